What follows belongs to an exercise in optimizing a design on an open flow for small area; a production flow would make more cautious choices.
Where RTL was checked, it was by simulation tests only, not by an equivalence proof against the original.
The runs stand in the order in which they began. Some may have run side by side, so a run need not build on the results above it, and the first need not be the original design.
Not every run is shown, and edits may drop behaviour that the tests do not exercise.
Function not checked in runs 2 to 8 and 11 to 13: the RTL went through the layout flow alone.
Power and IR drop assume default switching activity.

$ cat config.mk
export PLATFORM = sky130hd
export DESIGN_NAME = osd_core
export DESIGN_NICKNAME = osd_core
export VERILOG_FILES = /design/flow/design.v
export SDC_FILE = /design/flow/constraint.sdc
export NUM_CORES = 4
export LEC_CHECK = 0
export CAP_MARGIN = 20
export CORE_MARGIN = 2
export CORE_UTILIZATION = 40
export SLEW_MARGIN = 20
$ cat constraint.sdc
create_clock -name core_clock -period 25.0 [get_ports {pix_clk}]
set_input_delay 5.0000 -clock core_clock [delete_from_list [all_inputs] [get_ports {pix_clk}]]
set_output_delay 5.0000 -clock core_clock [all_outputs]
set_load 0.01 [all_outputs]
$ cat design.v
`timescale 1ns / 1ps
module string_decoder #(
    parameter STRING_LENGTH = 60,
    parameter CHAR_ENCODING = 12,
    parameter DATA_WIDTH = 24,
    parameter PAGES = 2, 
    parameter PNG_W = 64,
    parameter PNG_H = 64,
    parameter LAST_CHAR = 383
    ) (
    input [CHAR_ENCODING*STRING_LENGTH-1 : 0] str, 
    input [STRING_LENGTH*DATA_WIDTH-1 : 0] str_color,
    input [5*CHAR_ENCODING-1:0] data_in,
    input enable_start,
    input [$clog2(STRING_LENGTH)-1:0] char_count,
    output reg [$clog2((LAST_CHAR-31)*6)-1:0] data_addr, 
    output reg [$clog2(PAGES*PNG_W*PNG_H)-1:0] pattern_addr,
    output reg [CHAR_ENCODING-1:0] char_width,
    output reg [CHAR_ENCODING-1:0] char_length,
    output reg [DATA_WIDTH-1:0] char_color 
);
always @(*) begin 
char_width = data_in[3*CHAR_ENCODING-1:2*CHAR_ENCODING];
char_length = data_in[2*CHAR_ENCODING-1:CHAR_ENCODING];
pattern_addr = PNG_W*data_in[4*CHAR_ENCODING-1:3*CHAR_ENCODING] + data_in[5*CHAR_ENCODING-1:4*CHAR_ENCODING] + data_in[CHAR_ENCODING-1:0]*PNG_W*PNG_H;
char_color = str_color[STRING_LENGTH*DATA_WIDTH - DATA_WIDTH*char_count - 1 -: DATA_WIDTH];
case (enable_start) 
1'b0: begin data_addr = 'd0; 
             end
1'b1: begin data_addr = (str[CHAR_ENCODING*STRING_LENGTH - CHAR_ENCODING*char_count - 1 -: CHAR_ENCODING] - 32)*6;
             end
endcase
end
endmodule
`timescale 1ns / 1ps
module modify_pixel #(
    parameter PAGES = 2,
    parameter PNG_W = 64,
    parameter PNG_H = 64,
    parameter FRAME_W = 640,
    parameter FRAME_H = 480,
    parameter STRING_LENGTH = 60,
    parameter DATA_WIDTH = 24,
    parameter MSB_BPP = 8,
    parameter CHAR_ENCODING = 12
    ) (
    input [$clog2(PAGES*PNG_W*PNG_H)-1:0] pattern_addr,
    input [MSB_BPP-1:0] pix_font,
    input [DATA_WIDTH-1:0] char_color,
    input [CHAR_ENCODING-1:0] char_width, 
    input [CHAR_ENCODING-1:0] char_length, 
    input [MSB_BPP-1:0] pix_data,
    input pix_clk, rstb, fval, lval, dval,
    input [$clog2(FRAME_W-2):0] start_x,
    input [$clog2(FRAME_H-2):0] start_y,
    output reg [$clog2(PAGES*PNG_W*PNG_H)-1:0] scan_addr,
    output reg [DATA_WIDTH-1:0] pix_modified, 
    output enable_start,
    output reg [$clog2(STRING_LENGTH)-1:0] char_count,
    output reg fval_out, dval_out, lval_out
);
reg start;
integer line, column, pixel_count;
parameter TOP_VALUE = 2**MSB_BPP - 1;
assign enable_start = start;
always @(posedge pix_clk) begin
    scan_addr <= pattern_addr;
    if (dval == 1) begin
        pixel_count <= pixel_count + 1;
        if ((start_y*FRAME_W + start_x-1 + line*FRAME_W == pixel_count) || start == 1'b1) begin
            start <= 1'b1; 
            if (start == 1'b1) begin
                if (column < char_width ) begin  
                    scan_addr <= pattern_addr + PNG_W*line + column;
                    pix_modified[DATA_WIDTH-1:DATA_WIDTH-MSB_BPP] <= (TOP_VALUE - pix_font)*pix_data/TOP_VALUE + char_color[DATA_WIDTH-1:DATA_WIDTH-MSB_BPP]*pix_font/TOP_VALUE;  
                    pix_modified[DATA_WIDTH-MSB_BPP-1:DATA_WIDTH-MSB_BPP*2] <= (TOP_VALUE - pix_font)*pix_data/TOP_VALUE + char_color[DATA_WIDTH-MSB_BPP-1:DATA_WIDTH-MSB_BPP*2]*pix_font/TOP_VALUE;  
                    pix_modified[DATA_WIDTH-2*MSB_BPP-1:DATA_WIDTH-MSB_BPP*3] <= (TOP_VALUE - pix_font)*pix_data/TOP_VALUE + char_color[DATA_WIDTH-2*MSB_BPP-1:DATA_WIDTH-MSB_BPP*3]*pix_font/TOP_VALUE;  
                    column <= column + 1; 
                end
                else if (column == char_width && line + 1 == char_length) begin  
                    start <= 1'b0;
                    line <= 0;
                    column <= 0;
                end
                else if (char_count + 1 == STRING_LENGTH) begin  
                    start <= 1'b0;
                    char_count <= 0;
                    column <= 0;
                    line <= line + 1;
                    scan_addr <= pattern_addr + PNG_W*line + column;
                    pix_modified[DATA_WIDTH-1:DATA_WIDTH-MSB_BPP] <= (TOP_VALUE - pix_font)*pix_data/TOP_VALUE + char_color[DATA_WIDTH-1:DATA_WIDTH-MSB_BPP]*pix_font/TOP_VALUE;  
                    pix_modified[DATA_WIDTH-MSB_BPP-1:DATA_WIDTH-MSB_BPP*2] <= (TOP_VALUE - pix_font)*pix_data/TOP_VALUE + char_color[DATA_WIDTH-MSB_BPP-1:DATA_WIDTH-MSB_BPP*2]*pix_font/TOP_VALUE;  
                    pix_modified[DATA_WIDTH-2*MSB_BPP-1:DATA_WIDTH-MSB_BPP*3] <= (TOP_VALUE - pix_font)*pix_data/TOP_VALUE + char_color[DATA_WIDTH-2*MSB_BPP-1:DATA_WIDTH-MSB_BPP*3]*pix_font/TOP_VALUE;  
                end
                else begin  
                    char_count <= char_count + 1;
                    column <= 0;
                    scan_addr <= pattern_addr + PNG_W*line + column;
                    pix_modified[DATA_WIDTH-1:DATA_WIDTH-MSB_BPP] <= (TOP_VALUE - pix_font)*pix_data/TOP_VALUE + char_color[DATA_WIDTH-1:DATA_WIDTH-MSB_BPP]*pix_font/TOP_VALUE;  
                    pix_modified[DATA_WIDTH-MSB_BPP-1:DATA_WIDTH-MSB_BPP*2] <= (TOP_VALUE - pix_font)*pix_data/TOP_VALUE + char_color[DATA_WIDTH-MSB_BPP-1:DATA_WIDTH-MSB_BPP*2]*pix_font/TOP_VALUE;  
                    pix_modified[DATA_WIDTH-2*MSB_BPP-1:DATA_WIDTH-MSB_BPP*3] <= (TOP_VALUE - pix_font)*pix_data/TOP_VALUE + char_color[DATA_WIDTH-2*MSB_BPP-1:DATA_WIDTH-MSB_BPP*3]*pix_font/TOP_VALUE;  
                end
            end
            else begin
                pix_modified <= {DATA_WIDTH/MSB_BPP{pix_data}};
            end  
        end
        else begin
            pix_modified <= {DATA_WIDTH/MSB_BPP{pix_data}};
        end
    end
    else begin
        pix_modified <= {DATA_WIDTH/MSB_BPP{pix_data}};
    end
    fval_out <= fval; dval_out <= dval; lval_out <= lval;
    if (fval == 0) begin 
        pixel_count <= 0;
        char_count <= 0;
        column <= 0;
        line <= 0;
    end
    if (rstb == 0) begin
        start <= 1'b0;
        pixel_count <= 0;
        char_count <= 0;
        column <= 0;
        line <= 0;
        scan_addr <= 0;
        pix_modified <= 0;
        fval_out <= 0; dval_out <= 0; lval_out <= 0;
    end
end
endmodule
`timescale 1ns / 1ps
module osd_core #(
    parameter STRING_LENGTH=4,
    parameter CHAR_ENCODING=8,
    parameter LAST_CHAR = 255,
    parameter DATA_WIDTH=24,
    parameter MSB_BPP=8,
    parameter PAGES=1,
    parameter PNG_W=256,
    parameter PNG_H=256,
    parameter FRAME_W=640,
    parameter FRAME_H=480
    ) (
    input pix_clk, rstb,
    input fval, dval, lval,
    input [CHAR_ENCODING*STRING_LENGTH-1:0] str,
    input [STRING_LENGTH*DATA_WIDTH-1:0] str_color,
    input [$clog2(FRAME_W-2):0] start_x,
    input [$clog2(FRAME_H-2):0] start_y,
    input [MSB_BPP-1:0] pix_data,
    output [$clog2((LAST_CHAR-31)*6)-1:0] data_addr,
    input [5*CHAR_ENCODING-1:0] data_in,
    output [$clog2(PAGES*PNG_W*PNG_H)-1:0] scan_addr,
    input [MSB_BPP-1:0] pix_font,
    output [DATA_WIDTH-1:0] pix_modified,
    output fval_out, dval_out, lval_out
);
wire [$clog2(PAGES*PNG_W*PNG_H)-1:0] pattern_add;
wire [DATA_WIDTH-1:0] char_color;
wire [CHAR_ENCODING-1:0] char_lengthh;
wire [CHAR_ENCODING-1:0] char_widthh;
wire [$clog2(STRING_LENGTH)-1:0] char_count;
wire start;
string_decoder #(.STRING_LENGTH(STRING_LENGTH), .CHAR_ENCODING(CHAR_ENCODING), .DATA_WIDTH(DATA_WIDTH), .PAGES(PAGES), .PNG_W(PNG_W), .PNG_H(PNG_H), .LAST_CHAR(LAST_CHAR))
d1 (
    .str(str),
    .str_color(str_color),
    .data_in(data_in),
    .enable_start(start),
    .data_addr(data_addr),
    .pattern_addr(pattern_add),
    .char_length(char_lengthh),
    .char_width(char_widthh),
    .char_count(char_count),
    .char_color(char_color)
);
modify_pixel #(.PAGES(PAGES), .PNG_W(PNG_W), .PNG_H(PNG_H), .FRAME_W(FRAME_W), .FRAME_H(FRAME_H), .STRING_LENGTH(STRING_LENGTH), .DATA_WIDTH(DATA_WIDTH), .MSB_BPP(MSB_BPP), .CHAR_ENCODING(CHAR_ENCODING))
d2 (
    .pattern_addr(pattern_add),
    .pix_font(pix_font),
    .scan_addr(scan_addr),
    .start_x(start_x),
    .start_y(start_y),
    .char_color(char_color),
    .char_length(char_lengthh),
    .char_width(char_widthh),
    .pix_clk(pix_clk),
    .rstb(rstb),
    .fval(fval),
    .lval(lval),
    .dval(dval),
    .pix_data(pix_data),
    .pix_modified(pix_modified),
    .enable_start(start),
    .char_count(char_count),
    .fval_out(fval_out),
    .lval_out(lval_out),
    .dval_out(dval_out)
);
endmodule
$ cat run.sh
#!/bin/bash
# synth_recipe.tcl (not shown) runs the flow's synth.tcl, then flattens the netlist and writes it again
# the make line also repeats each setting of config.mk as NAME=value (left out here)
make -C /OpenROAD-flow-scripts/flow DESIGN_CONFIG=/design/flow/config.mk WORK_HOME=/design/flow/orfs CLKGATE_MAP_FILE= SYNTH_SCRIPT=/design/flow/synth_recipe.tcl finish
==> out/results.tsv, run 1 <==
metric	value	unit
slew at the pin closest to its max-slew limit	1015	ps
ys flop type	dfxtp_1	
Antenna Nets Post-Route	0	
multiplexer area fraction after synthesis	6.180	%
#FFs+latches synth	142	
Max Cap Viol	0	
Synth top area share	13.76	%
clk root buf	clkbuf_16	
Final period util	81.70	%
I/O pin cnt	264	
initial core utilization	40.15	%
status	complete, no violations	
gpl congestion	0.8983	
vias post-DR	29840	
Area Overhead vs Synth	12.91	%
worst reg-to-reg path cell count	56	
CTS sink count	142	
Worst-path clk slew	70	ps
Yosys cell types	132	
CP Launch Type	primary input	
Total Wirelength	88840	um
buffers from clock root to sink, at most	2	
CTS Hold Buffers Added	0	
vias in the first global route	27980	
CTS Buf Count	17	
pre-CTS setup slack	4244	ps
Worst Hold Path Cells	2	
Final nets	4895	
Remaining DRCs	0	
Ys Warns	2	
Worst slew margin	31.68	%
Post-DP Area	35080	um2
Synth area leaders	ha_1 14%, fa_1 10%, dfxtp_1 9.0%	
Final Instance Count excl. Fillers	5238	
Placed Cells	5206	
Final Hold Fails	0	
top cells by count, synth	349 x inv_1, 347 x ha_1, 343 x nand2_1	
number of flops mapped to enable cells by yosys	0	
die area	81170	um2
pin count of the biggest net entering global routing	69	
CTS tree	yes	
DR pass1 iterations	6	
critical-path cell with the highest stage delay	mux2i_1	
kind of critical path	in2reg	
Crit Path Max Fanout	13	
# diodes	0	
Slew Viols, Final	0	
Reg2Reg Setup Slack	7490	ps
Synth Area in Simple Gates	22.82	%
final setup TNS	0	ps
max incr delay on CP	810	ps
final worst slack	4574	ps
Wirelength per Cell	16.96	um
area leader, netlist	ha_1	
grt ovf	0	
XOR/XNOR share of the synthesized area	8.011	%
Setup crit end kind	register	
Worst Hold End	d2.column[31]	
CTS H-tree lvls	4	
core footprint	78610	um2
Mapped Cells	4019	
die height	284.9	um
unrepaired setup endpoints after global routing	false	
Compound-Gate Fraction of Synth Area	23.49	%
Rows	103	
hold path start	d2.column[31]	
main combinational cell family by area after synthesis	adder cells	
Req. time, crit path	25310	ps
clock latency on the worst-skew pair	440	ps
Worst Path Arrival	20740	ps
most frequent cell after synthesis	inv_1	
Setup-failing EPs final	0	
Synth Area in Adders	24.32	%
DRT iter0 DRCs	1883	
fin area	35640	um2
Mapped Area	31560	um2
antenna violations before repair	1	
clock skew	15.28	ps
layout cells sized above 1	6.208	%
Max Clock Freq	0.04896	GHz
GRT Util Overall	21.27	%
worst reg2reg startpoint	d2.char_count[0]	
final worst path period need	20430	ps
vias per cell	5.696	
die width	284.9	um
post-CTS setup repair buffer count	0	
IO Port Bufs	254	
worst r2r dst	d2.pix_modified[7]	
syn_area_per_cell	7.854	um2
number of gates resized after cts	0	
Hold WC Path Type	reg2reg	
post-detail-place hpwl	71200	um
Post-synth ARST share	0	%
register area share after synthesis	9.006	%
first-pass GRT wire length	145600	um
[registers in the layout, indices dropped and copies added, names as in the netlist]
register and cells:
d2.column 32, d2.line 32, d2.pixel_count 32, d2.pix_modified 24
d2.scan_addr 16, d2.char_count 2, d2.dval_out 1, d2.fval_out 1
d2.lval_out 1, d2.start 1
[through the flow]
step / hold WS (ps) / util [%]
2_1_floorplan: 441.7 / -
3_3_place_gp: 461.5 / 44.62
3_5_place_dp: 471.1 / 44.63
4_1_cts: 486.6 / 45.34
5_1_grt: 518.1 / 45.34
6_report: 488.2 / 45.34
[worst max-delay path: cells and delay by family]
kind,cells,cell delay [ps]
adders and majority gates,8,3260
buffers and inverters,4,840
muxes,3,1420
xor gates and xnor gates,5,1000
and+or+nand+nor,14,3030
AOI/OAI and AO/OA,21,6150
[cell usage in the layout, fill, tap and decap left out, drive strengths merged, types with 159 or more instances in the layout]
cell / n
inv: 356
nand2: 343
nor2: 261
and2: 159
a21oi: 240
o21ai: 180
clkdlybuf4s50: 254
ha: 347
xnor2: 187
fa: 163
[layer usage]
metal	wire (um)	vias up	GRT usage, %
met5	0	-	0
met4	1348	0	3.914
met3	3741	72	1.736
met2	39210	676	34.09
met1	44530	14260	31.29
li1	-	14830	-
[final cells by class]
cell class,instances,area [um2]
multi-input cells,3374,26800
clock buffers,20,456.7
repair buffers,288,2798
well taps,1050,1314
flip-flops and latches,142,2846
clock inverters,12,101.3
fillers,7959,42970
inverters,352,1321
[logic make-up after synthesis]
logic type                 after synthesis
other                                    1
DFF                                    142
and+or+nand+nor                       1386
muxes                                  143
xor gates and xnor gates               284
adders and majority gates              517
buffers and inverters                  503
AOI/OAI and AO/OA                     1043
[worst max-delay path by stage]
stage	startpoint	endpoint	slack, ps	cells past startpoint
2_1_floorplan	str_color[49]	d2.pix_modified[7]	7760	54
3_3_place_gp	str_color[33]	d2.pix_modified[7]	4360	54
3_5_place_dp	str_color[51]	d2.pix_modified[7]	4240	55
4_1_cts	str_color[51]	d2.pix_modified[7]	4680	55
5_1_grt	str_color[33]	d2.pix_modified[7]	3470	55
6_report	str_color[33]	d2.pix_modified[7]	4570	55
Power of run 1 is not shown: the default activity estimate is doubtful for this run.
==> inputs of run 2 (changes only) <==
==> design.v (replaced) <==
`timescale 1ns / 1ps
module osd_core (
    input pix_clk, rstb,
    input fval, dval, lval,
    input [31:0] str,
    input [95:0] str_color,
    input [10:0] start_x,
    input [9:0] start_y,
    input [7:0] pix_data,
    output [10:0] data_addr,
    input [39:0] data_in,
    output [15:0] scan_addr,
    input [7:0] pix_font,
    output [23:0] pix_modified,
    output fval_out, dval_out, lval_out
);
reg        start;
reg  [1:0] char_count;
reg  [7:0] column;
reg  [8:0] line;
reg  [8:0] prow;
reg  [9:0] pcol;
reg [15:0] scan_r;
reg [23:0] pix_r;
reg        fval_r, dval_r, lval_r;
assign scan_addr = scan_r;
assign pix_modified = pix_r;
assign fval_out = fval_r;
assign dval_out = dval_r;
assign lval_out = lval_r;
reg  [7:0] ch;
reg [23:0] color;
always @(*) begin
    case (char_count)
    2'd0: begin ch = str[31:24]; color = str_color[95:72]; end
    2'd1: begin ch = str[23:16]; color = str_color[71:48]; end
    2'd2: begin ch = str[15:8];  color = str_color[47:24]; end
    default: begin ch = str[7:0]; color = str_color[23:0]; end
    endcase
end
wire [9:0] rec = {2'b00, ch} + {1'b0, ch, 1'b0} + 10'd928;
assign data_addr = start ? {rec, 1'b0} : 11'd0;
wire [7:0] gx = data_in[39:32];
wire [7:0] gy = data_in[31:24];
wire [7:0] gw = data_in[23:16];
wire [7:0] gh = data_in[15:8];
wire col_end   = (column == gw);
wire last_line = ({1'b0, line} + 10'd1 == {2'b00, gh});
wire act       = dval & start & rstb;
wire hold      = act & col_end & last_line;    
wire blend     = act & ~(col_end & last_line);
wire last_char = (char_count == 2'd3);
wire [9:0] trow  = {1'b0, start_y[8:0]} + {1'b0, line};
wire match = (pcol == start_x[9:0]) && ({1'b0, prow} == trow);
wire pwrap = pcol[9] & (&pcol[6:0]);           
wire [7:0] a = pix_font & {8{blend}};
wire [7:0] p = pix_data & {8{rstb}};
wire [7:0] na = ~a;
wire [15:0] x1 = na * p;
wire [8:0]  s1 = {1'b0, x1[15:8]} + {1'b0, x1[7:0]} + 9'd1;
wire [7:0]  q1 = x1[15:8] + {7'd0, s1[8]};
function [7:0] chan;
    input [7:0] c;
    input [7:0] aa;
    input [7:0] qq;
    reg [15:0] x2;
    reg [8:0] s2;
    begin
        x2 = c * aa;
        s2 = {1'b0, x2[15:8]} + {1'b0, x2[7:0]} + 9'd1;
        chan = qq + x2[15:8] + {7'd0, s2[8]};
    end
endfunction
wire [23:0] pix_next = {chan(color[23:16], a, q1), chan(color[15:8], a, q1), chan(color[7:0], a, q1)};
always @(posedge pix_clk) begin
    fval_r <= fval & rstb;
    dval_r <= dval & rstb;
    lval_r <= lval & rstb;
    if (!hold) pix_r <= pix_next;
    scan_r <= ({gy, gx} + (blend ? {line[7:0], column} : 16'd0)) & {16{rstb}};
    if (!rstb)
        start <= 1'b0;
    else if (dval & (match | start))
        start <= ~(start & col_end & (last_line | last_char));
    if (!fval || !rstb) begin
        prow <= 9'd0;
        pcol <= 10'd1;
        char_count <= 2'd0;
        column <= 8'd0;
        line <= 9'd0;
    end else begin
        if (dval) begin
            pcol <= pwrap ? 10'd0 : pcol + 10'd1;
            prow <= prow + {8'd0, pwrap};
        end
        if (act) column <= col_end ? 8'd0 : column + 8'd1;
        if (act & col_end & ~last_line) char_count <= char_count + 2'd1;
        if (hold) line <= 9'd0;
        else if (act & col_end & last_char) line <= line + 9'd1;
    end
end
endmodule
--- a/config.mk
+++ b/config.mk
@@ -6,4 +6,5 @@
 export NUM_CORES = 4
 export LEC_CHECK = 0
+export ABC_AREA = 1
 export CAP_MARGIN = 20
 export CORE_MARGIN = 2
==> out/results.tsv, run 2 <==
metric	value	unit	change
#FFs+latches synth	82		-42%
Total Wirelength	49460	um	-44%
IO Port Bufs	252		-0.79%
final setup TNS	0	ps	unchanged
CTS Buf Count	9		-8
register area share after synthesis	11.45	%	+2.4 points
Worst-path clk slew	70	ps	about the same
syn_area_per_cell	7.049	um2	-10%
most frequent cell after synthesis	nand2_1		
Crit Path Max Fanout	4		-9
Core Util, Final	48.32	%	+3.0 points
max reg flops	24		
clock latency on the worst-skew pair	380	ps	-60 ps
Final Hold Fails	0		unchanged
Post-synth ARST share	0	%	unchanged
Rows	74		-28%
CP Launch Type	primary input		
antenna violations before repair	3		+2
die height	206.7	um	-27%
post-CTS setup repair buffer count	0		unchanged
grt ovf	0		unchanged
Wirelength per Cell	15.96	um	-5.9%
Final period util	53.65	%	-28 points
Req. time, crit path	20000	ps	-5310 ps
Synth area leaders	fa_1 19%, ha_1 18%, nand2_1 13%		
top cells by count, synth	578 x nand2_1, 509 x inv_1, 232 x ha_1		
GRT Util Overall	23.66	%	+2.4 points
Final nets	3155		-36%
most frequent CP cell	nor2_1		
Largest regs	pix_r: 24 flops, scan_r: 16 flops, pcol: 10 flops		
gpl congestion	0.9135		+1.7%
Antenna Nets Post-Route	0		unchanged
Remaining DRCs	0		unchanged
most frequent cells in the layout	578 x nand2_1, 508 x inv_1, 252 x clkdlybuf4s50_1		
clk root buf	clkbuf_16		
status	complete, no violations		
unrepaired setup endpoints after global routing	false		
Setup-failing EPs final	0		unchanged
ys flop type	dfxtp_1		
Worst slew margin	30.28	%	-1.4 points
Yosys cell types	54		-59%
area leader, netlist	fa_1		
Hold WC Path Type	reg2reg		
die area	42730	um2	-47%
Final Instance Count excl. Fillers	3099		-41%
VDD IR max	49.71	uV	
kind of critical path	in2out		
I/O pin cnt	264		unchanged
Placed Cells	3080		-41%
CTS tree	yes		
number of gates resized after cts	0		unchanged
clock skew	11.11	ps	-4.168 ps
Slew Viols, Final	0		unchanged
max incr delay on CP	620	ps	-190 ps
number of flops mapped to enable cells by yosys	24		+24
slew at the pin closest to its max-slew limit	1046	ps	+30.31 ps
vias post-DR	15470		-48%
first-pass GRT wire length	79170	um	-46%
post-detail-place hpwl	40820	um	-43%
CTS Hold Buffers Added	0		unchanged
pin count of the biggest net entering global routing	62		-10%
core footprint	40740	um2	-48%
vias in the first global route	15520		-45%
critical-path cell with the highest stage delay	clkdlybuf4s50_1		
most common cell after layout, fill and taps aside	nand2_1		
final worst path period need	13410	ps	-7014 ps
Biggest register	pix_r		
Mapped Area	16440	um2	-48%
DR pass1 iterations	5		-1
Ys Warns	1		-1
filler cell count in the final layout	4027		-49%
die width	206.7	um	-27%
layout cells sized above 1	2.769	%	-3.4 points
Max Cap Viol	0		unchanged
cell family with most CP delay	buffers and inverters		
Worst Path Arrival	8410	ps	-12,330 ps
Mapped Cells	2332		-42%
DRT iter0 DRCs	856		-55%
CTS H-tree lvls	3		-1
Pleak	10.78	nW	
vias per cell	4.991		-12%
pwr/cell area	44.34	nW/um2	
CTS sink count	82		-42%
Setup crit end kind	output port		
Max Clock Freq	0.07456	GHz	+52%
CP Cell Sequence	clkdlybuf4s50_1 > a22o_1 > o22ai_1 > inv_1 > ha_1 > ha_1 > inv_1 > nor2_1 > nor2_1 > nor2_1 > nor2_1 > inv_1 > a21oi_1 > nor2_1 > inv_1 > o21ai_0 > o21ai_0 > a21oi_1 > clkdlybuf4s50_1		
buffers from clock root to sink, at most	2		unchanged
Synth top area share	18.75	%	+5.0 points
Area Overhead vs Synth	19.76	%	
crit path buf inv count	6		+2
initial core utilization	40.35	%	+0.20 points
run 2: per-stage QoR:
step	setup slack, ps	cell area [um2]	hold WS, ps	power, mW
after floorplan	12970	16440	443.4	0.5233
after global placement	11460	19400	458.9	0.7311
after detailed placement	11390	19400	476.0	0.7324
after CTS	11560	19680	488.4	0.8790
after global routing	11170	19690	505.9	0.9522
final	11590	19690	489.1	0.8730
run 2: layout make-up:
type | count | area [um2] | share of cell area (%)
Multi-Input combinational cell | 1684 | 12300 | 62.48
Timing Repair Buffer | 261 | 2590 | 13.16
Inverter | 521 | 1966 | 9.985
Sequential cell | 82 | 1882 | 9.559
Tap cell | 532 | 665.6 | 3.381
Clock buffer | 10 | 229.0 | 1.163
Clock inverter | 6 | 46.29 | 0.2352
Antenna cell | 3 | 7.507 | 0.03813
run 2: worst paths after layout:
kind,cells after the start,endpoint,slack (ps),from
worst max-delay path,19,data_addr[10],11590,str[20]
worst min-delay path,1,prow[3],490,prow[3]
worst max register to register,47,pix_r[14],15870,line[0]
worst min register to register,1,prow[3],490,prow[3]
run 2: kinds of logic after synthesis:
group,synth area share [%]
xor+xnor,4.369
fa+ha+maj,36.41
compound gates,9.560
simple gates,24.46
flops,11.45
buf+inv,13.72
other cells,0.02281
run 2: power breakdown:
part / switching, mW / internal (mW) / total (mW)
registers: 0.00797 / 0.179 / 0.187
clock network: 0.0672 / 0.0688 / 0.136
logic: 0.335 / 0.215 / 0.550
total: 0.410 / 0.463 / 0.873
run 2: layer usage:
| layer | up-vias | part of all wire [%] | global-route usage, % |
|---|---|---|---|
| met5 | - | 0 | 0 |
| met4 | 0 | 3.1 | 8.916 |
| met3 | 79 | 6.2 | 3.642 |
| met2 | 423 | 45 | 39.61 |
| met1 | 7260 | 45 | 30.79 |
| li1 | 7706 | - | - |
==> inputs of run 3 (changes only) <==
--- a/config.mk
+++ b/config.mk
@@ -6,5 +6,4 @@
 export NUM_CORES = 4
 export LEC_CHECK = 0
-export ABC_AREA = 1
 export CAP_MARGIN = 20
 export CORE_MARGIN = 2
==> out/results.tsv, run 3 <==
metric	value	unit	change
most common cell after layout, fill and taps aside	inv_1		
ys flop type	dfxtp_1		
number of gates resized after cts	0		unchanged
Highest Signal Layer	met5		
unrepaired setup endpoints after global routing	false		
initial core utilization	40.74	%	+0.39 points
fin area	18740	um2	-4.8%
Max Clock Freq	0.06584	GHz	-12%
Synth area leaders	fa_1 20%, ha_1 19%, dfxtp_1 7.5%		
Post-DP Area	18450	um2	-4.9%
Mapped Cells	1830		-22%
Synth top area share	20.00	%	+1.2 points
die width	200.3	um	-3.1%
met3 routed WL	2597	um	-15%
pin count of the biggest net entering global routing	62		unchanged
Worst-path clk slew	70	ps	about the same
Crit Path Max Fanout	28		+24
syn_area_per_cell	8.425	um2	+20%
clock latency on the worst-skew pair	380	ps	about the same
number of flops mapped to enable cells by yosys	24		unchanged
CTS tree	yes		
clk root buf	clkbuf_16		
most frequent cells in the layout	253 x inv_1, 252 x clkdlybuf4s50_1, 232 x ha_1		
DR pass1 iterations	6		+1
Hold WC Path Type	reg2reg		
buffers from clock root to sink, at most	2		unchanged
Yosys cell types	75		+39%
top cells by count, synth	253 x inv_1, 232 x ha_1, 204 x nor2_1		
Setup crit end kind	register		
Ys Warns	1		unchanged
area leader, netlist	fa_1		
max reg flops	24		unchanged
Rows	71		-4.1%
register area share after synthesis	12.20	%	+0.76 points
gpl congestion	0.8835		-3.3%
Hold WS	503.7	ps	+14.60 ps
post-CTS setup repair buffer count	0		unchanged
post-detail-place hpwl	38080	um	-6.7%
CP Launch Type	primary input		
first-pass GRT wire length	75430	um	-4.7%
Core Util, Final	49.52	%	+1.2 points
Placed Cells	2552		-17%
Worst slew margin	30.80	%	+0.52 points
Mapped Area	15420	um2	-6.2%
DRT iter0 DRCs	643		-25%
VDD IR max	78.37	uV	+58%
core footprint	37840	um2	-7.1%
vias in the first global route	13800		-11%
Final period util	60.75	%	+7.1 points
Worst Path Arrival	15310	ps	+6900 ps
critical-path cell with the highest stage delay	fa_1		
CTS sink count	82		unchanged
Final Instance Count excl. Fillers	2571		-17%
layout cells sized above 1	3.014	%	+0.24 points
filler cell count in the final layout	3692		-8.3%
CTS Buf Count	9		unchanged
Antenna Nets Post-Route	0		unchanged
#FFs+latches synth	82		unchanged
Final Hold Fails	0		unchanged
Total Wirelength	47010	um	-5.0%
GRT Util Overall	23.80	%	+0.14 points
CTS Hold Buffers Added	0		unchanged
pwr/cell area	46.21	nW/um2	+4.2%
status	complete, no violations		
Biggest register	pix_r		
metal2 WL	21590	um	-3.9%
Post-synth ARST share	0	%	unchanged
CTS H-tree lvls	3		unchanged
die height	200.3	um	-3.1%
antenna violations before repair	4		+1
kind of critical path	in2reg		
Slew Viols, Final	0		unchanged
pre-CTS setup slack	9494	ps	-1900 ps
Max Cap Viol	0		unchanged
Req. time, crit path	25130	ps	+5130 ps
vias post-DR	13470		-13%
Final nets	2648		-16%
clock skew	13.79	ps	+2.677 ps
final setup TNS	0	ps	unchanged
vias per cell	5.240		+5.0%
total power	0.8659	mW	-0.81%
Pleak	9.226	nW	-14%
most frequent CP cell	fa_1		
final worst slack	9812	ps	-1776 ps
most frequent cell after synthesis	inv_1		
max incr delay on CP	550	ps	-70 ps
IO Port Bufs	252		unchanged
length of routed wiring on met1	21620	um	-3.5%
Wirelength per Cell	18.28	um	+15%
Largest regs	pix_r: 24 flops, scan_r: 16 flops, pcol: 10 flops		
I/O pin cnt	264		unchanged
slew at the pin closest to its max-slew limit	1038	ps	-7.865 ps
final worst path period need	15190	ps	+1776 ps
Setup-failing EPs final	0		unchanged
Remaining DRCs	0		unchanged
die area	40130	um2	-6.1%
Area Overhead vs Synth	21.54	%	
grt ovf	0		unchanged
## run 3: changes by cell type after synthesis, moves of 29 or more
| cell | before | now |
|---|---|---|
| and2_1 | 0 | 48 |
| inv_1 | 509 | 253 |
| o22ai_1 | 30 | 1 |
| xnor2_1 | 28 | 112 |
| a21oi_1 | 110 | 70 |
| a21o_1 | 6 | 41 |
| nand3_1 | 82 | 27 |
| nand2_1 | 578 | 194 |
## run 3: layer usage
metal  vias up  track usage [%]
met4         2            6.905
met5         -                0
met2       397            39.24
li1       6486                -
met3        59            3.824
met1      6529            32.20
## run 3: area by class of cell
class / count / area, um2 / area share (%)
Multi-Input combinational cell: 1438 / 12340 / 65.85
Timing Repair Buffer: 267 / 2635 / 14.06
Sequential cell: 82 / 1882 / 10.04
Inverter: 254 / 953.4 / 5.088
Tap cell: 511 / 639.4 / 3.412
Clock buffer: 12 / 246.5 / 1.315
Clock inverter: 4 / 36.28 / 0.1936
Antenna cell: 3 / 7.507 / 0.04006
## run 3: cell families after synthesis
| kind of cell | after synthesis | share of synthesized area, % |
|---|---|---|
| muxes | 34 | 2.329 |
| and+or+nand+nor | 583 | 17.14 |
| buffers and inverters | 310 | 7.766 |
| other | 1 | 0.02432 |
| DFF | 82 | 12.20 |
| xor gates and xnor gates | 162 | 9.340 |
| adders and majority gates | 398 | 39.62 |
| AOI/OAI and AO/OA | 260 | 11.58 |
## run 3: path summary, 6_finish.rpt
path               startpoint        end  slack, ps  depth (start not counted)
hold / removal        prow[8]    prow[8]        500                          2
hold reg to reg       prow[8]    prow[8]        500                          2
setup reg to reg      line[2]  pix_r[22]      14110                         34
setup / recovery  data_in[15]  pix_r[22]       9810                         35
## run 3: power breakdown
| part | internal, mW | switching, mW | total (mW) |
|---|---|---|---|
| clock | 0.0713 | 0.0650 | 0.136 |
| sequential | 0.181 | 0.00678 | 0.188 |
| combinational | 0.243 | 0.298 | 0.541 |
| total | 0.496 | 0.370 | 0.866 |
## run 3: critical path, delay by kind of cell
family                     cells  cell delay [ps]
adders and majority gates     11             4840
xor gates and xnor gates       1               80
AOI/OAI and AO/OA             11             2360
and+or+nand+nor                6             1840
buffers and inverters          6             1140
==> inputs of run 4 (changes only) <==
==> design.v (replaced) <==
`timescale 1ns / 1ps
module rca #(parameter N = 8) (
    input  [N-1:0] a,
    input  [N-1:0] b,
    input          ci,
    output [N-1:0] s,
    output         co
);
wire [N:0] c;
assign c[0] = ci;
genvar i;
generate for (i = 0; i < N; i = i + 1) begin : g
    assign s[i] = a[i] ^ b[i] ^ c[i];
    assign c[i+1] = (a[i] & b[i]) | (a[i] & c[i]) | (b[i] & c[i]);
end endgenerate
assign co = c[N];
endmodule
module inc #(parameter N = 8) (
    input  [N-1:0] a,
    input          ci,
    output [N-1:0] s
);
wire [N:0] c;
assign c[0] = ci;
genvar i;
generate for (i = 0; i < N; i = i + 1) begin : g
    assign s[i] = a[i] ^ c[i];
    assign c[i+1] = a[i] & c[i];
end endgenerate
endmodule
module cge #(parameter N = 8) (
    input  [N-1:0] a,
    input  [N-1:0] b,
    output         co
);
wire [N:0] c;
assign c[0] = 1'b1;
genvar i;
generate for (i = 0; i < N; i = i + 1) begin : g
    assign c[i+1] = (a[i] & b[i]) | (a[i] & c[i]) | (b[i] & c[i]);
end endgenerate
assign co = c[N];
endmodule
module mul8 (
    input  [7:0] a,
    input  [7:0] b,
    output [15:0] p
);
    wire pp0_0 = a[0] & b[0];
    wire pp0_1 = a[0] & b[1];
    wire pp0_2 = a[0] & b[2];
    wire pp0_3 = a[0] & b[3];
    wire pp0_4 = a[0] & b[4];
    wire pp0_5 = a[0] & b[5];
    wire pp0_6 = a[0] & b[6];
    wire pp0_7 = a[0] & b[7];
    wire pp1_0 = a[1] & b[0];
    wire pp1_1 = a[1] & b[1];
    wire pp1_2 = a[1] & b[2];
    wire pp1_3 = a[1] & b[3];
    wire pp1_4 = a[1] & b[4];
    wire pp1_5 = a[1] & b[5];
    wire pp1_6 = a[1] & b[6];
    wire pp1_7 = a[1] & b[7];
    wire pp2_0 = a[2] & b[0];
    wire pp2_1 = a[2] & b[1];
    wire pp2_2 = a[2] & b[2];
    wire pp2_3 = a[2] & b[3];
    wire pp2_4 = a[2] & b[4];
    wire pp2_5 = a[2] & b[5];
    wire pp2_6 = a[2] & b[6];
    wire pp2_7 = a[2] & b[7];
    wire pp3_0 = a[3] & b[0];
    wire pp3_1 = a[3] & b[1];
    wire pp3_2 = a[3] & b[2];
    wire pp3_3 = a[3] & b[3];
    wire pp3_4 = a[3] & b[4];
    wire pp3_5 = a[3] & b[5];
    wire pp3_6 = a[3] & b[6];
    wire pp3_7 = a[3] & b[7];
    wire pp4_0 = a[4] & b[0];
    wire pp4_1 = a[4] & b[1];
    wire pp4_2 = a[4] & b[2];
    wire pp4_3 = a[4] & b[3];
    wire pp4_4 = a[4] & b[4];
    wire pp4_5 = a[4] & b[5];
    wire pp4_6 = a[4] & b[6];
    wire pp4_7 = a[4] & b[7];
    wire pp5_0 = a[5] & b[0];
    wire pp5_1 = a[5] & b[1];
    wire pp5_2 = a[5] & b[2];
    wire pp5_3 = a[5] & b[3];
    wire pp5_4 = a[5] & b[4];
    wire pp5_5 = a[5] & b[5];
    wire pp5_6 = a[5] & b[6];
    wire pp5_7 = a[5] & b[7];
    wire pp6_0 = a[6] & b[0];
    wire pp6_1 = a[6] & b[1];
    wire pp6_2 = a[6] & b[2];
    wire pp6_3 = a[6] & b[3];
    wire pp6_4 = a[6] & b[4];
    wire pp6_5 = a[6] & b[5];
    wire pp6_6 = a[6] & b[6];
    wire pp6_7 = a[6] & b[7];
    wire pp7_0 = a[7] & b[0];
    wire pp7_1 = a[7] & b[1];
    wire pp7_2 = a[7] & b[2];
    wire pp7_3 = a[7] & b[3];
    wire pp7_4 = a[7] & b[4];
    wire pp7_5 = a[7] & b[5];
    wire pp7_6 = a[7] & b[6];
    wire pp7_7 = a[7] & b[7];
    wire h0_s = pp0_6 ^ pp1_5;
    wire h0_c = pp0_6 & pp1_5;
    wire f1_s = pp0_7 ^ pp1_6 ^ pp2_5;
    wire f1_c = (pp0_7 & pp1_6) | (pp0_7 & pp2_5) | (pp1_6 & pp2_5);
    wire h2_s = pp3_4 ^ pp4_3;
    wire h2_c = pp3_4 & pp4_3;
    wire f3_s = pp1_7 ^ pp2_6 ^ pp3_5;
    wire f3_c = (pp1_7 & pp2_6) | (pp1_7 & pp3_5) | (pp2_6 & pp3_5);
    wire h4_s = pp4_4 ^ pp5_3;
    wire h4_c = pp4_4 & pp5_3;
    wire f5_s = pp2_7 ^ pp3_6 ^ pp4_5;
    wire f5_c = (pp2_7 & pp3_6) | (pp2_7 & pp4_5) | (pp3_6 & pp4_5);
    wire h6_s = pp0_4 ^ pp1_3;
    wire h6_c = pp0_4 & pp1_3;
    wire f7_s = pp0_5 ^ pp1_4 ^ pp2_3;
    wire f7_c = (pp0_5 & pp1_4) | (pp0_5 & pp2_3) | (pp1_4 & pp2_3);
    wire h8_s = pp3_2 ^ pp4_1;
    wire h8_c = pp3_2 & pp4_1;
    wire f9_s = h0_s ^ pp2_4 ^ pp3_3;
    wire f9_c = (h0_s & pp2_4) | (h0_s & pp3_3) | (pp2_4 & pp3_3);
    wire f10_s = pp4_2 ^ pp5_1 ^ pp6_0;
    wire f10_c = (pp4_2 & pp5_1) | (pp4_2 & pp6_0) | (pp5_1 & pp6_0);
    wire f11_s = f1_s ^ h2_s ^ pp5_2;
    wire f11_c = (f1_s & h2_s) | (f1_s & pp5_2) | (h2_s & pp5_2);
    wire f12_s = pp6_1 ^ pp7_0 ^ h0_c;
    wire f12_c = (pp6_1 & pp7_0) | (pp6_1 & h0_c) | (pp7_0 & h0_c);
    wire f13_s = f3_s ^ h4_s ^ pp6_2;
    wire f13_c = (f3_s & h4_s) | (f3_s & pp6_2) | (h4_s & pp6_2);
    wire f14_s = pp7_1 ^ f1_c ^ h2_c;
    wire f14_c = (pp7_1 & f1_c) | (pp7_1 & h2_c) | (f1_c & h2_c);
    wire f15_s = f5_s ^ pp5_4 ^ pp6_3;
    wire f15_c = (f5_s & pp5_4) | (f5_s & pp6_3) | (pp5_4 & pp6_3);
    wire f16_s = pp7_2 ^ f3_c ^ h4_c;
    wire f16_c = (pp7_2 & f3_c) | (pp7_2 & h4_c) | (f3_c & h4_c);
    wire f17_s = pp3_7 ^ pp4_6 ^ pp5_5;
    wire f17_c = (pp3_7 & pp4_6) | (pp3_7 & pp5_5) | (pp4_6 & pp5_5);
    wire f18_s = pp6_4 ^ pp7_3 ^ f5_c;
    wire f18_c = (pp6_4 & pp7_3) | (pp6_4 & f5_c) | (pp7_3 & f5_c);
    wire f19_s = pp4_7 ^ pp5_6 ^ pp6_5;
    wire f19_c = (pp4_7 & pp5_6) | (pp4_7 & pp6_5) | (pp5_6 & pp6_5);
    wire h20_s = pp0_3 ^ pp1_2;
    wire h20_c = pp0_3 & pp1_2;
    wire f21_s = h6_s ^ pp2_2 ^ pp3_1;
    wire f21_c = (h6_s & pp2_2) | (h6_s & pp3_1) | (pp2_2 & pp3_1);
    wire f22_s = f7_s ^ h8_s ^ pp5_0;
    wire f22_c = (f7_s & h8_s) | (f7_s & pp5_0) | (h8_s & pp5_0);
    wire f23_s = f9_s ^ f10_s ^ f7_c;
    wire f23_c = (f9_s & f10_s) | (f9_s & f7_c) | (f10_s & f7_c);
    wire f24_s = f11_s ^ f12_s ^ f9_c;
    wire f24_c = (f11_s & f12_s) | (f11_s & f9_c) | (f12_s & f9_c);
    wire f25_s = f13_s ^ f14_s ^ f11_c;
    wire f25_c = (f13_s & f14_s) | (f13_s & f11_c) | (f14_s & f11_c);
    wire f26_s = f15_s ^ f16_s ^ f13_c;
    wire f26_c = (f15_s & f16_s) | (f15_s & f13_c) | (f16_s & f13_c);
    wire f27_s = f17_s ^ f18_s ^ f15_c;
    wire f27_c = (f17_s & f18_s) | (f17_s & f15_c) | (f18_s & f15_c);
    wire f28_s = f19_s ^ pp7_4 ^ f17_c;
    wire f28_c = (f19_s & pp7_4) | (f19_s & f17_c) | (pp7_4 & f17_c);
    wire f29_s = pp5_7 ^ pp6_6 ^ pp7_5;
    wire f29_c = (pp5_7 & pp6_6) | (pp5_7 & pp7_5) | (pp6_6 & pp7_5);
    wire h30_s = pp0_2 ^ pp1_1;
    wire h30_c = pp0_2 & pp1_1;
    wire f31_s = h20_s ^ pp2_1 ^ pp3_0;
    wire f31_c = (h20_s & pp2_1) | (h20_s & pp3_0) | (pp2_1 & pp3_0);
    wire f32_s = f21_s ^ pp4_0 ^ h20_c;
    wire f32_c = (f21_s & pp4_0) | (f21_s & h20_c) | (pp4_0 & h20_c);
    wire f33_s = f22_s ^ h6_c ^ f21_c;
    wire f33_c = (f22_s & h6_c) | (f22_s & f21_c) | (h6_c & f21_c);
    wire f34_s = f23_s ^ h8_c ^ f22_c;
    wire f34_c = (f23_s & h8_c) | (f23_s & f22_c) | (h8_c & f22_c);
    wire f35_s = f24_s ^ f10_c ^ f23_c;
    wire f35_c = (f24_s & f10_c) | (f24_s & f23_c) | (f10_c & f23_c);
    wire f36_s = f25_s ^ f12_c ^ f24_c;
    wire f36_c = (f25_s & f12_c) | (f25_s & f24_c) | (f12_c & f24_c);
    wire f37_s = f26_s ^ f14_c ^ f25_c;
    wire f37_c = (f26_s & f14_c) | (f26_s & f25_c) | (f14_c & f25_c);
    wire f38_s = f27_s ^ f16_c ^ f26_c;
    wire f38_c = (f27_s & f16_c) | (f27_s & f26_c) | (f16_c & f26_c);
    wire f39_s = f28_s ^ f18_c ^ f27_c;
    wire f39_c = (f28_s & f18_c) | (f28_s & f27_c) | (f18_c & f27_c);
    wire f40_s = f29_s ^ f19_c ^ f28_c;
    wire f40_c = (f29_s & f19_c) | (f29_s & f28_c) | (f19_c & f28_c);
    wire f41_s = pp6_7 ^ pp7_6 ^ f29_c;
    wire f41_c = (pp6_7 & pp7_6) | (pp6_7 & f29_c) | (pp7_6 & f29_c);
    wire r1_s = pp0_1 ^ pp1_0;
    wire r1_c = pp0_1 & pp1_0;
    wire r2_s = h30_s ^ pp2_0 ^ r1_c;
    wire r2_c = (h30_s & pp2_0) | (h30_s & r1_c) | (pp2_0 & r1_c);
    wire r3_s = f31_s ^ h30_c ^ r2_c;
    wire r3_c = (f31_s & h30_c) | (f31_s & r2_c) | (h30_c & r2_c);
    wire r4_s = f32_s ^ f31_c ^ r3_c;
    wire r4_c = (f32_s & f31_c) | (f32_s & r3_c) | (f31_c & r3_c);
    wire r5_s = f33_s ^ f32_c ^ r4_c;
    wire r5_c = (f33_s & f32_c) | (f33_s & r4_c) | (f32_c & r4_c);
    wire r6_s = f34_s ^ f33_c ^ r5_c;
    wire r6_c = (f34_s & f33_c) | (f34_s & r5_c) | (f33_c & r5_c);
    wire r7_s = f35_s ^ f34_c ^ r6_c;
    wire r7_c = (f35_s & f34_c) | (f35_s & r6_c) | (f34_c & r6_c);
    wire r8_s = f36_s ^ f35_c ^ r7_c;
    wire r8_c = (f36_s & f35_c) | (f36_s & r7_c) | (f35_c & r7_c);
    wire r9_s = f37_s ^ f36_c ^ r8_c;
    wire r9_c = (f37_s & f36_c) | (f37_s & r8_c) | (f36_c & r8_c);
    wire r10_s = f38_s ^ f37_c ^ r9_c;
    wire r10_c = (f38_s & f37_c) | (f38_s & r9_c) | (f37_c & r9_c);
    wire r11_s = f39_s ^ f38_c ^ r10_c;
    wire r11_c = (f39_s & f38_c) | (f39_s & r10_c) | (f38_c & r10_c);
    wire r12_s = f40_s ^ f39_c ^ r11_c;
    wire r12_c = (f40_s & f39_c) | (f40_s & r11_c) | (f39_c & r11_c);
    wire r13_s = f41_s ^ f40_c ^ r12_c;
    wire r13_c = (f41_s & f40_c) | (f41_s & r12_c) | (f40_c & r12_c);
    wire r14_s = pp7_7 ^ f41_c ^ r13_c;
    wire r14_c = (pp7_7 & f41_c) | (pp7_7 & r13_c) | (f41_c & r13_c);
    assign p = {r14_c, r14_s, r13_s, r12_s, r11_s, r10_s, r9_s, r8_s, r7_s, r6_s, r5_s, r4_s, r3_s, r2_s, r1_s, pp0_0};
endmodule
`timescale 1ns / 1ps
module osd_core (
    input pix_clk, rstb,
    input fval, dval, lval,
    input [31:0] str,
    input [95:0] str_color,
    input [10:0] start_x,
    input [9:0] start_y,
    input [7:0] pix_data,
    output [10:0] data_addr,
    input [39:0] data_in,
    output [15:0] scan_addr,
    input [7:0] pix_font,
    output [23:0] pix_modified,
    output fval_out, dval_out, lval_out
);
reg        start;         
reg  [1:0] char_count;
reg  [7:0] column;
reg  [8:0] line;
reg  [8:0] prow;          
reg  [9:0] pcol;
reg [15:0] scan_r;
reg [23:0] pix_r;
reg        fval_r, dval_r, lval_r;
assign scan_addr = scan_r;
assign pix_modified = pix_r;
assign fval_out = fval_r;
assign dval_out = dval_r;
assign lval_out = lval_r;
reg  [7:0] ch;
reg [23:0] color;
always @(*) begin
    case (char_count)
    2'd0: begin ch = str[31:24]; color = str_color[95:72]; end
    2'd1: begin ch = str[23:16]; color = str_color[71:48]; end
    2'd2: begin ch = str[15:8];  color = str_color[47:24]; end
    default: begin ch = str[7:0]; color = str_color[23:0]; end
    endcase
end
wire [9:0] ch3;
wire [9:0] rec;
wire       ch3_co, rec_co;
rca #(9) u_ch3 (.a({1'b0, ch}), .b({ch, 1'b0}), .ci(1'b0), .s(ch3[8:0]), .co(ch3_co));
assign ch3[9] = ch3_co;
rca #(10) u_rec (.a(ch3), .b(10'd928), .ci(1'b0), .s(rec), .co(rec_co));
assign data_addr = {rec & {10{start}}, 1'b0};
wire [7:0] gx = data_in[39:32];
wire [7:0] gy = data_in[31:24];
wire [7:0] gw = data_in[23:16];
wire [7:0] gh = data_in[15:8];
wire [8:0] line_inc;
inc #(9) u_line_inc (.a(line), .ci(1'b1), .s(line_inc));
wire col_end   = (column == gw);
wire last_line = (line_inc == {1'b0, gh});
wire act       = dval & start & rstb;
wire hold      = act & col_end & last_line;    
wire blend     = act & ~(col_end & last_line);
wire last_char = char_count[1] & char_count[0];
wire [8:0] trow;
wire       trow_co;
rca #(9) u_trow (.a(start_y[8:0]), .b(line), .ci(1'b0), .s(trow), .co(trow_co));
wire match = (pcol == start_x[9:0]) && (prow == trow) && !trow_co;
wire pwrap = pcol[9] & (&pcol[6:0]);           
wire [7:0] a = pix_font & {8{blend}};
wire [7:0] p = pix_data & {8{rstb}};
wire [15:0] x1;
mul8 u_m1 (.a(~a), .b(p), .p(x1));
wire c1;
cge #(8) u_c1 (.a(x1[15:8]), .b(x1[7:0]), .co(c1));
wire [7:0] q1;                                  
inc #(8) u_q1 (.a(x1[15:8]), .ci(c1), .s(q1));
wire [23:0] pix_next;
genvar k;
generate for (k = 0; k < 3; k = k + 1) begin : ch_g
    wire [15:0] x2;
    wire c2, co;
    mul8 u_m2 (.a(color[8*k +: 8]), .b(a), .p(x2));
    cge #(8) u_c2 (.a(x2[15:8]), .b(x2[7:0]), .co(c2));
    rca #(8) u_out (.a(q1), .b(x2[15:8]), .ci(c2), .s(pix_next[8*k +: 8]), .co(co));
end endgenerate
wire [7:0] column_inc;
inc #(8) u_col (.a(column), .ci(1'b1), .s(column_inc));
wire [9:0] pcol_inc;
inc #(10) u_pcol (.a(pcol), .ci(1'b1), .s(pcol_inc));
wire [8:0] prow_inc;
inc #(9) u_prow (.a(prow), .ci(pwrap), .s(prow_inc));
wire [15:0] scan_next;
wire scan_co;
rca #(16) u_scan (.a({gy, gx}), .b({line[7:0], column} & {16{blend}}), .ci(1'b0), .s(scan_next), .co(scan_co));
always @(posedge pix_clk) begin
    fval_r <= fval & rstb;
    dval_r <= dval & rstb;
    lval_r <= lval & rstb;
    if (!hold) pix_r <= pix_next;
    scan_r <= scan_next & {16{rstb}};
    if (!rstb)
        start <= 1'b0;
    else if (dval & (match | start))
        start <= ~(start & col_end & (last_line | last_char));
    if (!fval || !rstb) begin
        prow <= 9'd0;
        pcol <= 10'd1;
        char_count <= 2'd0;
        column <= 8'd0;
        line <= 9'd0;
    end else begin
        if (dval) begin
            pcol <= pwrap ? 10'd0 : pcol_inc;
            prow <= prow_inc;
        end
        if (act) column <= col_end ? 8'd0 : column_inc;
        if (act & col_end & ~last_line) char_count <= char_count + 2'd1;
        if (act & col_end & last_char & ~last_line) line <= line_inc;
    end
end
endmodule
==> flow/run.sh (new file) <==
#!/bin/bash
set -e
cp standard.sh standard.sh.log
echo 'export BUFFER_PORTS_ARGS = -buffer_cell sky130_fd_sc_hd__buf_1' >> config.mk
bash standard.sh > standard_run.log 2>&1
==> standard.sh (new file) <==
#!/bin/bash
# synth_recipe.tcl (not shown) runs the flow's synth.tcl, then flattens the netlist and writes it again
# the make line also repeats each setting of config.mk as NAME=value (left out here)
make -C /OpenROAD-flow-scripts/flow DESIGN_CONFIG=/design/flow/config.mk WORK_HOME=/design/flow/orfs CLKGATE_MAP_FILE= SYNTH_SCRIPT=/design/flow/synth_recipe.tcl "${@:-finish}"
--- a/config.mk
+++ b/config.mk
@@ -10,2 +10,3 @@
 export CORE_UTILIZATION = 40
 export SLEW_MARGIN = 20
+export BUFFER_PORTS_ARGS = -buffer_cell sky130_fd_sc_hd__buf_1
removed: run.sh
==> out/results.tsv, run 4 <==
metric	value	unit	change
Post-DP Area	14230	um2	-23%
Area Overhead vs Synth	12.62	%	
most frequent CP cell	fa_1		
CTS Buf Count	9		unchanged
Mapped Cells	1448		-21%
CTS tree	yes		
Rows	65		-8.5%
CTS sink count	82		unchanged
combinational share of power	56.5	%	-6.0 points
most common cell after layout, fill and taps aside	buf_1		
Clk network pwr share	18.2	%	+2.5 points
ys flop type	dfxtp_1		
number of gates resized after cts	0		unchanged
fin area	14520	um2	-23%
first-pass GRT wire length	57080	um	-24%
Max Clock Freq	0.05795	GHz	-12%
initial core utilization	40.75	%	about the same
Post-synth ARST share	0	%	unchanged
#FFs+latches synth	82		unchanged
top cells by count, synth	245 x inv_1, 226 x fa_1, 214 x nor2_1		
max reg flops	24		unchanged
Ys Warns	1		unchanged
kind of critical path	in2reg		
vias post-DR	10420		-23%
Synth area leaders	fa_1 35%, dfxtp_1 9.0%, ha_1 8.0%		
syn_area_per_cell	8.904	um2	+5.7%
register area share after synthesis	14.60	%	+2.4 points
GRT Util Overall	21.92	%	-1.9 points
clock latency on the worst-skew pair	350	ps	-30 ps
most frequent cells in the layout	251 x buf_1, 245 x inv_1, 226 x fa_1		
Hold WC Path Type	reg2reg		
Antenna Nets Post-Route	0		unchanged
Final Hold Fails	0		unchanged
Req. time, crit path	25090	ps	-40 ps
DR pass1 iterations	5		-1
vias per cell	5.031		-4.0%
Final nets	2182		-18%
Wirelength per Cell	17.22	um	-5.8%
buffers from clock root to sink, at most	2		unchanged
gpl congestion	0.8543		-3.3%
final setup TNS	0	ps	unchanged
Max Cap Viol	0		unchanged
layout cells sized above 1	6.055	%	+3.0 points
# diodes	0		-3
vias in the first global route	10840		-21%
Worst-path clk slew	60	ps	about the same
number of flops mapped to enable cells by yosys	24		unchanged
status	complete, no violations		
CP Launch Type	primary input		
final worst path period need	17260	ps	+2068 ps
post-detail-place hpwl	29030	um	-24%
clock skew	12.91	ps	-0.8792 ps
IO Port Bufs	252		unchanged
Worst Path Arrival	17350	ps	+2040 ps
clk root buf	clkbuf_16		
Final period util	69.02	%	+8.3 points
pwr/cell area	50.26	nW/um2	+8.8%
Sw Share	42.46	%	-0.29 points
pin count of the biggest net entering global routing	60		-3.2%
antenna violations before repair	0		-4
die area	33680	um2	-16%
Net Sw Power	0.3098	mW	-16%
P_int	0.4198	mW	-15%
CTS Hold Buffers Added	0		unchanged
Synth top area share	35.09	%	+15 points
Mapped Area	12890	um2	-16%
Total Wirelength	35660	um	-24%
Worst slew margin	31.43	%	+0.63 points
grt ovf	0		unchanged
Setup crit end kind	register		
VDD IR max	80.63	uV	+2.9%
DRT iter0 DRCs	623		-3.1%
share of total power in sequential cells	25.3	%	+3.6 points
Biggest register	pix_r		
post-CTS setup repair buffer count	0		unchanged
Pleak	6.416	nW	-30%
die width	183.5	um	-8.4%
Yosys cell types	64		-15%
Remaining DRCs	0		unchanged
Slew Viols, Final	0		unchanged
I/O pin cnt	264		unchanged
die height	183.5	um	-8.4%
unrepaired setup endpoints after global routing	false		
total power	0.7297	mW	-16%
CTS H-tree lvls	3		unchanged
core footprint	31640	um2	-16%
area leader, netlist	fa_1		
most frequent cell after synthesis	inv_1		
Largest regs	pix_r: 24 flops, scan_r: 16 flops, pcol: 10 flops		
Setup-failing EPs final	0		unchanged
Crit Path Max Fanout	44		+57%
critical-path cell with the highest stage delay	nor2_2		
slew at the pin closest to its max-slew limit	1029	ps	-9.414 ps
max incr delay on CP	590	ps	+40 ps
[run 4: area by class of cell]
type / count / area, um2
clock inverter: 6 / 66.31
fill: 3147 / 17120
multi-input combinational: 1053 / 9833
tap: 402 / 503.0
sequential: 82 / 1882
inverter: 249 / 934.6
timing repair buffer: 269 / 1075
clock buffer: 9 / 225.2
[run 4: worst paths after layout]
| path | from | endpoint | slack [ps] | cells past startpoint |
|---|---|---|---|---|
| worst min register to register | pcol[7] | pcol[7] | 490 | 2 |
| worst min-delay path | pcol[7] | pcol[7] | 490 | 2 |
| worst max register to register | line[0] | pix_r[15] | 11190 | 50 |
| worst max-delay path | rstb | pix_r[15] | 7740 | 42 |
[run 4: worst max-delay path, delay by kind of cell]
| family | cells | cell delay [ps] |
|---|---|---|
| xor gates and xnor gates | 2 | 280 |
| AOI/OAI and AO/OA | 3 | 480 |
| buffers and inverters | 9 | 1230 |
| adders and majority gates | 21 | 8170 |
| and+or+nand+nor | 7 | 2130 |
[run 4: cells by family (layout without fill, tap and decap cells)]
family / count (synthesis) / after routing / synth area share [%]
flops: 82 / 82 / 14.60
xor+xnor: 74 / 74 / 5.027
fa+ha+maj: 320 / 320 / 44.02
other cells: 1 / 1 / 0.02909
mux: 33 / 33 / 2.649
simple gates: 496 / 496 / 17.05
compound gates: 129 / 129 / 7.473
buf+inv: 313 / 533 / 9.152
[run 4: power groups by stage]
stage                     registers [mW]  logic [mW]  clock network, mW
after floorplan                    0.198       0.271                  0
after global placement             0.188       0.412                  0
after detailed placement           0.188       0.417                  0
after CTS                          0.185       0.418              0.136
after global routing               0.187       0.462              0.141
final                              0.185       0.413              0.132
[run 4: stage by stage]
stage	hold WS [ps]	util (%)	std cells	worst slack [ps]
floorplan	464.8	-	1448	9092
global placement	480.6	44.97	2055	7452
detailed placement	490.0	44.97	2055	7316
CTS	499.6	45.89	2070	7680
global route	522.6	45.89	2070	7037
finish	494.0	45.89	2070	7744
[run 4: layer usage]
metal,track usage (%),vias up,share of wire [%]
met4,7.392,0,2.6
met1,29.05,5045,44
li1,-,4955,-
met5,0,-,0
met3,3.110,39,6.6
met2,36.86,376,47
==> inputs of run 5 (changes only) <==
--- a/config.mk
+++ b/config.mk
@@ -9,4 +9,5 @@
 export CORE_MARGIN = 2
 export CORE_UTILIZATION = 40
+export CTS_BUF_LIST = sky130_fd_sc_hd__clkbuf_8
 export SLEW_MARGIN = 20
 export BUFFER_PORTS_ARGS = -buffer_cell sky130_fd_sc_hd__buf_1
==> out/results.tsv, run 5 <==
metric	value	unit	change
top cells by count, synth	245 x inv_1, 226 x fa_1, 214 x nor2_1		
die width	183.5	um	unchanged
CTS Buf Count	9		unchanged
Max Clock Freq	0.05799	GHz	about the same
Total Wirelength	35510	um	-0.41%
final setup TNS	0	ps	unchanged
Worst Path Arrival	17360	ps	about the same
VDD IR max	78.70	uV	-2.4%
Synth top area share	35.09	%	unchanged
Area Overhead vs Synth	11.83	%	
Biggest register	pix_r		
CTS Hold Buffers Added	0		unchanged
# diodes	0		unchanged
Req. time, crit path	25120	ps	+30 ps
critical-path cell with the highest stage delay	nor2_2		
final worst path period need	17240	ps	-12.28 ps
Pleak	6.370	nW	-0.72%
Antenna Nets Post-Route	0		unchanged
I/O pin cnt	264		unchanged
Synth area leaders	fa_1 35%, dfxtp_1 9.0%, ha_1 8.0%		
most frequent CP cell	fa_1		
slew at the pin closest to its max-slew limit	1008	ps	-20.13 ps
pre-CTS setup slack	7316	ps	unchanged
clock skew	20.69	ps	+7.784 ps
Ys Warns	1		unchanged
most common cell after layout, fill and taps aside	buf_1		
layout cells sized above 1	6.055	%	unchanged
max incr delay on CP	590	ps	about the same
syn_area_per_cell	8.904	um2	unchanged
number of gates resized after cts	0		unchanged
IO Port Bufs	252		unchanged
Core Util, Final	45.57	%	-0.32 points
worst r2r dst	pix_r[15]		
post-detail-place hpwl	29030	um	unchanged
vias in the first global route	10800		-0.34%
Remaining DRCs	0		unchanged
#FFs+latches synth	82		unchanged
fin area	14420	um2	-0.70%
vias per cell	5.053		+0.43%
Largest regs	pix_r: 24 flops, scan_r: 16 flops, pcol: 10 flops		
final worst slack	7756	ps	+12.28 ps
first-pass GRT wire length	56890	um	-0.34%
pin count of the biggest net entering global routing	60		unchanged
Crit Path Max Fanout	44		unchanged
antenna violations before repair	0		unchanged
register area share after synthesis	14.60	%	unchanged
Post-DP Area	14230	um2	unchanged
ys flop type	dfxtp_1		
Hold WS	500.4	ps	+6.413 ps
clock latency on the worst-skew pair	380	ps	+30 ps
Reg2Reg Setup Slack	11180	ps	about the same
Mapped Cells	1448		unchanged
gpl congestion	0.8543		unchanged
Yosys cell types	64		unchanged
CTS H-tree lvls	3		unchanged
CP Launch Type	primary input		
most frequent cell after synthesis	inv_1		
CTS sink count	82		unchanged
worst reg-to-reg path cell count	50		unchanged
GRT Util Overall	21.79	%	-0.13 points
Rows	65		unchanged
pwr/cell area	48.10	nW/um2	-4.3%
vias post-DR	10460		+0.43%
worst reg2reg startpoint	line[0]		
area leader, netlist	fa_1		
Worst Hold Path Cells	2		unchanged
die area	33680	um2	unchanged
CTS tree	yes		
most frequent cells in the layout	251 x buf_1, 245 x inv_1, 226 x fa_1		
number of flops mapped to enable cells by yosys	24		unchanged
Slew Viols, Final	0		unchanged
DR pass1 iterations	5		unchanged
initial core utilization	40.75	%	unchanged
Final period util	68.97	%	about the same
Wirelength per Cell	17.15	um	-0.41%
post-CTS setup repair buffer count	0		unchanged
Max Cap Viol	0		unchanged
Mapped Area	12890	um2	unchanged
Worst slew margin	32.77	%	+1.3 points
DRT iter0 DRCs	581		-6.7%
clk root buf	clkbuf_8		
status	complete, no violations		
max reg flops	24		unchanged
Worst Hold End	pcol[7]		
Final Hold Fails	0		unchanged
die height	183.5	um	unchanged
hold path start	pcol[7]		
Worst-path clk slew	80	ps	+20 ps
grt ovf	0		unchanged
buffers from clock root to sink, at most	2		unchanged
unrepaired setup endpoints after global routing	false		
Setup crit end kind	register		
Hold WC Path Type	reg2reg		
core footprint	31640	um2	unchanged
Final nets	2182		unchanged
Setup-failing EPs final	0		unchanged
kind of critical path	in2reg		
Post-synth ARST share	0	%	unchanged
==> run 5: cell types whose count changed in the layout (fill, tap and decap cells not counted) <==
cell / delta
clkbuf_8: +9
clkbuf_16: -9
==> run 5: worst max-delay path by stage <==
| stage | cells after the start | start | end | slack (ps) |
|---|---|---|---|---|
| detailed placement | 42 | rstb | pix_r[15] | 7320 |
| floorplan | 44 | data_in[16] | pix_r[15] | 9090 |
| global placement | 41 | rstb | pix_r[15] | 7450 |
| CTS | 42 | rstb | pix_r[15] | 7710 |
| global route | 42 | rstb | pix_r[15] | 7070 |
| finish | 42 | rstb | pix_r[15] | 7760 |
==> run 5: through the flow <==
| step | std cells | power, mW |
|---|---|---|
| CTS | 2070 | 0.7038 |
| floorplan | 1448 | 0.4686 |
| detailed placement | 2055 | 0.6055 |
| global route | 2070 | 0.7536 |
| finish | 2070 | 0.6935 |
| global placement | 2055 | 0.5996 |
==> run 5: logic make-up (layout without fill, tap and decap cells) <==
kind of cell | count (synthesis) | count (layout) | synth area share [%]
AO/OA/AOI/OAI | 129 | 129 | 7.473
flip-flops | 82 | 82 | 14.60
buffers and inverters | 313 | 533 | 9.152
adder cells (fa/ha/maj) | 320 | 320 | 44.02
AND/OR/NAND/NOR | 496 | 496 | 17.05
multiplexers | 33 | 33 | 2.649
other | 1 | 1 | 0.02909
XOR/XNOR | 74 | 74 | 5.027
==> run 5: cell type report <==
class                           count  area, um2
Timing Repair Buffer              269       1075
Sequential cell                    82       1882
Tap cell                          402      503.0
Fill cell                        3156      17220
Multi-Input combinational cell   1053       9833
Clock inverter                      6      66.31
Clock buffer                        9      123.9
Inverter                          249      934.6
==> run 5: per-layer routing <==
metal	part of all wire, %	vias to the layer above	track usage, %
met1	43	5080	29.06
met5	0	-	0
met4	2.7	0	7.040
met3	7.1	41	2.971
li1	-	4953	-
met2	47	386	36.68
==> run 5: critical path: cells and delay by family <==
kind / cells / cell delay [ps]
xor+xnor: 2 / 280
simple gates: 7 / 2140
fa+ha+maj: 21 / 8170
buf+inv: 9 / 1230
compound gates: 3 / 480
==> run 5: power breakdown <==
group / internal [mW] / switching, mW
Sequential: 0.178 / 0.00625
Combinational: 0.164 / 0.248
Clock: 0.0460 / 0.0510
==> inputs of run 6 (changes only) <==
==> design.v (replaced) <==
`timescale 1ns / 1ps
module fa (input a, input b, input c, output s, output co);
assign s = a ^ b ^ c;
assign co = (a & b) | (a & c) | (b & c);
endmodule
module ha (input a, input b, output s, output co);
assign s = a ^ b;
assign co = a & b;
endmodule
module rca #(parameter N = 8) (
    input  [N-1:0] a,
    input  [N-1:0] b,
    output [N-1:0] s,
    output         co
);
wire [N:0] c;
ha u0 (.a(a[0]), .b(b[0]), .s(s[0]), .co(c[1]));
genvar i;
generate for (i = 1; i < N; i = i + 1) begin : g
    fa u (.a(a[i]), .b(b[i]), .c(c[i]), .s(s[i]), .co(c[i+1]));
end endgenerate
assign co = c[N];
endmodule
module rcac #(parameter N = 8) (
    input  [N-1:0] a,
    input  [N-1:0] b,
    input          ci,
    output [N-1:0] s
);
wire [N:0] c;
assign c[0] = ci;
genvar i;
generate for (i = 0; i < N - 1; i = i + 1) begin : g
    fa u (.a(a[i]), .b(b[i]), .c(c[i]), .s(s[i]), .co(c[i+1]));
end endgenerate
assign s[N-1] = a[N-1] ^ b[N-1] ^ c[N-1];
endmodule
module inc #(parameter N = 8) (
    input  [N-1:0] a,
    input          ci,
    output [N-1:0] s
);
wire [N:0] c;
assign c[0] = ci;
genvar i;
generate for (i = 0; i < N - 1; i = i + 1) begin : g
    ha u (.a(a[i]), .b(c[i]), .s(s[i]), .co(c[i+1]));
end endgenerate
assign s[N-1] = a[N-1] ^ c[N-1];
endmodule
module inc1 #(parameter N = 8) (
    input  [N-1:0] a,
    output [N-1:0] s
);
wire [N:0] c;
assign s[0] = ~a[0];
assign c[1] = a[0];
genvar i;
generate for (i = 1; i < N - 1; i = i + 1) begin : g
    ha u (.a(a[i]), .b(c[i]), .s(s[i]), .co(c[i+1]));
end endgenerate
assign s[N-1] = a[N-1] ^ c[N-1];
endmodule
module cge #(parameter N = 8) (
    input  [N-1:0] a,
    input  [N-1:0] b,
    output         co
);
wire [N:0] c;
assign c[0] = 1'b1;
genvar i;
generate for (i = 0; i < N; i = i + 1) begin : g
    assign c[i+1] = (a[i] & b[i]) | (a[i] & c[i]) | (b[i] & c[i]);
end endgenerate
assign co = c[N];
endmodule
module rec_addr (
    input  [7:0] ch,
    output [9:0] rec
);
wire [2:0] u = ch[7:5] - 3'd1;
wire sg = ~(ch[7] | ch[6] | ch[5]);
wire [9:0] d = {sg, sg, u, ch[4:0]};
wire [9:0] c;
assign rec[0] = d[0];
ha u1 (.a(d[1]), .b(d[0]), .s(rec[1]), .co(c[2]));
genvar i;
generate for (i = 2; i < 9; i = i + 1) begin : g
    fa u (.a(d[i]), .b(d[i-1]), .c(c[i]), .s(rec[i]), .co(c[i+1]));
end endgenerate
assign rec[9] = c[9];
endmodule
module mul8 (
    input  [7:0] a,
    input  [7:0] b,
    output [15:0] p
);
    wire pp0_0 = a[0] & b[0];
    wire pp0_1 = a[0] & b[1];
    wire pp0_2 = a[0] & b[2];
    wire pp0_3 = a[0] & b[3];
    wire pp0_4 = a[0] & b[4];
    wire pp0_5 = a[0] & b[5];
    wire pp0_6 = a[0] & b[6];
    wire pp0_7 = a[0] & b[7];
    wire pp1_0 = a[1] & b[0];
    wire pp1_1 = a[1] & b[1];
    wire pp1_2 = a[1] & b[2];
    wire pp1_3 = a[1] & b[3];
    wire pp1_4 = a[1] & b[4];
    wire pp1_5 = a[1] & b[5];
    wire pp1_6 = a[1] & b[6];
    wire pp1_7 = a[1] & b[7];
    wire pp2_0 = a[2] & b[0];
    wire pp2_1 = a[2] & b[1];
    wire pp2_2 = a[2] & b[2];
    wire pp2_3 = a[2] & b[3];
    wire pp2_4 = a[2] & b[4];
    wire pp2_5 = a[2] & b[5];
    wire pp2_6 = a[2] & b[6];
    wire pp2_7 = a[2] & b[7];
    wire pp3_0 = a[3] & b[0];
    wire pp3_1 = a[3] & b[1];
    wire pp3_2 = a[3] & b[2];
    wire pp3_3 = a[3] & b[3];
    wire pp3_4 = a[3] & b[4];
    wire pp3_5 = a[3] & b[5];
    wire pp3_6 = a[3] & b[6];
    wire pp3_7 = a[3] & b[7];
    wire pp4_0 = a[4] & b[0];
    wire pp4_1 = a[4] & b[1];
    wire pp4_2 = a[4] & b[2];
    wire pp4_3 = a[4] & b[3];
    wire pp4_4 = a[4] & b[4];
    wire pp4_5 = a[4] & b[5];
    wire pp4_6 = a[4] & b[6];
    wire pp4_7 = a[4] & b[7];
    wire pp5_0 = a[5] & b[0];
    wire pp5_1 = a[5] & b[1];
    wire pp5_2 = a[5] & b[2];
    wire pp5_3 = a[5] & b[3];
    wire pp5_4 = a[5] & b[4];
    wire pp5_5 = a[5] & b[5];
    wire pp5_6 = a[5] & b[6];
    wire pp5_7 = a[5] & b[7];
    wire pp6_0 = a[6] & b[0];
    wire pp6_1 = a[6] & b[1];
    wire pp6_2 = a[6] & b[2];
    wire pp6_3 = a[6] & b[3];
    wire pp6_4 = a[6] & b[4];
    wire pp6_5 = a[6] & b[5];
    wire pp6_6 = a[6] & b[6];
    wire pp6_7 = a[6] & b[7];
    wire pp7_0 = a[7] & b[0];
    wire pp7_1 = a[7] & b[1];
    wire pp7_2 = a[7] & b[2];
    wire pp7_3 = a[7] & b[3];
    wire pp7_4 = a[7] & b[4];
    wire pp7_5 = a[7] & b[5];
    wire pp7_6 = a[7] & b[6];
    wire pp7_7 = a[7] & b[7];
    wire h0_s, h0_c;
    ha u_h0 (.a(pp0_6), .b(pp1_5), .s(h0_s), .co(h0_c));
    wire f1_s, f1_c;
    fa u_f1 (.a(pp0_7), .b(pp1_6), .c(pp2_5), .s(f1_s), .co(f1_c));
    wire h2_s, h2_c;
    ha u_h2 (.a(pp3_4), .b(pp4_3), .s(h2_s), .co(h2_c));
    wire f3_s, f3_c;
    fa u_f3 (.a(pp1_7), .b(pp2_6), .c(pp3_5), .s(f3_s), .co(f3_c));
    wire h4_s, h4_c;
    ha u_h4 (.a(pp4_4), .b(pp5_3), .s(h4_s), .co(h4_c));
    wire f5_s, f5_c;
    fa u_f5 (.a(pp2_7), .b(pp3_6), .c(pp4_5), .s(f5_s), .co(f5_c));
    wire h6_s, h6_c;
    ha u_h6 (.a(pp0_4), .b(pp1_3), .s(h6_s), .co(h6_c));
    wire f7_s, f7_c;
    fa u_f7 (.a(pp0_5), .b(pp1_4), .c(pp2_3), .s(f7_s), .co(f7_c));
    wire h8_s, h8_c;
    ha u_h8 (.a(pp3_2), .b(pp4_1), .s(h8_s), .co(h8_c));
    wire f9_s, f9_c;
    fa u_f9 (.a(h0_s), .b(pp2_4), .c(pp3_3), .s(f9_s), .co(f9_c));
    wire f10_s, f10_c;
    fa u_f10 (.a(pp4_2), .b(pp5_1), .c(pp6_0), .s(f10_s), .co(f10_c));
    wire f11_s, f11_c;
    fa u_f11 (.a(f1_s), .b(h2_s), .c(pp5_2), .s(f11_s), .co(f11_c));
    wire f12_s, f12_c;
    fa u_f12 (.a(pp6_1), .b(pp7_0), .c(h0_c), .s(f12_s), .co(f12_c));
    wire f13_s, f13_c;
    fa u_f13 (.a(f3_s), .b(h4_s), .c(pp6_2), .s(f13_s), .co(f13_c));
    wire f14_s, f14_c;
    fa u_f14 (.a(pp7_1), .b(f1_c), .c(h2_c), .s(f14_s), .co(f14_c));
    wire f15_s, f15_c;
    fa u_f15 (.a(f5_s), .b(pp5_4), .c(pp6_3), .s(f15_s), .co(f15_c));
    wire f16_s, f16_c;
    fa u_f16 (.a(pp7_2), .b(f3_c), .c(h4_c), .s(f16_s), .co(f16_c));
    wire f17_s, f17_c;
    fa u_f17 (.a(pp3_7), .b(pp4_6), .c(pp5_5), .s(f17_s), .co(f17_c));
    wire f18_s, f18_c;
    fa u_f18 (.a(pp6_4), .b(pp7_3), .c(f5_c), .s(f18_s), .co(f18_c));
    wire f19_s, f19_c;
    fa u_f19 (.a(pp4_7), .b(pp5_6), .c(pp6_5), .s(f19_s), .co(f19_c));
    wire h20_s, h20_c;
    ha u_h20 (.a(pp0_3), .b(pp1_2), .s(h20_s), .co(h20_c));
    wire f21_s, f21_c;
    fa u_f21 (.a(h6_s), .b(pp2_2), .c(pp3_1), .s(f21_s), .co(f21_c));
    wire f22_s, f22_c;
    fa u_f22 (.a(f7_s), .b(h8_s), .c(pp5_0), .s(f22_s), .co(f22_c));
    wire f23_s, f23_c;
    fa u_f23 (.a(f9_s), .b(f10_s), .c(f7_c), .s(f23_s), .co(f23_c));
    wire f24_s, f24_c;
    fa u_f24 (.a(f11_s), .b(f12_s), .c(f9_c), .s(f24_s), .co(f24_c));
    wire f25_s, f25_c;
    fa u_f25 (.a(f13_s), .b(f14_s), .c(f11_c), .s(f25_s), .co(f25_c));
    wire f26_s, f26_c;
    fa u_f26 (.a(f15_s), .b(f16_s), .c(f13_c), .s(f26_s), .co(f26_c));
    wire f27_s, f27_c;
    fa u_f27 (.a(f17_s), .b(f18_s), .c(f15_c), .s(f27_s), .co(f27_c));
    wire f28_s, f28_c;
    fa u_f28 (.a(f19_s), .b(pp7_4), .c(f17_c), .s(f28_s), .co(f28_c));
    wire f29_s, f29_c;
    fa u_f29 (.a(pp5_7), .b(pp6_6), .c(pp7_5), .s(f29_s), .co(f29_c));
    wire h30_s, h30_c;
    ha u_h30 (.a(pp0_2), .b(pp1_1), .s(h30_s), .co(h30_c));
    wire f31_s, f31_c;
    fa u_f31 (.a(h20_s), .b(pp2_1), .c(pp3_0), .s(f31_s), .co(f31_c));
    wire f32_s, f32_c;
    fa u_f32 (.a(f21_s), .b(pp4_0), .c(h20_c), .s(f32_s), .co(f32_c));
    wire f33_s, f33_c;
    fa u_f33 (.a(f22_s), .b(h6_c), .c(f21_c), .s(f33_s), .co(f33_c));
    wire f34_s, f34_c;
    fa u_f34 (.a(f23_s), .b(h8_c), .c(f22_c), .s(f34_s), .co(f34_c));
    wire f35_s, f35_c;
    fa u_f35 (.a(f24_s), .b(f10_c), .c(f23_c), .s(f35_s), .co(f35_c));
    wire f36_s, f36_c;
    fa u_f36 (.a(f25_s), .b(f12_c), .c(f24_c), .s(f36_s), .co(f36_c));
    wire f37_s, f37_c;
    fa u_f37 (.a(f26_s), .b(f14_c), .c(f25_c), .s(f37_s), .co(f37_c));
    wire f38_s, f38_c;
    fa u_f38 (.a(f27_s), .b(f16_c), .c(f26_c), .s(f38_s), .co(f38_c));
    wire f39_s, f39_c;
    fa u_f39 (.a(f28_s), .b(f18_c), .c(f27_c), .s(f39_s), .co(f39_c));
    wire f40_s, f40_c;
    fa u_f40 (.a(f29_s), .b(f19_c), .c(f28_c), .s(f40_s), .co(f40_c));
    wire f41_s, f41_c;
    fa u_f41 (.a(pp6_7), .b(pp7_6), .c(f29_c), .s(f41_s), .co(f41_c));
    wire r1_s, r1_c;
    ha u_r1 (.a(pp0_1), .b(pp1_0), .s(r1_s), .co(r1_c));
    wire r2_s, r2_c;
    fa u_r2 (.a(h30_s), .b(pp2_0), .c(r1_c), .s(r2_s), .co(r2_c));
    wire r3_s, r3_c;
    fa u_r3 (.a(f31_s), .b(h30_c), .c(r2_c), .s(r3_s), .co(r3_c));
    wire r4_s, r4_c;
    fa u_r4 (.a(f32_s), .b(f31_c), .c(r3_c), .s(r4_s), .co(r4_c));
    wire r5_s, r5_c;
    fa u_r5 (.a(f33_s), .b(f32_c), .c(r4_c), .s(r5_s), .co(r5_c));
    wire r6_s, r6_c;
    fa u_r6 (.a(f34_s), .b(f33_c), .c(r5_c), .s(r6_s), .co(r6_c));
    wire r7_s, r7_c;
    fa u_r7 (.a(f35_s), .b(f34_c), .c(r6_c), .s(r7_s), .co(r7_c));
    wire r8_s, r8_c;
    fa u_r8 (.a(f36_s), .b(f35_c), .c(r7_c), .s(r8_s), .co(r8_c));
    wire r9_s, r9_c;
    fa u_r9 (.a(f37_s), .b(f36_c), .c(r8_c), .s(r9_s), .co(r9_c));
    wire r10_s, r10_c;
    fa u_r10 (.a(f38_s), .b(f37_c), .c(r9_c), .s(r10_s), .co(r10_c));
    wire r11_s, r11_c;
    fa u_r11 (.a(f39_s), .b(f38_c), .c(r10_c), .s(r11_s), .co(r11_c));
    wire r12_s, r12_c;
    fa u_r12 (.a(f40_s), .b(f39_c), .c(r11_c), .s(r12_s), .co(r12_c));
    wire r13_s, r13_c;
    fa u_r13 (.a(f41_s), .b(f40_c), .c(r12_c), .s(r13_s), .co(r13_c));
    wire r14_s, r14_c;
    fa u_r14 (.a(pp7_7), .b(f41_c), .c(r13_c), .s(r14_s), .co(r14_c));
    assign p = {r14_c, r14_s, r13_s, r12_s, r11_s, r10_s, r9_s, r8_s, r7_s, r6_s, r5_s, r4_s, r3_s, r2_s, r1_s, pp0_0};
endmodule
`timescale 1ns / 1ps
module osd_core (
    input pix_clk, rstb,
    input fval, dval, lval,
    input [31:0] str,
    input [95:0] str_color,
    input [10:0] start_x,
    input [9:0] start_y,
    input [7:0] pix_data,
    output [10:0] data_addr,
    input [39:0] data_in,
    output [15:0] scan_addr,
    input [7:0] pix_font,
    output [23:0] pix_modified,
    output fval_out, dval_out, lval_out
);
reg        start;         
reg  [1:0] char_count;
reg  [7:0] column;
reg  [8:0] line;
reg  [8:0] prow;          
reg  [9:0] pcol;
reg [15:0] scan_r;
reg [23:0] pix_r;
reg        fval_r, dval_r, lval_r;
assign scan_addr = scan_r;
assign pix_modified = pix_r;
assign fval_out = fval_r;
assign dval_out = dval_r;
assign lval_out = lval_r;
reg  [7:0] ch;
reg [23:0] color;
always @(*) begin
    case (char_count)
    2'd0: begin ch = str[31:24]; color = str_color[95:72]; end
    2'd1: begin ch = str[23:16]; color = str_color[71:48]; end
    2'd2: begin ch = str[15:8];  color = str_color[47:24]; end
    default: begin ch = str[7:0]; color = str_color[23:0]; end
    endcase
end
wire [9:0] rec;
rec_addr u_rec (.ch(ch), .rec(rec));
assign data_addr = {rec & {10{start}}, 1'b0};
wire [7:0] gx = data_in[39:32];
wire [7:0] gy = data_in[31:24];
wire [7:0] gw = data_in[23:16];
wire [7:0] gh = data_in[15:8];
wire [8:0] line_inc;
inc1 #(9) u_line_inc (.a(line), .s(line_inc));
wire col_end   = (column == gw);
wire last_line = (line_inc == {1'b0, gh});
wire act       = dval & start & rstb;
wire hold      = act & col_end & last_line;    
wire blend     = act & ~(col_end & last_line);
wire last_char = char_count[1] & char_count[0];
wire [8:0] trow;
wire       trow_co;
rca #(9) u_trow (.a(start_y[8:0]), .b(line), .s(trow), .co(trow_co));
wire match = (pcol == start_x[9:0]) && (prow == trow) && !trow_co;
wire pwrap = pcol[9] & (&pcol[6:0]);           
wire [7:0] a = pix_font & {8{blend}};
wire [7:0] p = pix_data & {8{rstb}};
wire [15:0] x1;
mul8 u_m1 (.a(~a), .b(p), .p(x1));
wire c1;
cge #(8) u_c1 (.a(x1[15:8]), .b(x1[7:0]), .co(c1));
wire [7:0] q1;                                  
inc #(8) u_q1 (.a(x1[15:8]), .ci(c1), .s(q1));
wire [23:0] pix_next;
genvar k;
generate for (k = 0; k < 3; k = k + 1) begin : ch_g
    wire [15:0] x2;
    wire c2;
    mul8 u_m2 (.a(color[8*k +: 8]), .b(a), .p(x2));
    cge #(8) u_c2 (.a(x2[15:8]), .b(x2[7:0]), .co(c2));
    rcac #(8) u_out (.a(q1), .b(x2[15:8]), .ci(c2), .s(pix_next[8*k +: 8]));
end endgenerate
wire [7:0] column_inc;
inc1 #(8) u_col (.a(column), .s(column_inc));
wire [9:0] pcol_inc;
inc1 #(10) u_pcol (.a(pcol), .s(pcol_inc));
wire [8:0] prow_inc;
inc #(9) u_prow (.a(prow), .ci(pwrap), .s(prow_inc));
wire [15:0] scan_next;
wire scan_co;
rca #(16) u_scan (.a({gy, gx}), .b({line[7:0], column} & {16{blend}}), .s(scan_next), .co(scan_co));
always @(posedge pix_clk) begin
    fval_r <= fval & rstb;
    dval_r <= dval & rstb;
    lval_r <= lval & rstb;
    if (!hold) pix_r <= pix_next;
    scan_r <= scan_next & {16{rstb}};
    if (!rstb)
        start <= 1'b0;
    else if (dval & (match | start))
        start <= ~(start & col_end & (last_line | last_char));
    if (!fval || !rstb) begin
        prow <= 9'd0;
        pcol <= 10'd1;
        char_count <= 2'd0;
        column <= 8'd0;
        line <= 9'd0;
    end else begin
        if (dval) begin
            pcol <= pwrap ? 10'd0 : pcol_inc;
            prow <= prow_inc;
        end
        if (act) column <= col_end ? 8'd0 : column_inc;
        if (act & col_end & ~last_line) char_count <= char_count + 2'd1;
        if (act & col_end & last_char & ~last_line) line <= line_inc;
    end
end
endmodule
--- a/config.mk
+++ b/config.mk
@@ -9,5 +9,5 @@
 export CORE_MARGIN = 2
 export CORE_UTILIZATION = 40
-export CTS_BUF_LIST = sky130_fd_sc_hd__clkbuf_8
 export SLEW_MARGIN = 20
+export SYNTH_HIERARCHICAL = 1
 export BUFFER_PORTS_ARGS = -buffer_cell sky130_fd_sc_hd__buf_1
==> out/results.tsv, run 6 <==
metric	value	unit	change
vias post-DR	9170		-12%
first-pass GRT wire length	52230	um	-8.2%
Pleak	6.411	nW	+0.63%
most frequent CP cell	fa_1		
Mapped Cells	1182		-18%
worst reg-to-reg path cell count	39		-22%
DRT iter0 DRCs	629		+8.3%
pin count of the biggest net entering global routing	75		+25%
I/O pin cnt	264		unchanged
Setup crit end kind	register		
die width	181.2	um	-1.3%
clock latency on the worst-skew pair	360	ps	-20 ps
Synth area leaders	fa_1 39%, and2_1 16%, dfxtp_1 9.2%		
clk root buf	clkbuf_16		
Largest regs	pix_r: 24 flops, scan_r: 16 flops, pcol: 10 flops		
Synth top area share	38.74	%	+3.6 points
most frequent cell after synthesis	and2_1		
Worst-path clk slew	70	ps	about the same
max incr delay on CP	880	ps	+290 ps
Remaining DRCs	0		unchanged
Worst Path Arrival	16780	ps	-580 ps
area leader, netlist	fa_1		
Slew Viols, Final	0		unchanged
max reg flops	24		unchanged
pwr/cell area	46.93	nW/um2	-2.4%
Mapped Area	12560	um2	-2.6%
Hold WC Path Type	reg2reg		
Biggest register	pix_r		
number of flops mapped to enable cells by yosys	24		unchanged
Yosys cell types	36		-44%
Area Overhead vs Synth	9.495	%	
die area	32830	um2	-2.5%
Final Hold Fails	0		unchanged
post-CTS setup repair buffer count	0		unchanged
Worst Hold Path Cells	2		unchanged
Max Clock Freq	0.05987	GHz	+3.2%
DR pass1 iterations	9		+4
final worst path period need	16700	ps	-541.3 ps
ys flop type	dfxtp_1		
most common cell after layout, fill and taps aside	and2_1		
IO Port Bufs	252		unchanged
unrepaired setup endpoints after global routing	false		
Total Wirelength	32030	um	-9.8%
number of gates resized after cts	0		unchanged
kind of critical path	in2reg		
grt ovf	0		unchanged
buffers from clock root to sink, at most	2		unchanged
Max Cap Viol	0		unchanged
antenna violations before repair	2		+2
Setup-failing EPs final	0		unchanged
Post-synth ARST share	0	%	unchanged
clock skew	14.80	ps	-5.889 ps
Reg2Reg Setup Slack	11410	ps	+230 ps
register area share after synthesis	14.98	%	+0.39 points
core footprint	30750	um2	-2.8%
Antenna Nets Post-Route	0		unchanged
CTS tree	yes		
gpl congestion	0.8222		-3.8%
CTS H-tree lvls	3		unchanged
status	complete, no violations		
vias per cell	5.225		+3.4%
die height	181.2	um	-1.3%
Ys Warns	7		+6
#FFs+latches synth	82		unchanged
vias in the first global route	9791		-9.4%
initial core utilization	40.84	%	+0.089 points
GRT Util Overall	20.21	%	-1.6 points
Core Util, Final	44.72	%	-0.85 points
post-detail-place hpwl	24870	um	-14%
Rows	64		-1.5%
CTS Buf Count	9		unchanged
CTS sink count	82		unchanged
Final nets	1881		-14%
layout cells sized above 1	2.727	%	-3.3 points
most frequent cells in the layout	316 x and2_1, 252 x buf_1, 243 x fa_1		
final setup TNS	0	ps	unchanged
Worst slew margin	25.70	%	-7.1 points
CTS Hold Buffers Added	0		unchanged
slew at the pin closest to its max-slew limit	1114	ps	+106.1 ps
Final period util	66.81	%	-2.2 points
critical-path cell with the highest stage delay	and2_1		
VDD IR max	47.74	uV	-39%
Crit Path Max Fanout	24		-45%
Req. time, crit path	25080	ps	-40 ps
CP Launch Type	primary input		
Wirelength per Cell	18.25	um	+6.4%
top cells by count, synth	316 x and2_1, 243 x fa_1, 76 x ha_1		
syn_area_per_cell	10.62	um2	+19%
-- run 6: cell count changes in the layout (fill, tap and decap cells not counted), moves of 15 or more --
cell | previous run | this run
and2_1 | 23 | 316
o21ai_1 | 18 | 0
mux2i_1 | 24 | 9
nand2_1 | 137 | 38
xnor2_1 | 35 | 5
a21oi_1 | 29 | 61
or2_2 | 37 | 1
fa_1 | 226 | 243
inv_1 | 245 | 11
nor2_1 | 213 | 59
nor2b_1 | 20 | 0
-- run 6: cells by family (layout without fill, tap and decap cells) --
| logic type | after synthesis | count (layout) | share of synthesized area, % |
|---|---|---|---|
| AO/OA/AOI/OAI | 139 | 139 | 7.702 |
| XOR/XNOR | 44 | 44 | 3.427 |
| adder cells (fa/ha/maj) | 319 | 319 | 46.31 |
| buffers and inverters | 117 | 292 | 5.559 |
| flip-flops | 82 | 82 | 14.98 |
| multiplexers | 9 | 9 | 0.7174 |
| other | 1 | 3 | 0.02986 |
| AND/OR/NAND/NOR | 471 | 471 | 21.27 |
-- run 6: report_power, final --
group          internal (mW)  switching [mW]
Sequential             0.180         0.00642
Clock                 0.0808          0.0589
Combinational          0.122           0.198
Total                  0.382           0.263
-- run 6: final cells by class --
| class | instances | area (um2) |
|---|---|---|
| repair buffers | 264 | 1036 |
| clock inverters | 5 | 57.56 |
| clock buffers | 11 | 242.7 |
| diodes | 2 | 5.005 |
| fillers | 3019 | 17000 |
| multi-input cells | 983 | 9987 |
| inverters | 12 | 45.04 |
| well taps | 396 | 495.5 |
| flip-flops and latches | 82 | 1882 |
-- run 6: path summary, 6_finish.rpt --
path | from | to
max | dval | pix_r[23]
min | column[5] | column[5]
max reg2reg | line[0] | pix_r[23]
min reg2reg | column[5] | column[5]
-- run 6: worst max-delay path: cells and delay by family --
kind | cells | cell delay [ps]
AO/OA/AOI/OAI | 2 | 590
XOR/XNOR | 1 | 230
adder cells (fa/ha/maj) | 20 | 8240
buffers and inverters | 3 | 650
AND/OR/NAND/NOR | 7 | 2030
-- run 6: stage by stage --
stage / total power [mW] / hold WS [ps] / setup slack [ps] / area, um2 / cells
6_report: 0.6453 / 499.0 / 8298 / 13750 / 1755
5_1_grt: 0.6938 / 522.0 / 7637 / 13750 / 1755
4_1_cts: 0.6572 / 501.8 / 8331 / 13740 / 1753
3_5_place_dp: 0.5146 / 490.8 / 7955 / 13440 / 1737
3_3_place_gp: 0.5102 / 482.1 / 8058 / 13440 / 1737
2_1_floorplan: 0.4015 / 468.5 / 9207 / 12560 / 1182
-- run 6: per-layer routing --
layer  global-route usage [%]  vias to the layer above  wire length [um]
li1                         -                     4257                 -
met1                    27.76                     4644             14470
met2                    33.87                      244             15660
met3                    2.661                       25              1452
met4                    5.106                        0               446
met5                        0                        -                 0
-- run 6: per-module statistics from Yosys, one instance, submodules excluded, a selection --
module / times used / flops+latches
osd_core: 1 / 82
mul8: 4 / 0
fa: 243 / 0
ha: 71 / 0
rec_addr: 1 / 0
==> inputs of run 7 (changes only) <==
--- a/design.v
+++ b/design.v
@@ -91,73 +91,73 @@
 assign rec[9] = c[9];
 endmodule
-module mul8 (
-    input  [7:0] a,
-    input  [7:0] b,
+module mul8n (
+    input  [7:0] an,
+    input  [7:0] bn,
     output [15:0] p
 );
-    wire pp0_0 = a[0] & b[0];
-    wire pp0_1 = a[0] & b[1];
-    wire pp0_2 = a[0] & b[2];
-    wire pp0_3 = a[0] & b[3];
-    wire pp0_4 = a[0] & b[4];
-    wire pp0_5 = a[0] & b[5];
-    wire pp0_6 = a[0] & b[6];
-    wire pp0_7 = a[0] & b[7];
-    wire pp1_0 = a[1] & b[0];
-    wire pp1_1 = a[1] & b[1];
-    wire pp1_2 = a[1] & b[2];
-    wire pp1_3 = a[1] & b[3];
-    wire pp1_4 = a[1] & b[4];
-    wire pp1_5 = a[1] & b[5];
-    wire pp1_6 = a[1] & b[6];
-    wire pp1_7 = a[1] & b[7];
-    wire pp2_0 = a[2] & b[0];
-    wire pp2_1 = a[2] & b[1];
-    wire pp2_2 = a[2] & b[2];
-    wire pp2_3 = a[2] & b[3];
-    wire pp2_4 = a[2] & b[4];
-    wire pp2_5 = a[2] & b[5];
-    wire pp2_6 = a[2] & b[6];
-    wire pp2_7 = a[2] & b[7];
-    wire pp3_0 = a[3] & b[0];
-    wire pp3_1 = a[3] & b[1];
-    wire pp3_2 = a[3] & b[2];
-    wire pp3_3 = a[3] & b[3];
-    wire pp3_4 = a[3] & b[4];
-    wire pp3_5 = a[3] & b[5];
-    wire pp3_6 = a[3] & b[6];
-    wire pp3_7 = a[3] & b[7];
-    wire pp4_0 = a[4] & b[0];
-    wire pp4_1 = a[4] & b[1];
-    wire pp4_2 = a[4] & b[2];
-    wire pp4_3 = a[4] & b[3];
-    wire pp4_4 = a[4] & b[4];
-    wire pp4_5 = a[4] & b[5];
-    wire pp4_6 = a[4] & b[6];
-    wire pp4_7 = a[4] & b[7];
-    wire pp5_0 = a[5] & b[0];
-    wire pp5_1 = a[5] & b[1];
-    wire pp5_2 = a[5] & b[2];
-    wire pp5_3 = a[5] & b[3];
-    wire pp5_4 = a[5] & b[4];
-    wire pp5_5 = a[5] & b[5];
-    wire pp5_6 = a[5] & b[6];
-    wire pp5_7 = a[5] & b[7];
-    wire pp6_0 = a[6] & b[0];
-    wire pp6_1 = a[6] & b[1];
-    wire pp6_2 = a[6] & b[2];
-    wire pp6_3 = a[6] & b[3];
-    wire pp6_4 = a[6] & b[4];
-    wire pp6_5 = a[6] & b[5];
-    wire pp6_6 = a[6] & b[6];
-    wire pp6_7 = a[6] & b[7];
-    wire pp7_0 = a[7] & b[0];
-    wire pp7_1 = a[7] & b[1];
-    wire pp7_2 = a[7] & b[2];
-    wire pp7_3 = a[7] & b[3];
-    wire pp7_4 = a[7] & b[4];
-    wire pp7_5 = a[7] & b[5];
-    wire pp7_6 = a[7] & b[6];
-    wire pp7_7 = a[7] & b[7];
+    wire pp0_0 = ~(an[0] | bn[0]);
+    wire pp0_1 = ~(an[0] | bn[1]);
+    wire pp0_2 = ~(an[0] | bn[2]);
+    wire pp0_3 = ~(an[0] | bn[3]);
+    wire pp0_4 = ~(an[0] | bn[4]);
+    wire pp0_5 = ~(an[0] | bn[5]);
+    wire pp0_6 = ~(an[0] | bn[6]);
+    wire pp0_7 = ~(an[0] | bn[7]);
+    wire pp1_0 = ~(an[1] | bn[0]);
+    wire pp1_1 = ~(an[1] | bn[1]);
+    wire pp1_2 = ~(an[1] | bn[2]);
+    wire pp1_3 = ~(an[1] | bn[3]);
+    wire pp1_4 = ~(an[1] | bn[4]);
+    wire pp1_5 = ~(an[1] | bn[5]);
+    wire pp1_6 = ~(an[1] | bn[6]);
+    wire pp1_7 = ~(an[1] | bn[7]);
+    wire pp2_0 = ~(an[2] | bn[0]);
+    wire pp2_1 = ~(an[2] | bn[1]);
+    wire pp2_2 = ~(an[2] | bn[2]);
+    wire pp2_3 = ~(an[2] | bn[3]);
+    wire pp2_4 = ~(an[2] | bn[4]);
+    wire pp2_5 = ~(an[2] | bn[5]);
+    wire pp2_6 = ~(an[2] | bn[6]);
+    wire pp2_7 = ~(an[2] | bn[7]);
+    wire pp3_0 = ~(an[3] | bn[0]);
+    wire pp3_1 = ~(an[3] | bn[1]);
+    wire pp3_2 = ~(an[3] | bn[2]);
+    wire pp3_3 = ~(an[3] | bn[3]);
+    wire pp3_4 = ~(an[3] | bn[4]);
+    wire pp3_5 = ~(an[3] | bn[5]);
+    wire pp3_6 = ~(an[3] | bn[6]);
+    wire pp3_7 = ~(an[3] | bn[7]);
+    wire pp4_0 = ~(an[4] | bn[0]);
+    wire pp4_1 = ~(an[4] | bn[1]);
+    wire pp4_2 = ~(an[4] | bn[2]);
+    wire pp4_3 = ~(an[4] | bn[3]);
+    wire pp4_4 = ~(an[4] | bn[4]);
+    wire pp4_5 = ~(an[4] | bn[5]);
+    wire pp4_6 = ~(an[4] | bn[6]);
+    wire pp4_7 = ~(an[4] | bn[7]);
+    wire pp5_0 = ~(an[5] | bn[0]);
+    wire pp5_1 = ~(an[5] | bn[1]);
+    wire pp5_2 = ~(an[5] | bn[2]);
+    wire pp5_3 = ~(an[5] | bn[3]);
+    wire pp5_4 = ~(an[5] | bn[4]);
+    wire pp5_5 = ~(an[5] | bn[5]);
+    wire pp5_6 = ~(an[5] | bn[6]);
+    wire pp5_7 = ~(an[5] | bn[7]);
+    wire pp6_0 = ~(an[6] | bn[0]);
+    wire pp6_1 = ~(an[6] | bn[1]);
+    wire pp6_2 = ~(an[6] | bn[2]);
+    wire pp6_3 = ~(an[6] | bn[3]);
+    wire pp6_4 = ~(an[6] | bn[4]);
+    wire pp6_5 = ~(an[6] | bn[5]);
+    wire pp6_6 = ~(an[6] | bn[6]);
+    wire pp6_7 = ~(an[6] | bn[7]);
+    wire pp7_0 = ~(an[7] | bn[0]);
+    wire pp7_1 = ~(an[7] | bn[1]);
+    wire pp7_2 = ~(an[7] | bn[2]);
+    wire pp7_3 = ~(an[7] | bn[3]);
+    wire pp7_4 = ~(an[7] | bn[4]);
+    wire pp7_5 = ~(an[7] | bn[5]);
+    wire pp7_6 = ~(an[7] | bn[6]);
+    wire pp7_7 = ~(an[7] | bn[7]);
     wire h0_s, h0_c;
     ha u_h0 (.a(pp0_6), .b(pp1_5), .s(h0_s), .co(h0_c));
@@ -337,5 +337,5 @@
 wire [7:0] p = pix_data & {8{rstb}};
 wire [15:0] x1;
-mul8 u_m1 (.a(~a), .b(p), .p(x1));
+mul8n u_m1 (.an(a), .bn(~p), .p(x1));
 wire c1;
 cge #(8) u_c1 (.a(x1[15:8]), .b(x1[7:0]), .co(c1));
@@ -347,5 +347,5 @@
     wire [15:0] x2;
     wire c2;
-    mul8 u_m2 (.a(color[8*k +: 8]), .b(a), .p(x2));
+    mul8n u_m2 (.an(~color[8*k +: 8]), .bn(~a), .p(x2));
     cge #(8) u_c2 (.a(x2[15:8]), .b(x2[7:0]), .co(c2));
     rcac #(8) u_out (.a(q1), .b(x2[15:8]), .ci(c2), .s(pix_next[8*k +: 8]));
--- a/config.mk
+++ b/config.mk
@@ -9,4 +9,5 @@
 export CORE_MARGIN = 2
 export CORE_UTILIZATION = 40
+export CTS_BUF_LIST = sky130_fd_sc_hd__clkbuf_8
 export SLEW_MARGIN = 20
 export SYNTH_HIERARCHICAL = 1
==> out/results.tsv, run 7 <==
metric	value	unit	change
max reg flops	24		unchanged
worst reg-to-reg path cell count	40		+2.6%
I/O pin cnt	264		unchanged
Post-synth ARST share	0	%	unchanged
Max Clock Freq	0.06034	GHz	+0.79%
vias in the first global route	9975		+1.9%
layout cells sized above 1	4.348	%	+1.6 points
pin count of the biggest net entering global routing	51		-32%
Area Overhead vs Synth	5.055	%	
most frequent cells in the layout	291 x nor2_1, 252 x buf_1, 243 x fa_1		
unrepaired setup endpoints after global routing	false		
number of gates resized after cts	0		unchanged
Max Cap Viol	0		unchanged
Final Hold Fails	0		unchanged
die height	181.0	um	-0.13%
vias post-DR	9430		+2.8%
#FFs+latches synth	82		unchanged
Hold WC Path Type	reg2reg		
Reg2Reg Setup Slack	11450	ps	+40 ps
buffers from clock root to sink, at most	2		unchanged
CP Launch Type	primary input		
final worst path period need	16570	ps	-130.4 ps
Req. time, crit path	25120	ps	+40 ps
Setup-failing EPs final	0		unchanged
die area	32750	um2	-0.25%
register area share after synthesis	15.02	%	+0.039 points
Final period util	66.29	%	-0.52 points
IO Port Bufs	252		unchanged
kind of critical path	in2reg		
gpl congestion	0.8346		+1.5%
DRT iter0 DRCs	644		+2.4%
clock skew	11.09	ps	-3.710 ps
Worst slew margin	26.77	%	+1.1 points
number of flops mapped to enable cells by yosys	24		unchanged
post-detail-place hpwl	25880	um	+4.1%
CP Capture Point	pix_r[23]		
Core Util, Final	42.79	%	-1.9 points
Worst Path Arrival	16700	ps	-80 ps
Worst-path clk slew	100	ps	+30 ps
CTS tree	yes		
Wirelength per Cell	18.32	um	+0.37%
CTS sink count	82		unchanged
vias per cell	5.310		+1.6%
Largest regs	pix_r: 24 flops, scan_r: 16 flops, pcol: 10 flops		
Antenna Nets Post-Route	0		unchanged
grt ovf	0		unchanged
top cells by count, synth	291 x nor2_1, 243 x fa_1, 91 x buf_4		
post-CTS setup repair buffer count	0		unchanged
pwr/cell area	45.92	nW/um2	-2.1%
Slew Viols, Final	0		unchanged
Synth area leaders	fa_1 39%, dfxtp_1 9.3%, nor2_1 8.7%		
Placed Cells	1759		+1.3%
filler cell count in the final layout	3054		+1.2%
max incr delay on CP	810	ps	-70 ps
Biggest register	pix_r		
clock latency on the worst-skew pair	400	ps	+40 ps
clk root buf	clkbuf_8		
most frequent cell after synthesis	nor2_1		
area leader, netlist	fa_1		
die width	181.0	um	-0.13%
most frequent CP cell	fa_1		
area of the multi-input gates	9326	um2	-6.6%
Yosys cell types	36		unchanged
Final Instance Count excl. Fillers	1776		+1.2%
Total Wirelength	32530	um	+1.6%
Synth top area share	38.84	%	+0.10 points
status	complete, no violations		
Pleak	6.231	nW	-2.8%
# diodes	0		-2
GRT Util Overall	20.58	%	+0.36 points
slew at the pin closest to its max-slew limit	1096	ps	-18.63 ps
final setup TNS	0	ps	unchanged
crit path launch	data_in[13]		
CTS Buf Count	9		unchanged
syn_area_per_cell	10.05	um2	-5.4%
Mapped Area	12530	um2	-0.26%
initial core utilization	40.73	%	-0.11 points
worst reg2reg startpoint	line[1]		
worst r2r dst	pix_r[23]		
VDD IR max	76.25	uV	+60%
CTS H-tree lvls	3		unchanged
Ys Warns	7		unchanged
Final nets	1904		+1.2%
Mapped Cells	1246		+5.4%
core footprint	30750	um2	unchanged
antenna violations before repair	1		-1
Remaining DRCs	0		unchanged
ys flop type	dfxtp_1		
DR pass1 iterations	8		-1
first-pass GRT wire length	52650	um	+0.79%
most common cell after layout, fill and taps aside	nor2_1		
register area	1882	um2	unchanged
Setup crit end kind	register		
CTS Hold Buffers Added	0		unchanged
critical-path cell with the highest stage delay	nand2_1		
Rows	64		unchanged
Crit Path Max Fanout	32		+33%
run 7: cell types whose count changed after synthesis, sizes merged:
| cell | change |
|---|---|
| a21oi | -24 |
| and2 | -264 |
| buf | +61 |
| clkbuf | +3 |
| nand2 | +32 |
| nor2 | +232 |
| o21ai | +24 |
run 7: worst max-delay path: cells and delay by family:
| family | cells | cell delay (ps) |
|---|---|---|
| compound gates | 2 | 220 |
| xor+xnor | 2 | 380 |
| buf+inv | 2 | 350 |
| fa+ha+maj | 21 | 8510 |
| simple gates | 7 | 2220 |
run 7: final cells by class:
| type | instances | area share [%] |
|---|---|---|
| clock buffer | 9 | 0.9413 |
| clock inverter | 7 | 0.6085 |
| inverter | 12 | 0.3423 |
| multi-input combinational | 983 | 70.88 |
| sequential | 82 | 14.30 |
| tap | 396 | 3.765 |
| timing repair buffer | 287 | 9.166 |
run 7: power breakdown:
group | internal, mW | switching, mW
registers | 0.180 | 0.00602
logic | 0.117 | 0.198
clock network | 0.0472 | 0.0569
run 7: worst min path at each step:
stage / startpoint / endpoint / slack [ps] / depth (start not counted)
detailed placement: pcol[7] / pcol[7] / 480 / 2
floorplan: pcol[7] / pcol[7] / 460 / 2
global placement: pcol[7] / pcol[7] / 470 / 2
CTS: pcol[7] / pcol[7] / 490 / 2
global route: pcol[7] / pcol[7] / 520 / 2
finish: pcol[7] / pcol[7] / 490 / 2
run 7: per-module statistics from Yosys (local to each module, per instance), a selection:
module	flip-flops and latches	cell area (um2)	cells	copies in the design
fa	0	20.02	1	243
ha	0	12.51	1	71
osd_core	82	4146	465	1
mul8n	0	518.0	96	4
rec_addr	0	52.55	8	1
run 7: metal layers:
metal	vias up	GRT usage, %	share of wire [%]
li1	4298	-	-
met3	46	2.681	5.2
met5	-	0	0.040
met2	316	35.40	50
met4	2	6.732	2.7
met1	4768	26.97	42
run 7: through the flow:
stage | setup WS, ps | area, um2 | hold slack [ps] | power [mW]
6_report | 8428 | 13160 | 494.6 | 0.6043
2_1_floorplan | 9095 | 12530 | 460.8 | 0.4070
5_1_grt | 7850 | 13160 | 522.8 | 0.6492
4_1_cts | 8471 | 13150 | 492.8 | 0.6132
3_5_place_dp | 8021 | 12950 | 478.4 | 0.5064
3_3_place_gp | 8178 | 12950 | 467.4 | 0.5020
run 7: cell families after synthesis:
family                   count (synthesis)  share of synthesized area [%]
AND/OR/NAND/NOR                        471                          16.05
adder cells (fa/ha/maj)                319                          46.43
buffers and inverters                  181                          10.59
AO/OA/AOI/OAI                          139                          7.722
flip-flops                              82                          15.02
XOR/XNOR                                44                          3.436
multiplexers                             9                         0.7192
other                                    1                        0.02994
==> inputs of run 8 (changes only) <==
==> design.v (replaced) <==
`timescale 1ns / 1ps
module fa (input a, input b, input c, output s, output co);
assign s = a ^ b ^ c;
assign co = (a & b) | (a & c) | (b & c);
endmodule
module ha (input a, input b, output s, output co);
assign s = a ^ b;
assign co = a & b;
endmodule
module rca #(parameter N = 8) (
    input  [N-1:0] a,
    input  [N-1:0] b,
    output [N-1:0] s,
    output         co
);
wire [N:0] c;
ha u0 (.a(a[0]), .b(b[0]), .s(s[0]), .co(c[1]));
genvar i;
generate for (i = 1; i < N; i = i + 1) begin : g
    fa u (.a(a[i]), .b(b[i]), .c(c[i]), .s(s[i]), .co(c[i+1]));
end endgenerate
assign co = c[N];
endmodule
module rcac #(parameter N = 8) (
    input  [N-1:0] a,
    input  [N-1:0] b,
    input          ci,
    output [N-1:0] s
);
wire [N:0] c;
assign c[0] = ci;
genvar i;
generate for (i = 0; i < N - 1; i = i + 1) begin : g
    fa u (.a(a[i]), .b(b[i]), .c(c[i]), .s(s[i]), .co(c[i+1]));
end endgenerate
assign s[N-1] = a[N-1] ^ b[N-1] ^ c[N-1];
endmodule
module inc #(parameter N = 8) (
    input  [N-1:0] a,
    input          ci,
    output [N-1:0] s
);
wire [N:0] c;
assign c[0] = ci;
genvar i;
generate for (i = 0; i < N - 1; i = i + 1) begin : g
    ha u (.a(a[i]), .b(c[i]), .s(s[i]), .co(c[i+1]));
end endgenerate
assign s[N-1] = a[N-1] ^ c[N-1];
endmodule
module inc1 #(parameter N = 8) (
    input  [N-1:0] a,
    output [N-1:0] s
);
wire [N:0] c;
assign s[0] = ~a[0];
assign c[1] = a[0];
genvar i;
generate for (i = 1; i < N - 1; i = i + 1) begin : g
    ha u (.a(a[i]), .b(c[i]), .s(s[i]), .co(c[i+1]));
end endgenerate
assign s[N-1] = a[N-1] ^ c[N-1];
endmodule
module cge #(parameter N = 8) (
    input  [N-1:0] a,
    input  [N-1:0] b,
    output         co
);
wire [N:0] c;
assign c[0] = 1'b1;
genvar i;
generate for (i = 0; i < N; i = i + 1) begin : g
    assign c[i+1] = (a[i] & b[i]) | (a[i] & c[i]) | (b[i] & c[i]);
end endgenerate
assign co = c[N];
endmodule
module rec_addr (
    input  [7:0] ch,
    output [9:0] rec
);
wire [2:0] u = ch[7:5] - 3'd1;
wire sg = ~(ch[7] | ch[6] | ch[5]);
wire [9:0] d = {sg, sg, u, ch[4:0]};
wire [9:0] c;
assign rec[0] = d[0];
ha u1 (.a(d[1]), .b(d[0]), .s(rec[1]), .co(c[2]));
genvar i;
generate for (i = 2; i < 9; i = i + 1) begin : g
    fa u (.a(d[i]), .b(d[i-1]), .c(c[i]), .s(rec[i]), .co(c[i+1]));
end endgenerate
assign rec[9] = c[9];
endmodule
module cgen #(parameter N = 8) (
    input  [N-1:0] an,
    input  [N-1:0] bn,
    output         cn
);
wire [N:0] c;
assign c[0] = 1'b0;
genvar i;
generate for (i = 0; i < N; i = i + 1) begin : g
    assign c[i+1] = (an[i] & bn[i]) | (an[i] & c[i]) | (bn[i] & c[i]);
end endgenerate
assign cn = c[N];
endmodule
module dec #(parameter N = 8) (
    input  [N-1:0] a,
    input          bi,
    output [N-1:0] s
);
wire [N:0] b;
assign b[0] = bi;
genvar i;
generate for (i = 0; i < N; i = i + 1) begin : g
    xor2m u_x (.a(a[i]), .b(b[i]), .y(s[i]));
    assign b[i+1] = ~a[i] & b[i];
end endgenerate
endmodule
module xor2m (input a, input b, output y);
assign y = a ^ b;
endmodule
module han (input an, input bn, output sn, output cn);
xnor2m u_x (.a(an), .b(bn), .y(sn));
or2m u_o (.a(an), .b(bn), .y(cn));
endmodule
module xnor2m (input a, input b, output y);
assign y = ~(a ^ b);
endmodule
module or2m (input a, input b, output y);
assign y = a | b;
endmodule
module triple (
    input  [7:0] x,
    output [9:0] x3
);
wire [9:0] c;
assign x3[0] = x[0];
ha u1 (.a(x[1]), .b(x[0]), .s(x3[1]), .co(c[2]));
genvar i;
generate for (i = 2; i < 8; i = i + 1) begin : g
    fa u (.a(x[i]), .b(x[i-1]), .c(c[i]), .s(x3[i]), .co(c[i+1]));
end endgenerate
ha u8 (.a(x[7]), .b(c[8]), .s(x3[8]), .co(x3[9]));
endmodule
module mul8r4 (
    input  [7:0] x,
    input  [9:0] x3,
    input  [3:0] s1,
    input  [3:0] s2,
    input  [3:0] s3,
    output [15:0] pn
);
    wire ppn0_0 = ~((s1[0] & x[0]) | (s3[0] & x3[0]));
    wire ppn0_1 = ~((s1[0] & x[1]) | (s2[0] & x[0]) | (s3[0] & x3[1]));
    wire ppn0_2 = ~((s1[0] & x[2]) | (s2[0] & x[1]) | (s3[0] & x3[2]));
    wire ppn0_3 = ~((s1[0] & x[3]) | (s2[0] & x[2]) | (s3[0] & x3[3]));
    wire ppn0_4 = ~((s1[0] & x[4]) | (s2[0] & x[3]) | (s3[0] & x3[4]));
    wire ppn0_5 = ~((s1[0] & x[5]) | (s2[0] & x[4]) | (s3[0] & x3[5]));
    wire ppn0_6 = ~((s1[0] & x[6]) | (s2[0] & x[5]) | (s3[0] & x3[6]));
    wire ppn0_7 = ~((s1[0] & x[7]) | (s2[0] & x[6]) | (s3[0] & x3[7]));
    wire ppn0_8 = ~((s2[0] & x[7]) | (s3[0] & x3[8]));
    wire ppn0_9 = ~((s3[0] & x3[9]));
    wire ppn1_0 = ~((s1[1] & x[0]) | (s3[1] & x3[0]));
    wire ppn1_1 = ~((s1[1] & x[1]) | (s2[1] & x[0]) | (s3[1] & x3[1]));
    wire ppn1_2 = ~((s1[1] & x[2]) | (s2[1] & x[1]) | (s3[1] & x3[2]));
    wire ppn1_3 = ~((s1[1] & x[3]) | (s2[1] & x[2]) | (s3[1] & x3[3]));
    wire ppn1_4 = ~((s1[1] & x[4]) | (s2[1] & x[3]) | (s3[1] & x3[4]));
    wire ppn1_5 = ~((s1[1] & x[5]) | (s2[1] & x[4]) | (s3[1] & x3[5]));
    wire ppn1_6 = ~((s1[1] & x[6]) | (s2[1] & x[5]) | (s3[1] & x3[6]));
    wire ppn1_7 = ~((s1[1] & x[7]) | (s2[1] & x[6]) | (s3[1] & x3[7]));
    wire ppn1_8 = ~((s2[1] & x[7]) | (s3[1] & x3[8]));
    wire ppn1_9 = ~((s3[1] & x3[9]));
    wire ppn2_0 = ~((s1[2] & x[0]) | (s3[2] & x3[0]));
    wire ppn2_1 = ~((s1[2] & x[1]) | (s2[2] & x[0]) | (s3[2] & x3[1]));
    wire ppn2_2 = ~((s1[2] & x[2]) | (s2[2] & x[1]) | (s3[2] & x3[2]));
    wire ppn2_3 = ~((s1[2] & x[3]) | (s2[2] & x[2]) | (s3[2] & x3[3]));
    wire ppn2_4 = ~((s1[2] & x[4]) | (s2[2] & x[3]) | (s3[2] & x3[4]));
    wire ppn2_5 = ~((s1[2] & x[5]) | (s2[2] & x[4]) | (s3[2] & x3[5]));
    wire ppn2_6 = ~((s1[2] & x[6]) | (s2[2] & x[5]) | (s3[2] & x3[6]));
    wire ppn2_7 = ~((s1[2] & x[7]) | (s2[2] & x[6]) | (s3[2] & x3[7]));
    wire ppn2_8 = ~((s2[2] & x[7]) | (s3[2] & x3[8]));
    wire ppn2_9 = ~((s3[2] & x3[9]));
    wire ppn3_0 = ~((s1[3] & x[0]) | (s3[3] & x3[0]));
    wire ppn3_1 = ~((s1[3] & x[1]) | (s2[3] & x[0]) | (s3[3] & x3[1]));
    wire ppn3_2 = ~((s1[3] & x[2]) | (s2[3] & x[1]) | (s3[3] & x3[2]));
    wire ppn3_3 = ~((s1[3] & x[3]) | (s2[3] & x[2]) | (s3[3] & x3[3]));
    wire ppn3_4 = ~((s1[3] & x[4]) | (s2[3] & x[3]) | (s3[3] & x3[4]));
    wire ppn3_5 = ~((s1[3] & x[5]) | (s2[3] & x[4]) | (s3[3] & x3[5]));
    wire ppn3_6 = ~((s1[3] & x[6]) | (s2[3] & x[5]) | (s3[3] & x3[6]));
    wire ppn3_7 = ~((s1[3] & x[7]) | (s2[3] & x[6]) | (s3[3] & x3[7]));
    wire ppn3_8 = ~((s2[3] & x[7]) | (s3[3] & x3[8]));
    wire ppn3_9 = ~((s3[3] & x3[9]));
    wire h0_s, h0_c;
    han u_h0 (.an(ppn0_6), .bn(ppn1_4), .sn(h0_s), .cn(h0_c));
    wire f1_s, f1_c;
    fa u_f1 (.a(ppn0_7), .b(ppn1_5), .c(ppn2_3), .s(f1_s), .co(f1_c));
    wire f2_s, f2_c;
    fa u_f2 (.a(ppn0_8), .b(ppn1_6), .c(ppn2_4), .s(f2_s), .co(f2_c));
    wire f3_s, f3_c;
    fa u_f3 (.a(ppn0_9), .b(ppn1_7), .c(ppn2_5), .s(f3_s), .co(f3_c));
    wire h4_s, h4_c;
    han u_h4 (.an(ppn1_8), .bn(ppn2_6), .sn(h4_s), .cn(h4_c));
    wire h5_s, h5_c;
    han u_h5 (.an(ppn1_9), .bn(ppn2_7), .sn(h5_s), .cn(h5_c));
    wire h6_s, h6_c;
    han u_h6 (.an(ppn0_4), .bn(ppn1_2), .sn(h6_s), .cn(h6_c));
    wire f7_s, f7_c;
    fa u_f7 (.a(ppn0_5), .b(ppn1_3), .c(ppn2_1), .s(f7_s), .co(f7_c));
    wire f8_s, f8_c;
    fa u_f8 (.a(h0_s), .b(ppn2_2), .c(ppn3_0), .s(f8_s), .co(f8_c));
    wire f9_s, f9_c;
    fa u_f9 (.a(f1_s), .b(ppn3_1), .c(h0_c), .s(f9_s), .co(f9_c));
    wire f10_s, f10_c;
    fa u_f10 (.a(f2_s), .b(ppn3_2), .c(f1_c), .s(f10_s), .co(f10_c));
    wire f11_s, f11_c;
    fa u_f11 (.a(f3_s), .b(ppn3_3), .c(f2_c), .s(f11_s), .co(f11_c));
    wire f12_s, f12_c;
    fa u_f12 (.a(h4_s), .b(ppn3_4), .c(f3_c), .s(f12_s), .co(f12_c));
    wire f13_s, f13_c;
    fa u_f13 (.a(h5_s), .b(ppn3_5), .c(h4_c), .s(f13_s), .co(f13_c));
    wire f14_s, f14_c;
    fa u_f14 (.a(ppn2_8), .b(ppn3_6), .c(h5_c), .s(f14_s), .co(f14_c));
    wire h15_s, h15_c;
    han u_h15 (.an(ppn2_9), .bn(ppn3_7), .sn(h15_s), .cn(h15_c));
    wire h16_s, h16_c;
    han u_h16 (.an(ppn0_2), .bn(ppn1_0), .sn(h16_s), .cn(h16_c));
    wire f17_s, f17_c;
    fa u_f17 (.a(ppn0_3), .b(ppn1_1), .c(h16_c), .s(f17_s), .co(f17_c));
    wire f18_s, f18_c;
    fa u_f18 (.a(h6_s), .b(ppn2_0), .c(f17_c), .s(f18_s), .co(f18_c));
    wire f19_s, f19_c;
    fa u_f19 (.a(f7_s), .b(h6_c), .c(f18_c), .s(f19_s), .co(f19_c));
    wire f20_s, f20_c;
    fa u_f20 (.a(f8_s), .b(f7_c), .c(f19_c), .s(f20_s), .co(f20_c));
    wire f21_s, f21_c;
    fa u_f21 (.a(f9_s), .b(f8_c), .c(f20_c), .s(f21_s), .co(f21_c));
    wire f22_s, f22_c;
    fa u_f22 (.a(f10_s), .b(f9_c), .c(f21_c), .s(f22_s), .co(f22_c));
    wire f23_s, f23_c;
    fa u_f23 (.a(f11_s), .b(f10_c), .c(f22_c), .s(f23_s), .co(f23_c));
    wire f24_s, f24_c;
    fa u_f24 (.a(f12_s), .b(f11_c), .c(f23_c), .s(f24_s), .co(f24_c));
    wire f25_s, f25_c;
    fa u_f25 (.a(f13_s), .b(f12_c), .c(f24_c), .s(f25_s), .co(f25_c));
    wire f26_s, f26_c;
    fa u_f26 (.a(f14_s), .b(f13_c), .c(f25_c), .s(f26_s), .co(f26_c));
    wire f27_s, f27_c;
    fa u_f27 (.a(h15_s), .b(f14_c), .c(f26_c), .s(f27_s), .co(f27_c));
    wire f28_s, f28_c;
    fa u_f28 (.a(ppn3_8), .b(h15_c), .c(f27_c), .s(f28_s), .co(f28_c));
    wire o15 = ~(ppn3_9 ^ f28_c);
    assign pn = {o15, f28_s, f27_s, f26_s, f25_s, f24_s, f23_s, f22_s, f21_s, f20_s, f19_s, f18_s, f17_s, h16_s, ppn0_1, ppn0_0};
endmodule
`timescale 1ns / 1ps
module osd_core (
    input pix_clk, rstb,
    input fval, dval, lval,
    input [31:0] str,
    input [95:0] str_color,
    input [10:0] start_x,
    input [9:0] start_y,
    input [7:0] pix_data,
    output [10:0] data_addr,
    input [39:0] data_in,
    output [15:0] scan_addr,
    input [7:0] pix_font,
    output [23:0] pix_modified,
    output fval_out, dval_out, lval_out
);
reg        start;         
reg  [1:0] char_count;
reg  [7:0] column;
reg  [8:0] line;
reg  [8:0] prow;          
reg  [9:0] pcol;
reg [15:0] scan_r;
reg [23:0] pix_r;
reg        fval_r, dval_r, lval_r;
assign scan_addr = scan_r;
assign pix_modified = pix_r;
assign fval_out = fval_r;
assign dval_out = dval_r;
assign lval_out = lval_r;
reg  [7:0] ch;
reg [23:0] color;
always @(*) begin
    case (char_count)
    2'd0: begin ch = str[31:24]; color = str_color[95:72]; end
    2'd1: begin ch = str[23:16]; color = str_color[71:48]; end
    2'd2: begin ch = str[15:8];  color = str_color[47:24]; end
    default: begin ch = str[7:0]; color = str_color[23:0]; end
    endcase
end
wire [9:0] rec;
rec_addr u_rec (.ch(ch), .rec(rec));
assign data_addr = {rec & {10{start}}, 1'b0};
wire [7:0] gx = data_in[39:32];
wire [7:0] gy = data_in[31:24];
wire [7:0] gw = data_in[23:16];
wire [7:0] gh = data_in[15:8];
wire [8:0] line_inc;
inc1 #(9) u_line_inc (.a(line), .s(line_inc));
wire col_end   = (column == gw);
wire last_line = (line_inc == {1'b0, gh});
wire act       = dval & start & rstb;
wire hold      = act & col_end & last_line;    
wire blend     = act & ~(col_end & last_line);
wire last_char = char_count[1] & char_count[0];
wire [8:0] trow;
wire       trow_co;
rca #(9) u_trow (.a(start_y[8:0]), .b(line), .s(trow), .co(trow_co));
wire match = (pcol == start_x[9:0]) && (prow == trow) && !trow_co;
wire pwrap = pcol[9] & (&pcol[6:0]);           
wire [7:0] a = pix_font & {8{blend}};
wire [7:0] p = pix_data & {8{rstb}};
wire [3:0] s0, s1, s2, s3;                      
genvar k;
generate for (k = 0; k < 4; k = k + 1) begin : dig_g
    assign s0[k] = ~a[2*k] & ~a[2*k+1];
    assign s1[k] =  a[2*k] & ~a[2*k+1];
    assign s2[k] = ~a[2*k] &  a[2*k+1];
    assign s3[k] =  a[2*k] &  a[2*k+1];
end endgenerate
wire [9:0] p3;
triple u_p3 (.x(p), .x3(p3));
wire [15:0] x1n;
mul8r4 u_m1 (.x(p), .x3(p3), .s1(s2), .s2(s1), .s3(s0), .pn(x1n));
wire c1n;
cgen #(8) u_c1 (.an(x1n[15:8]), .bn(x1n[7:0]), .cn(c1n));
wire [7:0] q1n;
dec #(8) u_q1 (.a(x1n[15:8]), .bi(~c1n), .s(q1n));
wire [23:0] pix_next;
generate for (k = 0; k < 3; k = k + 1) begin : ch_g
    wire [7:0] c = color[8*k +: 8];
    wire [9:0] c3;
    triple u_c3 (.x(c), .x3(c3));
    wire [15:0] x2n;
    mul8r4 u_m2 (.x(c), .x3(c3), .s1(s1), .s2(s2), .s3(s3), .pn(x2n));
    wire c2n;
    cgen #(8) u_c2 (.an(x2n[15:8]), .bn(x2n[7:0]), .cn(c2n));
    wire [7:0] outn;
    rcac #(8) u_out (.a(q1n), .b(x2n[15:8]), .ci(c2n), .s(outn));
    assign pix_next[8*k +: 8] = ~outn;
end endgenerate
wire [7:0] column_inc;
inc1 #(8) u_col (.a(column), .s(column_inc));
wire [9:0] pcol_inc;
inc1 #(10) u_pcol (.a(pcol), .s(pcol_inc));
wire [8:0] prow_inc;
inc #(9) u_prow (.a(prow), .ci(pwrap), .s(prow_inc));
wire [15:0] scan_next;
wire scan_co;
rca #(16) u_scan (.a({gy, gx}), .b({line[7:0], column} & {16{blend}}), .s(scan_next), .co(scan_co));
always @(posedge pix_clk) begin
    fval_r <= fval & rstb;
    dval_r <= dval & rstb;
    lval_r <= lval & rstb;
    if (!hold) pix_r <= pix_next;
    scan_r <= scan_next & {16{rstb}};
    if (!rstb)
        start <= 1'b0;
    else if (dval & (match | start))
        start <= ~(start & col_end & (last_line | last_char));
    if (!fval || !rstb) begin
        prow <= 9'd0;
        pcol <= 10'd1;
        char_count <= 2'd0;
        column <= 8'd0;
        line <= 9'd0;
    end else begin
        if (dval) begin
            pcol <= pwrap ? 10'd0 : pcol_inc;
            prow <= prow_inc;
        end
        if (act) column <= col_end ? 8'd0 : column_inc;
        if (act & col_end & ~last_line) char_count <= char_count + 2'd1;
        if (act & col_end & last_char & ~last_line) line <= line_inc;
    end
end
endmodule
==> out/results.tsv, run 8 <==
metric	value	unit	change
Final period util	68.41	%	+2.1 points
Largest regs	pix_r: 24 flops, scan_r: 16 flops, pcol: 10 flops		
number of gates resized after cts	0		unchanged
Final Hold Fails	0		unchanged
number of flops mapped to enable cells by yosys	24		unchanged
Max Clock Freq	0.05847	GHz	-3.1%
GRT Util Overall	21.59	%	+1.0 points
share of total power in sequential cells	29.3	%	-1.4 points
ys flop type	dfxtp_1		
CP Launch Type	primary input		
critical-path cell with the highest stage delay	fa_1		
final setup TNS	0	ps	unchanged
Yosys cell types	51		+42%
Clk network pwr share	18.6	%	+1.4 points
area leader, netlist	fa_1		
most frequent cell after synthesis	fa_1		
Mapped Cells	1144		-8.2%
Pleak	3.977	nW	-36%
pwr/cell area	50.70	nW/um2	+10%
Net Sw Power	0.2679	mW	+2.7%
top cells by count, synth	167 x fa_1, 152 x a222oi_1, 76 x buf_4		
vias in the first global route	9772		-2.0%
Total Wirelength	33380	um	+2.6%
Mapped Area	11830	um2	-5.6%
CTS Buf Count	9		unchanged
unrepaired setup endpoints after global routing	false		
IO Port Bufs	252		unchanged
Synth area leaders	fa_1 28%, a222oi_1 13%, dfxtp_1 9.8%		
filler cell count in the final layout	2816		-7.8%
pre-CTS setup slack	7583	ps	-437.7 ps
register area share after synthesis	15.91	%	+0.89 points
Hold WC Path Type	reg2reg		
CTS tree	yes		
Area Overhead vs Synth	5.364	%	
clock skew	20.57	ps	+9.483 ps
final worst path period need	17100	ps	+530.2 ps
layout cells sized above 1	6.041	%	+1.7 points
Core Util, Final	43.06	%	+0.27 points
VDD IR max	39.65	uV	-48%
slew at the pin closest to its max-slew limit	1085	ps	-11.15 ps
final worst slack	7898	ps	-530.2 ps
Ys Warns	7		unchanged
core footprint	28940	um2	-5.9%
Post-synth ARST share	0	%	unchanged
Setup-failing EPs final	0		unchanged
Sw Share	42.41	%	-0.75 points
Worst Hold Path Cells	2		unchanged
most frequent CP cell	fa_1		
Worst slew margin	27.69	%	+0.92 points
Max Cap Viol	0		unchanged
Final nets	1675		-12%
vias per cell	5.979		+13%
post-CTS setup repair buffer count	0		unchanged
Remaining DRCs	0		unchanged
most common cell after layout, fill and taps aside	buf_1		
grt ovf	0		unchanged
max incr delay on CP	570	ps	-240 ps
P_int	0.3638	mW	+5.9%
clock latency on the worst-skew pair	380	ps	-20 ps
DR pass1 iterations	12		+4
Synth top area share	28.27	%	-11 points
worst reg-to-reg path cell count	39		-2.5%
Antenna Nets Post-Route	0		unchanged
Req. time, crit path	25130	ps	about the same
vias post-DR	9823		+4.2%
antenna violations before repair	1		unchanged
gpl congestion	0.8615		+3.2%
most frequent cells in the layout	252 x buf_1, 167 x fa_1, 152 x a222oi_1		
die width	175.9	um	-2.8%
kind of critical path	in2reg		
max reg flops	24		unchanged
syn_area_per_cell	10.34	um2	+2.8%
die height	175.9	um	-2.8%
Crit Path Max Fanout	10		-69%
status	complete, no violations		
first-pass GRT wire length	52640	um	about the same
post-detail-place hpwl	25370	um	-2.0%
I/O pin cnt	264		unchanged
buffers from clock root to sink, at most	2		unchanged
Wirelength per Cell	20.32	um	+11%
Rows	62		-3.1%
clk root buf	clkbuf_8		
Setup crit end kind	register		
initial core utilization	40.87	%	+0.13 points
pin count of the biggest net entering global routing	63		+24%
#FFs+latches synth	82		unchanged
Slew Viols, Final	0		unchanged
CTS H-tree lvls	3		unchanged
DRT iter0 DRCs	1695		+160%
die area	30950	um2	-5.5%
combinational share of power	52.1	%	about the same
Worst Path Arrival	17230	ps	+530 ps
Worst-path clk slew	90	ps	about the same
Biggest register	pix_r		
CTS Hold Buffers Added	0		unchanged
CTS sink count	82		unchanged
[run 8: path summary, 6_finish.rpt]
kind	startpoint	end	slack [ps]
setup / recovery	str_color[66]	pix_r[23]	7900
hold / removal	column[2]	column[2]	510
setup reg to reg	line[0]	pix_r[23]	11450
hold reg to reg	column[2]	column[2]	510
[run 8: worst max-delay path: cells and delay by family]
family / cells / cell delay [ps]
AOI/OAI and AO/OA: 5 / 1880
adders and majority gates: 23 / 9800
and+or+nand+nor: 1 / 130
xor gates and xnor gates: 1 / 200
buffers and inverters: 3 / 230
[run 8: layer usage]
metal	up-vias	wire (um)	track usage, %
li1	4435	-	-
met1	4747	14110	29.28
met2	606	15320	35.48
met3	35	3256	4.048
met4	0	688	5.923
met5	-	0	0
[run 8: power groups by stage]
stage / clock (mW) / combinational, mW / sequential (mW)
6_report: 0.118 / 0.329 / 0.185
4_1_cts: 0.121 / 0.335 / 0.186
3_5_place_dp: 0 / 0.334 / 0.189
3_3_place_gp: 0 / 0.326 / 0.189
2_1_floorplan: 0 / 0.252 / 0.199
5_1_grt: 0.126 / 0.381 / 0.187
[run 8: per-module statistics from Yosys, one instance, submodules excluded, a selection]
module    copies in the design  cells inside  flops+latches
xnor2m                      24             1              0
xor2m                        8             1              0
fa                         167             1              0
rec_addr                     1             8              0
mul8r4                       4            77              0
ha                          40             1              0
triple                       4             1              0
osd_core                     1           490             82
or2m                        24             1              0
[run 8: layout make-up]
cell class                      count  area (um2)  share of cell area [%]
Sequential cell                    82        1882                   15.10
Clock inverter                      6       95.09                  0.7632
Tap cell                          384       480.5                   3.856
Antenna cell                        1       2.502                 0.02008
Inverter                           42       157.7                   1.265
Clock buffer                       10       137.6                   1.105
Timing Repair Buffer              286        1201                   9.641
Multi-Input combinational cell    832        8503                   68.25
[run 8: logic make-up after synthesis]
family          count (synthesis)  share of synthesized area (%)
xor+xnor                       79                          6.232
fa+ha+maj                     212                          33.03
mux                             9                         0.7619
buf+inv                       230                          12.59
other cells                     1                        0.03171
flops                          82                          15.91
compound gates                288                          20.41
simple gates                  243                          11.03
[run 8: per-stage QoR]
stage / hold slack (ps) / cell area [um2] / instances / power [mW]
CTS: 512.2 / 12450 / 1642 / 0.6417
floorplan: 468.4 / 11830 / 1144 / 0.4510
detailed placement: 499.0 / 12220 / 1626 / 0.5229
global placement: 485.1 / 12220 / 1626 / 0.5145
global route: 533.5 / 12460 / 1643 / 0.6943
finish: 506.4 / 12460 / 1643 / 0.6317
==> inputs of run 9 (changes only) <==
--- a/design.v
+++ b/design.v
@@ -314,27 +314,33 @@
 wire [7:0] a = pix_font & {8{blend}};
 wire [7:0] p = pix_data & {8{rstb}};
-wire [3:0] s0, s1, s2, s3;                      
+wire [3:0] na1, na2, na3;                       
 genvar k;
 generate for (k = 0; k < 4; k = k + 1) begin : dig_g
-    assign s0[k] = ~a[2*k] & ~a[2*k+1];
-    assign s1[k] =  a[2*k] & ~a[2*k+1];
-    assign s2[k] = ~a[2*k] &  a[2*k+1];
-    assign s3[k] =  a[2*k] &  a[2*k+1];
+    assign na1[k] = ~a[2*k] &  a[2*k+1];
+    assign na2[k] =  a[2*k] & ~a[2*k+1];
+    assign na3[k] = ~a[2*k] & ~a[2*k+1];
 end endgenerate
 wire [9:0] p3;
 triple u_p3 (.x(p), .x3(p3));
 wire [15:0] x1n;
-mul8r4 u_m1 (.x(p), .x3(p3), .s1(s2), .s2(s1), .s3(s0), .pn(x1n));
+mul8r4 u_m1 (.x(p), .x3(p3), .s1(na1), .s2(na2), .s3(na3), .pn(x1n));
 wire c1n;
 cgen #(8) u_c1 (.an(x1n[15:8]), .bn(x1n[7:0]), .cn(c1n));
 wire [7:0] q1n;
 dec #(8) u_q1 (.a(x1n[15:8]), .bi(~c1n), .s(q1n));
+wire [9:0] a3;
+triple u_a3 (.x(a), .x3(a3));
 wire [23:0] pix_next;
 generate for (k = 0; k < 3; k = k + 1) begin : ch_g
     wire [7:0] c = color[8*k +: 8];
-    wire [9:0] c3;
-    triple u_c3 (.x(c), .x3(c3));
+    wire [3:0] c1, c2, c3;
+    genvar j;
+    for (j = 0; j < 4; j = j + 1) begin : dig_g
+        assign c1[j] =  c[2*j] & ~c[2*j+1];
+        assign c2[j] = ~c[2*j] &  c[2*j+1];
+        assign c3[j] =  c[2*j] &  c[2*j+1];
+    end
     wire [15:0] x2n;
-    mul8r4 u_m2 (.x(c), .x3(c3), .s1(s1), .s2(s2), .s3(s3), .pn(x2n));
+    mul8r4 u_m2 (.x(a), .x3(a3), .s1(c1), .s2(c2), .s3(c3), .pn(x2n));
     wire c2n;
     cgen #(8) u_c2 (.an(x2n[15:8]), .bn(x2n[7:0]), .cn(c2n));
==> flow/run.sh (replaced) <==
#!/bin/bash
# The standard layout with area-oriented settings:
#  - port buffers made from the smallest buffer cell (every port still gets one)
#  - synthesis (abc) buffers removed at floorplan
#  - no dummy loads added to the clock tree
# Each tool's output is in the ORFS logs under orfs/logs; make's output is in
# standard_run.log.
set -e
cat >> config.mk <<'EOT'
export BUFFER_PORTS_ARGS = -buffer_cell sky130_fd_sc_hd__buf_1
export REMOVE_ABC_BUFFERS = 1
export CTS_ARGS = -sink_clustering_enable -repair_clock_nets -dont_use_dummy_load -buf_list sky130_fd_sc_hd__clkbuf_8
EOT
bash standard.sh > standard_run.log 2>&1
--- a/config.mk
+++ b/config.mk
@@ -6,9 +6,11 @@
 export NUM_CORES = 4
 export LEC_CHECK = 0
-export CAP_MARGIN = 20
+export CAP_MARGIN = 0
 export CORE_MARGIN = 2
 export CORE_UTILIZATION = 40
-export CTS_BUF_LIST = sky130_fd_sc_hd__clkbuf_8
-export SLEW_MARGIN = 20
+export GPL_TIMING_DRIVEN = 0
+export SLEW_MARGIN = 0
 export SYNTH_HIERARCHICAL = 1
 export BUFFER_PORTS_ARGS = -buffer_cell sky130_fd_sc_hd__buf_1
+export REMOVE_ABC_BUFFERS = 1
+export CTS_ARGS = -sink_clustering_enable -repair_clock_nets -dont_use_dummy_load -buf_list sky130_fd_sc_hd__clkbuf_8
==> out/results.tsv, run 9 <==
metric	value	unit	change
most frequent CP cell	fa_1		
CTS sink count	82		unchanged
Net Sw Power	0.2576	mW	-3.8%
final worst slack	6179	ps	-1719 ps
Total Wirelength	32030	um	-4.0%
Final period util	75.28	%	+6.9 points
Worst-path clk slew	80	ps	about the same
Setup crit end kind	register		
filler cell count in the final layout	2881		+2.3%
most frequent cells in the layout	252 x buf_1, 155 x fa_1, 152 x a222oi_1		
final setup TNS	0	ps	unchanged
initial core utilization	40.68	%	-0.19 points
Remaining DRCs	0		unchanged
DR pass1 iterations	13		+1
I/O pin cnt	264		unchanged
critical-path cell with the highest stage delay	fa_1		
Rows	62		unchanged
VDD IR max	60.72	uV	+53%
Req. time, crit path	25110	ps	-20 ps
clock skew	26.03	ps	+5.460 ps
Final Hold Fails	0		unchanged
Setup-failing EPs final	0		unchanged
DRT iter0 DRCs	1555		-8.3%
Area Overhead vs Synth	2.768	%	
Mapped Area	11710	um2	-0.99%
P_int	0.3270	mW	-10%
share of total power in sequential cells	32.0	%	+2.7 points
#FFs+latches synth	82		unchanged
area leader, netlist	fa_1		
most frequent cell after synthesis	fa_1		
ys flop type	dfxtp_1		
status	complete, no violations		
Sw Share	44.07	%	+1.7 points
CP Launch Type	primary input		
Hold WC Path Type	reg2reg		
Post-synth ARST share	0	%	unchanged
worst reg2reg startpoint	line[1]		
CTS tree	yes		
max reg flops	24		unchanged
Hold WS	504.4	ps	-1.954 ps
slew at the pin closest to its max-slew limit	1331	ps	+246.6 ps
Max Cap Viol	0		unchanged
Final nets	1652		-1.4%
final worst path period need	18820	ps	+1719 ps
die area	30650	um2	-0.98%
clk root buf	clkbuf_8		
vias post-DR	9784		-0.40%
pre-CTS setup slack	5851	ps	-1732 ps
unrepaired setup endpoints after global routing	false		
CTS Buf Count	9		unchanged
antenna violations before repair	0		-1
first-pass GRT wire length	50670	um	-3.7%
buffers from clock root to sink, at most	2		unchanged
max incr delay on CP	900	ps	+330 ps
layout cells sized above 1	2.251	%	-3.8 points
IO Port Bufs	252		unchanged
register area share after synthesis	16.07	%	+0.16 points
post-detail-place hpwl	24770	um	-2.3%
Max Clock Freq	0.05313	GHz	-9.1%
pwr/cell area	48.59	nW/um2	-4.2%
Slew Viols, Final	0		unchanged
Yosys cell types	46		-9.8%
CTS H-tree lvls	3		unchanged
vias in the first global route	9568		-2.1%
combinational share of power	55.1	%	+3.0 points
clock latency on the worst-skew pair	360	ps	-20 ps
kind of critical path	in2reg		
Antenna Nets Post-Route	0		unchanged
number of flops mapped to enable cells by yosys	24		unchanged
Worst slew margin	11.25	%	-16 points
Clk network pwr share	12.8	%	-5.8 points
post-CTS setup repair buffer count	0		unchanged
Ys Warns	7		unchanged
Synth top area share	26.50	%	-1.8 points
syn_area_per_cell	10.04	um2	-2.9%
gpl congestion	0.8960		+4.0%
Wirelength per Cell	19.68	um	-3.2%
Pleak	3.768	nW	-5.3%
top cells by count, synth	155 x fa_1, 152 x a222oi_1, 73 x buf_4		
Biggest register	pix_r		
Crit Path Max Fanout	37		+27
vias per cell	6.010		+0.52%
Synth area leaders	fa_1 27%, a222oi_1 13%, dfxtp_1 9.9%		
Mapped Cells	1166		+1.9%
die height	175.1	um	-0.49%
CTS Hold Buffers Added	0		unchanged
crit path launch	data_in[10]		
grt ovf	0		unchanged
die width	175.1	um	-0.49%
Largest regs	pix_r: 24 flops, scan_r: 16 flops, pcol: 10 flops		
number of gates resized after cts	0		unchanged
GRT Util Overall	20.62	%	-0.97 points
most common cell after layout, fill and taps aside	buf_1		
core footprint	28780	um2	-0.54%
pin count of the biggest net entering global routing	63		unchanged
Worst Path Arrival	18930	ps	+1700 ps
hold path start	column[2]		
# diodes	0		-1
-- run 9: Yosys stat by module, one instance, submodules excluded, a selection --
module    cells inside  flops+latches  area, um2  times used
ha                   1              0      12.51          36
xor2m                1              0      8.758           8
triple               1              0      7.507           2
fa                   1              0      20.02         155
or2m                 1              0      6.256          24
xnor2m               1              0      8.758          24
osd_core           530             82       4507           1
mul8r4              77              0      644.4           4
rec_addr             8              0      52.55           1
-- run 9: cell type report --
type                       instances  area [um2]  share of cell area (%)
timing repair buffer             255        1008                   8.382
multi-input combinational        856        8379                   69.64
tap                              384       480.5                   3.993
sequential                        82        1882                   15.64
inverter                          42       157.7                   1.310
clock buffer                       9       123.9                   1.030
-- run 9: power groups by stage --
stage,Sequential (mW),Combinational (mW),Clock [mW]
after floorplan,0.199,0.215,0
after global placement,0.191,0.322,0
after detailed placement,0.191,0.329,0
after CTS,0.188,0.329,0.0785
after global routing,0.190,0.373,0.0829
final,0.187,0.322,0.0750
-- run 9: kinds of logic after synthesis --
group / count (synthesis) / synth area share, %
multiplexers: 9 / 0.7695
adder cells (fa/ha/maj): 196 / 30.89
buffers and inverters: 228 / 12.47
AND/OR/NAND/NOR: 283 / 12.94
other: 1 / 0.03203
flip-flops: 82 / 16.07
AO/OA/AOI/OAI: 288 / 20.53
XOR/XNOR: 79 / 6.295
-- run 9: through the flow --
step                      util, %  area (um2)  power (mW)  cells
final                       41.81       12030      0.5846   1628
after detailed placement    41.37       11910      0.5200   1619
after floorplan                 -       10410      0.4141    980
after CTS                   41.80       12030      0.5954   1628
after global placement      41.11       11830      0.5128   1616
after global routing        41.81       12030      0.6460   1628
-- run 9: metal layers --
| metal | up-vias | GRT usage, % | part of all wire [%] |
|---|---|---|---|
| met2 | 587 | 34.35 | 47 |
| met3 | 40 | 3.177 | 9.1 |
| met5 | - | 0 | 0 |
| li1 | 4426 | - | - |
| met4 | 0 | 5.660 | 1.9 |
| met1 | 4731 | 27.91 | 42 |
-- run 9: worst paths after layout --
check / endpoint / slack [ps] / cells after the start
worst min register to register: column[2] / 500 / 2
worst max-delay path: pix_r[15] / 6180 / 38
worst max register to register: pix_r[15] / 9300 / 43
worst min-delay path: column[2] / 500 / 2
-- run 9: critical path, delay by kind of cell --
kind | cells | cell delay, ps
AOI/OAI and AO/OA | 4 | 960
xor gates and xnor gates | 2 | 360
adders and majority gates | 24 | 10490
buffers and inverters | 4 | 490
and+or+nand+nor | 4 | 1590
==> inputs of run 10 (changes only) <==
==> flow/run.sh (replaced) <==
#!/bin/bash
set -e
cp standard.sh standard.sh.log
echo 'export BUFFER_PORTS_ARGS = -buffer_cell sky130_fd_sc_hd__buf_1' >> config.mk
bash standard.sh > standard_run.log 2>&1
==> config.mk (replaced) <==
export PLATFORM = sky130hd
export DESIGN_NAME = osd_core
export DESIGN_NICKNAME = osd_core
export VERILOG_FILES = /design/flow/design.v
export SDC_FILE = /design/flow/constraint.sdc
export NUM_CORES = 4
export LEC_CHECK = 0
export CAP_MARGIN = 20
export CORE_MARGIN = 2
export CORE_UTILIZATION = 40
export CTS_BUF_LIST = sky130_fd_sc_hd__clkbuf_8
export SLEW_MARGIN = 20
export SYNTH_HIERARCHICAL = 1
export BUFFER_PORTS_ARGS = -buffer_cell sky130_fd_sc_hd__buf_1
==> out/results.tsv, run 10 <==
metric	value	unit	change
most common cell after layout, fill and taps aside	buf_1		
grt ovf	0		unchanged
Worst-path clk slew	120	ps	+40 ps
# diodes	0		unchanged
vias per cell	5.944		-1.1%
final worst slack	6701	ps	+522.3 ps
Max Cap Viol	0		unchanged
critical-path cell with the highest stage delay	fa_1		
Hold WS	508.6	ps	+4.179 ps
register area share after synthesis	16.07	%	unchanged
vias post-DR	9825		+0.42%
pre-CTS setup slack	6412	ps	+561.3 ps
pwr/cell area	48.88	nW/um2	+0.60%
most frequent CP cell	fa_1		
VDD IR max	43.97	uV	-28%
unrepaired setup endpoints after global routing	false		
Crit Path Max Fanout	37		unchanged
Post-synth ARST share	0	%	unchanged
clock latency on the worst-skew pair	380	ps	+20 ps
Final nets	1670		+1.1%
gpl congestion	0.8768		-2.1%
Setup-failing EPs final	0		unchanged
clk root buf	clkbuf_8		
first-pass GRT wire length	51720	um	+2.1%
worst reg-to-reg path cell count	44		+2.3%
CTS Hold Buffers Added	0		unchanged
vias in the first global route	9580		+0.13%
core footprint	28780	um2	unchanged
top cells by count, synth	155 x fa_1, 152 x a222oi_1, 73 x buf_4		
register area	1882	um2	unchanged
#FFs+latches synth	82		unchanged
die height	175.1	um	unchanged
filler cell count in the final layout	2857		-0.83%
max incr delay on CP	710	ps	-190 ps
Ys Warns	7		unchanged
kind of critical path	in2reg		
Hold WC Path Type	reg2reg		
Pleak	3.888	nW	+3.2%
Antenna Nets Post-Route	0		unchanged
area of the multi-input gates	8368	um2	-0.13%
Largest regs	pix_r: 24 flops, scan_r: 16 flops, pcol: 10 flops		
crit path launch	data_in[14]		
Final Hold Fails	0		unchanged
total power	0.5960	mW	+1.9%
layout cells sized above 1	3.940	%	+1.7 points
fin area	12190	um2	+1.3%
Worst Hold Path Cells	2		unchanged
Setup crit end kind	register		
buffers from clock root to sink, at most	2		unchanged
status	complete, no violations		
I/O pin cnt	264		unchanged
max reg flops	24		unchanged
DRT iter0 DRCs	1678		+7.9%
Placed Cells	1637		+1.1%
die width	175.1	um	unchanged
Worst Path Arrival	18450	ps	-480 ps
die area	30650	um2	unchanged
Req. time, crit path	25150	ps	+40 ps
CTS tree	yes		
GRT Util Overall	21.03	%	+0.41 points
Biggest register	pix_r		
Worst slew margin	30.12	%	+19 points
Yosys cell types	46		unchanged
Synth area leaders	fa_1 27%, a222oi_1 13%, dfxtp_1 9.9%		
Wirelength per Cell	19.77	um	+0.46%
Mapped Cells	1166		unchanged
Reg2Reg Setup Slack	9760	ps	+460 ps
post-detail-place hpwl	25390	um	+2.5%
final worst path period need	18300	ps	-522.3 ps
Max Clock Freq	0.05465	GHz	+2.9%
pin count of the biggest net entering global routing	60		-4.8%
post-CTS setup repair buffer count	0		unchanged
DR pass1 iterations	14		+1
Final Instance Count excl. Fillers	1653		+1.5%
worst r2r dst	pix_r[7]		
IO Port Bufs	252		unchanged
Remaining DRCs	0		unchanged
most frequent cells in the layout	252 x buf_1, 155 x fa_1, 152 x a222oi_1		
syn_area_per_cell	10.04	um2	unchanged
Core Util, Final	42.36	%	+0.56 points
slew at the pin closest to its max-slew limit	1037	ps	-294.0 ps
initial core utilization	40.68	%	unchanged
Area Overhead vs Synth	4.136	%	
CP Launch Type	primary input		
Mapped Area	11710	um2	unchanged
final setup TNS	0	ps	unchanged
Synth top area share	26.50	%	unchanged
CP Capture Point	pix_r[7]		
most frequent cell after synthesis	fa_1		
Slew Viols, Final	0		unchanged
Rows	62		unchanged
Total Wirelength	32670	um	+2.0%
antenna violations before repair	0		unchanged
Post-DP Area	11990	um2	+0.70%
CTS sink count	82		unchanged
number of gates resized after cts	0		unchanged
clock skew	22.16	ps	-3.876 ps
number of flops mapped to enable cells by yosys	24		unchanged
Final period util	73.19	%	-2.1 points
worst reg2reg startpoint	line[1]		
CTS Buf Count	9		unchanged
CTS H-tree lvls	3		unchanged
ys flop type	dfxtp_1		
area leader, netlist	fa_1		
run 10: changes by cell type in the layout (fill, tap and decap cells not counted), sizes merged:
cell / delta
inv: +5
buf: +18
clkinv: +2
run 10: metal layers:
layer,wire [um],share of wire (%),track usage [%]
met1,13920,43,29.70
met4,191,0.58,2.569
met3,2748,8.4,2.872
met5,0,0,0
met2,15810,48,35.38
run 10: logic make-up after synthesis:
group,Yosys count,synth area share [%]
mux,9,0.7695
simple gates,283,12.94
fa+ha+maj,196,30.89
xor+xnor,79,6.295
other cells,1,0.03203
flops,82,16.07
buf+inv,228,12.47
compound gates,288,20.53
run 10: worst min-delay path by stage:
stage	startpoint	to	slack, ps
3_3_place_gp	pcol[8]	pcol[8]	480
2_1_floorplan	column[1]	column[1]	470
6_report	pcol[7]	pcol[7]	510
5_1_grt	pcol[7]	pcol[7]	540
3_5_place_dp	pcol[7]	pcol[7]	490
4_1_cts	pcol[7]	pcol[7]	510
run 10: critical path: cells and delay by family:
family	cells	cell delay, ps
adders and majority gates	24	9990
and+or+nand+nor	4	1270
AOI/OAI and AO/OA	4	1060
buffers and inverters	5	690
xor gates and xnor gates	2	380
run 10: layout make-up:
type                            count  area share [%]
Clock buffer                        9           1.016
Inverter                           42           1.293
Tap cell                          384           3.941
Clock inverter                      7          0.6260
Multi-Input combinational cell    856           68.64
Timing Repair Buffer              273           9.052
Sequential cell                    82           15.44
run 10: per-module statistics from Yosys, one instance, submodules excluded, a selection:
module / cells / copies in the design
fa: 1 / 155
ha: 1 / 36
mul8r4: 77 / 4
or2m: 1 / 24
osd_core: 530 / 1
rec_addr: 8 / 1
triple: 1 / 2
xnor2m: 1 / 24
xor2m: 1 / 8
run 10: where the power goes:
part / leakage (nW) / switching (mW) / internal, mW / total, mW
sequential: 0.734 / 0.00519 / 0.179 / 0.184
combinational: 3.05 / 0.195 / 0.114 / 0.309
clock: 0.103 / 0.0625 / 0.0400 / 0.103
total: 3.89 / 0.263 / 0.333 / 0.596
==> inputs of run 11 (changes only) <==
--- a/design.v
+++ b/design.v
@@ -31,8 +31,7 @@
 assign c[0] = ci;
 genvar i;
-generate for (i = 0; i < N - 1; i = i + 1) begin : g
+generate for (i = 0; i < N; i = i + 1) begin : g
     fa u (.a(a[i]), .b(b[i]), .c(c[i]), .s(s[i]), .co(c[i+1]));
 end endgenerate
-assign s[N-1] = a[N-1] ^ b[N-1] ^ c[N-1];
 endmodule
 module inc #(parameter N = 8) (
@@ -282,17 +281,14 @@
 assign dval_out = dval_r;
 assign lval_out = lval_r;
-reg  [7:0] ch;
-reg [23:0] color;
-always @(*) begin
-    case (char_count)
-    2'd0: begin ch = str[31:24]; color = str_color[95:72]; end
-    2'd1: begin ch = str[23:16]; color = str_color[71:48]; end
-    2'd2: begin ch = str[15:8];  color = str_color[47:24]; end
-    default: begin ch = str[7:0]; color = str_color[23:0]; end
-    endcase
-end
+wire [3:0] sel = {4{start}} & {char_count == 2'd3, char_count == 2'd2,
+                              char_count == 2'd1, char_count == 2'd0};
+wire  [7:0] chm = ({8{sel[0]}} & str[31:24]) | ({8{sel[1]}} & str[23:16]) |
+                  ({8{sel[2]}} & str[15:8])  | ({8{sel[3]}} & str[7:0]);
+wire  [7:0] ch = {chm[7:6], chm[5] | ~start, chm[4:0]};
+wire [23:0] color = ({24{sel[0]}} & str_color[95:72]) | ({24{sel[1]}} & str_color[71:48]) |
+                    ({24{sel[2]}} & str_color[47:24]) | ({24{sel[3]}} & str_color[23:0]);
 wire [9:0] rec;
 rec_addr u_rec (.ch(ch), .rec(rec));
-assign data_addr = {rec & {10{start}}, 1'b0};
+assign data_addr = {rec, 1'b0};
 wire [7:0] gx = data_in[39:32];
 wire [7:0] gy = data_in[31:24];
@@ -313,5 +309,5 @@
 wire pwrap = pcol[9] & (&pcol[6:0]);           
 wire [7:0] a = pix_font & {8{blend}};
-wire [7:0] p = pix_data & {8{rstb}};
+wire [7:0] p = pix_data;
 wire [3:0] na1, na2, na3;                       
 genvar k;
@@ -319,5 +315,5 @@
     assign na1[k] = ~a[2*k] &  a[2*k+1];
     assign na2[k] =  a[2*k] & ~a[2*k+1];
-    assign na3[k] = ~a[2*k] & ~a[2*k+1];
+    assign na3[k] = ~a[2*k] & ~a[2*k+1] & rstb;    
 end endgenerate
 wire [9:0] p3;
==> flow/run.sh (replaced) <==
#!/bin/bash
# The standard layout with area-oriented settings:
#  - port buffers made from the smallest buffer cell (every port still gets one)
#  - synthesis (abc) buffers removed at floorplan
#  - no dummy loads added to the clock tree
# Each tool's output is in the ORFS logs under orfs/logs; make's output is in
# standard_run.log.
set -e
cat >> config.mk <<'EOT'
export BUFFER_PORTS_ARGS = -buffer_cell sky130_fd_sc_hd__buf_1
export REMOVE_ABC_BUFFERS = 1
export RECOVER_POWER = 100
export CTS_ARGS = -sink_clustering_enable -repair_clock_nets -dont_use_dummy_load -buf_list sky130_fd_sc_hd__clkbuf_8
EOT
bash standard.sh > standard_run.log 2>&1
--- a/config.mk
+++ b/config.mk
@@ -6,9 +6,13 @@
 export NUM_CORES = 4
 export LEC_CHECK = 0
-export CAP_MARGIN = 20
+export CAP_MARGIN = 0
 export CORE_MARGIN = 2
 export CORE_UTILIZATION = 40
-export CTS_BUF_LIST = sky130_fd_sc_hd__clkbuf_8
-export SLEW_MARGIN = 20
+export GPL_TIMING_DRIVEN = 0
+export PLACE_DENSITY = 0.45
+export SLEW_MARGIN = 0
 export SYNTH_HIERARCHICAL = 1
 export BUFFER_PORTS_ARGS = -buffer_cell sky130_fd_sc_hd__buf_1
+export REMOVE_ABC_BUFFERS = 1
+export RECOVER_POWER = 100
+export CTS_ARGS = -sink_clustering_enable -repair_clock_nets -dont_use_dummy_load -buf_list sky130_fd_sc_hd__clkbuf_8
==> out/results.tsv, run 11 <==
metric	value	unit	change
max incr delay on CP	950	ps	+240 ps
slew at the pin closest to its max-slew limit	1682	ps	+645.1 ps
max reg flops	24		unchanged
first-pass GRT wire length	54340	um	+5.1%
Hold WS	497.5	ps	-11.11 ps
Wirelength per Cell	20.79	um	+5.2%
clock skew	25.40	ps	+3.246 ps
area leader, netlist	fa_1		
register area	1883	um2	about the same
filler cell count in the final layout	2951		+3.3%
register area share after synthesis	16.06	%	about the same
Synth top area share	26.99	%	+0.49 points
CTS tree	yes		
Synth area leaders	fa_1 27%, a222oi_1 10%, dfxtp_1 9.9%		
most common cell after layout, fill and taps aside	buf_1		
CTS sink count	82		unchanged
vias per cell	5.923		-0.35%
Setup-failing EPs final	0		unchanged
Pleak	3.586	nW	-7.8%
Core Util, Final	41.58	%	-0.78 points
initial core utilization	40.72	%	about the same
worst reg-to-reg path cell count	44		unchanged
final worst path period need	19750	ps	+1456 ps
Hold WC Path Type	reg2reg		
CTS Buf Count	9		unchanged
vias in the first global route	9636		+0.58%
VDD IR max	39.31	uV	-11%
Yosys cell types	49		+6.5%
Ys Warns	7		unchanged
most frequent cell after synthesis	fa_1		
layout check failures	capacitance limit, slew limit		
Antenna Nets Post-Route	0		unchanged
final setup TNS	0	ps	unchanged
Remaining DRCs	0		unchanged
most frequent CP cell	fa_1		
worst reg2reg startpoint	line[1]		
Worst Hold End	column[2]		
hold path start	column[2]		
die height	175.2	um	about the same
clk root buf	clkbuf_8		
post-detail-place hpwl	26260	um	+3.4%
pwr/cell area	39.69	nW/um2	-19%
vias post-DR	9696		-1.3%
Worst-path clk slew	90	ps	-30 ps
status	complete, but fails checks		
Mapped Cells	1178		+1.0%
CTS Hold Buffers Added	0		unchanged
Final period util	79.02	%	+5.8 points
pin count of the biggest net entering global routing	55		-8.3%
Total Wirelength	34040	um	+4.2%
IO Port Bufs	252		unchanged
CP Launch Type	primary input		
number of gates resized after cts	0		unchanged
top cells by count, synth	158 x fa_1, 121 x a222oi_1, 94 x a22oi_1		
Area Overhead vs Synth	2.114	%	
Max Cap Viol	2		+2
Worst Hold Path Cells	2		unchanged
antenna violations before repair	0		unchanged
Biggest register	pix_r		
most frequent cells in the layout	250 x buf_1, 158 x fa_1, 121 x a222oi_1		
DR pass1 iterations	15		+1
Final nets	1664		-0.36%
Largest regs	pix_r: 24 flops, scan_r: 16 flops, pcol: 10 flops		
worst r2r dst	pix_r[7]		
die width	175.2	um	about the same
ys flop type	dfxtp_1		
Reg2Reg Setup Slack	8270	ps	-1490 ps
# diodes	0		unchanged
kind of critical path	in2reg		
Req. time, crit path	25130	ps	-20 ps
number of flops mapped to enable cells by yosys	24		unchanged
critical-path cell with the highest stage delay	fa_1		
#FFs+latches synth	82		unchanged
buffers from clock root to sink, at most	2		unchanged
layout cells sized above 1	2.075	%	-1.9 points
Worst slew margin	-12.22	%	-42 points
Mapped Area	11720	um2	about the same
I/O pin cnt	264		unchanged
clock latency on the worst-skew pair	360	ps	-20 ps
core footprint	28780	um2	unchanged
grt ovf	0		unchanged
Setup crit end kind	register		
Post-synth ARST share	0	%	unchanged
unrepaired setup endpoints after global routing	false		
area of the multi-input gates	8352	um2	-0.19%
gpl congestion	0.7925		-9.6%
Crit Path Max Fanout	26		-30%
Slew Viols, Final	67		+67
post-CTS setup repair buffer count	0		unchanged
Worst Path Arrival	19890	ps	+1440 ps
DRT iter0 DRCs	1415		-16%
Rows	62		unchanged
Max Clock Freq	0.05062	GHz	-7.4%
Final Hold Fails	0		unchanged
die area	30680	um2	about the same
CTS H-tree lvls	3		unchanged
GRT Util Overall	22.34	%	+1.3 points
syn_area_per_cell	9.948	um2	-0.92%
## run 11: cell count changes in the layout (fill, tap and decap cells not counted), moves of 16 or more
cell / change
a22oi_1: +62
nand2_1: +25
o21ai_0: -25
and2_1: -25
buf_4: -21
a21oi_1: +16
nor2b_1: -24
a222oi_1: -31
## run 11: metrics by stage
step	power (mW)	std cells	setup slack [ps]	area, um2
5_1_grt	0.5189	1637	4572	11970
3_3_place_gp	0.4101	1626	4736	11830
2_1_floorplan	0.3239	990	6878	10400
3_5_place_dp	0.4119	1628	5631	11870
6_report	0.4750	1637	5246	11970
4_1_cts	0.4891	1637	6009	11990
## run 11: worst max-delay path by stage
stage | to | cells after the start | slack [ps] | start
after floorplan | pix_r[15] | 36 | 6880 | data_in[12]
after global placement | pix_r[7] | 36 | 4740 | dval
after detailed placement | pix_r[7] | 37 | 5630 | dval
after CTS | pix_r[7] | 37 | 6010 | dval
after global routing | pix_r[15] | 38 | 4570 | data_in[12]
final | pix_r[7] | 37 | 5250 | dval
## run 11: Yosys stat by module, one instance, submodules excluded, a selection
module,cells inside,flops+latches,copies in the design
ha,1,0,36
mul8r4,77,0,4
or2m,1,0,24
osd_core,542,82,1
rec_addr,8,0,1
xnor2m,1,0,24
xor2m,1,0,8
## run 11: report_power, final
group	switching, mW	internal (mW)
clock network	0.0430	0.0322
logic	0.145	0.0791
registers	0.00660	0.169
## run 11: logic make-up after synthesis
logic type	Yosys count	share of synthesized area [%]
adders and majority gates	199	31.37
muxes	9	0.7688
other	1	0.03200
buffers and inverters	230	12.61
xor gates and xnor gates	76	5.680
AOI/OAI and AO/OA	318	22.06
and+or+nand+nor	263	11.42
DFF	82	16.06
## run 11: critical path, delay by kind of cell
family / cells / cell delay, ps
AO/OA/AOI/OAI: 4 / 870
AND/OR/NAND/NOR: 4 / 1810
buffers and inverters: 4 / 1030
adder cells (fa/ha/maj): 25 / 11140
## run 11: cell type report
cell class	instances	share of cell area (%)
sequential	82	15.74
multi-input combinational	866	69.79
timing repair buffer	254	8.103
inverter	42	1.317
tap	384	4.015
clock buffer	9	1.035
## run 11: routing by layer
| metal | global-route usage [%] | up-vias | part of all wire [%] |
|---|---|---|---|
| li1 | - | 4456 | - |
| met1 | 32.02 | 4774 | 46 |
| met2 | 36.45 | 457 | 46 |
| met3 | 3.003 | 9 | 7.0 |
| met4 | 3.889 | 0 | 0.65 |
| met5 | 0 | - | 0 |
==> inputs of run 12 (changes only) <==
--- a/design.v
+++ b/design.v
@@ -96,11 +96,14 @@
 );
 wire [N:0] c;
-assign c[0] = 1'b0;
+assign c[1] = an[0] & bn[0];
 genvar i;
-generate for (i = 0; i < N; i = i + 1) begin : g
-    assign c[i+1] = (an[i] & bn[i]) | (an[i] & c[i]) | (bn[i] & c[i]);
+generate for (i = 1; i < N; i = i + 1) begin : g
+    maj u (.a(an[i]), .b(bn[i]), .c(c[i]), .y(c[i+1]));
 end endgenerate
 assign cn = c[N];
 endmodule
+module maj (input a, input b, input c, output y);
+assign y = (a & b) | (a & c) | (b & c);
+endmodule
 module dec #(parameter N = 8) (
     input  [N-1:0] a,
@@ -281,11 +284,15 @@
 assign dval_out = dval_r;
 assign lval_out = lval_r;
-wire [3:0] sel = {4{start}} & {char_count == 2'd3, char_count == 2'd2,
-                              char_count == 2'd1, char_count == 2'd0};
-wire  [7:0] chm = ({8{sel[0]}} & str[31:24]) | ({8{sel[1]}} & str[23:16]) |
-                  ({8{sel[2]}} & str[15:8])  | ({8{sel[3]}} & str[7:0]);
-wire  [7:0] ch = {chm[7:6], chm[5] | ~start, chm[4:0]};
-wire [23:0] color = ({24{sel[0]}} & str_color[95:72]) | ({24{sel[1]}} & str_color[71:48]) |
-                    ({24{sel[2]}} & str_color[47:24]) | ({24{sel[3]}} & str_color[23:0]);
+reg  [7:0] chm;
+reg [23:0] color;
+always @(*) begin
+    case (char_count)
+    2'd0:    begin chm = str[31:24]; color = str_color[95:72]; end
+    2'd1:    begin chm = str[23:16]; color = str_color[71:48]; end
+    2'd2:    begin chm = str[15:8];  color = str_color[47:24]; end
+    default: begin chm = str[7:0];   color = str_color[23:0];  end
+    endcase
+end
+wire [7:0] ch = {chm[7:6] & {2{start}}, chm[5] | ~start, chm[4:0] & {5{start}}};
 wire [9:0] rec;
 rec_addr u_rec (.ch(ch), .rec(rec));
--- a/flow/run.sh
+++ b/flow/run.sh
@@ -10,5 +10,4 @@
 export BUFFER_PORTS_ARGS = -buffer_cell sky130_fd_sc_hd__buf_1
 export REMOVE_ABC_BUFFERS = 1
-export RECOVER_POWER = 100
 export CTS_ARGS = -sink_clustering_enable -repair_clock_nets -dont_use_dummy_load -buf_list sky130_fd_sc_hd__clkbuf_8
 EOT
--- a/config.mk
+++ b/config.mk
@@ -10,9 +10,7 @@
 export CORE_UTILIZATION = 40
 export GPL_TIMING_DRIVEN = 0
-export PLACE_DENSITY = 0.45
 export SLEW_MARGIN = 0
 export SYNTH_HIERARCHICAL = 1
 export BUFFER_PORTS_ARGS = -buffer_cell sky130_fd_sc_hd__buf_1
 export REMOVE_ABC_BUFFERS = 1
-export RECOVER_POWER = 100
 export CTS_ARGS = -sink_clustering_enable -repair_clock_nets -dont_use_dummy_load -buf_list sky130_fd_sc_hd__clkbuf_8
==> out/results.tsv, run 12 <==
metric	value	unit	change
status	complete, no violations		
clock skew	24.81	ps	-0.5962 ps
Compound-Gate Fraction of Synth Area	18.55	%	-3.5 points
Yosys cell types	44		-10%
CTS H-tree lvls	3		unchanged
initial core utilization	40.52	%	-0.20 points
final worst slack	5718	ps	+471.9 ps
critical-path cell with the highest stage delay	fa_1		
register area share after synthesis	16.18	%	+0.12 points
kind of critical path	in2reg		
Synth Area in Adders	34.32	%	+3.0 points
top cells by count, synth	158 x fa_1, 144 x a222oi_1, 74 x buf_4		
most common cell after layout, fill and taps aside	buf_1		
gpl congestion	0.8666		+9.4%
post-CTS setup repair buffer count	0		unchanged
CP Launch Type	primary input		
die area	30460	um2	-0.74%
final setup TNS	0	ps	unchanged
unrepaired setup endpoints after global routing	false		
number of gates resized after cts	0		unchanged
core footprint	28700	um2	-0.27%
Ys Warns	7		unchanged
CTS sink count	82		unchanged
# diodes	0		unchanged
post-detail-place hpwl	24250	um	-7.6%
most frequent cell after synthesis	fa_1		
layout cells sized above 1	4.380	%	+2.3 points
Pleak	3.766	nW	+5.0%
#FFs+latches synth	82		unchanged
filler cell count in the final layout	2843		-3.7%
vias post-DR	9362		-3.4%
Req. time, crit path	25120	ps	about the same
Antenna Nets Post-Route	0		unchanged
syn_area_per_cell	10.26	um2	+3.2%
Slew Viols, Final	0		-100%
vias in the first global route	9310		-3.4%
most frequent CP cell	fa_1		
Final Hold Fails	0		unchanged
Worst slew margin	12.57	%	+25 points
Total Wirelength	31620	um	-7.1%
pin count of the biggest net entering global routing	54		-1.8%
Synth top area share	27.20	%	+0.21 points
CTS Hold Buffers Added	0		unchanged
clk root buf	clkbuf_8		
Synth area leaders	fa_1 27%, a222oi_1 12%, dfxtp_1 10%		
Post-synth ARST share	0	%	unchanged
vias per cell	5.873		-0.84%
Final period util	77.13	%	-1.9 points
DR pass1 iterations	14		-1
first-pass GRT wire length	50190	um	-7.6%
pwr/cell area	40.33	nW/um2	+1.6%
GRT Util Overall	20.62	%	-1.7 points
Wirelength per Cell	19.84	um	-4.6%
crit path launch	data_in[13]		
IO Port Bufs	252		unchanged
multiplexer area fraction after synthesis	0.7746	%	+0.0059 points
area of the multi-input gates	8305	um2	-0.55%
pre-CTS setup slack	5399	ps	-231.8 ps
area leader, netlist	fa_1		
Mapped Cells	1133		-3.8%
Worst-path clk slew	100	ps	about the same
CTS Buf Count	9		unchanged
Rows	62		unchanged
Largest regs	pix_r: 24 flops, scan_r: 16 flops, pcol: 10 flops		
Hold WC Path Type	reg2reg		
Crit Path Max Fanout	37		+42%
DRT iter0 DRCs	1467		+3.7%
Biggest register	pix_r		
buffers from clock root to sink, at most	2		unchanged
worst reg2reg startpoint	line[1]		
slew at the pin closest to its max-slew limit	1311	ps	-370.9 ps
Final nets	1621		-2.6%
register area	1882	um2	about the same
number of flops mapped to enable cells by yosys	24		unchanged
grt ovf	0		unchanged
CTS tree	yes		
Max Clock Freq	0.05186	GHz	+2.4%
antenna violations before repair	0		unchanged
die width	174.5	um	-0.37%
Core Util, Final	41.56	%	about the same
Remaining DRCs	0		unchanged
Area Overhead vs Synth	2.561	%	
hold path start	pcol[8]		
XOR/XNOR share of the synthesized area	5.724	%	+0.043 points
clock latency on the worst-skew pair	360	ps	about the same
max incr delay on CP	900	ps	-50 ps
Setup crit end kind	register		
final worst path period need	19280	ps	-471.9 ps
I/O pin cnt	264		unchanged
max reg flops	24		unchanged
Worst Path Arrival	19400	ps	-490 ps
Max Cap Viol	0		-2
main combinational cell family by area after synthesis	adder cells		
die height	174.5	um	-0.37%
most frequent cells in the layout	252 x buf_1, 158 x fa_1, 144 x a222oi_1		
VDD IR max	42.58	uV	+8.3%
Mapped Area	11630	um2	-0.76%
Setup-failing EPs final	0		unchanged
ys flop type	dfxtp_1		
Synth Area in Simple Gates	11.90	%	+0.47 points
-- run 12: Yosys stat by module, one instance, submodules excluded, a selection --
module | times used | cells inside
maj | 28 | 1
or2m | 24 | 1
mul8r4 | 4 | 77
triple | 2 | 1
xnor2m | 24 | 1
xor2m | 8 | 1
ha | 36 | 1
rec_addr | 1 | 8
osd_core | 1 | 517
fa | 158 | 1
-- run 12: cell type report --
class / instances / area share, %
clock buffer: 9 / 1.038
inverter: 38 / 1.196
multi-input combinational: 827 / 69.63
sequential: 82 / 15.78
tap: 384 / 4.028
timing repair buffer: 254 / 8.329
-- run 12: layer usage --
layer | up-vias | share of wire [%] | track usage [%] | wire, um
met5 | - | 0 | 0 | 0
met4 | 0 | 1.9 | 5.347 | 615
met3 | 40 | 8.7 | 2.975 | 2741
met2 | 568 | 47 | 34.09 | 14860
met1 | 4492 | 42 | 28.41 | 13400
li1 | 4262 | - | - | -
-- run 12: path summary, 6_finish.rpt --
| path | to | slack, ps | depth (start not counted) |
|---|---|---|---|
| worst max-delay path | pix_r[23] | 5720 | 35 |
| worst min-delay path | pcol[8] | 500 | 2 |
| worst max register to register | pix_r[23] | 8800 | 40 |
| worst min register to register | pcol[8] | 500 | 2 |
-- run 12: worst max-delay path, delay by kind of cell --
kind | cells | cell delay (ps)
fa+ha+maj | 27 | 11680
simple gates | 3 | 1710
compound gates | 2 | 710
xor+xnor | 1 | 140
buf+inv | 2 | 130
-- run 12: logic make-up (layout without fill, tap and decap cells) --
group	after synthesis	count (layout)
compound gates	256	256
xor+xnor	76	76
fa+ha+maj	227	227
buf+inv	224	301
flops	82	82
mux	9	9
other cells	1	1
simple gates	258	258
-- run 12: per-stage QoR --
stage	instance area, um2	std cells	total power, mW	hold slack, ps
final	11930	1594	0.4810	495.8
after global placement	11740	1583	0.4055	479.5
after CTS	11920	1594	0.4875	503.4
after floorplan	10320	947	0.3277	468.5
after global routing	11930	1594	0.5185	527.9
after detailed placement	11800	1585	0.4124	488.5
-- run 12: where the power goes --
part / switching (mW) / internal, mW / leakage [nW]
Combinational: 0.148 / 0.0833 / 2.96
Clock: 0.0429 / 0.0323 / 0.0647
Sequential: 0.00650 / 0.169 / 0.737
Total: 0.197 / 0.284 / 3.77
==> inputs of run 13 (changes only) <==
--- a/flow/run.sh
+++ b/flow/run.sh
@@ -10,5 +10,5 @@
 export BUFFER_PORTS_ARGS = -buffer_cell sky130_fd_sc_hd__buf_1
 export REMOVE_ABC_BUFFERS = 1
-export CTS_ARGS = -sink_clustering_enable -repair_clock_nets -dont_use_dummy_load -buf_list sky130_fd_sc_hd__clkbuf_8
+export CTS_ARGS = -sink_clustering_enable -repair_clock_nets -dont_use_dummy_load -buf_list sky130_fd_sc_hd__clkbuf_4 -root_buf sky130_fd_sc_hd__clkbuf_8 -sink_clustering_size 7 -sink_clustering_max_diameter 50
 EOT
 bash standard.sh > standard_run.log 2>&1
--- a/config.mk
+++ b/config.mk
@@ -14,3 +14,3 @@
 export BUFFER_PORTS_ARGS = -buffer_cell sky130_fd_sc_hd__buf_1
 export REMOVE_ABC_BUFFERS = 1
-export CTS_ARGS = -sink_clustering_enable -repair_clock_nets -dont_use_dummy_load -buf_list sky130_fd_sc_hd__clkbuf_8
+export CTS_ARGS = -sink_clustering_enable -repair_clock_nets -dont_use_dummy_load -buf_list sky130_fd_sc_hd__clkbuf_4 -root_buf sky130_fd_sc_hd__clkbuf_8 -sink_clustering_size 7 -sink_clustering_max_diameter 50
==> out/results.tsv, run 13 <==
metric	value	unit	change
vias per cell	5.873		unchanged
DR pass1 iterations	14		unchanged
Ys Warns	7		unchanged
top cells by count, synth	158 x fa_1, 144 x a222oi_1, 74 x buf_4		
# diodes	0		unchanged
Mapped Cells	1133		unchanged
initial core utilization	40.52	%	unchanged
Worst-path clk slew	100	ps	about the same
final worst slack	5718	ps	unchanged
Synth area leaders	fa_1 27%, a222oi_1 12%, dfxtp_1 10%		
filler cell count in the final layout	2843		unchanged
VDD IR max	42.58	uV	unchanged
Crit Path Max Fanout	37		unchanged
register area	1882	um2	unchanged
die width	174.5	um	unchanged
max incr delay on CP	900	ps	about the same
gpl congestion	0.8666		unchanged
Yosys cell types	44		unchanged
pre-CTS setup slack	5399	ps	unchanged
final setup TNS	0	ps	unchanged
Slew Viols, Final	0		unchanged
pin count of the biggest net entering global routing	54		unchanged
CTS sink count	82		unchanged
Final Hold Fails	0		unchanged
max reg flops	24		unchanged
buffers from clock root to sink, at most	2		unchanged
status	complete, no violations		
Remaining DRCs	0		unchanged
die area	30460	um2	unchanged
vias in the first global route	9310		unchanged
Final nets	1621		unchanged
Post-synth ARST share	0	%	unchanged
CP Launch Type	primary input		
Largest regs	pix_r: 24 flops, scan_r: 16 flops, pcol: 10 flops		
Setup crit end kind	register		
post-CTS setup repair buffer count	0		unchanged
pwr/cell area	40.33	nW/um2	unchanged
CTS Hold Buffers Added	0		unchanged
ys flop type	dfxtp_1		
register area share after synthesis	16.18	%	unchanged
DRT iter0 DRCs	1467		unchanged
kind of critical path	in2reg		
CTS tree	yes		
Antenna Nets Post-Route	0		unchanged
most frequent CP cell	fa_1		
syn_area_per_cell	10.26	um2	unchanged
slew at the pin closest to its max-slew limit	1311	ps	unchanged
Core Util, Final	41.56	%	unchanged
die height	174.5	um	unchanged
GRT Util Overall	20.62	%	unchanged
antenna violations before repair	0		unchanged
clock skew	24.81	ps	unchanged
core footprint	28700	um2	unchanged
critical-path cell with the highest stage delay	fa_1		
clock latency on the worst-skew pair	360	ps	about the same
layout cells sized above 1	4.380	%	unchanged
Pleak	3.766	nW	unchanged
most frequent cell after synthesis	fa_1		
Hold WS	495.8	ps	unchanged
Biggest register	pix_r		
Req. time, crit path	25120	ps	about the same
number of flops mapped to enable cells by yosys	24		unchanged
grt ovf	0		unchanged
most common cell after layout, fill and taps aside	buf_1		
Area Overhead vs Synth	2.561	%	unchanged
Worst Path Arrival	19400	ps	about the same
#FFs+latches synth	82		unchanged
Rows	62		unchanged
Hold WC Path Type	reg2reg		
first-pass GRT wire length	50190	um	unchanged
area leader, netlist	fa_1		
Worst slew margin	12.57	%	unchanged
Final period util	77.13	%	unchanged
post-detail-place hpwl	24250	um	unchanged
area of the multi-input gates	8305	um2	unchanged
CTS Buf Count	9		unchanged
unrepaired setup endpoints after global routing	false		
clk root buf	clkbuf_8		
IO Port Bufs	252		unchanged
Max Clock Freq	0.05186	GHz	unchanged
Total Wirelength	31620	um	unchanged
number of gates resized after cts	0		unchanged
Setup-failing EPs final	0		unchanged
crit path buf inv count	2		unchanged
Max Cap Viol	0		unchanged
Synth top area share	27.20	%	unchanged
vias post-DR	9362		unchanged
cell family with most CP delay	adder cells		
most frequent cells in the layout	252 x buf_1, 158 x fa_1, 144 x a222oi_1		
I/O pin cnt	264		unchanged
Mapped Area	11630	um2	unchanged
final worst path period need	19280	ps	unchanged
Wirelength per Cell	19.84	um	unchanged
CTS H-tree lvls	3		unchanged
-- run 13: cell counts after synthesis --
No cell type changed its count.
-- run 13: worst reg2reg max path: cells and delay by family, from the launching register on --
family          cells  cell delay [ps]
fa+ha+maj          33            12960
simple gates        3             1700
compound gates      2              710
flops               1              360
xor+xnor            1              180
buf+inv             1               40
-- run 13: cells by family (layout without fill, tap and decap cells) --
kind of cell	Yosys count	after routing	share of synthesized area [%]
flip-flops	82	82	16.18
buffers and inverters	224	301	12.52
AND/OR/NAND/NOR	258	258	11.90
AO/OA/AOI/OAI	256	256	18.55
XOR/XNOR	76	76	5.724
other	1	1	0.03224
multiplexers	9	9	0.7746
adder cells (fa/ha/maj)	227	227	34.32
-- run 13: area by class of cell --
cell class / instances / share of cell area [%]
clock buffers: 9 / 1.038
inverters: 38 / 1.196
multi-input cells: 827 / 69.63
flip-flops and latches: 82 / 15.78
well taps: 384 / 4.028
repair buffers: 254 / 8.329
-- run 13: worst paths after layout --
check,end,slack (ps),depth (start not counted),start
max,pix_r[23],5720,35,data_in[13]
min reg2reg,pcol[8],500,2,pcol[8]
max reg2reg,pix_r[23],8800,40,line[1]
min,pcol[8],500,2,pcol[8]
-- run 13: Yosys stat by module (local to each module, per instance), a selection --
module    copies in the design  flops+latches  cells inside  area (um2)
maj                         28              0             1       11.26
rec_addr                     1              0             8       52.55
xor2m                        8              0             1       8.758
mul8r4                       4              0            77       644.4
ha                          36              0             1       12.51
osd_core                     1             82           517        4476
or2m                        24              0             1       6.256
triple                       2              0             1       7.507
-- run 13: through the flow --
step	instance area (um2)	power, mW	std cells
CTS	11920	0.4875	1594
finish	11930	0.4810	1594
floorplan	10320	0.3277	947
global placement	11740	0.4055	1583
global route	11930	0.5185	1594
detailed placement	11800	0.4124	1585
-- run 13: power by group --
part	switching [mW]	internal (mW)	leakage, nW	total, mW
clock	0.0429	0.0323	0.0647	0.0751
combinational	0.148	0.0833	2.96	0.231
sequential	0.00650	0.169	0.737	0.175
-- run 13: per-layer routing --
metal | routed length [um] | up-vias | global-route usage [%] | share of wire [%]
met1 | 13400 | 4492 | 28.41 | 42
met5 | 0 | - | 0 | 0
li1 | - | 4262 | - | -
met4 | 615 | 0 | 5.347 | 1.9
met3 | 2741 | 40 | 2.975 | 8.7
met2 | 14860 | 568 | 34.09 | 47
==> inputs of run 14 (changes only) <==
--- a/design.v
+++ b/design.v
@@ -122,4 +122,16 @@
 assign y = a ^ b;
 endmodule
+module mux4h (input [3:0] s, input [3:0] d, output y);
+assign y = |(s & d);
+endmodule
+module dig (input b0, input b1, output s1, output s2, output s3);
+assign s1 = b0 & ~b1;
+assign s2 = ~b0 & b1;
+assign s3 = b0 & b1;
+assign lo = b0;
+endmodule
+module eqn #(parameter N = 8) (input [N-1:0] a, input [N-1:0] b, output y);
+assign y = ~|(a ^ b);
+endmodule
 module han (input an, input bn, output sn, output cn);
 xnor2m u_x (.a(an), .b(bn), .y(sn));
@@ -151,7 +163,8 @@
     input  [3:0] s2,
     input  [3:0] s3,
+    input  [3:0] d0,
     output [15:0] pn
 );
-    wire ppn0_0 = ~((s1[0] & x[0]) | (s3[0] & x3[0]));
+    wire ppn0_0 = ~(d0[0] & x[0]);
     wire ppn0_1 = ~((s1[0] & x[1]) | (s2[0] & x[0]) | (s3[0] & x3[1]));
     wire ppn0_2 = ~((s1[0] & x[2]) | (s2[0] & x[1]) | (s3[0] & x3[2]));
@@ -163,5 +176,5 @@
     wire ppn0_8 = ~((s2[0] & x[7]) | (s3[0] & x3[8]));
     wire ppn0_9 = ~((s3[0] & x3[9]));
-    wire ppn1_0 = ~((s1[1] & x[0]) | (s3[1] & x3[0]));
+    wire ppn1_0 = ~(d0[1] & x[0]);
     wire ppn1_1 = ~((s1[1] & x[1]) | (s2[1] & x[0]) | (s3[1] & x3[1]));
     wire ppn1_2 = ~((s1[1] & x[2]) | (s2[1] & x[1]) | (s3[1] & x3[2]));
@@ -173,5 +186,5 @@
     wire ppn1_8 = ~((s2[1] & x[7]) | (s3[1] & x3[8]));
     wire ppn1_9 = ~((s3[1] & x3[9]));
-    wire ppn2_0 = ~((s1[2] & x[0]) | (s3[2] & x3[0]));
+    wire ppn2_0 = ~(d0[2] & x[0]);
     wire ppn2_1 = ~((s1[2] & x[1]) | (s2[2] & x[0]) | (s3[2] & x3[1]));
     wire ppn2_2 = ~((s1[2] & x[2]) | (s2[2] & x[1]) | (s3[2] & x3[2]));
@@ -183,5 +196,5 @@
     wire ppn2_8 = ~((s2[2] & x[7]) | (s3[2] & x3[8]));
     wire ppn2_9 = ~((s3[2] & x3[9]));
-    wire ppn3_0 = ~((s1[3] & x[0]) | (s3[3] & x3[0]));
+    wire ppn3_0 = ~(d0[3] & x[0]);
     wire ppn3_1 = ~((s1[3] & x[1]) | (s2[3] & x[0]) | (s3[3] & x3[1]));
     wire ppn3_2 = ~((s1[3] & x[2]) | (s2[3] & x[1]) | (s3[3] & x3[2]));
@@ -284,15 +297,16 @@
 assign dval_out = dval_r;
 assign lval_out = lval_r;
-reg  [7:0] chm;
-reg [23:0] color;
-always @(*) begin
-    case (char_count)
-    2'd0:    begin chm = str[31:24]; color = str_color[95:72]; end
-    2'd1:    begin chm = str[23:16]; color = str_color[71:48]; end
-    2'd2:    begin chm = str[15:8];  color = str_color[47:24]; end
-    default: begin chm = str[7:0];   color = str_color[23:0];  end
-    endcase
-end
-wire [7:0] ch = {chm[7:6] & {2{start}}, chm[5] | ~start, chm[4:0] & {5{start}}};
+wire [3:0] csel = {char_count == 2'd3, char_count == 2'd2, char_count == 2'd1, char_count == 2'd0};
+wire [3:0] ssel = csel & {4{start}};
+wire  [7:0] chm;
+wire [23:0] color;
+genvar k;
+generate for (k = 0; k < 8; k = k + 1) begin : chm_g
+    mux4h u (.s(ssel), .d({str[k], str[8+k], str[16+k], str[24+k]}), .y(chm[k]));
+end endgenerate
+generate for (k = 0; k < 24; k = k + 1) begin : color_g
+    mux4h u (.s(csel), .d({str_color[k], str_color[24+k], str_color[48+k], str_color[72+k]}), .y(color[k]));
+end endgenerate
+wire [7:0] ch = {chm[7:6], chm[5] | ~start, chm[4:0]};
 wire [9:0] rec;
 rec_addr u_rec (.ch(ch), .rec(rec));
@@ -304,6 +318,7 @@
 wire [8:0] line_inc;
 inc1 #(9) u_line_inc (.a(line), .s(line_inc));
-wire col_end   = (column == gw);
-wire last_line = (line_inc == {1'b0, gh});
+wire col_end, last_line;
+eqn #(8) u_col_end (.a(column), .b(gw), .y(col_end));
+eqn #(9) u_last_line (.a(line_inc), .b({1'b0, gh}), .y(last_line));
 wire act       = dval & start & rstb;
 wire hold      = act & col_end & last_line;    
@@ -313,10 +328,12 @@
 wire       trow_co;
 rca #(9) u_trow (.a(start_y[8:0]), .b(line), .s(trow), .co(trow_co));
-wire match = (pcol == start_x[9:0]) && (prow == trow) && !trow_co;
+wire col_hit, row_hit;
+eqn #(10) u_col_hit (.a(pcol), .b(start_x[9:0]), .y(col_hit));
+eqn #(9) u_row_hit (.a(prow), .b(trow), .y(row_hit));
+wire match = col_hit & row_hit & ~trow_co;
 wire pwrap = pcol[9] & (&pcol[6:0]);           
 wire [7:0] a = pix_font & {8{blend}};
 wire [7:0] p = pix_data;
 wire [3:0] na1, na2, na3;                       
-genvar k;
 generate for (k = 0; k < 4; k = k + 1) begin : dig_g
     assign na1[k] = ~a[2*k] &  a[2*k+1];
@@ -327,5 +344,5 @@
 triple u_p3 (.x(p), .x3(p3));
 wire [15:0] x1n;
-mul8r4 u_m1 (.x(p), .x3(p3), .s1(na1), .s2(na2), .s3(na3), .pn(x1n));
+mul8r4 u_m1 (.x(p), .x3(p3), .s1(na1), .s2(na2), .s3(na3), .d0(na1 | na3), .pn(x1n));
 wire c1n;
 cgen #(8) u_c1 (.an(x1n[15:8]), .bn(x1n[7:0]), .cn(c1n));
@@ -340,10 +357,8 @@
     genvar j;
     for (j = 0; j < 4; j = j + 1) begin : dig_g
-        assign c1[j] =  c[2*j] & ~c[2*j+1];
-        assign c2[j] = ~c[2*j] &  c[2*j+1];
-        assign c3[j] =  c[2*j] &  c[2*j+1];
+        dig u (.b0(c[2*j]), .b1(c[2*j+1]), .s1(c1[j]), .s2(c2[j]), .s3(c3[j]));
     end
     wire [15:0] x2n;
-    mul8r4 u_m2 (.x(a), .x3(a3), .s1(c1), .s2(c2), .s3(c3), .pn(x2n));
+    mul8r4 u_m2 (.x(a), .x3(a3), .s1(c1), .s2(c2), .s3(c3), .d0({c[6], c[4], c[2], c[0]}), .pn(x2n));
     wire c2n;
     cgen #(8) u_c2 (.an(x2n[15:8]), .bn(x2n[7:0]), .cn(c2n));
@@ -352,10 +367,16 @@
     assign pix_next[8*k +: 8] = ~outn;
 end endgenerate
+wire run = fval & rstb;                         
+wire pw = dval & pwrap;
+wire col_adv = act & ~col_end;
+wire col_clr = ~run | (act & col_end);
+wire line_adv = act & col_end & last_char & ~last_line;
+wire cc_adv = act & col_end & ~last_line;
 wire [7:0] column_inc;
-inc1 #(8) u_col (.a(column), .s(column_inc));
+inc #(8) u_col (.a(column), .ci(col_adv), .s(column_inc));
 wire [9:0] pcol_inc;
-inc1 #(10) u_pcol (.a(pcol), .s(pcol_inc));
+inc #(10) u_pcol (.a(pcol), .ci(dval), .s(pcol_inc));
 wire [8:0] prow_inc;
-inc #(9) u_prow (.a(prow), .ci(pwrap), .s(prow_inc));
+inc #(9) u_prow (.a(prow), .ci(pw), .s(prow_inc));
 wire [15:0] scan_next;
 wire scan_co;
@@ -371,19 +392,12 @@
     else if (dval & (match | start))
         start <= ~(start & col_end & (last_line | last_char));
-    if (!fval || !rstb) begin
-        prow <= 9'd0;
-        pcol <= 10'd1;
-        char_count <= 2'd0;
-        column <= 8'd0;
+    column <= column_inc & {8{~col_clr}};
+    pcol <= run ? (pcol_inc & {10{~pw}}) : 10'd1;
+    prow <= prow_inc & {9{run}};
+    char_count <= (char_count + {1'b0, cc_adv}) & {2{run}};
+    if (!run)
         line <= 9'd0;
-    end else begin
-        if (dval) begin
-            pcol <= pwrap ? 10'd0 : pcol_inc;
-            prow <= prow_inc;
-        end
-        if (act) column <= col_end ? 8'd0 : column_inc;
-        if (act & col_end & ~last_line) char_count <= char_count + 2'd1;
-        if (act & col_end & last_char & ~last_line) line <= line_inc;
-    end
+    else if (line_adv)
+        line <= line_inc;
 end
 endmodule
--- a/flow/run.sh
+++ b/flow/run.sh
@@ -10,5 +10,6 @@
 export BUFFER_PORTS_ARGS = -buffer_cell sky130_fd_sc_hd__buf_1
 export REMOVE_ABC_BUFFERS = 1
-export CTS_ARGS = -sink_clustering_enable -repair_clock_nets -dont_use_dummy_load -buf_list sky130_fd_sc_hd__clkbuf_4 -root_buf sky130_fd_sc_hd__clkbuf_8 -sink_clustering_size 7 -sink_clustering_max_diameter 50
+export RECOVER_POWER = 100
+export CTS_ARGS = -sink_clustering_enable -repair_clock_nets -dont_use_dummy_load -buf_list sky130_fd_sc_hd__clkbuf_8
 EOT
 bash standard.sh > standard_run.log 2>&1
==> config.mk (replaced) <==
export PLATFORM = sky130hd
export DESIGN_NAME = osd_core
export DESIGN_NICKNAME = osd_core
export VERILOG_FILES = /design/flow/design.v
export SDC_FILE = /design/flow/constraint.sdc
export NUM_CORES = 4
export LEC_CHECK = 0
export CAP_MARGIN = 20
export CORE_MARGIN = 2
export CORE_UTILIZATION = 40
export GPL_TIMING_DRIVEN = 0
export SLEW_MARGIN = 20
export SYNTH_HIERARCHICAL = 1
export BUFFER_PORTS_ARGS = -buffer_cell sky130_fd_sc_hd__buf_1
export REMOVE_ABC_BUFFERS = 1
export RECOVER_POWER = 100
export CTS_ARGS = -sink_clustering_enable -repair_clock_nets -dont_use_dummy_load -buf_list sky130_fd_sc_hd__clkbuf_8
==> out/results.tsv, run 14 <==
metric	value	unit	change
first-pass GRT wire length	48960	um	-2.4%
CTS Hold Buffers Added	0		unchanged
Post-DP Area	11650	um2	-1.2%
Max Cap Viol	3		+3
Worst slew margin	-16.28	%	-29 points
syn_area_per_cell	10.80	um2	+5.2%
vias per cell	5.766		-1.8%
CTS H-tree lvls	3		unchanged
worst reg2reg startpoint	line[1]		
post-CTS setup repair buffer count	0		unchanged
pin count of the biggest net entering global routing	42		-22%
max reg flops	24		unchanged
worst r2r dst	pix_r[15]		
most frequent cells in the layout	250 x buf_1, 158 x fa_1, 112 x a222oi_1		
Reg2Reg Setup Slack	7950	ps	-850 ps
Ys Warns	8		+1
Rows	61		-1.6%
IO Port Bufs	252		unchanged
Sw Share	42.30	%	+1.4 points
Biggest register	pix_r		
I/O pin cnt	264		unchanged
Worst Hold End	line[2]		
DR pass1 iterations	13		-1
Req. time, crit path	25130	ps	about the same
status	complete, but fails checks		
Final Instance Count excl. Fillers	1550		-2.8%
GRT Util Overall	20.45	%	-0.16 points
Final Hold Fails	0		unchanged
# diodes	0		unchanged
VDD IR max	41.19	uV	-3.3%
Worst Hold Path Cells	2		unchanged
total power	0.4977	mW	+3.5%
CTS sink count	82		unchanged
Worst Path Arrival	20150	ps	+750 ps
vias post-DR	8938		-4.5%
Final period util	80.07	%	+2.9 points
max incr delay on CP	1410	ps	+510 ps
Worst-path clk slew	80	ps	-20 ps
CTS tree	yes		
clock latency on the worst-skew pair	390	ps	+30 ps
die area	29770	um2	-2.2%
CTS Buf Count	9		unchanged
Mapped Cells	1052		-7.1%
vias in the first global route	9054		-2.7%
hold path start	line[2]		
P_int	0.2872	mW	+1.1%
kind of critical path	in2reg		
fin area	11760	um2	-1.4%
layout cells sized above 1	6.826	%	+2.4 points
antenna violations before repair	0		unchanged
pwr/cell area	42.34	nW/um2	+5.0%
Final nets	1582		-2.4%
clock skew	46.96	ps	+22.15 ps
die width	172.6	um	-1.1%
final worst path period need	20020	ps	+734.4 ps
DRT iter0 DRCs	1499		+2.2%
grt ovf	0		unchanged
final setup TNS	0	ps	unchanged
most common cell after layout, fill and taps aside	buf_1		
Net Sw Power	0.2105	mW	+6.9%
Wirelength per Cell	19.74	um	-0.50%
Area Overhead vs Synth	3.446	%	
Pleak	3.754	nW	-0.31%
Setup-failing EPs final	0		unchanged
Largest regs	pix_r: 24 flops, scan_r: 16 flops, pcol: 10 flops		
gpl congestion	0.8628		-0.44%
critical-path cell with the highest stage delay	a21oi_1		
Crit Path Max Fanout	41		+11%
slew at the pin closest to its max-slew limit	1744	ps	+432.9 ps
post-detail-place hpwl	23870	um	-1.6%
number of gates resized after cts	0		unchanged
initial core utilization	40.79	%	+0.27 points
Mapped Area	11360	um2	-2.3%
share of total power in sequential cells	35.5	%	-0.9 points
Antenna Nets Post-Route	0		unchanged
CP Launch Type	primary input		
die height	172.6	um	-1.1%
Slew Viols, Final	98		+98
Max Clock Freq	0.04996	GHz	-3.7%
most frequent CP cell	fa_1		
combinational share of power	48.5	%	+0.5 points
worst reg-to-reg path cell count	42		+5.0%
core footprint	27860	um2	-2.9%
Hold WC Path Type	reg2reg		
unrepaired setup endpoints after global routing	false		
Setup crit end kind	register		
Total Wirelength	30590	um	-3.2%
Placed Cells	1540		-2.8%
Remaining DRCs	0		unchanged
buffers from clock root to sink, at most	2		unchanged
clk root buf	clkbuf_8		
layout check failures	capacitance limit, slew limit		
Core Util, Final	42.20	%	+0.64 points
Clk network pwr share	16.1	%	+0.5 points
run 14: power by group through the flow:
stage | logic (mW) | clock network [mW] | registers, mW
4_1_cts | 0.246 | 0.0836 | 0.177
3_5_place_dp | 0.244 | 0 | 0.180
2_1_floorplan | 0.139 | 0 | 0.187
3_3_place_gp | 0.243 | 0 | 0.180
5_1_grt | 0.272 | 0.0886 | 0.178
6_report | 0.241 | 0.0801 | 0.176
run 14: final cells by class:
class | instances | area, um2
multi-input cells | 793 | 8162
inverters | 32 | 120.1
well taps | 378 | 473.0
flip-flops and latches | 82 | 1882
repair buffers | 256 | 994.7
clock buffers | 9 | 123.9
fillers | 2725 | 16100
run 14: metal layers:
layer | GRT usage [%] | part of all wire [%] | up-vias | routed length, um
met2 | 34.59 | 48 | 514 | 14790
met5 | 0 | 0 | - | 0
met3 | 3.232 | 8.1 | 58 | 2465
met4 | 5.947 | 2.6 | 0 | 787
met1 | 27.10 | 41 | 4323 | 12550
li1 | - | - | 4043 | -
run 14: worst max-delay path by stage:
| stage | from | endpoint | slack [ps] | cells after the start |
|---|---|---|---|---|
| finish | rstb | pix_r[15] | 4980 | 33 |
| global route | rstb | pix_r[15] | 4210 | 33 |
| CTS | data_in[9] | pix_r[15] | 6220 | 35 |
| detailed placement | data_in[9] | pix_r[15] | 5850 | 35 |
| global placement | data_in[9] | pix_r[15] | 5910 | 35 |
| floorplan | data_in[9] | pix_r[15] | 7310 | 34 |
run 14: worst max-delay path: cells and delay by family:
kind	cells	cell delay, ps
and+or+nand+nor	2	1660
AOI/OAI and AO/OA	2	1820
adders and majority gates	27	10450
buffers and inverters	2	1200
run 14: through the flow:
stage / hold slack (ps) / setup slack (ps)
after floorplan: 494.7 / 7310
after global placement: 527.0 / 5914
after detailed placement: 526.7 / 5853
after CTS: 537.6 / 6223
after global routing: 567.9 / 4209
final: 533.6 / 4983
==> inputs of run 15 (changes only) <==
--- a/flow/run.sh
+++ b/flow/run.sh
@@ -10,5 +10,4 @@
 export BUFFER_PORTS_ARGS = -buffer_cell sky130_fd_sc_hd__buf_1
 export REMOVE_ABC_BUFFERS = 1
-export RECOVER_POWER = 100
 export CTS_ARGS = -sink_clustering_enable -repair_clock_nets -dont_use_dummy_load -buf_list sky130_fd_sc_hd__clkbuf_8
 EOT
--- a/config.mk
+++ b/config.mk
@@ -6,12 +6,11 @@
 export NUM_CORES = 4
 export LEC_CHECK = 0
-export CAP_MARGIN = 20
+export CAP_MARGIN = 0
 export CORE_MARGIN = 2
 export CORE_UTILIZATION = 40
 export GPL_TIMING_DRIVEN = 0
-export SLEW_MARGIN = 20
+export SLEW_MARGIN = 0
 export SYNTH_HIERARCHICAL = 1
 export BUFFER_PORTS_ARGS = -buffer_cell sky130_fd_sc_hd__buf_1
 export REMOVE_ABC_BUFFERS = 1
-export RECOVER_POWER = 100
 export CTS_ARGS = -sink_clustering_enable -repair_clock_nets -dont_use_dummy_load -buf_list sky130_fd_sc_hd__clkbuf_8
==> out/results.tsv, run 15 <==
metric	value	unit	change
status	complete, no violations		
Crit Path Max Fanout	28		-32%
vias per cell	5.819		+0.90%
clk root buf	clkbuf_8		
syn_area_per_cell	10.80	um2	unchanged
Final nets	1581		-0.063%
Final period util	75.53	%	-4.5 points
grt ovf	0		unchanged
initial core utilization	40.79	%	unchanged
Biggest register	pix_r		
Setup-failing EPs final	0		unchanged
final worst path period need	18880	ps	-1134 ps
Wirelength per Cell	19.82	um	+0.44%
CP Launch Type	primary input		
crit path launch	data_in[9]		
number of gates resized after cts	0		unchanged
most frequent cells in the layout	251 x buf_1, 158 x fa_1, 112 x a222oi_1		
Req. time, crit path	25130	ps	about the same
max incr delay on CP	920	ps	-490 ps
CTS tree	yes		
post-CTS setup repair buffer count	0		unchanged
DR pass1 iterations	12		-1
vias in the first global route	9083		+0.32%
layout cells sized above 1	7.686	%	+0.86 points
Remaining DRCs	0		unchanged
hold path start	line[5]		
Placed Cells	1540		unchanged
Worst slew margin	18.49	%	+35 points
vias post-DR	9013		+0.84%
Total Wirelength	30710	um	+0.38%
pwr/cell area	42.21	nW/um2	-0.31%
IO Port Bufs	252		unchanged
Hold WC Path Type	reg2reg		
antenna violations before repair	0		unchanged
CTS H-tree lvls	3		unchanged
I/O pin cnt	264		unchanged
CTS Hold Buffers Added	0		unchanged
final setup TNS	0	ps	unchanged
Largest regs	pix_r: 24 flops, scan_r: 16 flops, pcol: 10 flops		
core footprint	27860	um2	unchanged
Pleak	3.772	nW	+0.48%
critical-path cell with the highest stage delay	fa_1		
Worst-path clk slew	80	ps	about the same
Mapped Area	11360	um2	unchanged
Area Overhead vs Synth	3.964	%	
Worst Path Arrival	19020	ps	-1130 ps
kind of critical path	in2reg		
pin count of the biggest net entering global routing	42		unchanged
Final Instance Count excl. Fillers	1549		-0.065%
CTS Buf Count	9		unchanged
max reg flops	24		unchanged
GRT Util Overall	20.60	%	+0.14 points
DRT iter0 DRCs	1496		-0.20%
Setup crit end kind	register		
slew at the pin closest to its max-slew limit	1223	ps	-521.6 ps
post-detail-place hpwl	23830	um	-0.16%
Rows	61		unchanged
VDD IR max	43.98	uV	+6.8%
clock latency on the worst-skew pair	380	ps	about the same
Final Hold Fails	0		unchanged
Slew Viols, Final	0		-100%
total power	0.4986	mW	+0.19%
Ys Warns	8		unchanged
buffers from clock root to sink, at most	2		unchanged
worst reg2reg startpoint	line[1]		
unrepaired setup endpoints after global routing	false		
# diodes	0		unchanged
first-pass GRT wire length	49520	um	+1.1%
Antenna Nets Post-Route	0		unchanged
most frequent CP cell	fa_1		
die width	172.6	um	unchanged
Hold WS	548.3	ps	+14.74 ps
cell family with most CP delay	adder cells		
most common cell after layout, fill and taps aside	buf_1		
die area	29770	um2	unchanged
Max Clock Freq	0.05296	GHz	+6.0%
crit path buf inv count	2		unchanged
gpl congestion	0.8628		unchanged
Max Cap Viol	0		-3
clock skew	41.69	ps	-5.269 ps
Mapped Cells	1052		unchanged
CTS sink count	82		unchanged
die height	172.6	um	unchanged
==> run 15: tightest hold or removal path, stage by stage, from the launching register on <==
cell,delay (ps)
dfxtp_1,350
o21ai_0,90
a21oi_1,60
==> run 15: through the flow <==
stage / cell area, um2 / utilization [%] / setup WS [ps]
after floorplan: 10190 / - / 7310
after global placement: 11610 / 41.68 / 5914
after detailed placement: 11690 / 41.96 / 5830
after CTS: 11810 / 42.41 / 6205
after global routing: 11810 / 42.41 / 5689
final: 11810 / 42.41 / 6117
==> run 15: worst paths after layout <==
path	end	slack [ps]	depth (start not counted)
worst max-delay path	pix_r[15]	6120	35
worst min-delay path	line[5]	550	2
worst max register to register	pix_r[15]	9060	42
worst min register to register	line[5]	550	2
==> run 15: area by class of cell <==
type                       instances  area (um2)
multi-input combinational        793        8198
timing repair buffer             255        1017
clock buffer                       9       123.9
tap                              378       473.0
fill                            2730       16040
sequential                        82        1882
inverter                          32       120.1
==> run 15: power breakdown <==
part / switching (mW) / internal, mW
Clock: 0.0475 / 0.0323
Combinational: 0.156 / 0.0862
Sequential: 0.00780 / 0.169
Total: 0.211 / 0.287
==> run 15: per-layer routing <==
metal	vias up	GRT usage [%]	wire (um)
li1	4042	-	-
met1	4351	27.24	12330
met2	570	34.91	14840
met3	50	3.496	2781
met4	0	5.556	755
met5	-	0	0
==> inputs of run 16 (changes only) <==
--- a/design.v
+++ b/design.v
@@ -103,4 +103,18 @@
 assign cn = c[N];
 endmodule
+module cgenc #(parameter N = 8) (
+    input  [N-1:0] an,
+    input  [N-1:0] bn,
+    input          cin,
+    output         cn
+);
+wire [N:0] c;
+assign c[0] = cin;
+genvar i;
+generate for (i = 0; i < N; i = i + 1) begin : g
+    maj u (.a(an[i]), .b(bn[i]), .c(c[i]), .y(c[i+1]));
+end endgenerate
+assign cn = c[N];
+endmodule
 module maj (input a, input b, input c, output y);
 assign y = (a & b) | (a & c) | (b & c);
@@ -267,4 +281,119 @@
     assign pn = {o15, f28_s, f27_s, f26_s, f25_s, f24_s, f23_s, f22_s, f21_s, f20_s, f19_s, f18_s, f17_s, h16_s, ppn0_1, ppn0_0};
 endmodule
+module mul8r4e (
+    input  [7:0] x,
+    input  [9:0] x3,
+    input  [3:0] s1,
+    input  [3:0] s2,
+    input  [3:0] s3,
+    input  [3:0] d0,
+    input         e8n,
+    output [15:0] pn
+);
+    wire ppn0_0 = ~(d0[0] & x[0]);
+    wire ppn0_1 = ~((s1[0] & x[1]) | (s2[0] & x[0]) | (s3[0] & x3[1]));
+    wire ppn0_2 = ~((s1[0] & x[2]) | (s2[0] & x[1]) | (s3[0] & x3[2]));
+    wire ppn0_3 = ~((s1[0] & x[3]) | (s2[0] & x[2]) | (s3[0] & x3[3]));
+    wire ppn0_4 = ~((s1[0] & x[4]) | (s2[0] & x[3]) | (s3[0] & x3[4]));
+    wire ppn0_5 = ~((s1[0] & x[5]) | (s2[0] & x[4]) | (s3[0] & x3[5]));
+    wire ppn0_6 = ~((s1[0] & x[6]) | (s2[0] & x[5]) | (s3[0] & x3[6]));
+    wire ppn0_7 = ~((s1[0] & x[7]) | (s2[0] & x[6]) | (s3[0] & x3[7]));
+    wire ppn0_8 = ~((s2[0] & x[7]) | (s3[0] & x3[8]));
+    wire ppn0_9 = ~((s3[0] & x3[9]));
+    wire ppn1_0 = ~(d0[1] & x[0]);
+    wire ppn1_1 = ~((s1[1] & x[1]) | (s2[1] & x[0]) | (s3[1] & x3[1]));
+    wire ppn1_2 = ~((s1[1] & x[2]) | (s2[1] & x[1]) | (s3[1] & x3[2]));
+    wire ppn1_3 = ~((s1[1] & x[3]) | (s2[1] & x[2]) | (s3[1] & x3[3]));
+    wire ppn1_4 = ~((s1[1] & x[4]) | (s2[1] & x[3]) | (s3[1] & x3[4]));
+    wire ppn1_5 = ~((s1[1] & x[5]) | (s2[1] & x[4]) | (s3[1] & x3[5]));
+    wire ppn1_6 = ~((s1[1] & x[6]) | (s2[1] & x[5]) | (s3[1] & x3[6]));
+    wire ppn1_7 = ~((s1[1] & x[7]) | (s2[1] & x[6]) | (s3[1] & x3[7]));
+    wire ppn1_8 = ~((s2[1] & x[7]) | (s3[1] & x3[8]));
+    wire ppn1_9 = ~((s3[1] & x3[9]));
+    wire ppn2_0 = ~(d0[2] & x[0]);
+    wire ppn2_1 = ~((s1[2] & x[1]) | (s2[2] & x[0]) | (s3[2] & x3[1]));
+    wire ppn2_2 = ~((s1[2] & x[2]) | (s2[2] & x[1]) | (s3[2] & x3[2]));
+    wire ppn2_3 = ~((s1[2] & x[3]) | (s2[2] & x[2]) | (s3[2] & x3[3]));
+    wire ppn2_4 = ~((s1[2] & x[4]) | (s2[2] & x[3]) | (s3[2] & x3[4]));
+    wire ppn2_5 = ~((s1[2] & x[5]) | (s2[2] & x[4]) | (s3[2] & x3[5]));
+    wire ppn2_6 = ~((s1[2] & x[6]) | (s2[2] & x[5]) | (s3[2] & x3[6]));
+    wire ppn2_7 = ~((s1[2] & x[7]) | (s2[2] & x[6]) | (s3[2] & x3[7]));
+    wire ppn2_8 = ~((s2[2] & x[7]) | (s3[2] & x3[8]));
+    wire ppn2_9 = ~((s3[2] & x3[9]));
+    wire ppn3_0 = ~(d0[3] & x[0]);
+    wire ppn3_1 = ~((s1[3] & x[1]) | (s2[3] & x[0]) | (s3[3] & x3[1]));
+    wire ppn3_2 = ~((s1[3] & x[2]) | (s2[3] & x[1]) | (s3[3] & x3[2]));
+    wire ppn3_3 = ~((s1[3] & x[3]) | (s2[3] & x[2]) | (s3[3] & x3[3]));
+    wire ppn3_4 = ~((s1[3] & x[4]) | (s2[3] & x[3]) | (s3[3] & x3[4]));
+    wire ppn3_5 = ~((s1[3] & x[5]) | (s2[3] & x[4]) | (s3[3] & x3[5]));
+    wire ppn3_6 = ~((s1[3] & x[6]) | (s2[3] & x[5]) | (s3[3] & x3[6]));
+    wire ppn3_7 = ~((s1[3] & x[7]) | (s2[3] & x[6]) | (s3[3] & x3[7]));
+    wire ppn3_8 = ~((s2[3] & x[7]) | (s3[3] & x3[8]));
+    wire ppn3_9 = ~((s3[3] & x3[9]));
+    wire h0_s, h0_c;
+    han u_h0 (.an(e8n), .bn(ppn0_8), .sn(h0_s), .cn(h0_c));
+    wire h1_s, h1_c;
+    han u_h1 (.an(ppn0_9), .bn(ppn1_7), .sn(h1_s), .cn(h1_c));
+    wire h2_s, h2_c;
+    han u_h2 (.an(ppn0_6), .bn(ppn1_4), .sn(h2_s), .cn(h2_c));
+    wire f3_s, f3_c;
+    fa u_f3 (.a(ppn0_7), .b(ppn1_5), .c(ppn2_3), .s(f3_s), .co(f3_c));
+    wire f4_s, f4_c;
+    fa u_f4 (.a(h0_s), .b(ppn1_6), .c(ppn2_4), .s(f4_s), .co(f4_c));
+    wire f5_s, f5_c;
+    fa u_f5 (.a(h1_s), .b(ppn2_5), .c(ppn3_3), .s(f5_s), .co(f5_c));
+    wire f6_s, f6_c;
+    fa u_f6 (.a(ppn1_8), .b(ppn2_6), .c(ppn3_4), .s(f6_s), .co(f6_c));
+    wire h7_s, h7_c;
+    han u_h7 (.an(ppn1_9), .bn(ppn2_7), .sn(h7_s), .cn(h7_c));
+    wire h8_s, h8_c;
+    han u_h8 (.an(ppn0_4), .bn(ppn1_2), .sn(h8_s), .cn(h8_c));
+    wire f9_s, f9_c;
+    fa u_f9 (.a(ppn0_5), .b(ppn1_3), .c(ppn2_1), .s(f9_s), .co(f9_c));
+    wire f10_s, f10_c;
+    fa u_f10 (.a(h2_s), .b(ppn2_2), .c(ppn3_0), .s(f10_s), .co(f10_c));
+    wire f11_s, f11_c;
+    fa u_f11 (.a(f3_s), .b(ppn3_1), .c(h2_c), .s(f11_s), .co(f11_c));
+    wire f12_s, f12_c;
+    fa u_f12 (.a(f4_s), .b(ppn3_2), .c(f3_c), .s(f12_s), .co(f12_c));
+    wire f13_s, f13_c;
+    fa u_f13 (.a(f5_s), .b(h0_c), .c(f4_c), .s(f13_s), .co(f13_c));
+    wire f14_s, f14_c;
+    fa u_f14 (.a(f6_s), .b(h1_c), .c(f5_c), .s(f14_s), .co(f14_c));
+    wire f15_s, f15_c;
+    fa u_f15 (.a(h7_s), .b(ppn3_5), .c(f6_c), .s(f15_s), .co(f15_c));
+    wire f16_s, f16_c;
+    fa u_f16 (.a(ppn2_8), .b(ppn3_6), .c(h7_c), .s(f16_s), .co(f16_c));
+    wire h17_s, h17_c;
+    han u_h17 (.an(ppn2_9), .bn(ppn3_7), .sn(h17_s), .cn(h17_c));
+    wire h18_s, h18_c;
+    han u_h18 (.an(ppn0_2), .bn(ppn1_0), .sn(h18_s), .cn(h18_c));
+    wire f19_s, f19_c;
+    fa u_f19 (.a(ppn0_3), .b(ppn1_1), .c(h18_c), .s(f19_s), .co(f19_c));
+    wire f20_s, f20_c;
+    fa u_f20 (.a(h8_s), .b(ppn2_0), .c(f19_c), .s(f20_s), .co(f20_c));
+    wire f21_s, f21_c;
+    fa u_f21 (.a(f9_s), .b(h8_c), .c(f20_c), .s(f21_s), .co(f21_c));
+    wire f22_s, f22_c;
+    fa u_f22 (.a(f10_s), .b(f9_c), .c(f21_c), .s(f22_s), .co(f22_c));
+    wire f23_s, f23_c;
+    fa u_f23 (.a(f11_s), .b(f10_c), .c(f22_c), .s(f23_s), .co(f23_c));
+    wire f24_s, f24_c;
+    fa u_f24 (.a(f12_s), .b(f11_c), .c(f23_c), .s(f24_s), .co(f24_c));
+    wire f25_s, f25_c;
+    fa u_f25 (.a(f13_s), .b(f12_c), .c(f24_c), .s(f25_s), .co(f25_c));
+    wire f26_s, f26_c;
+    fa u_f26 (.a(f14_s), .b(f13_c), .c(f25_c), .s(f26_s), .co(f26_c));
+    wire f27_s, f27_c;
+    fa u_f27 (.a(f15_s), .b(f14_c), .c(f26_c), .s(f27_s), .co(f27_c));
+    wire f28_s, f28_c;
+    fa u_f28 (.a(f16_s), .b(f15_c), .c(f27_c), .s(f28_s), .co(f28_c));
+    wire f29_s, f29_c;
+    fa u_f29 (.a(h17_s), .b(f16_c), .c(f28_c), .s(f29_s), .co(f29_c));
+    wire f30_s, f30_c;
+    fa u_f30 (.a(ppn3_8), .b(h17_c), .c(f29_c), .s(f30_s), .co(f30_c));
+    wire o15 = ~(ppn3_9 ^ f30_c);
+    assign pn = {o15, f30_s, f29_s, f28_s, f27_s, f26_s, f25_s, f24_s, f23_s, f22_s, f21_s, f20_s, f19_s, h18_s, ppn0_1, ppn0_0};
+endmodule
 `timescale 1ns / 1ps
 module osd_core (
@@ -347,6 +476,4 @@
 wire c1n;
 cgen #(8) u_c1 (.an(x1n[15:8]), .bn(x1n[7:0]), .cn(c1n));
-wire [7:0] q1n;
-dec #(8) u_q1 (.a(x1n[15:8]), .bi(~c1n), .s(q1n));
 wire [9:0] a3;
 triple u_a3 (.x(a), .x3(a3));
@@ -360,9 +487,10 @@
     end
     wire [15:0] x2n;
-    mul8r4 u_m2 (.x(a), .x3(a3), .s1(c1), .s2(c2), .s3(c3), .d0({c[6], c[4], c[2], c[0]}), .pn(x2n));
+    mul8r4e u_m2 (.x(a), .x3(a3), .s1(c1), .s2(c2), .s3(c3), .d0({c[6], c[4], c[2], c[0]}),
+                  .e8n(c1n), .pn(x2n));
     wire c2n;
-    cgen #(8) u_c2 (.an(x2n[15:8]), .bn(x2n[7:0]), .cn(c2n));
+    cgenc #(8) u_c2 (.an(x2n[15:8]), .bn(x2n[7:0]), .cin(~c1n), .cn(c2n));
     wire [7:0] outn;
-    rcac #(8) u_out (.a(q1n), .b(x2n[15:8]), .ci(c2n), .s(outn));
+    rcac #(8) u_out (.a(x1n[15:8]), .b(x2n[15:8]), .ci(c2n), .s(outn));
     assign pix_next[8*k +: 8] = ~outn;
 end endgenerate
==> out/results.tsv, run 16 <==
metric	value	unit	change
CTS H-tree lvls	3		unchanged
Remaining DRCs	0		unchanged
Final Instance Count excl. Fillers	1541		-0.52%
post-CTS setup repair buffer count	0		unchanged
slew at the pin closest to its max-slew limit	1221	ps	-1.300 ps
Area Overhead vs Synth	3.753	%	
Crit Path Max Fanout	10		-64%
Antenna Nets Post-Route	0		unchanged
Mapped Area	11330	um2	-0.25%
most common cell after layout, fill and taps aside	buf_1		
CTS Hold Buffers Added	0		unchanged
grt ovf	0		unchanged
final setup TNS	0	ps	unchanged
Biggest register	pix_r		
critical-path cell with the highest stage delay	xnor2_1		
VDD IR max	29.18	uV	-34%
max incr delay on CP	860	ps	-60 ps
post-detail-place hpwl	23890	um	+0.26%
Req. time, crit path	25100	ps	-30 ps
vias per cell	5.839		+0.35%
clk root buf	clkbuf_8		
vias post-DR	8998		-0.17%
Hold WS	544.7	ps	-3.551 ps
status	complete, no violations		
antenna violations before repair	0		unchanged
Post-DP Area	11640	um2	-0.46%
most frequent CP cell	fa_1		
first-pass GRT wire length	48750	um	-1.6%
fin area	11760	um2	-0.46%
DR pass1 iterations	12		unchanged
Hold WC Path Type	reg2reg		
Wirelength per Cell	20.58	um	+3.8%
Worst slew margin	18.58	%	+0.087 points
# diodes	0		unchanged
Ys Warns	8		unchanged
CP Launch Type	primary input		
Worst Path Arrival	22090	ps	+3070 ps
CTS sink count	82		unchanged
Setup crit end kind	register		
pwr/cell area	44.00	nW/um2	+4.2%
I/O pin cnt	264		unchanged
Largest regs	pix_r: 24 flops, scan_r: 16 flops, pcol: 10 flops		
Setup-failing EPs final	0		unchanged
Slew Viols, Final	0		unchanged
Mapped Cells	1044		-0.76%
layout cells sized above 1	7.653	%	-0.033 points
number of gates resized after cts	0		unchanged
die width	172.3	um	-0.12%
Final Hold Fails	0		unchanged
clock latency on the worst-skew pair	370	ps	about the same
pre-CTS setup slack	2719	ps	-3111 ps
Rows	61		unchanged
Pleak	3.721	nW	-1.3%
Worst-path clk slew	90	ps	about the same
buffers from clock root to sink, at most	2		unchanged
final worst slack	3009	ps	-3108 ps
Placed Cells	1532		-0.52%
GRT Util Overall	21.25	%	+0.66 points
initial core utilization	40.69	%	-0.10 points
vias in the first global route	8708		-4.1%
DRT iter0 DRCs	1189		-21%
Final nets	1576		-0.32%
gpl congestion	0.9379		+8.7%
pin count of the biggest net entering global routing	42		unchanged
syn_area_per_cell	10.86	um2	+0.51%
Max Cap Viol	0		unchanged
clock skew	27.77	ps	-13.92 ps
CTS tree	yes		
die height	172.3	um	-0.12%
die area	29700	um2	-0.25%
kind of critical path	in2reg		
IO Port Bufs	252		unchanged
core footprint	27860	um2	unchanged
CTS Buf Count	9		unchanged
most frequent cells in the layout	251 x buf_1, 161 x fa_1, 112 x a222oi_1		
unrepaired setup endpoints after global routing	false		
Max Clock Freq	0.04547	GHz	-14%
final worst path period need	21990	ps	+3108 ps
Total Wirelength	31720	um	+3.3%
Final period util	87.96	%	+12 points
max reg flops	24		unchanged
## run 16: layout make-up
cell class	count	area, um2
fill	2749	16100
inverter	31	116.4
sequential	82	1882
multi-input combinational	786	8173
clock buffer	9	123.9
timing repair buffer	255	992.2
tap	378	473.0
## run 16: through the flow
| stage | utilization (%) | power, mW |
|---|---|---|
| 2_1_floorplan | - | 0.3337 |
| 6_report | 42.21 | 0.5174 |
| 3_5_place_dp | 41.77 | 0.4348 |
| 5_1_grt | 42.21 | 0.5608 |
| 4_1_cts | 42.21 | 0.5234 |
| 3_3_place_gp | 41.58 | 0.4374 |
## run 16: final timing paths
path                     from   endpoint  slack, ps  cells past startpoint
setup / recovery  pix_data[1]  pix_r[23]       3010                     42
setup reg to reg      line[1]  pix_r[23]       6300                     50
hold / removal        line[8]    line[8]        540                      2
hold reg to reg       line[8]    line[8]        540                      2
## run 16: layer usage
metal / wire [um] / track usage (%)
met5: 0 / 0
met4: 690 / 6.138
met2: 15270 / 36.18
met3: 2763 / 3.799
met1: 12990 / 27.70
## run 16: worst max-delay path: cells and delay by family
family / cells / cell delay, ps
adder cells (fa/ha/maj): 37 / 15400
XOR/XNOR: 2 / 990
AO/OA/AOI/OAI: 1 / 380
buffers and inverters: 2 / 260
## run 16: power by group
part / switching, mW / internal [mW] / total [mW]
Sequential: 0.00654 / 0.168 / 0.175
Combinational: 0.159 / 0.0992 / 0.259
Clock: 0.0513 / 0.0325 / 0.0837
Total: 0.217 / 0.300 / 0.517
==> inputs of run 17 (changes only) <==
--- a/flow/run.sh
+++ b/flow/run.sh
@@ -1,4 +1,6 @@
 #!/bin/bash
 # The standard layout with area-oriented settings:
+#  - synthesis: abc maps without assuming a large load on each output
+#    (ABC_LOAD_IN_FF 0), so it does not upsize gates for it
 #  - port buffers made from the smallest buffer cell (every port still gets one)
 #  - synthesis (abc) buffers removed at floorplan
@@ -12,3 +14,3 @@
 export CTS_ARGS = -sink_clustering_enable -repair_clock_nets -dont_use_dummy_load -buf_list sky130_fd_sc_hd__clkbuf_8
 EOT
-bash standard.sh > standard_run.log 2>&1
+bash standard.sh ABC_LOAD_IN_FF=0 finish > standard_run.log 2>&1
==> out/results.tsv, run 17 <==
metric	value	unit	change
status	complete, no violations		
first-pass GRT wire length	49490	um	+1.5%
Mapped Cells	1044		unchanged
grt ovf	0		unchanged
Rows	61		unchanged
Reg2Reg Setup Slack	5950	ps	-350 ps
Area Overhead vs Synth	5.267	%	
DRT iter0 DRCs	1473		+24%
Pleak	3.686	nW	-0.96%
worst reg-to-reg path cell count	50		unchanged
Final Hold Fails	0		unchanged
critical-path cell with the highest stage delay	xnor2_1		
CTS tree	yes		
Placed Cells	1540		+0.52%
Ys Warns	8		unchanged
Remaining DRCs	0		unchanged
filler cell count in the final layout	2741		-0.29%
Worst slew margin	10.77	%	-7.8 points
pin count of the biggest net entering global routing	42		unchanged
Hold WC Path Type	reg2reg		
max incr delay on CP	1010	ps	+150 ps
most frequent cells in the layout	251 x buf_1, 161 x fa_1, 112 x a222oi_1		
vias in the first global route	8759		+0.59%
clk root buf	clkbuf_8		
Setup-failing EPs final	0		unchanged
worst r2r dst	pix_r[7]		
Antenna Nets Post-Route	0		unchanged
most common cell after layout, fill and taps aside	buf_1		
post-detail-place hpwl	25220	um	+5.6%
IO Port Bufs	252		unchanged
vias per cell	5.814		-0.44%
CP Launch Type	primary input		
Biggest register	pix_r		
VDD IR max	47.11	uV	+61%
CTS sink count	82		unchanged
initial core utilization	40.49	%	-0.19 points
Worst Hold End	line[8]		
Final nets	1584		+0.51%
CTS H-tree lvls	3		unchanged
Worst-path clk slew	90	ps	about the same
Max Clock Freq	0.04524	GHz	-0.52%
pwr/cell area	42.07	nW/um2	-4.4%
Total Wirelength	32340	um	+2.0%
Req. time, crit path	25150	ps	+50 ps
CTS Buf Count	9		unchanged
unrepaired setup endpoints after global routing	false		
vias post-DR	9011		+0.14%
DR pass1 iterations	15		+3
Max Cap Viol	0		unchanged
die height	171.2	um	-0.63%
post-CTS setup repair buffer count	0		unchanged
Slew Viols, Final	0		unchanged
Final Instance Count excl. Fillers	1550		+0.58%
core footprint	27630	um2	-0.82%
buffers from clock root to sink, at most	2		unchanged
Worst Path Arrival	22250	ps	+160 ps
Setup crit end kind	register		
kind of critical path	in2reg		
Largest regs	pix_r: 24 flops, scan_r: 16 flops, pcol: 10 flops		
slew at the pin closest to its max-slew limit	1338	ps	+117.1 ps
cell family with most CP delay	adder cells		
die area	29320	um2	-1.3%
most frequent CP cell	fa_1		
final worst path period need	22110	ps	+115.7 ps
Worst Hold Path Cells	2		unchanged
gpl congestion	0.8662		-7.6%
layout cells sized above 1	2.647	%	-5.0 points
number of gates resized after cts	0		unchanged
crit path buf inv count	2		unchanged
CTS Hold Buffers Added	0		unchanged
Mapped Area	11190	um2	-1.3%
antenna violations before repair	1		+1
total power	0.4955	mW	-4.2%
Final period util	88.43	%	+0.46 points
hold path start	line[8]		
GRT Util Overall	22.18	%	+0.93 points
final setup TNS	0	ps	unchanged
Crit Path Max Fanout	10		unchanged
clock skew	37.95	ps	+10.17 ps
syn_area_per_cell	10.72	um2	-1.3%
clock latency on the worst-skew pair	380	ps	about the same
I/O pin cnt	264		unchanged
worst reg2reg startpoint	line[1]		
max reg flops	24		unchanged
die width	171.2	um	-0.63%
Wirelength per Cell	20.86	um	+1.4%
-- run 17: cell types whose count changed in the layout (fill, tap and decap cells not counted), sizes merged --
cell / change
and2b: -12
nor2b: +12
buf: +8
diode: +1
-- run 17: where the power goes --
group | total (mW) | switching (mW) | internal [mW]
combinational | 0.239 | 0.149 | 0.0903
sequential | 0.174 | 0.00542 | 0.168
clock | 0.0824 | 0.0501 | 0.0324
-- run 17: per-layer routing --
layer | global-route usage, % | part of all wire [%]
met1 | 28.96 | 41
met3 | 3.935 | 9.1
met4 | 7.775 | 3.1
met2 | 37.08 | 47
met5 | 0 | 0
-- run 17: layout make-up --
class	instances	area (um2)	share of cell area [%]
diodes	1	2.502	0.02125
well taps	378	473.0	4.016
multi-input cells	786	8030	68.18
inverters	31	116.4	0.9880
repair buffers	263	1150	9.763
clock buffers	9	123.9	1.052
flip-flops and latches	82	1882	15.98
-- run 17: through the flow --
step | setup slack, ps | util (%) | cell area (um2) | hold slack (ps)
2_1_floorplan | 3896 | - | 10020 | 495.4
5_1_grt | 2230 | 42.62 | 11780 | 583.2
3_3_place_gp | 2156 | 41.40 | 11440 | 523.1
3_5_place_dp | 2408 | 42.17 | 11650 | 522.1
6_report | 2893 | 42.63 | 11780 | 534.4
4_1_cts | 2839 | 42.62 | 11780 | 537.0
-- run 17: worst max-delay path by stage --
stage,start,to,slack (ps),cells after the start
after detailed placement,pix_data[1],pix_r[7],2410,42
after global placement,rstb,pix_r[7],2160,41
after floorplan,pix_data[1],pix_r[15],3900,41
after CTS,pix_data[1],pix_r[7],2840,42
final,pix_data[1],pix_r[7],2890,42
after global routing,pix_data[1],pix_r[7],2230,42
-- run 17: worst min-delay path, cell delays in order (launching register included) --
cell and delay (ps):
dfxtp_1 350, o21ai_0 80, a21oi_1 60
==> inputs of run 18 (changes only) <==
==> flow/run.sh (replaced) <==
#!/bin/bash
# The standard layout with area-oriented settings:
#  - port buffers made from the smallest buffer cell (every port still gets one)
#  - synthesis (abc) buffers removed at floorplan
#  - no dummy loads added to the clock tree
# Each tool's output is in the ORFS logs under orfs/logs; make's output is in
# standard_run.log.
set -e
cat >> config.mk <<'EOT'
export BUFFER_PORTS_ARGS = -buffer_cell sky130_fd_sc_hd__buf_1
export REMOVE_ABC_BUFFERS = 1
export CTS_ARGS = -sink_clustering_enable -repair_clock_nets -dont_use_dummy_load -buf_list sky130_fd_sc_hd__clkbuf_8
EOT
bash standard.sh > standard_run.log 2>&1
--- a/config.mk
+++ b/config.mk
@@ -8,5 +8,5 @@
 export CAP_MARGIN = 0
 export CORE_MARGIN = 2
-export CORE_UTILIZATION = 40
+export CORE_UTILIZATION = 50
 export GPL_TIMING_DRIVEN = 0
 export SLEW_MARGIN = 0
==> out/results.tsv, run 18 <==
metric	value	unit	change
Rows	55		-9.8%
Final Hold Fails	0		unchanged
pin count of the biggest net entering global routing	42		unchanged
grt ovf	0		unchanged
hold path start	line[8]		
clk root buf	clkbuf_8		
max reg flops	24		unchanged
post-CTS setup repair buffer count	0		unchanged
Remaining DRCs	0		unchanged
buffers from clock root to sink, at most	2		unchanged
Final period util	87.35	%	-1.1 points
core footprint	22430	um2	-19%
Req. time, crit path	25130	ps	-20 ps
register area	1882	um2	unchanged
antenna violations before repair	1		unchanged
critical-path cell with the highest stage delay	xnor2_1		
vias per cell	6.171		+6.2%
IO Port Bufs	252		unchanged
Worst Hold Path Cells	2		unchanged
Crit Path Max Fanout	10		unchanged
worst reg2reg startpoint	line[1]		
CTS sink count	82		unchanged
clock latency on the worst-skew pair	400	ps	+20 ps
Total Wirelength	30170	um	-6.7%
worst r2r dst	pix_r[15]		
clock skew	40.51	ps	+2.569 ps
max incr delay on CP	770	ps	-240 ps
most frequent CP cell	fa_1		
CP Launch Type	primary input		
I/O pin cnt	264		unchanged
pwr/cell area	44.00	nW/um2	+4.6%
GRT Util Overall	24.79	%	+2.6 points
Pleak	3.721	nW	+0.97%
die width	154.6	um	-9.7%
Antenna Nets Post-Route	0		unchanged
VDD IR max	39.85	uV	-15%
vias post-DR	8936		-0.83%
Area Overhead vs Synth	2.727	%	
first-pass GRT wire length	46600	um	-5.9%
CTS H-tree lvls	3		unchanged
syn_area_per_cell	10.86	um2	+1.3%
area of the multi-input gates	8173	um2	+1.8%
Placed Cells	1439		-6.6%
Max Cap Viol	0		unchanged
layout cells sized above 1	7.653	%	+5.0 points
CTS tree	yes		
slew at the pin closest to its max-slew limit	1278	ps	-60.01 ps
Worst-path clk slew	70	ps	-20 ps
# diodes	0		-1
Max Clock Freq	0.04579	GHz	+1.2%
Worst Hold End	line[8]		
vias in the first global route	8565		-2.2%
Setup crit end kind	register		
CTS Hold Buffers Added	0		unchanged
Final Instance Count excl. Fillers	1448		-6.6%
Ys Warns	8		unchanged
Final nets	1576		-0.51%
most frequent cells in the layout	251 x buf_1, 161 x fa_1, 112 x a222oi_1		
Mapped Cells	1044		unchanged
Setup-failing EPs final	0		unchanged
unrepaired setup endpoints after global routing	false		
final worst path period need	21840	ps	-269.8 ps
Hold WC Path Type	reg2reg		
die height	154.6	um	-9.7%
CTS Buf Count	9		unchanged
Worst Path Arrival	21970	ps	-280 ps
Reg2Reg Setup Slack	6410	ps	+460 ps
worst reg-to-reg path cell count	50		unchanged
filler cell count in the final layout	2126		-22%
die area	23890	um2	-19%
Mapped Area	11330	um2	+1.3%
kind of critical path	in2reg		
Slew Viols, Final	0		unchanged
Worst slew margin	14.77	%	+4.0 points
most common cell after layout, fill and taps aside	buf_1		
Biggest register	pix_r		
DR pass1 iterations	15		unchanged
DRT iter0 DRCs	1386		-5.9%
number of gates resized after cts	0		unchanged
status	complete, no violations		
initial core utilization	50.52	%	+10 points
Hold WS	541.5	ps	+7.109 ps
final setup TNS	0	ps	unchanged
Wirelength per Cell	20.84	um	-0.12%
post-detail-place hpwl	22740	um	-9.8%
Largest regs	pix_r: 24 flops, scan_r: 16 flops, pcol: 10 flops		
gpl congestion	0.8544		-1.4%
==> run 18: worst max path at each step <==
stage	from	to	slack, ps	cells after the start
floorplan	pix_data[1]	pix_r[15]	4120	41
global placement	rstb	pix_r[15]	2830	41
detailed placement	pix_data[1]	pix_r[15]	2830	42
CTS	pix_data[1]	pix_r[15]	3170	42
global route	pix_data[1]	pix_r[15]	2610	42
finish	pix_data[1]	pix_r[15]	3160	42
==> run 18: power breakdown <==
group	internal, mW	switching, mW	total (mW)	leakage [nW]
Clock	0.0324	0.0501	0.0825	0.0647
Combinational	0.0995	0.156	0.256	2.92
Sequential	0.168	0.00590	0.174	0.737
Total	0.300	0.212	0.512	3.72
==> run 18: through the flow <==
step                      power, mW  instance area [um2]  utilization, %  setup WS (ps)
after floorplan              0.3337                10160               -           4123
after global placement       0.4285                11470           51.11           2826
after detailed placement     0.4317                11520           51.35           2831
after CTS                    0.5167                11640           51.90           3167
after global routing         0.5475                11640           51.90           2615
final                        0.5123                11640           51.90           3163
==> run 18: final cells by class <==
cell class / instances / area share (%)
tap: 285 / 3.063
clock buffer: 9 / 1.064
inverter: 31 / 0.9994
multi-input combinational: 786 / 70.19
sequential: 82 / 16.16
timing repair buffer: 255 / 8.521
==> run 18: worst max-delay path, delay by kind of cell <==
family	cells	cell delay, ps
adders and majority gates	37	15420
xor gates and xnor gates	2	900
AOI/OAI and AO/OA	1	370
buffers and inverters	2	250
==> run 18: metal layers <==
layer  vias up  share of wire, %  global-route usage, %
li1       4030                 -                      -
met1      4345                41                  33.19
met2       509                48                  41.37
met3        52               8.9                  4.623
met4         0               2.3                  7.011
met5         -                 0                      0
==> inputs of run 19 (changes only) <==
--- a/config.mk
+++ b/config.mk
@@ -6,9 +6,9 @@
 export NUM_CORES = 4
 export LEC_CHECK = 0
-export CAP_MARGIN = 0
+export CAP_MARGIN = 20
 export CORE_MARGIN = 2
-export CORE_UTILIZATION = 50
+export CORE_UTILIZATION = 40
 export GPL_TIMING_DRIVEN = 0
-export SLEW_MARGIN = 0
+export SLEW_MARGIN = 20
 export SYNTH_HIERARCHICAL = 1
 export BUFFER_PORTS_ARGS = -buffer_cell sky130_fd_sc_hd__buf_1
==> out/results.tsv, run 19 <==
metric	value	unit	change
Worst Hold Path Cells	2		unchanged
P_int	0.3002	mW	about the same
Slew Viols, Final	0		unchanged
max reg flops	24		unchanged
Final Hold Fails	0		unchanged
Rows	61		+11%
VDD IR max	29.32	uV	-26%
Max Cap Viol	0		unchanged
clock skew	32.41	ps	-8.108 ps
die width	172.3	um	+11%
gpl congestion	0.9379		+9.8%
final worst path period need	21950	ps	+116.6 ps
worst reg2reg startpoint	line[0]		
Mapped Area	11330	um2	unchanged
slew at the pin closest to its max-slew limit	1193	ps	-85.62 ps
hold path start	line[8]		
antenna violations before repair	0		-1
Crit Path Max Fanout	10		unchanged
Final nets	1574		-0.13%
final setup TNS	0	ps	unchanged
die area	29700	um2	+24%
core footprint	27860	um2	+24%
Biggest register	pix_r		
combinational share of power	49.8	%	about the same
crit path launch	pix_data[1]		
Worst slew margin	20.48	%	+5.7 points
filler cell count in the final layout	2763		+30%
number of gates resized after cts	0		unchanged
vias post-DR	9073		+1.5%
Hold WS	549.9	ps	+8.357 ps
pin count of the biggest net entering global routing	42		unchanged
CTS Hold Buffers Added	0		unchanged
vias in the first global route	8729		+1.9%
unrepaired setup endpoints after global routing	false		
Core Util, Final	42.15	%	-9.8 points
most frequent cells in the layout	251 x buf_1, 161 x fa_1, 112 x a222oi_1		
GRT Util Overall	21.35	%	-3.4 points
CP Launch Type	primary input		
first-pass GRT wire length	48960	um	+5.1%
Net Sw Power	0.2178	mW	+2.7%
post-detail-place hpwl	23900	um	+5.1%
Worst-path clk slew	90	ps	+20 ps
Final period util	87.81	%	+0.47 points
fin area	11740	um2	+0.84%
IO Port Bufs	252		unchanged
Hold WC Path Type	reg2reg		
post-CTS setup repair buffer count	0		unchanged
worst r2r dst	pix_r[23]		
Final Instance Count excl. Fillers	1539		+6.3%
grt ovf	0		unchanged
most common cell after layout, fill and taps aside	buf_1		
final worst slack	3046	ps	-116.6 ps
pwr/cell area	44.11	nW/um2	+0.26%
worst reg-to-reg path cell count	50		unchanged
Antenna Nets Post-Route	0		unchanged
# diodes	0		unchanged
kind of critical path	in2reg		
max incr delay on CP	830	ps	+60 ps
Sw Share	42.04	%	+0.64 points
most frequent CP cell	fa_1		
Worst Path Arrival	22060	ps	+90 ps
Worst Hold End	line[8]		
Reg2Reg Setup Slack	6280	ps	-130 ps
layout cells sized above 1	7.752	%	+0.099 points
buffers from clock root to sink, at most	2		unchanged
CTS tree	yes		
status	complete, no violations		
Pleak	3.708	nW	-0.35%
Area Overhead vs Synth	3.588	%	
clock latency on the worst-skew pair	380	ps	-20 ps
clk root buf	clkbuf_8		
Post-DP Area	11610	um2	+0.83%
DR pass1 iterations	10		-5
Ys Warns	8		unchanged
share of total power in sequential cells	33.8	%	-0.2 points
Setup crit end kind	register		
I/O pin cnt	264		unchanged
syn_area_per_cell	10.86	um2	unchanged
Wirelength per Cell	20.65	um	-0.89%
pre-CTS setup slack	2708	ps	-123.0 ps
DRT iter0 DRCs	1027		-26%
vias per cell	5.895		-4.5%
CTS sink count	82		unchanged
initial core utilization	40.69	%	-9.8 points
critical-path cell with the highest stage delay	xnor2_1		
Total Wirelength	31790	um	+5.3%
Req. time, crit path	25110	ps	-20 ps
Largest regs	pix_r: 24 flops, scan_r: 16 flops, pcol: 10 flops		
Mapped Cells	1044		unchanged
die height	172.3	um	+11%
Remaining DRCs	0		unchanged
CTS H-tree lvls	3		unchanged
CTS Buf Count	9		unchanged
Clk network pwr share	16.4	%	+0.3 points
Placed Cells	1530		+6.3%
Setup-failing EPs final	0		unchanged
Max Clock Freq	0.04555	GHz	-0.53%
total power	0.5180	mW	+1.1%
[run 19: cell type report]
cell class	count	area (um2)	share of cell area, %
Sequential cell	82	1882	16.03
Inverter	31	116.4	0.9910
Multi-Input combinational cell	786	8188	69.74
Timing Repair Buffer	253	958.4	8.163
Tap cell	378	473.0	4.028
Clock buffer	9	123.9	1.055
[run 19: metal layers]
layer / routed length, um / share of wire [%] / GRT usage, % / vias up
met3: 2921 / 9.2 / 4.143 / 49
li1: - / - / - / 4016
met1: 12790 / 40 / 27.49 / 4424
met2: 15310 / 48 / 36.35 / 584
met4: 759 / 2.4 / 6.467 / 0
met5: 0 / 0 / 0 / -
[run 19: critical path, delay by kind of cell]
kind            cells  cell delay, ps
xor+xnor            2             950
buf+inv             2             280
fa+ha+maj          37           15420
compound gates      1             380
[run 19: power by group through the flow]
stage          logic [mW]  registers, mW  clock network [mW]
2_1_floorplan       0.147          0.187                   0
3_3_place_gp        0.259          0.178                   0
3_5_place_dp        0.257          0.178                   0
4_1_cts             0.262          0.176              0.0883
5_1_grt             0.290          0.177              0.0938
6_report            0.258          0.175              0.0849
[run 19: worst max path at each step]
stage | endpoint | slack (ps) | cells after the start
after floorplan | pix_r[15] | 4120 | 41
after global placement | pix_r[23] | 2730 | 41
after detailed placement | pix_r[23] | 2710 | 42
after CTS | pix_r[23] | 3040 | 42
after global routing | pix_r[23] | 2530 | 42
final | pix_r[23] | 3050 | 42

separate check: timing with driven ports:
Ports are ideal in the flow. The routed layouts listed here were re-timed in OpenROAD. Step 1 (the two cells are an assumption about what drives the block):
set clk [get_ports {pix_clk}]
set_driving_cell -lib_cell sky130_fd_sc_hd__clkbuf_16 $clk
set_driving_cell -lib_cell sky130_fd_sc_hd__buf_2 [delete_from_list [all_inputs] $clk]
Step 2 times the ports against the registers' clock, not the clock port: input delays grow and output delays shrink by t, the midpoint of the rising clock arrivals with the driver on. a / b / c = ideal / step 1 / step 2; a / b = the first two.
run | shift t [ns] | slack for setup (ns) | worst register clock-pin slew, ns | worst data-port slew with drivers (ns)
run 1 | 0.476 | 4.574 / 4.586 / 4.110 | 0.07 / 0.07 | 0.06
run 2 | 0.435 | 11.589 / 11.557 / 11.310 | 0.08 / 0.08 | 0.08
run 3 | 0.426 | 9.812 / 9.831 / 9.405 | 0.08 / 0.08 | 0.10
run 4 | 0.388 | 7.744 / 7.767 / 7.379 | 0.07 / 0.07 | 0.09
run 5 | 0.402 | 7.756 / 7.770 / 7.368 | 0.10 / 0.10 | 0.09
run 6 | 0.399 | 8.298 / 8.324 / 7.926 | 0.07 / 0.07 | 0.08
run 7 | 0.436 | 8.428 / 8.453 / 8.017 | 0.10 / 0.10 | 0.07
run 8 | 0.415 | 7.898 / 7.926 / 7.511 | 0.11 / 0.11 | 0.08
run 9 | 0.379 | 6.179 / 6.184 / 5.806 | 0.09 / 0.09 | 0.05
run 10 | 0.412 | 6.701 / 6.718 / 6.306 | 0.12 / 0.12 | 0.08
run 11 | 0.388 | 5.246 / 5.262 / 4.874 | 0.09 / 0.09 | 0.07
run 12 | 0.388 | 5.718 / 5.736 / 5.349 | 0.10 / 0.10 | 0.05
run 13 | 0.388 | 5.718 / 5.736 / 5.349 | 0.10 / 0.10 | 0.05
run 14 | 0.408 | 4.983 / 4.993 / 4.585 | 0.12 / 0.12 | 0.08
run 15 | 0.404 | 6.117 / 6.115 / 5.711 | 0.11 / 0.11 | 0.07
run 16 | 0.400 | 3.009 / 3.027 / 2.626 | 0.10 / 0.10 | 0.07
run 17 | 0.412 | 2.893 / 2.905 / 2.493 | 0.10 / 0.10 | 0.10
run 18 | 0.419 | 3.163 / 3.182 / 2.762 | 0.12 / 0.12 | 0.07
run 19 | 0.408 | 3.046 / 3.063 / 2.655 | 0.11 / 0.11 | 0.07
For run 1, which loses most, drivers alone change the setup slack by +0.012 ns; drivers and shift together by -0.464 ns.
